From an optimization exercise on the open Yosys and OpenROAD flow, aimed at small area; shortcuts taken in it are not production practice.
The RTL was checked by simulation tests, not by an equivalence proof against the original design.
Order is by start time. A run may have started before the one above it ended, and the first run may already hold edits.
Not every run is shown, and edits may drop behaviour that the tests do not exercise.
Power and IR drop assume default switching activity.

--- flow/constraint.sdc ---
create_clock -name core_clock -period 4.0 [get_ports {GCK}]
set_input_delay 0.8000 -clock core_clock [delete_from_list [all_inputs] [get_ports {GCK}]]
set_output_delay 0.8000 -clock core_clock [all_outputs]
set_load 0.01 [all_outputs]
--- flow/design.v ---
module PWMConvert(GCK, Vsync, mode, rst, OUT, data, addr, en);
input            GCK;
input            Vsync;
input            mode;
input            rst;
input     [15:0] data;
output    [15:0] OUT;
output    [ 8:0] addr;
output           en;
reg       [15:0] OUT;
reg              en;
reg       [10:0] rd_addr;
reg       [15:0] rd_reg     [0:15];
reg       [15:0] out_buffer [0:15];
reg       [ 2:0] out_cs;
reg       [ 2:0] out_ns;
reg              push_reg;
reg              rd_addr_add;
reg              push_buffer;
reg              r_push_reg;
reg              r_push_buffer;
reg              r_carry_60;
reg       [ 4:0] cnt;
parameter [ 2:0] OUT_IDLE   = 3'b000,
                 OUT_ACTION = 3'b001,
                 OUT_SEND   = 3'b010,
                 OUT_PUSH   = 3'b011,
                 OUT_STALL  = 3'b100;
integer i;
always @(posedge GCK or posedge rst) begin
  if (rst) out_cs <= OUT_IDLE;
  else     out_cs <= out_ns;
end
always @(*) begin
  out_ns = out_cs;
  case (out_cs)
    OUT_IDLE: begin
      out_ns = OUT_ACTION;
    end
    OUT_ACTION: begin
      if (cnt[4]) out_ns = OUT_SEND;
    end
    OUT_SEND: begin
      if (~Vsync) out_ns = OUT_PUSH;
    end
    OUT_PUSH: begin
      out_ns = OUT_STALL;
    end
    OUT_STALL: begin
      out_ns = OUT_IDLE;
    end
  endcase
end
always @(*) begin
  push_reg     = 1'b0;
  rd_addr_add  = 1'b0;
  push_buffer  = 1'b0;
  case (out_cs)
    OUT_ACTION: begin
      push_reg = 1'b1;
      rd_addr_add  = 1'b1;
    end
    OUT_PUSH: begin
      push_buffer  = 1'b1;
    end
  endcase
end
always @(posedge GCK or posedge rst) begin
  if (rst) begin
    r_push_reg     <= 1'b0;
    r_carry_60     <= 1'b0;
    r_push_buffer  <= 1'b0;
  end
  else begin
    r_push_reg     <= push_reg;  
    r_carry_60     <= ~rd_addr[9];
    r_push_buffer  <= push_buffer;
  end
end
assign addr = rd_addr[8:0];
always @(posedge GCK or posedge rst) begin
  if (rst)      cnt <= 5'b0;
  else begin
    if (~Vsync) cnt <= 5'b1;
    else        cnt <= cnt + 5'b1;
  end
end
always @(posedge GCK or posedge rst) begin
  if (rst)    en <= 1'b0;
  else begin
    if (mode) en <= rd_addr[10];
    else      en <= rd_addr[9];
  end
end
always @(posedge GCK or posedge rst) begin
  if (rst)           rd_addr <= 11'h10;
  else begin
    if (rd_addr_add) rd_addr <= rd_addr + 11'b1;
  end
end
always @(posedge GCK or posedge rst) begin
  if (rst) begin
    for (i = 0; i < 16; i = i + 1) begin
      rd_reg[i] <= 15'b0;
    end
  end
  else begin
    if (r_push_reg) begin
      rd_reg[15] <= mode ? {1'b0, data[15:1]} + (data[0] & r_carry_60) : data;
      for (i = 0; i < 15; i = i + 1) begin
        rd_reg[i] <= rd_reg[i + 1];
      end
    end
  end
end
always @(posedge GCK or posedge rst) begin
  if (rst) begin
    OUT <= 16'b0;
    for (i = 0; i < 16; i = i + 1) begin
      out_buffer[i] <= 16'b0;
    end
  end
  else begin
    for (i = 0; i < 16; i = i + 1) begin
      {OUT[i], out_buffer[i]} <= r_push_buffer ? ({1'b1, ~rd_reg[i]}) : {OUT[i], out_buffer[i]} + 17'b1;
    end
  end
end
endmodule
--- flow/config.mk ---
export PLATFORM = sky130hd
export DESIGN_NAME = PWMConvert
export DESIGN_NICKNAME = PWMConvert
export VERILOG_FILES = /design/flow/design.v
export SDC_FILE = /design/flow/constraint.sdc
export NUM_CORES = 4
export LEC_CHECK = 0
export CAP_MARGIN = 20
export CORE_MARGIN = 2
export CORE_UTILIZATION = 40
export SLEW_MARGIN = 20
--- flow/run.sh ---
#!/bin/bash
# synth_recipe.tcl (not shown) runs the flow's synth.tcl, then flattens the netlist and writes it again
# the make line also repeats each setting of config.mk as NAME=value (left out here)
make -C /OpenROAD-flow-scripts/flow DESIGN_CONFIG=/design/flow/config.mk WORK_HOME=/design/flow/orfs CLKGATE_MAP_FILE= SYNTH_SCRIPT=/design/flow/synth_recipe.tcl finish
==> flow_summary.ini, run 1 <==
[floorplanning]
initial_core_util_pct = 40.6
fp.coreArea_mm2 = 0.0619
core.rowCount = 91
io_pins = 46
die_area_mm2 = 0.0649
dieHeight_um = 255
die_width_um = 255

[timing]
maxSlewViolCount = 0
finalHoldViolations = 0
fin_ws_ns = 1.47
relSlewSlack_pct = 30.9
setup_tns_ns = 0
period_share_pct = 63.2
grt_setup_unrepaired = false
skew_ns = 0.0160
worst_pin_slew_ns = 1.04
fin_crit_ns = 2.53
fmax_mhz = 395
hold_slack_ns = 0.447
setup_violations = 0

[worst_setup_path]
crit_arrival_ns = 1.73
worst_setup_path_start_kind = flip-flop
crit_family = flip-flops
critPathBufInv = 1
crit_fanout = 6
max_stage_delay_ns = 0.58
reg2reg_from = r_push_buffer
path_cells = clkdlybuf4s50_1
timing.critical_path.slowest_stage_cell = dfstp_2
crit_start = rd_addr[4]
worstSetupPathType = reg2out
cp-end-kind = primary output
crit_required_ns = 3.20

[place]
place_hpwl_um = 34500
routabilityCongestion = 0.827
port_buffers = 45
dpl_worst_slack_ns = 1.18

[global_routing]
use_met2_pct = 26.7
antenna_found_initial = 0
busiest_layer = met2
grt_overflow_total = 0
grt_max_degree = 98
use_met3_pct = 2.35
grt_first_pass_wirelength_um = 87300
globalRouteTotalUtil_pct = 16.5
grt_use_met1_pct = 23.3
grt_pass1_vias = 16300

[outcome]
status = timing/DRC/antenna clean

[pwr]
p_seq_share_pct = 49.8
p_leak_nw = 12.6
switching_power_mw = 5.39
power.density_mw_per_mm2 = 620
p_int_mw = 12.4
swShare_pct = 30.4
vdd_drop_max_mv = 0.356
p_comb_share_pct = 19.0
total_power_mw = 17.8
clkPwrFrac_pct = 31.2

[min_path]
holdCritPathClass = reg2reg
worstHoldStart = rd_reg[0][7]

[cells_and_area]
final-seq-area_mm2 = 0.0138
area_growth_pct = 14.0
diodes = 0
nNetsFinal = 2220
drive_gt1_share_pct = 17.9
fill_cells = 5647
multiInputGateArea_mm2 = 0.0107

[clock_tree]
cts_buffers = 59
ctsResizeCount = 0
cts-root-buf = clkbuf_16
clk_pin_slew_worst_paths_ns = 0.06
cts_tree = built
clockBufferDepth = 3
insertion_delay_ns = 0.62
hold_buffers = 0
cts_max_level = 2
cts.sinks = 551
cts_setup_buffers = 0

[synthesis]
yosysTopAreaCell = dfrtp_1
synth.yosys.seq_area_share_pct = 54.9
synth_edf_count = 0
synthTopCellsByArea = dfrtp_1, mux2_2, mux2i_1
syn_area_mm2 = 0.0251
syn_inst = 2137
synth_nets = 2177
avgSynthCellArea_um2 = 11.8
synth_cell_type_count = 51
synth_seq_cells = 551
synthArstFlopShare_pct = 100
synth_ff_type = dfrtp_1
synth_top_area_share_pct = 54.8
yosys_warnings = 3

[drt]
drc = 0
dr.pass1.iters = 5
wl_per_cell_um = 16.9
drt_iter0_markers = 825
viasPerCell = 5.29
totalWireLength_um = 51800
vias = 16200
antenna_left = 0

[flow_run]
maxCapViolCount = 0
-- final cells by class --
type	count	area share, %
multi-input combinational	1435	37.4
timing repair buffer	75	3.10
sequential	551	48.1
clock inverter	22	0.882
clock buffer	85	6.05
inverter	58	0.799
tap	837	3.65
-- through the flow --
| stage | instances | util (%) | instance area [µm²] |
|---|---|---|---|
| 2_1_floorplan | 2137 | - | 25100 |
| 3_3_place_gp | 2956 | 43.1 | 26700 |
| 3_5_place_dp | 2956 | 43.1 | 26700 |
| 4_1_cts | 3063 | 46.3 | 28700 |
| 5_1_grt | 3063 | 46.3 | 28700 |
| 6_report | 3063 | 46.3 | 28700 |
-- kinds of logic after synthesis --
logic type      share of synthesized area, %
mux                                     16.9
compound gates                          5.34
flops                                   54.9
fa+ha+maj                               1.04
buf+inv                                 2.51
simple gates                            12.7
xor+xnor                                6.62
-- power by group through the flow --
stage / Sequential [mW] / Clock [mW] / Combinational [mW]
6_report: 8.84 / 5.55 / 3.37
5_1_grt: 9.09 / 5.97 / 3.84
4_1_cts: 8.86 / 5.73 / 3.42
3_5_place_dp: 8.94 / 0 / 3.38
3_3_place_gp: 8.87 / 0 / 3.25
2_1_floorplan: 8.28 / 0 / 2.83
-- layout by cell type (no fill, tap or decap), drive strengths merged, types with 2 or more instances in the layout --
cell type      netlist  routed
nand4               51      51
o21ai              111     111
or3                 22      22
bufinv               0       5
and3                20      20
nor2b                6       6
nor2                41      41
inv                 58      61
or2                  6       6
nand3               88      88
xnor2              145     145
nor3                72      72
dfrtp              550     550
a21boi               3       3
xor2                45      45
o21a                10      10
or4                  8       8
nand2              180     180
nor4                59      59
a21o                 2       2
clkinvlp             0       2
o211ai               5       5
clkinv               0      12
buf                 43      30
ha                  20      20
nand2b               3       3
clkbuf              50      85
mux2i              148     148
and3b                2       2
o31ai                2       2
a31oi               30      30
a21oi               26      26
o22ai                2       2
mux2               246     246
and2                26      26
clkdlybuf4s50        0      45
o31a                18      18
o221ai              12      12
and4                20      20
-- Yosys cell counts (20+ instances only) --
library cell and n:
nor3_1 72, and4_1 20, nand3_1 86, nor4_1 56, and3_1 20, nand2_1 180
o21ai_0 111, xor2_1 45, or3_1 22, xnor2_1 145, mux2i_1 148, and2_1 26
a31oi_1 30, inv_1 57, clkbuf_1 50, nor2_1 41, a21oi_1 26, ha_1 20
mux2_2 246, dfrtp_1 550, nand4_1 46, buf_2 25
-- final timing paths --
kind,slack (ns),depth (start not counted),end
hold / removal,0.45,1,out_buffer[0][7]
setup reg to reg,1.71,4,out_buffer[1][12]
setup / recovery,1.47,1,addr[4]
max in group asynchronous,2.30,4,rd_reg[7][7]
hold reg to reg,0.45,1,out_buffer[0][7]
min in group asynchronous,0.70,2,out_buffer[6][5]
-- worst register-to-register path: stages, from the launching register on --
cell and delay, ns:
dfrtp_4 0.70, inv_8 0.59, buf_4 0.61, nand2_1 0.13, o221ai_1 0.17
-- routing by layer --
layer,vias up,routed length (µm)
met4,0,909
met2,245,24300
met1,8161,24900
met5,-,0
met3,69,1630
li1,7725,-
==> run 2, diff against run 1 <==
==> flow/design.v (replaced) <==
module PWMConvert(GCK, Vsync, mode, rst, OUT, data, addr, en);
input            GCK;
input            Vsync;
input            mode;
input            rst;
input     [15:0] data;
output    [15:0] OUT;
output    [ 8:0] addr;
output           en;
reg       [15:0] OUT;
reg       [15:0] S;         
reg       [ 6:0] Q;         
reg       [ 1:0] lc;        
reg              pf_d;      
reg              p9_d;      
reg       [ 4:0] early [0:15];
reg       [ 4:0] c     [0:15];
integer i;
wire l1   = ~Vsync & (lc == 2'd0);
wire xfer = ~Vsync & (lc == 2'd2);
wire pf   = (S[15:4] == 12'd0);
always @(posedge GCK or posedge rst) begin
  if (rst) begin
    lc   <= 2'd3;
    S    <= 16'd0;
    Q    <= 7'd1;
    pf_d <= 1'b0;
    p9_d <= 1'b0;
  end
  else begin
    lc   <= Vsync ? 2'd0 : lc + 2'd1;
    S    <= l1 ? 16'd0 : S + 16'd1;
    if (l1) Q <= Q + 7'd1;
    pf_d <= pf;
    p9_d <= base[5];
  end
end
wire [6:0] base = pf ? Q : Q - 7'd1;
assign addr = {base[4:0], S[3:0]};
assign en   = mode ? base[6] : base[5];
wire [15:0] m   = mode ? {1'b0, data[15:1]} : data;
wire        cin = mode & data[0] & ~p9_d;
wire [15:0] v   = m + cin;
wire [17:0] d   = {2'b0, v} + 18'd1 - {2'b0, S};
wire arm   = (d[17:4] == 14'd0);              
wire early_ok = d[17] | (d[16:4] == 13'd0);   
wire [4:0] k = pf_d ? v[4:0] : d[4:0];
reg  [4:0] lfsr_pre;
always @(*) begin
  case (k)
      5'd0: lfsr_pre = 5'h00;
      5'd1: lfsr_pre = 5'h10;
      5'd2: lfsr_pre = 5'h18;
      5'd3: lfsr_pre = 5'h0c;
      5'd4: lfsr_pre = 5'h06;
      5'd5: lfsr_pre = 5'h13;
      5'd6: lfsr_pre = 5'h09;
      5'd7: lfsr_pre = 5'h14;
      5'd8: lfsr_pre = 5'h1a;
      5'd9: lfsr_pre = 5'h0d;
      5'd10: lfsr_pre = 5'h16;
      5'd11: lfsr_pre = 5'h1b;
      5'd12: lfsr_pre = 5'h1d;
      5'd13: lfsr_pre = 5'h1e;
      5'd14: lfsr_pre = 5'h0f;
      5'd15: lfsr_pre = 5'h17;
      5'd16: lfsr_pre = 5'h0b;
      5'd17: lfsr_pre = 5'h15;
      5'd18: lfsr_pre = 5'h0a;
      5'd19: lfsr_pre = 5'h05;
      5'd20: lfsr_pre = 5'h02;
      5'd21: lfsr_pre = 5'h11;
      5'd22: lfsr_pre = 5'h08;
      5'd23: lfsr_pre = 5'h04;
      5'd24: lfsr_pre = 5'h12;
      5'd25: lfsr_pre = 5'h19;
      5'd26: lfsr_pre = 5'h1c;
      5'd27: lfsr_pre = 5'h0e;
      5'd28: lfsr_pre = 5'h07;
      5'd29: lfsr_pre = 5'h03;
      5'd30: lfsr_pre = 5'h01;
      default: lfsr_pre = 5'h00;
  endcase
end
wire [4:0] bus = (pf_d & ~early_ok) ? 5'h1f : lfsr_pre;
always @(posedge GCK) begin
  for (i = 0; i < 16; i = i + 1) begin
    if (pf_d && S[3:0] == ((i + 1) & 15)) early[i] <= bus;
    if (xfer)
      c[i] <= early[i];
    else if (~pf_d && arm && S[3:0] == ((i + 1) & 15))
      c[i] <= bus;
    else
      c[i] <= {c[i][3:0], ~(c[i][4] ^ c[i][2])};
  end
end
always @(posedge GCK or posedge rst) begin
  if (rst) OUT <= 16'b0;
  else begin
    for (i = 0; i < 16; i = i + 1) begin
      if (xfer)              OUT[i] <= 1'b1;
      else if (c[i] == 5'd0) OUT[i] <= 1'b0;
    end
  end
end
endmodule
==> flow_summary.ini, run 2 <==
[drt]
wl_per_cell_um = 19.4
drc = 0
dr.pass1.iters = 5
vias = 9920
viasPerCell = 5.84
drt_iter0_markers = 885
antenna_left = 0
totalWireLength_um = 32900

[clock_tree]
cts_max_level = 1
cts.sinks = 203
hold_buffers = 0
cts-root-buf = clkbuf_16
clockBufferDepth = 3
insertion_delay_ns = 0.53
cts_buffers = 23
clk_pin_slew_worst_paths_ns = 0.06
cts_tree = built

[outcome]
status = complete, but fails checks
so.violations = negative setup slack

[timing]
fin_ws_ns = -0.937
relSlewSlack_pct = 12.0
setup_tns_ns = -138.38
worst_pin_slew_ns = 1.31
finalHoldViolations = 0
fmax_mhz = 203
setup_violations = 160
maxSlewViolCount = 0
grt_setup_unrepaired = true
period_share_pct = 123
skew_ns = 0.0118
fin_crit_ns = 4.94

[synthesis]
synth.yosys.seq_area_share_pct = 46.2
synth_most_common_cell = nor2_1
synth_ff_type = edfxtp_1
syn_inst = 1177
avgSynthCellArea_um2 = 9.35
yosysTopAreaCell = edfxtp_1
synth_nets = 1246
synthArstFlopShare_pct = 21.2
synthTopCellsByArea = edfxtp_1, dfxtp_1, dfrtp_1
syn_area_mm2 = 0.0110
synth_cell_type_count = 77
synth_edf_count = 80
synth_top_area_share_pct = 21.8
yosys_warnings = 3
netlist_top_cells_count = nor2_1, nand2_1, o21ai_0
synth_seq_cells = 203

[global_routing]
busiest_layer = met2
use_met3_pct = 3.63
antenna_found_initial = 0
grt_first_pass_wirelength_um = 51300
globalRouteTotalUtil_pct = 22.1
use_met2_pct = 36.6
grt_max_degree = 93
grt_use_met1_pct = 30.0
grt_pass1_vias = 9652
grt_overflow_total = 0

[flow_run]
maxCapViolCount = 0

[place]
routabilityCongestion = 0.873
dpl_worst_slack_ns = -2.19
port_buffers = 45
dp.cells = 1620
place_hpwl_um = 21400

[min_path]
holdCritPathClass = reg2reg
hold_path_depth = 2

[floorplanning]
core.rowCount = 60
die_width_um = 170
initial_core_util_pct = 40.8
io_pins = 46
die_area_mm2 = 0.0289
fp.coreArea_mm2 = 0.0270
dieHeight_um = 170

[pwr]
swShare_pct = 33.7
switching_power_mw = 3.01
power.density_mw_per_mm2 = 607
p_comb_share_pct = 37.1
clkPwrFrac_pct = 26.3
p_seq_share_pct = 36.6
p_leak_nw = 5.59
p_int_mw = 5.92
vdd_drop_max_mv = 0.405

[worst_setup_path]
reg2reg_from = p9_d
crit_end = early[3][3]
regToRegEndpoint = early[3][3]
crit_fanout = 8
cp-end-kind = flip-flop
worst_setup_path_start_kind = input pin
crit_start = mode
reg2reg_slack_ns = -0.86
crit_required_ns = 4.26
crit_arrival_ns = 5.19
worstSetupPathType = in2reg
ff2ff_path_depth = 20

[cells_and_area]
drive_gt1_share_pct = 23.0
fin_cells = 1698
area_growth_pct = 33.8
most-common-layout-cells = buf_4, nor2_1, nand2_1, dfxtp_1, edfxtp_1
diodes = 0
final_common_cell = buf_4
nNetsFinal = 1409
fill_cells = 2342
## run 2: cells by family after synthesis
group                      after synthesis  share of synthesized area [%]
xor gates and xnor gates                50                           3.98
and+or+nand+nor                        427                           19.1
muxes                                   17                           1.60
AOI/OAI and AO/OA                      303                           18.4
adders and majority gates               49                           5.71
buffers and inverters                  128                           5.07
DFF                                    203                           46.2
## run 2: critical path, cell delays in order
cell      delay, ns
buf_8          0.10
mux2_4         0.21
ha_4           0.15
nand3_4        0.06
a211o_1        0.28
nor4b_4        0.26
nand3_2        0.14
nor2_4         0.16
nand2_2        0.08
a21oi_2        0.12
a311oi_2       0.07
ha_2           0.23
fa_2           0.59
o32ai_2        0.10
or4_4          0.56
nor4_4         0.26
and4_4         0.28
and3_4         0.26
a21o_4         0.21
buf_8          0.15
nand2b_4       0.12
## run 2: through the flow
step	area, µm²	utilization (%)	hold WS, ns	power, mW
final	14700	54.6	0.440	8.94
after global routing	14700	54.6	0.463	9.41
after CTS	14200	52.9	0.445	8.82
after detailed placement	12800	47.6	0.431	6.16
after global placement	12800	47.6	0.423	6.14
after floorplan	11200	-	0.418	4.97
## run 2: area by class of cell
class,count,area (µm²),share of cell area [%]
tap,341,427,2.90
clock buffer,28,634,4.31
clock inverter,14,211,1.44
sequential,203,5080,34.5
timing repair buffer,223,2300,15.6
inverter,41,154,1.05
multi-input combinational,848,5920,40.2
## run 2: worst min path at each step
stage                       from       end  slack, ns
detailed placement  early[14][2]  c[14][2]       0.43
floorplan           early[12][2]  c[12][2]       0.42
finish              early[14][2]  c[14][2]       0.44
global placement     early[9][2]   c[9][2]       0.42
CTS                 early[14][2]  c[14][2]       0.44
global route        early[14][2]  c[14][2]       0.46
## run 2: power groups by stage
stage	registers [mW]	clock network, mW	logic (mW)
2_1_floorplan	3.18	0	1.79
3_3_place_gp	3.29	0	2.85
3_5_place_dp	3.29	0	2.87
4_1_cts	3.26	2.38	3.18
5_1_grt	3.34	2.47	3.60
6_report	3.27	2.35	3.31
## run 2: what timing repair did
item                                    CTS  global route
gates cloned                             10             8
gates resized for setup                  75            82
buffers inserted                         20             2
endpoints found under the setup margin  160           161
pin swaps                                63            78
## run 2: per-layer routing
| metal | vias up | wire [µm] |
|---|---|---|
| met5 | - | 0 |
| met4 | 0 | 877 |
| met3 | 79 | 2380 |
| met2 | 416 | 15300 |
| met1 | 4721 | 14400 |
| li1 | 4704 | - |
==> run 3, diff against run 2 <==
==> flow/design.v (replaced) <==
module PWMConvert(GCK, Vsync, mode, rst, OUT, data, addr, en);
input            GCK;
input            Vsync;
input            mode;
input            rst;
input     [15:0] data;
output    [15:0] OUT;
output    [ 8:0] addr;
output           en;
reg       [15:0] OUT;
reg       [15:0] R;         
reg       [ 6:0] Q;         
reg       [ 1:0] lc;        
reg              pf;        
reg              p9_d;      
reg       [ 4:0] early [0:15];
reg       [ 4:0] cs    [0:15];
integer i;
wire l1   = ~Vsync & (lc == 2'd0);
wire xfer = ~Vsync & (lc == 2'd2);
wire [6:0] base = pf ? Q : Q - 7'd1;
always @(posedge GCK or posedge rst) begin
  if (rst) begin
    lc   <= 2'd3;
    R    <= 16'hffff;
    Q    <= 7'd1;
    pf   <= 1'b1;
    p9_d <= 1'b0;
  end
  else begin
    lc   <= Vsync ? 2'd0 : lc + 2'd1;
    R    <= l1 ? 16'hffff : R + 16'd1;
    if (l1) Q <= Q + 7'd1;
    pf   <= l1 | (pf & (R[3:0] != 4'd14));
    p9_d <= base[5];
  end
end
assign addr = {base[4:0], R[3:0]};
assign en   = mode ? base[6] : base[5];
wire        pf_d = (R[15:4] == 12'd0);            
wire [15:0] m    = mode ? {1'b0, data[15:1]} : data;
wire        cin  = mode & data[0] & ~p9_d;
wire [ 4:0] vl5  = {1'b0, m[3:0]} + {4'b0, cin};   
wire [11:0] mh   = m[15:4];
wire [11:0] Rh   = R[15:4];
reg  [11:0] tp, tm;
integer b;
always @(*) begin
  tp[0] = 1'b1;
  tm[0] = 1'b1;
  for (b = 1; b < 12; b = b + 1) begin
    tp[b] = tp[b-1] &  Rh[b-1];
    tm[b] = tm[b-1] & ~Rh[b-1];
  end
end
wire [11:0] x   = mh ^ Rh;
wire        eqA = (x == 12'd0);    
wire        eqP = (x == tp);       
wire        eqM = (x == tm);       
wire        hi0 = vl5[4] ? eqM : eqA;    
wire        hi1 = vl5[4] ? eqA : eqP;    
wire        lge = (vl5[3:0] >= R[3:0]);
wire arm      = (hi0 & lge) | (hi1 & ~lge);       
wire early_ok = hi0 | (hi1 & ~lge);               
wire [4:0] v5 = {m[4] ^ vl5[4], vl5[3:0]};
wire [4:0] k  = pf_d ? v5 : v5 - R[4:0];
reg  [4:0] lfsr_pre;
always @(*) begin
  case (k)
      5'd0: lfsr_pre = 5'h00;
      5'd1: lfsr_pre = 5'h0f;
      5'd2: lfsr_pre = 5'h08;
      5'd3: lfsr_pre = 5'h1b;
      5'd4: lfsr_pre = 5'h02;
      5'd5: lfsr_pre = 5'h0e;
      5'd6: lfsr_pre = 5'h18;
      5'd7: lfsr_pre = 5'h13;
      5'd8: lfsr_pre = 5'h16;
      5'd9: lfsr_pre = 5'h04;
      5'd10: lfsr_pre = 5'h0d;
      5'd11: lfsr_pre = 5'h09;
      5'd12: lfsr_pre = 5'h0b;
      5'd13: lfsr_pre = 5'h0a;
      5'd14: lfsr_pre = 5'h1a;
      5'd15: lfsr_pre = 5'h12;
      5'd16: lfsr_pre = 5'h06;
      5'd17: lfsr_pre = 5'h0c;
      5'd18: lfsr_pre = 5'h19;
      5'd19: lfsr_pre = 5'h03;
      5'd20: lfsr_pre = 5'h1e;
      5'd21: lfsr_pre = 5'h10;
      5'd22: lfsr_pre = 5'h07;
      5'd23: lfsr_pre = 5'h1c;
      5'd24: lfsr_pre = 5'h11;
      5'd25: lfsr_pre = 5'h17;
      5'd26: lfsr_pre = 5'h14;
      5'd27: lfsr_pre = 5'h05;
      5'd28: lfsr_pre = 5'h1d;
      5'd29: lfsr_pre = 5'h01;
      5'd30: lfsr_pre = 5'h1f;
      default: lfsr_pre = 5'h00;
  endcase
end
wire [4:0] bus = (pf_d & ~early_ok) ? 5'h15 : lfsr_pre;
always @(posedge GCK) begin
  if (pf_d) begin
    early[15] <= ~bus;
    for (i = 0; i < 15; i = i + 1) early[i] <= early[i + 1];
  end
  for (i = 0; i < 16; i = i + 1) begin
    if (xfer)
      cs[i] <= ~early[(i + 1) & 15];
    else if (~pf_d && arm && R[3:0] == ((i + 1) & 15))
      cs[i] <= bus;
    else
      cs[i] <= {~cs[i][3:0], ~(cs[i][4] ^ cs[i][2])};
  end
end
always @(posedge GCK or posedge rst) begin
  if (rst) OUT <= 16'b0;
  else begin
    for (i = 0; i < 16; i = i + 1) begin
      if (xfer)               OUT[i] <= 1'b1;
      else if (cs[i] == 5'd0) OUT[i] <= 1'b0;
    end
  end
end
endmodule
==> flow_summary.ini, run 3 <==
[timing]
maxSlewViolCount = 0
period_share_pct = 95.2
grt_setup_unrepaired = false
fmax_mhz = 263
skew_ns = 0.0200
worst_pin_slew_ns = 0.904
relSlewSlack_pct = 39.0
finalHoldViolations = 0
setup_violations = 0
fin_ws_ns = 0.194
fin_crit_ns = 3.81

[synthesis]
synth_ff_type = edfxtp_1
synthXorXnorAreaFrac_pct = 4.89
synth-simple-area-share_pct = 16.1
synthTopCellsByArea = edfxtp_1, dfxtp_1, nand2_1
synth_compound_area_share_pct = 18.7
avgSynthCellArea_um2 = 9.75
synthAdderAreaFrac_pct = 2.77
synth_edf_count = 80
synth_nets = 1089
syn_area_mm2 = 0.0102
yosys_warnings = 3
synthArstFlopShare_pct = 21.2
synth_top_area_share_pct = 23.5
synth_cell_type_count = 73
synth_seq_cells = 203
synth_top_family_by_area = compound AO/OA/AOI/OAI gates
synth_most_common_cell = nand2_1
yosysTopAreaCell = edfxtp_1
synthMuxAreaShare_pct = 3.21
synth.yosys.seq_area_share_pct = 50.0
netlist_top_cells_count = nand2_1, o21ai_0, dfxtp_1, edfxtp_1, clkbuf_1
syn_inst = 1047

[cells_and_area]
area_growth_pct = 24.8
fill_cells = 2376
final_design_area_no_fill_mm2 = 0.0127
most-common-layout-cells = nand2_1, buf_4, o21ai_0, dfxtp_1, edfxtp_1
nNetsFinal = 1210
post-route-util_pct = 50.7
final_common_cell = nand2_1
diodes = 0
drive_gt1_share_pct = 21.4

[worst_setup_path]
crit_fanout = 12
cp-end-kind = flip-flop
path_common_cell = buf_4
path_cells = dlygate4sd2_1, buf_4, mux2i_4, xnor2_1, or4_1, or4_4, o21ai_2, o21ba_1, buf_12, buf_4, a211oi_2, buf_4, o22ai_1, a31o_2
crit_required_ns = 4.39
crit_arrival_ns = 4.19
crit_start = mode
worst_setup_path_start_kind = input pin
timing.critical_path.slowest_stage_cell = or4_1
max_stage_delay_ns = 0.56
ff2ff_path_depth = 12
worstSetupPathType = in2reg
reg2reg_from = R[4]

[clock_tree]
cts.sinks = 203
cts_tree = built
cts_max_level = 1
cts-root-buf = clkbuf_16
clockBufferDepth = 3
clk_pin_slew_worst_paths_ns = 0.06
insertion_delay_ns = 0.51
hold_buffers = 0
cts_buffers = 22

[global_routing]
grt_first_pass_wirelength_um = 40600
grt_overflow_total = 0
grt_pass1_vias = 7876
antenna_found_initial = 0
globalRouteTotalUtil_pct = 18.7
grt_max_degree = 75

[floorplanning]
fp.coreArea_mm2 = 0.0251
die_width_um = 164
die_area_mm2 = 0.0268
io_pins = 46
core.rowCount = 58
initial_core_util_pct = 40.6
dieHeight_um = 164

[pwr]
vdd_drop_max_mv = 0.460
p_leak_nw = 4.96
power.density_mw_per_mm2 = 852

[drt]
wl_per_cell_um = 16.2
dr.pass1.iters = 5
drc = 0
vias = 8127
antenna_left = 0
drt_iter0_markers = 511
viasPerCell = 5.37
totalWireLength_um = 24600

[min_path]
worstHoldStart = early[1][4]
holdCritPathClass = reg2reg
hold_path_depth = 0

[outcome]
status = timing/DRC/antenna clean

[flow_run]
maxCapViolCount = 0

[place]
routabilityCongestion = 0.859
place_hpwl_um = 17400
dpl_cell_area_mm2 = 0.0119
port_buffers = 45
dpl_worst_slack_ns = -0.604
run 3: cell count changes after synthesis, sizes merged, moves of 15 or more:
cell | before | now
a21oi | 25 | 40
a31oi | 70 | 46
buf | 42 | 18
dfrtp | 40 | 23
dfstp | 3 | 20
ha | 47 | 21
nand2 | 110 | 186
nand4 | 62 | 7
nor2 | 128 | 42
o211ai | 30 | 3
o22ai | 0 | 15
run 3: final cells by class:
type / count / area (µm²) / share of cell area, %
sequential: 203 / 5100 / 40.1
multi-input combinational: 745 / 4870 / 38.3
timing repair buffer: 169 / 1490 / 11.7
clock buffer: 32 / 639 / 5.02
tap: 330 / 413 / 3.24
inverter: 27 / 108 / 0.845
clock inverter: 7 / 101 / 0.796
run 3: per-stage QoR:
stage	hold WS [ns]	instances	TNS (ns)	total power, mW
floorplan	0.417	1047	-7.62	6.70
global placement	0.428	1471	-41.21	8.62
detailed placement	0.432	1471	-43.40	8.69
CTS	0.448	1513	0	10.8
global route	0.458	1513	0	11.6
finish	0.447	1513	0	10.9
run 3: worst paths after layout:
kind	endpoint	slack (ns)
worst max-delay path	cs[15][0]	0.19
worst min-delay path	early[0][4]	0.45
worst max register to register	cs[15][0]	0.48
worst min register to register	early[0][4]	0.45
max in group asynchronous	OUT[15]	2.61
min in group asynchronous	OUT[3]	0.73
run 3: kinds of logic (layout without fill, tap and decap cells):
logic type	count (synthesis)	after routing
adder cells (fa/ha/maj)	22	22
flip-flops	203	203
AO/OA/AOI/OAI	281	281
XOR/XNOR	57	57
AND/OR/NAND/NOR	354	354
buffers and inverters	99	235
multiplexers	31	31
run 3: layer usage:
metal	track usage [%]	vias to the layer above	routed length, µm
met5	0	-	0
met2	31.2	132	11500
li1	-	4041	-
met4	4.55	0	416
met3	2.25	33	855
met1	26.0	3921	11800
run 3: critical path, delay by kind of cell:
kind	cells	cell delay, ns
mux	1	0.29
compound gates	5	0.86
buf+inv	5	1.02
simple gates	2	1.10
xor+xnor	1	0.11
run 3: repair_timing:
item,4_1_cts,5_1_grt
setup endpoints to repair,42,65
pin swaps,3,1
setup buffers,3,0
gates resized for setup,4,15
run 3: report_power, final:
group          switching (mW)  internal (mW)
Clock                   0.794           1.24
Combinational            2.83           2.57
Sequential              0.536           2.87
==> run 4, diff against run 3 <==
--- a/flow/design.v
+++ b/flow/design.v
@@ -13,4 +13,6 @@
 reg       [ 1:0] lc;        
 reg              pf;        
+reg              pf_d;      
+reg              xfer;      
 reg              p9_d;      
 reg       [ 4:0] early [0:15];
@@ -18,25 +20,28 @@
 integer i;
 wire l1   = ~Vsync & (lc == 2'd0);
-wire xfer = ~Vsync & (lc == 2'd2);
 wire [6:0] base = pf ? Q : Q - 7'd1;
 always @(posedge GCK or posedge rst) begin
   if (rst) begin
     lc   <= 2'd3;
-    R    <= 16'hffff;
     Q    <= 7'd1;
     pf   <= 1'b1;
+    pf_d <= 1'b0;
+    xfer <= 1'b0;
     p9_d <= 1'b0;
   end
   else begin
     lc   <= Vsync ? 2'd0 : lc + 2'd1;
-    R    <= l1 ? 16'hffff : R + 16'd1;
     if (l1) Q <= Q + 7'd1;
     pf   <= l1 | (pf & (R[3:0] != 4'd14));
+    pf_d <= pf;
+    xfer <= ~Vsync & (lc == 2'd1);
     p9_d <= base[5];
   end
 end
+always @(posedge GCK) begin
+  R <= (l1 | rst) ? 16'hffff : R + 16'd1;
+end
 assign addr = {base[4:0], R[3:0]};
 assign en   = mode ? base[6] : base[5];
-wire        pf_d = (R[15:4] == 12'd0);            
 wire [15:0] m    = mode ? {1'b0, data[15:1]} : data;
 wire        cin  = mode & data[0] & ~p9_d;
==> flow_summary.ini, run 4 <==
[floorplanning]
initial_core_util_pct = 40.4
fp.coreArea_mm2 = 0.0250
die_area_mm2 = 0.0266
core.rowCount = 58
dieHeight_um = 163
io_pins = 46
die_width_um = 163

[timing]
fin_ws_ns = -0.0490
grt_setup_unrepaired = true
setup_violations = 10
fin_crit_ns = 4.05
period_share_pct = 101
worst_pin_slew_ns = 1.12
setup_tns_ns = -0.257
fmax_mhz = 247
skew_ns = 0.00722
finalHoldViolations = 0
maxSlewViolCount = 0
relSlewSlack_pct = 25.3

[cells_and_area]
final_common_cell = buf_4
area_growth_pct = 25.7
final_design_area_no_fill_mm2 = 0.0127
nNetsFinal = 1132
most-common-layout-cells = buf_4, dfxtp_1, nand2_1, edfxtp_1, nor2_1
drive_gt1_share_pct = 21.8
diodes = 0

[synthesis]
syn_inst = 964
yosysTopAreaCell = edfxtp_1
synth_most_common_cell = dfxtp_1
yosys_warnings = 3
synthXorXnorAreaFrac_pct = 6.12
synthAdderAreaFrac_pct = 2.79
synth_ff_type = dfxtp_1
synthArstFlopShare_pct = 14.1
avgSynthCellArea_um2 = 10.5
synthMuxAreaShare_pct = 3.43
synth.yosys.seq_area_share_pct = 49.9
synth_top_area_share_pct = 23.7
synth_nets = 1006
synth_compound_area_share_pct = 16.3
synth_seq_cells = 205
netlist_top_cells_count = dfxtp_1, nand2_1, edfxtp_1
synth_edf_count = 80
synth_top_family_by_area = simple AND/OR/NAND/NOR gates
synth-simple-area-share_pct = 17.2
synth_cell_type_count = 81
synthTopCellsByArea = edfxtp_1, dfxtp_1, dfrtp_1
syn_area_mm2 = 0.0101

[worst_setup_path]
cp-end-kind = flip-flop
worstSetupPathType = in2reg
crit_arrival_ns = 4.43
reg2reg_slack_ns = 0.06
worst_setup_path_start_kind = input pin
crit_required_ns = 4.38
crit_fanout = 7

[clock_tree]
cts.sinks = 205
clk_pin_slew_worst_paths_ns = 0.06
cts_max_level = 1
cts-root-buf = clkbuf_16
insertion_delay_ns = 0.49
cts_tree = built
cts_buffers = 22
clockBufferDepth = 3

[global_routing]
grt_max_degree = 108
antenna_found_initial = 0
globalRouteTotalUtil_pct = 19.7
grt_first_pass_wirelength_um = 41900
grt_pass1_vias = 7797
grt_overflow_total = 0

[min_path]
holdCritPathClass = reg2reg

[pwr]
p_int_mw = 5.92
clkPwrFrac_pct = 21.9
vdd_drop_max_mv = 0.354
switching_power_mw = 2.93
power.density_mw_per_mm2 = 696
total_power_mw = 8.85
p_leak_nw = 4.97
p_seq_share_pct = 44.7
p_comb_share_pct = 33.3
swShare_pct = 33.1

[flow_run]
maxCapViolCount = 0

[place]
dpl_worst_slack_ns = -0.848
place_hpwl_um = 18200
port_buffers = 45
routabilityCongestion = 0.835
dpl_cell_area_mm2 = 0.0116

[drt]
totalWireLength_um = 26500
drc = 0
vias = 8001
wl_per_cell_um = 18.5
dr.pass1.iters = 6
antenna_left = 0
drt_iter0_markers = 818
viasPerCell = 5.57

[outcome]
status = complete, but fails checks
so.violations = negative setup slack
## run 4: through the flow
step,hold slack [ns],cells,utilization (%)
finish,0.440,1436,50.8
global route,0.455,1436,50.8
CTS,0.436,1423,49.7
detailed placement,0.428,1372,46.3
global placement,0.427,1372,46.3
floorplan,0.411,964,-
## run 4: final cells by class
cell class              instances  area (µm²)
clock inverters                 3        15.0
flip-flops and latches        205        5060
clock buffers                  37         679
well taps                     330         413
fillers                      2295       12300
multi-input cells             665        4990
inverters                      27         101
repair buffers                169        1470
## run 4: cell families after synthesis
kind of cell	after synthesis
AOI/OAI and AO/OA	206
buffers and inverters	94
xor gates and xnor gates	69
adders and majority gates	22
DFF	205
and+or+nand+nor	335
muxes	33
## run 4: critical path, stage by stage
cell	delay [ns]
buf_8	0.10
mux2_4	0.30
ha_4	0.19
a311oi_2	0.33
a211oi_2	0.10
ha_1	0.35
nor2_2	0.11
a21oi_2	0.05
a41o_1	0.22
or4b_4	0.50
nor3_4	0.21
a31oi_4	0.18
buf_4	0.18
a21oi_2	0.10
buf_4	0.15
nor2_1	0.05
buf_4	0.17
a221o_1	0.35
## run 4: final timing paths
check | end | depth (start not counted) | startpoint
max in group asynchronous | Q[0] | 3 | rst
min in group asynchronous | OUT[3] | 2 | rst
worst min-delay path | cs[10][2] | 1 | cs[10][1]
worst max register to register | cs[10][0] | 19 | p9_d
worst max-delay path | cs[10][0] | 18 | mode
worst min register to register | cs[10][2] | 1 | cs[10][1]
## run 4: per-layer routing
metal | GRT usage (%) | vias to the layer above | wire [µm]
li1 | - | 3844 | -
met4 | 3.66 | 0 | 399
met2 | 33.1 | 211 | 12700
met3 | 2.51 | 31 | 1280
met1 | 27.5 | 3915 | 12100
met5 | 0 | - | 0
## run 4: timing repair
action,in CTS,in global routing
resized for setup,24,46
hold buffers,0,0
setup endpoints to repair,85,79
gates cloned,0,1
pin swaps,12,27
buffers inserted,11,12
## run 4: power by group through the flow
stage / Sequential, mW / Combinational, mW / Clock (mW)
floorplan: 3.72 / 1.86 / 0
global placement: 3.98 / 2.72 / 0
detailed placement: 3.97 / 2.75 / 0
CTS: 3.96 / 2.81 / 1.97
global route: 4.07 / 3.25 / 2.06
finish: 3.96 / 2.95 / 1.94
==> run 5, diff against run 4 <==
--- a/flow/config.mk
+++ b/flow/config.mk
@@ -9,3 +9,5 @@
 export CORE_MARGIN = 2
 export CORE_UTILIZATION = 40
+export CTS_BUF_LIST = sky130_fd_sc_hd__clkbuf_4
+export GPL_TIMING_DRIVEN = 0
 export SLEW_MARGIN = 20
==> flow_summary.ini, run 5 <==
[outcome]
status = timing/DRC/antenna clean

[timing]
fin_crit_ns = 3.92
grt_setup_unrepaired = true
relSlewSlack_pct = 37.3
setup_violations = 0
worst_pin_slew_ns = 0.934
skew_ns = 0.0360
fin_ws_ns = 0.0824
maxSlewViolCount = 0
fmax_mhz = 255
finalHoldViolations = 0
period_share_pct = 97.9

[global_routing]
antenna_found_initial = 0
globalRouteTotalUtil_pct = 21.3
grt_pass1_vias = 8131
grt_max_degree = 59
grt_overflow_total = 0
grt_first_pass_wirelength_um = 44500

[worst_setup_path]
worstSetupPathType = in2reg
worst_setup_path_start_kind = input pin
cp-end-kind = flip-flop
crit_family = compound AO/OA/AOI/OAI gates
path_cells = buf_12, mux2_4, ha_4, a311oi_4, a211oi_2, ha_1, nor2_2, a21oi_2, a41o_1, or4b_4, nor3_4, a31oi_4, buf_12, buf_6, o32a_1, buf_6, a311o_1
max_stage_delay_ns = 0.50
crit_arrival_ns = 4.44
crit_fanout = 6
reg2reg_from = p9_d
critPathBufInv = 4
crit_start = mode
timing.critical_path.slowest_stage_cell = or4b_4
crit_required_ns = 4.53

[pwr]
p_leak_nw = 4.83
total_power_mw = 8.66
vdd_drop_max_mv = 0.379
power.density_mw_per_mm2 = 683
p_int_mw = 5.64
p_comb_share_pct = 34.4
swShare_pct = 34.9
clkPwrFrac_pct = 20.8
p_seq_share_pct = 44.7
switching_power_mw = 3.03

[synthesis]
syn_inst = 964
synthArstFlopShare_pct = 14.1
synth_ff_type = dfxtp_1
synthTopCellsByArea = edfxtp_1, dfxtp_1, dfrtp_1
synth_cell_type_count = 81
synth_edf_count = 80
syn_area_mm2 = 0.0101
synth_most_common_cell = dfxtp_1
synth_top_area_share_pct = 23.7
netlist_top_cells_count = dfxtp_1, nand2_1, edfxtp_1
synth_seq_cells = 205
avgSynthCellArea_um2 = 10.5
synth_nets = 1006
yosys_warnings = 3
synth.yosys.seq_area_share_pct = 49.9
yosysTopAreaCell = edfxtp_1

[drt]
totalWireLength_um = 27800
dr.pass1.iters = 7
wl_per_cell_um = 19.1
vias = 8161
viasPerCell = 5.59
drt_iter0_markers = 693
antenna_left = 0
drc = 0

[clock_tree]
clockBufferDepth = 3
cts_tree = built
cts_buffers = 51
hold_buffers = 0
cts.sinks = 205
cts_max_level = 2
cts-root-buf = clkbuf_4
clk_pin_slew_worst_paths_ns = 0.07
insertion_delay_ns = 0.67

[cells_and_area]
drive_gt1_share_pct = 23.4
final_design_area_no_fill_mm2 = 0.0127
area_growth_pct = 25.3
fill_cells = 2314
post-route-util_pct = 50.7
nNetsFinal = 1131
final_common_cell = dfxtp_1
fin_cells = 1461
most-common-layout-cells = dfxtp_1, nand2_1, clkbuf_4, edfxtp_1, nor2_1
diodes = 0

[place]
dp.cells = 1341
place_hpwl_um = 19100
port_buffers = 45
dpl_worst_slack_ns = -1.97
dpl_cell_area_mm2 = 0.0112
routabilityCongestion = 0.863

[floorplanning]
io_pins = 46
core.rowCount = 58
die_width_um = 163
initial_core_util_pct = 40.4
die_area_mm2 = 0.0266
dieHeight_um = 163
fp.coreArea_mm2 = 0.0250

[flow_run]
maxCapViolCount = 0

[min_path]
holdCritPathClass = reg2reg
worstHoldStart = cs[10][0]
run 5: cell counts after synthesis:
Identical to the previous run, type by type.
run 5: worst paths after layout:
check | depth (start not counted) | endpoint | slack [ns]
worst min register to register | 1 | cs[10][1] | 0.43
min in group asynchronous | 2 | OUT[2] | 0.55
worst min-delay path | 1 | cs[10][1] | 0.43
worst max-delay path | 17 | cs[14][0] | 0.08
worst max register to register | 17 | cs[14][0] | 0.11
max in group asynchronous | 3 | lc[1] | 2.90
run 5: worst register-to-register path, cell delays in order, from the launching register on:
cell      delay [ns]
dfrtp_1         0.43
nor2_2          0.15
ha_4            0.21
nand3_2         0.11
a21oi_4         0.17
a211oi_2        0.06
ha_1            0.33
nor2_2          0.10
a21oi_2         0.05
a41o_1          0.25
or4b_4          0.50
nor3_4          0.21
a31oi_4         0.13
buf_12          0.16
buf_6           0.11
o32a_1          0.32
buf_6           0.15
a311o_1         0.34
run 5: logic make-up after synthesis:
| logic type | after synthesis | share of synthesized area (%) |
|---|---|---|
| buffers and inverters | 94 | 4.30 |
| adders and majority gates | 22 | 2.79 |
| muxes | 33 | 3.43 |
| AOI/OAI and AO/OA | 206 | 16.3 |
| and+or+nand+nor | 335 | 17.2 |
| xor gates and xnor gates | 69 | 6.12 |
| DFF | 205 | 49.9 |
run 5: final cells by class:
type / instances / area, µm² / share of cell area [%]
buffer: 59 / 310 / 2.45
clock buffer: 85 / 638 / 5.03
clock inverter: 10 / 46.3 / 0.365
inverter: 27 / 116 / 0.917
multi-input combinational: 665 / 5240 / 41.3
sequential: 205 / 5060 / 39.9
tap: 330 / 413 / 3.25
timing repair buffer: 80 / 863 / 6.80
run 5: timing repair:
action                                  in CTS  in global routing
setup buffers                               30                  1
resized for setup                           96                 26
endpoints found under the setup margin      85                 85
gates cloned                                 2                  0
pin swaps                                   57                 13
run 5: metrics by stage:
| stage | hold slack (ns) | TNS (ns) |
|---|---|---|
| 2_1_floorplan | 0.411 | -43.50 |
| 3_3_place_gp | 0.423 | -149.30 |
| 3_5_place_dp | 0.428 | -151.23 |
| 4_1_cts | 0.426 | -7.15 |
| 5_1_grt | 0.446 | -0.186 |
| 6_report | 0.427 | 0 |
run 5: power groups by stage:
stage               combinational [mW]  clock (mW)  sequential [mW]
global route                      3.27        1.97             3.99
finish                            2.98        1.80             3.87
CTS                               2.94        1.86             3.88
global placement                  2.54           0             3.96
detailed placement                2.64           0             3.90
floorplan                         1.86           0             3.72
run 5: layer usage:
| metal | GRT usage, % | share of wire, % | up-vias |
|---|---|---|---|
| met3 | 4.55 | 5.5 | 47 |
| met2 | 33.6 | 46 | 236 |
| met4 | 6.44 | 2.1 | 0 |
| li1 | - | - | 3886 |
| met5 | 0 | 0 | - |
| met1 | 29.5 | 47 | 3992 |
==> run 6, diff against run 5 <==
--- a/flow/design.v
+++ b/flow/design.v
@@ -9,16 +9,20 @@
 output           en;
 reg       [15:0] OUT;
-reg       [15:0] R;         
+reg       [15:0] T;         
 reg       [ 6:0] Q;         
 reg       [ 1:0] lc;        
 reg              pf;        
 reg              pf_d;      
+reg              p9_d;      
 reg              xfer;      
-reg              p9_d;      
+reg              sh_r;      
+reg              ld_r;      
+reg       [ 4:0] bus_r;     
 reg       [ 4:0] early [0:15];
 reg       [ 4:0] cs    [0:15];
 integer i;
-wire l1   = ~Vsync & (lc == 2'd0);
-wire [6:0] base = pf ? Q : Q - 7'd1;
+wire       l1    = ~Vsync & (lc == 2'd0);
+wire       pfrd  = l1 | pf;
+wire [6:0] base  = l1 ? Q + 7'd1 : pf ? Q : Q - 7'd1;
 always @(posedge GCK or posedge rst) begin
   if (rst) begin
@@ -33,6 +37,6 @@
     lc   <= Vsync ? 2'd0 : lc + 2'd1;
     if (l1) Q <= Q + 7'd1;
-    pf   <= l1 | (pf & (R[3:0] != 4'd14));
-    pf_d <= pf;
+    pf   <= l1 | (pf & (T[3:0] != 4'd14));
+    pf_d <= pfrd;
     xfer <= ~Vsync & (lc == 2'd1);
     p9_d <= base[5];
@@ -40,7 +44,9 @@
 end
 always @(posedge GCK) begin
-  R <= (l1 | rst) ? 16'hffff : R + 16'd1;
+  if (rst)     T <= 16'hffff;
+  else if (l1) T <= 16'd0;
+  else         T <= T + 16'd1;
 end
-assign addr = {base[4:0], R[3:0]};
+assign addr = {base[4:0], l1 ? 4'd15 : T[3:0]};
 assign en   = mode ? base[6] : base[5];
 wire [15:0] m    = mode ? {1'b0, data[15:1]} : data;
@@ -48,5 +54,5 @@
 wire [ 4:0] vl5  = {1'b0, m[3:0]} + {4'b0, cin};   
 wire [11:0] mh   = m[15:4];
-wire [11:0] Rh   = R[15:4];
+wire [11:0] Th   = T[15:4];
 reg  [11:0] tp, tm;
 integer b;
@@ -55,9 +61,9 @@
   tm[0] = 1'b1;
   for (b = 1; b < 12; b = b + 1) begin
-    tp[b] = tp[b-1] &  Rh[b-1];
-    tm[b] = tm[b-1] & ~Rh[b-1];
+    tp[b] = tp[b-1] &  Th[b-1];
+    tm[b] = tm[b-1] & ~Th[b-1];
   end
 end
-wire [11:0] x   = mh ^ Rh;
+wire [11:0] x   = mh ^ Th;
 wire        eqA = (x == 12'd0);    
 wire        eqP = (x == tp);       
@@ -65,9 +71,9 @@
 wire        hi0 = vl5[4] ? eqM : eqA;    
 wire        hi1 = vl5[4] ? eqA : eqP;    
-wire        lge = (vl5[3:0] >= R[3:0]);
+wire        lge = (vl5[3:0] >= T[3:0]);
 wire arm      = (hi0 & lge) | (hi1 & ~lge);       
 wire early_ok = hi0 | (hi1 & ~lge);               
 wire [4:0] v5 = {m[4] ^ vl5[4], vl5[3:0]};
-wire [4:0] k  = pf_d ? v5 : v5 - R[4:0];
+wire [4:0] k  = pf_d ? v5 : v5 - T[4:0];
 reg  [4:0] lfsr_pre;
 always @(*) begin
@@ -107,8 +113,12 @@
   endcase
 end
-wire [4:0] bus = (pf_d & ~early_ok) ? 5'h15 : lfsr_pre;
 always @(posedge GCK) begin
-  if (pf_d) begin
-    early[15] <= ~bus;
+  sh_r  <= pf_d;
+  ld_r  <= ~pf_d & arm;
+  bus_r <= (pf_d & ~early_ok) ? 5'h15 : lfsr_pre;
+end
+always @(posedge GCK) begin
+  if (sh_r) begin
+    early[15] <= ~bus_r;
     for (i = 0; i < 15; i = i + 1) early[i] <= early[i + 1];
   end
@@ -116,6 +126,6 @@
     if (xfer)
       cs[i] <= ~early[(i + 1) & 15];
-    else if (~pf_d && arm && R[3:0] == ((i + 1) & 15))
-      cs[i] <= bus;
+    else if (ld_r && T[3:0] == ((i + 2) & 15))
+      cs[i] <= bus_r;
     else
       cs[i] <= {~cs[i][3:0], ~(cs[i][4] ^ cs[i][2])};
--- a/flow/config.mk
+++ b/flow/config.mk
@@ -9,5 +9,3 @@
 export CORE_MARGIN = 2
 export CORE_UTILIZATION = 40
-export CTS_BUF_LIST = sky130_fd_sc_hd__clkbuf_4
-export GPL_TIMING_DRIVEN = 0
 export SLEW_MARGIN = 20
==> flow_summary.ini, run 6 <==
[outcome]
status = timing/DRC/antenna clean

[synthesis]
synth_cell_type_count = 77
synth_ff_type = dfxtp_1
synthAdderAreaFrac_pct = 2.97
avgSynthCellArea_um2 = 9.81
netlist_top_cells_count = nor2_1, a21oi_1, dfxtp_1
synth_top_area_share_pct = 24.1
synth_nets = 1057
synth_compound_area_share_pct = 15.9
synthArstFlopShare_pct = 13.7
synthXorXnorAreaFrac_pct = 5.96
synthTopCellsByArea = edfxtp_1, dfxtp_1, a21oi_1
synth-simple-area-share_pct = 15.9
synthMuxAreaShare_pct = 3.17
syn_area_mm2 = 0.00995
synth_top_family_by_area = simple AND/OR/NAND/NOR gates
synth_most_common_cell = nor2_1
synth_edf_count = 80
syn_inst = 1014
synth.yosys.seq_area_share_pct = 52.2
yosys_warnings = 3
yosysTopAreaCell = edfxtp_1
synth_seq_cells = 212

[floorplanning]
die_width_um = 162
initial_core_util_pct = 40.8
fp.coreArea_mm2 = 0.0244
die_area_mm2 = 0.0262
io_pins = 46
core.rowCount = 57
dieHeight_um = 162

[min_path]
holdPathEnd = cs[15][2]
worstHoldStart = early[0][2]
holdCritPathClass = reg2reg
hold_path_depth = 1

[timing]
fin_crit_ns = 3.86
skew_ns = 0.0211
finalHoldViolations = 0
period_share_pct = 96.6
fin_ws_ns = 0.136
setup_violations = 0
maxSlewViolCount = 0
setup_tns_ns = 0
hold_slack_ns = 0.423
fmax_mhz = 259
relSlewSlack_pct = 35.7
worst_pin_slew_ns = 0.964

[worst_setup_path]
ff2ff_path_depth = 11
crit_arrival_ns = 3.06
reg2reg_from = p9_d
crit_fanout = 3
worst_setup_path_start_kind = flip-flop
cp-end-kind = primary output
crit_required_ns = 3.20
worstSetupPathType = reg2out
regToRegEndpoint = bus_r[4]
reg2reg_slack_ns = 1.17

[clock_tree]
cts_setup_buffers = 0
cts-root-buf = clkbuf_16
clk_pin_slew_worst_paths_ns = 0.06
clockBufferDepth = 3
cts_max_level = 1
cts_tree = built
cts_buffers = 24
cts.sinks = 212
insertion_delay_ns = 0.52

[drt]
dr.pass1.iters = 5
viasPerCell = 5.27
vias = 7384
drc = 0
drt_iter0_markers = 453
wl_per_cell_um = 16.3
antenna_left = 0
totalWireLength_um = 22900

[cells_and_area]
most-common-layout-cells = nor2_1, a21oi_1, dfxtp_1, edfxtp_1, nand2_1
fill_cells = 2307
final_design_area_no_fill_mm2 = 0.0117
drive_gt1_share_pct = 9.74
diodes = 0
final_common_cell = nor2_1
area_growth_pct = 17.2
multiInputGateArea_mm2 = 0.00441
post-route-util_pct = 47.8
nNetsFinal = 1103
fin_cells = 1402
final-seq-area_mm2 = 0.00520

[place]
dpl_worst_slack_ns = -0.382
routabilityCongestion = 0.907
dp.cells = 1357
place_hpwl_um = 15300
port_buffers = 45
dpl_cell_area_mm2 = 0.0108

[global_routing]
grt_overflow_total = 0
grt_max_degree = 100
grt_first_pass_wirelength_um = 37300
antenna_found_initial = 0
grt_pass1_vias = 7051
globalRouteTotalUtil_pct = 17.7

[pwr]
p_int_mw = 5.58
power.density_mw_per_mm2 = 703
total_power_mw = 8.20
vdd_drop_max_mv = 0.304
p_seq_share_pct = 48.5
switching_power_mw = 2.62
p_leak_nw = 4.50
clkPwrFrac_pct = 26.1
p_comb_share_pct = 25.4
swShare_pct = 32.0

[flow_run]
maxCapViolCount = 0
[run 6: cell types whose count changed after synthesis, moves of 10 or more]
cell	previous run	this run
nand2_1	91	47
a21oi_1	9	135
nor2_1	67	168
a222oi_1	28	0
mux2i_1	28	14
a31oi_1	24	3
and2_1	28	3
nor3b_1	20	4
a221o_1	11	1
xnor2_1	40	30
nor3_1	26	14
a211oi_1	28	38
[run 6: metal layers]
layer,GRT usage [%],up-vias,wire length [µm]
li1,-,3715,-
met1,24.6,3504,10800
met2,29.1,138,10800
met3,2.66,27,864
met4,4.38,0,393
met5,0,-,0
[run 6: final cells by class]
| cell class | count | share of cell area (%) |
|---|---|---|
| inverters | 27 | 0.869 |
| clock buffers | 32 | 5.49 |
| clock inverters | 12 | 1.11 |
| well taps | 324 | 3.48 |
| repair buffers | 84 | 6.65 |
| flip-flops and latches | 212 | 44.6 |
| multi-input cells | 711 | 37.8 |
[run 6: cells by family (layout without fill, tap and decap cells)]
kind of cell | after synthesis | after routing
adders and majority gates | 23 | 23
xor gates and xnor gates | 66 | 66
muxes | 26 | 26
AOI/OAI and AO/OA | 261 | 261
buffers and inverters | 91 | 155
and+or+nand+nor | 335 | 335
DFF | 212 | 212
[run 6: timing repair]
item	4_1_cts	5_1_grt
resized for setup	0	3
hold buffers	0	0
endpoints found under the setup margin	0	2
[run 6: power by group through the flow]
stage / clock network [mW] / registers, mW / logic, mW
floorplan: 0 / 3.72 / 1.57
finish: 2.14 / 3.98 / 2.08
global route: 2.28 / 4.10 / 2.36
CTS: 2.19 / 4.02 / 2.04
detailed placement: 0 / 4.05 / 2.02
global placement: 0 / 4.04 / 2.00
[run 6: worst max path at each step]
stage / from / end / slack [ns]
final: lc[0] / en / 0.14
after global routing: lc[0] / en / -0.01
after detailed placement: mode / bus_r[4] / -0.38
after floorplan: mode / bus_r[4] / 0.006
after global placement: mode / bus_r[4] / -0.30
after CTS: lc[0] / en / 0.05
[run 6: worst max-delay path, cell delays in order, from the launching register on]
cell and delay, ns:
dfstp_2 0.54, inv_1 0.04, ha_1 0.19, nor2b_1 0.14, nor2_1 0.15, inv_1 0.13
nor4b_2 0.27, buf_4 0.15, a21oi_1 0.07, xnor2_1 0.12, mux2_2 0.26, clkdlybuf4s50_1 0.49
==> run 7, diff against run 6 <==
--- a/flow/config.mk
+++ b/flow/config.mk
@@ -9,3 +9,4 @@
 export CORE_MARGIN = 2
 export CORE_UTILIZATION = 40
+export GPL_TIMING_DRIVEN = 0
 export SLEW_MARGIN = 20
==> flow_summary.ini, run 7 <==
[drt]
dr.pass1.iters = 5
wl_per_cell_um = 17.2
drt_iter0_markers = 419
vias = 7549
antenna_left = 0
drc = 0
viasPerCell = 5.28
totalWireLength_um = 24600

[min_path]
holdPathEnd = sh_r
worstHoldStart = pf_d
hold_path_depth = 0
holdCritPathClass = reg2reg

[cells_and_area]
most-common-layout-cells = nor2_1, a21oi_1, dfxtp_1, edfxtp_1, clkbuf_1
final_common_cell = nor2_1
nNetsFinal = 1130
area_growth_pct = 17.8
drive_gt1_share_pct = 8.42
diodes = 0

[synthesis]
avgSynthCellArea_um2 = 9.81
syn_inst = 1014
synth_top_area_share_pct = 24.1
synthArstFlopShare_pct = 13.7
synth_nets = 1057
yosysTopAreaCell = edfxtp_1
synthTopCellsByArea = edfxtp_1, dfxtp_1, a21oi_1
synth_most_common_cell = nor2_1
netlist_top_cells_count = nor2_1, a21oi_1, dfxtp_1
yosys_warnings = 3
synth_seq_cells = 212
synth_ff_type = dfxtp_1
synth_cell_type_count = 77
synth_edf_count = 80
syn_area_mm2 = 0.00995
synth.yosys.seq_area_share_pct = 52.2

[global_routing]
antenna_found_initial = 0
grt_overflow_total = 0
grt_first_pass_wirelength_um = 39300
grt_max_degree = 55
globalRouteTotalUtil_pct = 18.8
grt_pass1_vias = 7404

[clock_tree]
cts-root-buf = clkbuf_16
insertion_delay_ns = 0.51
clockBufferDepth = 3
cts.sinks = 212
cts_buffers = 24
hold_buffers = 0
cts_tree = built
cts_max_level = 1
clk_pin_slew_worst_paths_ns = 0.06

[worst_setup_path]
worstSetupPathType = in2out
crit_arrival_ns = 2.98
crit_required_ns = 3.20
reg2reg_from = p9_d
crit_fanout = 10
ff2ff_path_depth = 11
worst_setup_path_start_kind = input pin
cp-end-kind = primary output
reg2reg_slack_ns = 1.03
regToRegEndpoint = bus_r[4]

[timing]
setup_violations = 0
fmax_mhz = 265
skew_ns = 0.00701
setup_tns_ns = 0
finalHoldViolations = 0
maxSlewViolCount = 0
period_share_pct = 94.4
fin_ws_ns = 0.223
worst_pin_slew_ns = 0.987
relSlewSlack_pct = 33.7
fin_crit_ns = 3.78
grt_setup_unrepaired = false
hold_slack_ns = 0.422

[place]
place_hpwl_um = 17000
dpl_worst_slack_ns = -1.07
port_buffers = 44
routabilityCongestion = 0.879

[pwr]
p_leak_nw = 4.49
vdd_drop_max_mv = 0.340
power.density_mw_per_mm2 = 702

[floorplanning]
initial_core_util_pct = 40.8
die_area_mm2 = 0.0262
die_width_um = 162
core.rowCount = 57
dieHeight_um = 162
io_pins = 46
fp.coreArea_mm2 = 0.0244

[outcome]
status = timing/DRC/antenna clean

[flow_run]
maxCapViolCount = 0
-- run 7: how the worst max path moves through the flow --
stage	startpoint	to	slack, ns	cells past startpoint
2_1_floorplan	mode	bus_r[4]	0.006	14
3_3_place_gp	mode	bus_r[0]	-1.03	16
3_5_place_dp	mode	bus_r[0]	-1.07	16
4_1_cts	mode	bus_r[4]	0.01	13
5_1_grt	Vsync	en	0.008	9
6_report	Vsync	addr[8]	0.22	10
-- run 7: final cells by class --
class	count	area, µm²
Clock buffer	38	734
Tap cell	324	405
Buffer	62	284
Multi-Input combinational cell	711	4440
Sequential cell	212	5200
Clock inverter	6	35.0
Fill cell	2289	12700
Timing Repair Buffer	49	517
Inverter	27	101
-- run 7: per-layer routing --
layer	vias up	global-route usage, %	share of wire [%]	wire length, µm
met2	150	30.6	46	11300
li1	3743	-	-	-
met4	0	4.91	2.4	588
met5	-	0	0	0
met3	42	2.37	3.8	936
met1	3614	26.5	48	11700
-- run 7: per-stage QoR --
step	std cells	cell area, µm²	util, %	total power, mW
after floorplan	1014	9970	-	5.28
after global placement	1382	10800	44.4	6.07
after detailed placement	1383	10900	44.5	6.10
after CTS	1428	11700	47.9	8.29
after global routing	1429	11700	48.0	8.75
final	1429	11700	48.0	8.23
-- run 7: cell families (layout without fill, tap and decap cells) --
logic type                 count (synthesis)  count (layout)  share of synthesized area [%]
xor gates and xnor gates                  66              66                           5.96
AOI/OAI and AO/OA                        261             261                           15.9
DFF                                      212             212                           52.2
adders and majority gates                 23              23                           2.97
and+or+nand+nor                          335             335                           15.9
muxes                                     26              26                           3.17
buffers and inverters                     91             182                           3.90
-- run 7: worst max-delay path, stage by stage --
cell             delay, ns
clkdlybuf4s50_1       0.55
nor2b_1               0.10
clkbuf_4              0.21
nor2_2                0.12
inv_2                 0.08
nor4b_4               0.24
nor2_1                0.10
xnor2_1               0.14
buf_4                 0.12
clkdlybuf4s50_1       0.52
-- run 7: where the power goes --
| part | total [mW] | internal (mW) | switching, mW |
|---|---|---|---|
| registers | 3.84 | 3.27 | 0.574 |
| logic | 2.28 | 1.06 | 1.22 |
| clock network | 2.11 | 1.26 | 0.851 |
-- run 7: timing repair --
action                     in CTS  in global routing
buffers inserted                3                  0
cloned                          0                  1
pin swaps                       4                  1
setup endpoints to repair       9                  8
gates resized for setup        14                  4
==> run 8, diff against run 7 <==
--- a/flow/config.mk
+++ b/flow/config.mk
@@ -9,4 +9,5 @@
 export CORE_MARGIN = 2
 export CORE_UTILIZATION = 40
-export GPL_TIMING_DRIVEN = 0
+export CTS_BUF_LIST = sky130_fd_sc_hd__clkbuf_4 sky130_fd_sc_hd__clkbuf_8
+export CTS_CLUSTER_SIZE = 30
 export SLEW_MARGIN = 20
==> flow_summary.ini, run 8 <==
[drt]
vias = 7472
wl_per_cell_um = 16.3
drt_iter0_markers = 477
dr.pass1.iters = 5
drc = 0
antenna_left = 0
totalWireLength_um = 23200
viasPerCell = 5.23

[worst_setup_path]
regToRegEndpoint = bus_r[4]
ff2ff_path_depth = 11
worst_setup_path_start_kind = input pin
cp-end-kind = flip-flop
max_stage_delay_ns = 0.61
reg2reg_slack_ns = 1.05
critPathBufInv = 1
timing.critical_path.slowest_stage_cell = clkdlybuf4s50_1
crit_arrival_ns = 4.26
crit_family = adder cells
path_cells = clkdlybuf4s50_1, mux2_2, ha_1, ha_1, ha_1, nor2b_1, o21ai_0, nor3b_1, o31a_2, mux2_1, nor3_1, o32ai_2
worstSetupPathType = in2reg
crit_required_ns = 4.41
crit_fanout = 6
path_common_cell = ha_1
reg2reg_from = p9_d

[timing]
period_share_pct = 96.3
maxSlewViolCount = 0
setup_tns_ns = 0
fmax_mhz = 260
fin_ws_ns = 0.149
worst_pin_slew_ns = 0.964
relSlewSlack_pct = 35.7
fin_crit_ns = 3.85
finalHoldViolations = 0
grt_setup_unrepaired = false
skew_ns = 0.0328
setup_violations = 0

[cells_and_area]
final_design_area_no_fill_mm2 = 0.0117
most-common-layout-cells = nor2_1, a21oi_1, dfxtp_1, edfxtp_1, nand2_1
final-seq-area_mm2 = 0.00520
nNetsFinal = 1117
fill_cells = 2301
final_common_cell = nor2_1
drive_gt1_share_pct = 11.9
multiInputGateArea_mm2 = 0.00440
diodes = 0
fin_cells = 1428
area_growth_pct = 17.8

[outcome]
status = timing/DRC/antenna clean

[place]
routabilityCongestion = 0.907
port_buffers = 45
dpl_worst_slack_ns = -0.382
dp.cells = 1357
dpl_cell_area_mm2 = 0.0108
place_hpwl_um = 15300

[global_routing]
grt_pass1_vias = 7145
grt_overflow_total = 0
grt_first_pass_wirelength_um = 37500
globalRouteTotalUtil_pct = 17.8
grt_max_degree = 100
antenna_found_initial = 0

[pwr]
power.density_mw_per_mm2 = 706
total_power_mw = 8.27
p_leak_nw = 4.54
vdd_drop_max_mv = 0.299

[flow_run]
maxCapViolCount = 0

[synthesis]
netlist_top_cells_count = nor2_1, a21oi_1, dfxtp_1
synth_ff_type = dfxtp_1
synthTopCellsByArea = edfxtp_1, dfxtp_1, a21oi_1
yosys_warnings = 3
synth_most_common_cell = nor2_1
synth_edf_count = 80
synth_top_area_share_pct = 24.1
syn_area_mm2 = 0.00995
syn_inst = 1014
synth_nets = 1057
synth_seq_cells = 212
yosysTopAreaCell = edfxtp_1
synthArstFlopShare_pct = 13.7
avgSynthCellArea_um2 = 9.81
synth_cell_type_count = 77
synth.yosys.seq_area_share_pct = 52.2

[floorplanning]
die_width_um = 162
initial_core_util_pct = 40.8
io_pins = 46
die_area_mm2 = 0.0262
dieHeight_um = 162
core.rowCount = 57
fp.coreArea_mm2 = 0.0244

[min_path]
holdPathEnd = cs[15][2]
worstHoldStart = early[0][2]
holdCritPathClass = reg2reg
hold_path_depth = 1

[clock_tree]
cts_max_level = 2
cts_tree = built
cts-root-buf = clkbuf_8
clockBufferDepth = 3
cts.sinks = 212
insertion_delay_ns = 0.53
clk_pin_slew_worst_paths_ns = 0.06
cts_buffers = 38
## run 8: changes by cell type in the layout (fill, tap and decap cells not counted), sizes merged
cell           delta
clkinvlp          +3
clkbuf           -34
dlymetal6s2s      -1
buf              +17
clkinv            +7
clkdlybuf4s50     +3
bufinv            +4
dlygate4sd2       -1
inv               +1
## run 8: kinds of logic after synthesis
family / synth area share (%)
buffers and inverters: 3.90
adder cells (fa/ha/maj): 2.97
AND/OR/NAND/NOR: 15.9
XOR/XNOR: 5.96
flip-flops: 52.2
multiplexers: 3.17
AO/OA/AOI/OAI: 15.9
## run 8: metal layers
metal	part of all wire [%]	global-route usage [%]
met1	47	24.4
met2	46	29.3
met3	4.4	2.96
met4	1.7	4.95
met5	0	0
## run 8: worst max path at each step
stage	cells past startpoint	start	endpoint
finish	12	mode	bus_r[4]
global route	12	mode	bus_r[4]
CTS	11	lc[0]	en
detailed placement	12	mode	bus_r[4]
global placement	12	mode	bus_r[4]
floorplan	14	mode	bus_r[4]
## run 8: what timing repair did
| action | CTS | global route |
|---|---|---|
| hold buffers | 0 | 0 |
| setup endpoints to repair | 0 | 1 |
| setup buffers | 0 | 0 |
| resized for setup | 0 | 2 |
## run 8: final cells by class
| class | instances | area share, % |
|---|---|---|
| Sequential cell | 212 | 44.4 |
| Multi-Input combinational cell | 711 | 37.6 |
| Inverter | 27 | 0.865 |
| Clock buffer | 49 | 5.33 |
| Timing Repair Buffer | 84 | 6.62 |
| Clock inverter | 21 | 1.78 |
| Tap cell | 324 | 3.46 |
## run 8: per-stage QoR
step	utilization [%]	hold slack (ns)
after CTS	47.9	0.424
final	48.1	0.420
after detailed placement	44.5	0.415
after global placement	44.5	0.410
after floorplan	-	0.345
after global routing	48.1	0.445
## run 8: where the power goes
| group | switching (mW) | internal, mW |
|---|---|---|
| registers | 0.715 | 3.27 |
| clock network | 0.914 | 1.29 |
| logic | 1.03 | 1.05 |
| total | 2.66 | 5.61 |
==> run 9, diff against run 8 <==
--- a/flow/config.mk
+++ b/flow/config.mk
@@ -9,5 +9,6 @@
 export CORE_MARGIN = 2
 export CORE_UTILIZATION = 40
-export CTS_BUF_LIST = sky130_fd_sc_hd__clkbuf_4 sky130_fd_sc_hd__clkbuf_8
+export CTS_BUF_LIST = sky130_fd_sc_hd__clkbuf_16
+export CTS_CLUSTER_DIAMETER = 60
 export CTS_CLUSTER_SIZE = 30
 export SLEW_MARGIN = 20
==> flow_summary.ini, run 9 <==
[outcome]
status = timing/DRC/antenna clean

[cells_and_area]
drive_gt1_share_pct = 9.74
area_growth_pct = 16.3
diodes = 0
nNetsFinal = 1098
most-common-layout-cells = nor2_1, a21oi_1, dfxtp_1, edfxtp_1, nand2_1
final_common_cell = nor2_1

[worst_setup_path]
crit_arrival_ns = 3.05
worst_setup_path_start_kind = flip-flop
crit_required_ns = 3.20
worstSetupPathType = reg2out
cp-end-kind = primary output
crit_fanout = 3

[pwr]
vdd_drop_max_mv = 0.277
p_leak_nw = 4.47
power.density_mw_per_mm2 = 698

[floorplanning]
fp.coreArea_mm2 = 0.0244
die_width_um = 162
core.rowCount = 57
io_pins = 46
die_area_mm2 = 0.0262
initial_core_util_pct = 40.8
dieHeight_um = 162

[clock_tree]
cts.sinks = 212
clk_pin_slew_worst_paths_ns = 0.08
hold_buffers = 0
cts_tree = built
cts_buffers = 19
cts-root-buf = clkbuf_16
cts_max_level = 1
clockBufferDepth = 3
insertion_delay_ns = 0.51

[drt]
drt_iter0_markers = 472
dr.pass1.iters = 4
totalWireLength_um = 23000
wl_per_cell_um = 16.5
viasPerCell = 5.27
drc = 0
antenna_left = 0
vias = 7335

[timing]
skew_ns = 0.0124
relSlewSlack_pct = 35.4
maxSlewViolCount = 0
finalHoldViolations = 0
fmax_mhz = 260
worst_pin_slew_ns = 0.969
setup_violations = 0
fin_crit_ns = 3.85
hold_slack_ns = 0.418
period_share_pct = 96.2
fin_ws_ns = 0.152

[global_routing]
globalRouteTotalUtil_pct = 17.5
grt_pass1_vias = 6962
grt_overflow_total = 0
grt_max_degree = 100
grt_first_pass_wirelength_um = 36900
antenna_found_initial = 0

[flow_run]
maxCapViolCount = 0

[place]
port_buffers = 45
place_hpwl_um = 15300
routabilityCongestion = 0.907
dpl_worst_slack_ns = -0.382

[synthesis]
synthArstFlopShare_pct = 13.7
synth_ff_type = dfxtp_1
syn_inst = 1014
syn_area_mm2 = 0.00995
synth_edf_count = 80
synth_top_area_share_pct = 24.1
netlist_top_cells_count = nor2_1, a21oi_1, dfxtp_1
synth_seq_cells = 212
synth.yosys.seq_area_share_pct = 52.2
synth_nets = 1057
synth_most_common_cell = nor2_1
synthTopCellsByArea = edfxtp_1, dfxtp_1, a21oi_1
avgSynthCellArea_um2 = 9.81
yosysTopAreaCell = edfxtp_1
yosys_warnings = 3
synth_cell_type_count = 77

[min_path]
holdCritPathClass = reg2reg
[run 9: cell types whose count changed in the layout (fill, tap and decap cells not counted), moves of 2 or more]
cell | previous run | this run
clkinvlp_4 | 4 | 0
clkinv_1 | 8 | 0
clkbuf_4 | 8 | 0
inv_6 | 1 | 3
bufinv_16 | 4 | 1
clkbuf_16 | 0 | 19
clkinv_2 | 4 | 1
inv_16 | 0 | 4
inv_8 | 0 | 5
clkbuf_8 | 41 | 0
[run 9: final timing paths]
kind / start / to / slack (ns) / cells past startpoint
min in group asynchronous: rst / xfer / 0.77 / 2
hold / removal: early[0][1] / cs[15][1] / 0.42 / 1
max in group asynchronous: rst / OUT[6] / 2.57 / 3
hold reg to reg: early[0][1] / cs[15][1] / 0.42 / 1
setup reg to reg: p9_d / bus_r[0] / 1.10 / 11
setup / recovery: lc[0] / en / 0.15 / 11
[run 9: stage by stage]
stage,TNS (ns),power [mW],utilization [%],cells,instance area (µm²)
floorplan,0,5.28,-,1014,9970
global placement,-1.03,6.04,44.5,1357,10800
detailed placement,-1.28,6.08,44.5,1357,10800
CTS,0,8.12,47.3,1391,11500
global route,-0.00946,8.59,47.5,1392,11600
finish,0,8.07,47.5,1392,11600
[run 9: area by class of cell]
class	count	area [µm²]
Sequential cell	212	5200
Clock buffer	19	475
Inverter	27	101
Fill cell	2294	12800
Tap cell	324	405
Multi-Input combinational cell	711	4410
Clock inverter	15	206
Timing Repair Buffer	84	776
[run 9: cells by family (layout without fill, tap and decap cells)]
logic type / Yosys count / in the layout / share of synthesized area [%]
multiplexers: 26 / 26 / 3.17
AO/OA/AOI/OAI: 261 / 261 / 15.9
buffers and inverters: 91 / 145 / 3.90
flip-flops: 212 / 212 / 52.2
AND/OR/NAND/NOR: 335 / 335 / 15.9
XOR/XNOR: 66 / 66 / 5.96
adder cells (fa/ha/maj): 23 / 23 / 2.97
[run 9: where the power goes]
group          switching, mW  internal [mW]  leakage [nW]
clock network          0.979           1.03         0.339
logic                   1.04           1.05          2.15
registers              0.712           3.26          1.98
[run 9: repair_timing]
action                     4_1_cts  5_1_grt
setup endpoints to repair        0        2
buffers inserted                 0        0
gates resized for setup          0        3
[run 9: layer usage]
metal  up-vias  GRT usage [%]  part of all wire [%]
met5         -              0                     0
met4         0           4.02                   1.7
met3        24           2.60                   3.9
met2       148           28.9                    47
met1      3474           24.4                    47
li1       3689              -                     -
[run 9: worst max-delay path: stages (launching register included)]
cell	delay, ns
dfstp_2	0.55
inv_1	0.04
ha_1	0.19
nor2b_1	0.14
nor2_1	0.15
inv_1	0.12
nor4b_2	0.27
buf_4	0.15
a21oi_1	0.07
xnor2_1	0.12
mux2_2	0.26
clkdlybuf4s50_1	0.49
==> run 10, diff against run 9 <==
==> flow/flow/run.sh (new file) <==
#!/bin/bash
# The standard layout (standard.sh, unchanged synthesis and steps) with two knobs:
# port buffers use the smallest buffer cell, and CTS inserts no dummy loads.
set -euo pipefail
export BUFFER_PORTS_ARGS="-buffer_cell sky130_fd_sc_hd__buf_1"
export CTS_ARGS="-sink_clustering_enable -repair_clock_nets -sink_clustering_size 20 -sink_clustering_max_diameter 50 -buf_list sky130_fd_sc_hd__clkbuf_8 -dont_use_dummy_load"
bash standard.sh > standard.log 2>&1
==> flow/standard.sh (new file) <==
#!/bin/bash
# synth_recipe.tcl (not shown) runs the flow's synth.tcl, then flattens the netlist and writes it again
# the make line also repeats each setting of config.mk as NAME=value (left out here)
make -C /OpenROAD-flow-scripts/flow DESIGN_CONFIG=/design/flow/config.mk WORK_HOME=/design/flow/orfs CLKGATE_MAP_FILE= SYNTH_SCRIPT=/design/flow/synth_recipe.tcl "${@:-finish}"
--- a/flow/config.mk
+++ b/flow/config.mk
@@ -9,6 +9,6 @@
 export CORE_MARGIN = 2
 export CORE_UTILIZATION = 40
-export CTS_BUF_LIST = sky130_fd_sc_hd__clkbuf_16
-export CTS_CLUSTER_DIAMETER = 60
-export CTS_CLUSTER_SIZE = 30
+export CTS_BUF_LIST = sky130_fd_sc_hd__clkbuf_8
+export CTS_CLUSTER_DIAMETER = 50
+export CTS_CLUSTER_SIZE = 20
 export SLEW_MARGIN = 20
removed: flow/run.sh
==> flow_summary.ini, run 10 <==
[cells_and_area]
drive_gt1_share_pct = 6.40
post-route-util_pct = 43.9
fill_cells = 2381
fin_cells = 1356
most-common-layout-cells = nor2_1, a21oi_1, dfxtp_1, edfxtp_1, nand2_1
final_common_cell = nor2_1
nNetsFinal = 1077
diodes = 0
area_growth_pct = 7.59

[synthesis]
synth.yosys.seq_area_share_pct = 52.2
synth_top_family_by_area = simple AND/OR/NAND/NOR gates
synthMuxAreaShare_pct = 3.17
netlist_top_cells_count = nor2_1, a21oi_1, dfxtp_1
synth_compound_area_share_pct = 15.9
synthAdderAreaFrac_pct = 2.97
synthXorXnorAreaFrac_pct = 5.96
syn_area_mm2 = 0.00995
syn_inst = 1014
synth_ff_type = dfxtp_1
synthArstFlopShare_pct = 13.7
synthTopCellsByArea = edfxtp_1, dfxtp_1, a21oi_1
synth_nets = 1057
synth_top_area_share_pct = 24.1
synth-simple-area-share_pct = 15.9
synth_cell_type_count = 77
synth_edf_count = 80
yosysTopAreaCell = edfxtp_1
avgSynthCellArea_um2 = 9.81
yosys_warnings = 3
synth_seq_cells = 212
synth_most_common_cell = nor2_1

[drt]
wl_per_cell_um = 16.7
viasPerCell = 5.30
totalWireLength_um = 22600
drc = 0
vias = 7185
antenna_left = 0
dr.pass1.iters = 5
drt_iter0_markers = 422

[place]
port_buffers = 45
dpl_worst_slack_ns = -0.0957
dp.cells = 1331
routabilityCongestion = 0.846
place_hpwl_um = 15000

[worst_setup_path]
worst_setup_path_start_kind = input pin
worstSetupPathType = in2reg
reg2reg_slack_ns = 0.83
crit_required_ns = 4.39
crit_fanout = 11
crit_arrival_ns = 4.01
cp-end-kind = flip-flop

[timing]
grt_setup_unrepaired = false
maxSlewViolCount = 0
hold_slack_ns = 0.344
relSlewSlack_pct = 35.2
worst_pin_slew_ns = 0.970
period_share_pct = 90.5
setup_violations = 0
setup_tns_ns = 0
finalHoldViolations = 0
fin_crit_ns = 3.62
fmax_mhz = 276
skew_ns = 0.0769
fin_ws_ns = 0.381

[floorplanning]
die_width_um = 162
core.rowCount = 57
dieHeight_um = 162
fp.coreArea_mm2 = 0.0244
die_area_mm2 = 0.0262
io_pins = 46
initial_core_util_pct = 40.8

[outcome]
status = timing/DRC/antenna clean

[clock_tree]
cts_setup_buffers = 0
cts_max_level = 1
cts.sinks = 212
clk_pin_slew_worst_paths_ns = 0.10
cts-root-buf = clkbuf_8
clockBufferDepth = 3
insertion_delay_ns = 0.56
cts_buffers = 24
hold_buffers = 0
cts_tree = built
ctsResizeCount = 0

[global_routing]
grt_first_pass_wirelength_um = 36600
use_met3_pct = 2.43
grt_overflow_total = 0
busiest_layer = met2
globalRouteTotalUtil_pct = 17.3
antenna_found_initial = 0
grt_pass1_vias = 6921
use_met2_pct = 28.1
grt_max_degree = 151
grt_use_met1_pct = 24.5

[pwr]
p_comb_share_pct = 26.1
clkPwrFrac_pct = 17.4
power.density_mw_per_mm2 = 658
p_seq_share_pct = 56.5
switching_power_mw = 2.41
swShare_pct = 34.2
p_int_mw = 4.63
vdd_drop_max_mv = 0.199
p_leak_nw = 4.03

[min_path]
holdCritPathClass = in2async

[flow_run]
maxCapViolCount = 0
## run 10: layout make-up
type / instances / area [µm²] / area share, %
sequential: 212 / 5200 / 48.6
timing repair buffer: 58 / 278 / 2.59
clock buffer: 24 / 330 / 3.09
tap: 324 / 405 / 3.79
multi-input combinational: 711 / 4390 / 41.0
inverter: 27 / 101 / 0.947
## run 10: per-stage QoR
step                      cell area (µm²)  power, mW
final                               10700       7.04
after global routing                10700       7.58
after CTS                           10700       7.11
after detailed placement            10400       5.86
after global placement              10400       5.84
after floorplan                      9970       5.28
## run 10: per-layer routing
metal,wire [µm],share of wire [%],up-vias
li1,-,-,3613
met1,11100,49,3409
met2,10300,45,128
met3,871,3.9,35
met4,410,1.8,0
met5,0,0,-
## run 10: cells by family after synthesis
kind of cell / count (synthesis)
buffers and inverters: 91
xor gates and xnor gates: 66
adders and majority gates: 23
AOI/OAI and AO/OA: 261
DFF: 212
and+or+nand+nor: 335
muxes: 26
## run 10: final timing paths
kind / from / endpoint / depth (start not counted)
min in group core_clock: early[0][0] / cs[15][0] / 1
setup / recovery: mode / bus_r[4] / 12
hold reg to reg: early[0][0] / cs[15][0] / 1
max in group asynchronous: rst / lc[0] / 3
setup reg to reg: p9_d / bus_r[4] / 11
hold / removal: rst / OUT[4] / 2
## run 10: critical path: stages
cell and delay [ns]:
clkbuf_2 0.16, buf_4 0.21, mux2_2 0.36, ha_1 0.24, xnor2_1 0.31, ha_1 0.33
nor2b_1 0.16, o21ai_1 0.23, a31oi_1 0.14, xnor2_1 0.66, o2111a_1 0.32, o32ai_2 0.09
## run 10: power groups by stage
| stage | logic [mW] | registers (mW) | clock network (mW) |
|---|---|---|---|
| final | 1.84 | 3.98 | 1.23 |
| after CTS | 1.85 | 3.99 | 1.27 |
| after floorplan | 1.57 | 3.72 | 0 |
| after detailed placement | 1.84 | 4.03 | 0 |
| after global routing | 2.12 | 4.11 | 1.35 |
| after global placement | 1.82 | 4.02 | 0 |
==> run 11, diff against run 10 <==
==> flow/run.sh (new file) <==
#!/bin/bash
# synth_recipe.tcl (not shown) runs the flow's synth.tcl, then flattens the netlist and writes it again
# the make line also repeats each setting of config.mk as NAME=value (left out here)
make -C /OpenROAD-flow-scripts/flow DESIGN_CONFIG=/design/flow/config.mk WORK_HOME=/design/flow/orfs CLKGATE_MAP_FILE= SYNTH_SCRIPT=/design/flow/synth_recipe.tcl finish
removed: flow/flow/run.sh
removed: flow/standard.sh
==> flow_summary.ini, run 11 <==
[clock_tree]
hold_buffers = 0
cts_max_level = 1
cts_tree = built
cts.sinks = 212
cts_buffers = 25
cts-root-buf = clkbuf_8
clk_pin_slew_worst_paths_ns = 0.10
insertion_delay_ns = 0.56
clockBufferDepth = 3

[timing]
finalHoldViolations = 0
setup_tns_ns = 0
fin_crit_ns = 3.85
grt_setup_unrepaired = false
period_share_pct = 96.3
setup_violations = 0
fmax_mhz = 260
skew_ns = 0.0255
maxSlewViolCount = 0
worst_pin_slew_ns = 0.960
relSlewSlack_pct = 35.9

[outcome]
status = timing/DRC/antenna clean

[worst_setup_path]
crit_fanout = 6
reg2reg_slack_ns = 0.99
crit_arrival_ns = 4.28
crit_required_ns = 4.43
crit_start = mode
cp-end-kind = flip-flop
worstSetupPathType = in2reg
worst_setup_path_start_kind = input pin
reg2reg_from = p9_d

[floorplanning]
fp.coreArea_mm2 = 0.0244
core.rowCount = 57
dieHeight_um = 162
die_area_mm2 = 0.0262
die_width_um = 162
initial_core_util_pct = 40.8
io_pins = 46

[synthesis]
synth-simple-area-share_pct = 15.9
synthXorXnorAreaFrac_pct = 5.96
yosysTopAreaCell = edfxtp_1
synth_top_area_share_pct = 24.1
yosys_warnings = 3
synth_nets = 1057
synth_compound_area_share_pct = 15.9
synthTopCellsByArea = edfxtp_1, dfxtp_1, a21oi_1
synth.yosys.seq_area_share_pct = 52.2
synth_edf_count = 80
synth_top_family_by_area = simple AND/OR/NAND/NOR gates
netlist_top_cells_count = nor2_1, a21oi_1, dfxtp_1
synth_most_common_cell = nor2_1
synth_ff_type = dfxtp_1
synth_cell_type_count = 77
synthArstFlopShare_pct = 13.7
synthMuxAreaShare_pct = 3.17
synthAdderAreaFrac_pct = 2.97
avgSynthCellArea_um2 = 9.81
syn_inst = 1014
synth_seq_cells = 212
syn_area_mm2 = 0.00995

[cells_and_area]
most-common-layout-cells = nor2_1, a21oi_1, dfxtp_1, edfxtp_1, nand2_1
drive_gt1_share_pct = 10.5
area_growth_pct = 15.3
final_common_cell = nor2_1
diodes = 0
fin_cells = 1403
nNetsFinal = 1104

[place]
port_buffers = 45
place_hpwl_um = 15300
dp.cells = 1357
routabilityCongestion = 0.907

[pwr]
power.density_mw_per_mm2 = 675
switching_power_mw = 2.68
p_seq_share_pct = 51.3
p_leak_nw = 4.44
p_int_mw = 5.06
swShare_pct = 34.6
p_comb_share_pct = 26.9
clkPwrFrac_pct = 21.8
vdd_drop_max_mv = 0.244

[min_path]
worstHoldStart = early[0][1]
holdCritPathClass = reg2reg

[global_routing]
globalRouteTotalUtil_pct = 17.5
grt_overflow_total = 0
antenna_found_initial = 0
grt_first_pass_wirelength_um = 37000
grt_pass1_vias = 7005
grt_max_degree = 100

[drt]
vias = 7408
viasPerCell = 5.28
dr.pass1.iters = 5
totalWireLength_um = 22800
antenna_left = 0
drt_iter0_markers = 418
wl_per_cell_um = 16.2
drc = 0

[flow_run]
maxCapViolCount = 0
run 11: path summary, 6_finish.rpt:
path,to,depth (start not counted)
worst min register to register,cs[15][1],1
worst max-delay path,bus_r[4],12
worst max register to register,bus_r[4],11
min in group asynchronous,OUT[12],2
worst min-delay path,cs[15][1],1
max in group asynchronous,OUT[3],3
run 11: kinds of logic (layout without fill, tap and decap cells):
group,count (synthesis),after routing
flops,212,212
compound gates,261,261
buf+inv,91,156
xor+xnor,66,66
mux,26,26
simple gates,335,335
fa+ha+maj,23,23
run 11: critical path, stage by stage:
cell             delay, ns
clkdlybuf4s50_1       0.62
mux2_2                0.37
ha_1                  0.19
ha_1                  0.30
ha_1                  0.29
nor2b_1               0.13
o21ai_0               0.20
nor3b_1               0.44
o31a_2                0.26
mux2_1                0.36
nor3_1                0.21
o32ai_2               0.13
run 11: layer usage:
metal / track usage, % / part of all wire [%] / up-vias
met4: 4.18 / 1.4 / 0
met3: 2.53 / 4.2 / 30
met1: 24.5 / 48 / 3516
met2: 28.7 / 47 / 154
met5: 0 / 0 / -
li1: - / - / 3708
run 11: timing repair:
item                                    CTS  global route
buffers inserted                          0             0
gates resized for setup                   0             3
endpoints found under the setup margin    0             1
run 11: final cells by class:
class                   count  area (µm²)
clock buffers              26         358
flip-flops and latches    212        5200
inverters                  27         101
clock inverters            19         221
multi-input cells         711        4400
fillers                  2306       12900
repair buffers             84         778
well taps                 324         405
run 11: power by group through the flow:
stage	sequential, mW	clock (mW)	combinational, mW
2_1_floorplan	3.72	0	1.57
3_3_place_gp	4.04	0	2.00
3_5_place_dp	4.05	0	2.02
4_1_cts	4.02	1.73	2.04
5_1_grt	4.09	1.82	2.36
6_report	3.97	1.69	2.08
run 11: metrics by stage:
stage / utilization (%) / power (mW) / cell area (µm²) / worst slack [ns] / hold slack, ns
2_1_floorplan: - / 5.28 / 9970 / 0.00597 / 0.345
3_3_place_gp: 44.5 / 6.04 / 10800 / -0.297 / 0.410
3_5_place_dp: 44.5 / 6.08 / 10800 / -0.382 / 0.415
4_1_cts: 46.8 / 7.79 / 11400 / 0.00697 / 0.419
5_1_grt: 47.0 / 8.27 / 11500 / 0.0265 / 0.421
6_report: 47.0 / 7.74 / 11500 / 0.148 / 0.417
==> run 12, diff against run 11 <==
==> flow/flow/run.sh (new file) <==
#!/bin/bash
# The standard layout (standard.sh) with these changes:
# - synthesis runs ORFS's own scripts, copied here, with an area-only ABC
#   script (flow/abc_area.script, selected by ABC_AREA=1) and without the
#   adder-extraction step (ADDER_MAP_FILE empty); registers are unchanged;
# - port buffers use the smallest buffer cell;
# - CTS inserts no dummy loads.
set -euo pipefail
rm -rf myscripts
cp -r "$FLOW_HOME/scripts" myscripts
cp flow/abc_area.script myscripts/abc_area.script
bash standard.sh SCRIPTS_DIR="$PWD/myscripts" ABC_AREA=1 ADDER_MAP_FILE= synth > synth.log 2>&1
export BUFFER_PORTS_ARGS="-buffer_cell sky130_fd_sc_hd__buf_1"
export CTS_ARGS="-sink_clustering_enable -repair_clock_nets -sink_clustering_size 20 -sink_clustering_max_diameter 50 -buf_list sky130_fd_sc_hd__clkbuf_8 -dont_use_dummy_load"
bash standard.sh > layout.log 2>&1
==> flow/flow/abc_area.script (new file) <==
strash
&get -n
&dch -f
&nf -R 1000
&put
topo
==> flow/standard.sh (new file) <==
#!/bin/bash
# synth_recipe.tcl (not shown) runs the flow's synth.tcl, then flattens the netlist and writes it again
# the make line also repeats each setting of config.mk as NAME=value (left out here)
make -C /OpenROAD-flow-scripts/flow DESIGN_CONFIG=/design/flow/config.mk WORK_HOME=/design/flow/orfs CLKGATE_MAP_FILE= SYNTH_SCRIPT=/design/flow/synth_recipe.tcl "${@:-finish}"
removed: flow/run.sh
==> flow_summary.ini, run 12 <==
[floorplanning]
io_pins = 46
initial_core_util_pct = 40.8
die_area_mm2 = 0.0235
fp.coreArea_mm2 = 0.0219
die_width_um = 153
core.rowCount = 54
dieHeight_um = 153

[global_routing]
antenna_found_initial = 0
grt_overflow_total = 0
grt_pass1_vias = 6330
globalRouteTotalUtil_pct = 17.0
grt_first_pass_wirelength_um = 32800
grt_max_degree = 103

[clock_tree]
ctsResizeCount = 0
insertion_delay_ns = 0.57
cts_max_level = 1
cts_setup_buffers = 0
clk_pin_slew_worst_paths_ns = 0.09
cts_tree = built
hold_buffers = 0
clockBufferDepth = 3
cts-root-buf = clkbuf_8
cts_buffers = 23
cts.sinks = 212

[worst_setup_path]
crit_required_ns = 3.20
ff2ff_path_depth = 13
worst_setup_path_start_kind = flip-flop
crit_arrival_ns = 2.51
crit_fanout = 6
regToRegEndpoint = bus_r[2]
worstSetupPathType = reg2out
reg2reg_from = p9_d
cp-end-kind = primary output
reg2reg_slack_ns = 0.92

[timing]
period_share_pct = 82.7
fmax_mhz = 302
setup_violations = 0
grt_setup_unrepaired = false
finalHoldViolations = 0
skew_ns = 0.109
maxSlewViolCount = 0
fin_ws_ns = 0.693
worst_pin_slew_ns = 1.07
fin_crit_ns = 3.31
setup_tns_ns = 0
relSlewSlack_pct = 27.8

[synthesis]
synth_seq_cells = 212
synthArstFlopShare_pct = 13.7
synth_most_common_cell = nor2_1
yosys_warnings = 3
synth_cell_type_count = 44
avgSynthCellArea_um2 = 9.96
synth_nets = 917
syn_inst = 897
synth_edf_count = 80
synth_ff_type = dfxtp_1
syn_area_mm2 = 0.00893
netlist_top_cells_count = nor2_1, a21oi_1, dfxtp_1
synthTopCellsByArea = edfxtp_1, dfxtp_1, a21oi_1
yosysTopAreaCell = edfxtp_1
synth_top_area_share_pct = 26.9
synth.yosys.seq_area_share_pct = 58.2

[place]
dpl_worst_slack_ns = 0.407
dpl_cell_area_mm2 = 0.00950
routabilityCongestion = 0.881
place_hpwl_um = 13500
port_buffers = 45

[drt]
totalWireLength_um = 20100
viasPerCell = 5.30
drc = 0
wl_per_cell_um = 16.1
antenna_left = 0
dr.pass1.iters = 5
vias = 6628
drt_iter0_markers = 375

[cells_and_area]
diodes = 0
drive_gt1_share_pct = 4.23
nNetsFinal = 992
most-common-layout-cells = nor2_1, a21oi_1, dfxtp_1, edfxtp_1, nand2_1
area_growth_pct = 9.92
final_common_cell = nor2_1
final_design_area_no_fill_mm2 = 0.00982
fill_cells = 2131
post-route-util_pct = 44.9

[pwr]
p_leak_nw = 3.59
vdd_drop_max_mv = 0.371
power.density_mw_per_mm2 = 672

[outcome]
status = timing/DRC/antenna clean

[min_path]
holdCritPathClass = in2async

[flow_run]
maxCapViolCount = 0
## run 12: final cells by class
cell class / instances / area, µm² / area share (%)
sequential: 212 / 5200 / 53.0
timing repair buffer: 55 / 244 / 2.48
tap: 280 / 350 / 3.57
inverter: 10 / 37.5 / 0.382
clock buffer: 23 / 317 / 3.22
multi-input combinational: 670 / 3670 / 37.4
## run 12: cells by family after synthesis
family                 synth area share, %
AO/OA/AOI/OAI                         17.3
multiplexers                          1.46
flip-flops                            58.2
buffers and inverters                0.840
AND/OR/NAND/NOR                       16.8
XOR/XNOR                              5.49
## run 12: worst max path at each step
stage / startpoint / end / cells after the start
floorplan: data[1] / bus_r[2] / 13
global placement: mode / bus_r[0] / 14
detailed placement: mode / bus_r[4] / 14
CTS: Q[1] / en / 9
global route: Q[1] / en / 9
finish: Q[1] / en / 9
## run 12: power breakdown
part	leakage [nW]	total, mW	switching (mW)	internal, mW
clock	0.165	1.20	0.685	0.510
sequential	1.98	3.87	0.657	3.21
combinational	1.45	1.53	0.821	0.714
## run 12: through the flow
stage                     std cells  total power [mW]  hold WS, ns
after global routing           1250              7.08        0.238
final                          1250              6.60        0.204
after detailed placement       1227              5.46        0.422
after floorplan                 897              4.94        0.405
after CTS                      1250              6.67        0.196
after global placement         1227              5.43        0.423
## run 12: layer usage
layer,vias to the layer above,part of all wire (%),GRT usage (%)
met4,0,1.4,3.63
li1,3382,-,-
met3,21,3.6,2.64
met5,-,0,0
met1,3108,49,23.7
met2,117,46,28.0
## run 12: worst max-delay path, stage by stage (launching register included)
cell	delay, ns
dfrtp_1	0.43
or2_0	0.26
nor3_1	0.27
nand2b_1	0.16
nor3_1	0.25
nor2_1	0.08
o21ai_0	0.21
nand2b_1	0.08
nand2_1	0.07
buf_1	0.14
==> run 13, diff against run 12 <==
--- a/flow/flow/run.sh
+++ b/flow/flow/run.sh
@@ -12,4 +12,4 @@
 bash standard.sh SCRIPTS_DIR="$PWD/myscripts" ABC_AREA=1 ADDER_MAP_FILE= synth > synth.log 2>&1
 export BUFFER_PORTS_ARGS="-buffer_cell sky130_fd_sc_hd__buf_1"
-export CTS_ARGS="-sink_clustering_enable -repair_clock_nets -sink_clustering_size 20 -sink_clustering_max_diameter 50 -buf_list sky130_fd_sc_hd__clkbuf_8 -dont_use_dummy_load"
+export CTS_ARGS="-sink_clustering_enable -repair_clock_nets -sink_clustering_size 10 -sink_clustering_max_diameter 40 -buf_list sky130_fd_sc_hd__clkbuf_4 -dont_use_dummy_load"
 bash standard.sh > layout.log 2>&1
==> flow_summary.ini, run 13 <==
[synthesis]
synth_top_area_share_pct = 26.9
synth_cell_type_count = 44
yosysTopAreaCell = edfxtp_1
synthArstFlopShare_pct = 13.7
syn_area_mm2 = 0.00893
synth_most_common_cell = nor2_1
synthTopCellsByArea = edfxtp_1, dfxtp_1, a21oi_1
synth_ff_type = dfxtp_1
synth.yosys.seq_area_share_pct = 58.2
netlist_top_cells_count = nor2_1, a21oi_1, dfxtp_1
syn_inst = 897
yosys_warnings = 3
synth_edf_count = 80
synth_seq_cells = 212
synth_nets = 917
avgSynthCellArea_um2 = 9.96

[place]
place_hpwl_um = 13500
dpl_cell_area_mm2 = 0.00950
port_buffers = 45
dp.cells = 1227
dpl_worst_slack_ns = 0.407
routabilityCongestion = 0.881

[drt]
vias = 6709
drt_iter0_markers = 443
antenna_left = 0
totalWireLength_um = 20100
wl_met3_um = 687
dr.pass1.iters = 4
met1_length_um = 9770
wl_per_cell_um = 16.0
dr_wl_met2_um = 9250
highest_layer = met4
viasPerCell = 5.33
drc = 0

[global_routing]
globalRouteTotalUtil_pct = 17.0
grt_max_degree = 103
grt_pass1_vias = 6442
grt_overflow_total = 0
antenna_found_initial = 1
grt_first_pass_wirelength_um = 32900

[timing]
setup_violations = 0
grt_setup_unrepaired = false
maxSlewViolCount = 0
fmax_mhz = 289
fin_ws_ns = 0.538
worst_pin_slew_ns = 1.06
finalHoldViolations = 0
skew_ns = 0.117
hold_slack_ns = 0.0609
fin_crit_ns = 3.46
relSlewSlack_pct = 28.8
period_share_pct = 86.6
setup_tns_ns = 0

[worst_setup_path]
worst_setup_path_start_kind = flip-flop
crit_start = Q[1]
reg2reg_slack_ns = 0.89
regToRegEndpoint = bus_r[2]
crit_end = en
reg2reg_from = p9_d
crit_required_ns = 3.20
ff2ff_path_depth = 13
cp-end-kind = primary output
crit_arrival_ns = 2.66
crit_fanout = 6
worstSetupPathType = reg2out

[clock_tree]
clk_pin_slew_worst_paths_ns = 0.10
insertion_delay_ns = 0.69
cts_max_level = 1
cts_tree = built
ctsResizeCount = 0
cts_buffers = 30
clockBufferDepth = 3
hold_buffers = 0
cts.sinks = 212
cts-root-buf = clkbuf_4
cts_setup_buffers = 0

[floorplanning]
io_pins = 46
dieHeight_um = 153
fp.coreArea_mm2 = 0.0219
initial_core_util_pct = 40.8
core.rowCount = 54
die_area_mm2 = 0.0235
die_width_um = 153

[pwr]
power.density_mw_per_mm2 = 658
switching_power_mw = 2.14
p_int_mw = 4.27
clkPwrFrac_pct = 15.6
p_seq_share_pct = 60.4
p_comb_share_pct = 23.9
p_leak_nw = 3.57
total_power_mw = 6.41
vdd_drop_max_mv = 0.312
swShare_pct = 33.4

[cells_and_area]
most-common-layout-cells = nor2_1, a21oi_1, dfxtp_1, edfxtp_1, nand2_1
final_design_area_no_fill_mm2 = 0.00973
nNetsFinal = 999
multiInputGateArea_mm2 = 0.00367
drive_gt1_share_pct = 4.91
post-route-util_pct = 44.5
final_common_cell = nor2_1
area_growth_pct = 8.95
fin_cells = 1259
final-seq-area_mm2 = 0.00520
fill_cells = 2156

[outcome]
status = timing/DRC/antenna clean

[min_path]
holdCritPathClass = in2async

[flow_run]
maxCapViolCount = 0
run 13: cell counts after synthesis:
No cell type changed its count.
run 13: kinds of logic after synthesis:
family	count (synthesis)	share of synthesized area (%)
XOR/XNOR	56	5.49
flip-flops	212	58.2
AO/OA/AOI/OAI	272	17.3
buffers and inverters	15	0.840
AND/OR/NAND/NOR	329	16.8
multiplexers	13	1.46
run 13: final cells by class:
| type | count | share of cell area [%] |
|---|---|---|
| Clock buffer | 30 | 2.31 |
| Tap cell | 280 | 3.60 |
| Timing Repair Buffer | 55 | 2.51 |
| Inverter | 10 | 0.386 |
| Multi-Input combinational cell | 670 | 37.7 |
| Sequential cell | 212 | 53.5 |
| Antenna cell | 2 | 0.0514 |
run 13: power groups by stage:
stage               Combinational [mW]  Sequential [mW]  Clock, mW
finish                            1.53             3.87       1.00
global route                      1.76             4.00       1.13
CTS                               1.55             3.88       1.05
detailed placement                1.53             3.92          0
global placement                  1.52             3.91          0
floorplan                         1.20             3.73          0
run 13: worst min-delay path by stage:
stage	from	to	slack [ns]	cells past startpoint
4_1_cts	rst	OUT[13]	0.02	2
6_report	rst	OUT[13]	0.06	2
3_5_place_dp	early[0][3]	cs[15][3]	0.42	1
5_1_grt	rst	OUT[13]	0.06	2
3_3_place_gp	early[0][3]	cs[15][3]	0.42	1
2_1_floorplan	early[0][0]	cs[15][0]	0.40	1
run 13: routing by layer:
layer / up-vias / global-route usage [%]
met3: 31 / 2.61
met2: 113 / 28.4
met1: 3153 / 23.3
li1: 3412 / -
met4: 0 / 4.06
met5: - / 0
run 13: worst max-delay path: stages, from the launching register on:
cell	delay, ns
dfrtp_1	0.44
or2_0	0.26
nor3_1	0.27
nand2b_1	0.16
nor3_1	0.26
nor2_1	0.09
o21ai_0	0.22
nand2b_1	0.08
nand2_1	0.07
buf_1	0.14
==> run 14, diff against run 13 <==
--- a/flow/flow/run.sh
+++ b/flow/flow/run.sh
@@ -12,4 +12,4 @@
 bash standard.sh SCRIPTS_DIR="$PWD/myscripts" ABC_AREA=1 ADDER_MAP_FILE= synth > synth.log 2>&1
 export BUFFER_PORTS_ARGS="-buffer_cell sky130_fd_sc_hd__buf_1"
-export CTS_ARGS="-sink_clustering_enable -repair_clock_nets -sink_clustering_size 10 -sink_clustering_max_diameter 40 -buf_list sky130_fd_sc_hd__clkbuf_4 -dont_use_dummy_load"
+export CTS_ARGS="-sink_clustering_enable -repair_clock_nets -sink_clustering_size 30 -sink_clustering_max_diameter 60 -buf_list sky130_fd_sc_hd__clkbuf_16 -dont_use_dummy_load"
 bash standard.sh > layout.log 2>&1
==> flow_summary.ini, run 14 <==
[clock_tree]
cts_tree = built
clockBufferDepth = 3
cts_buffers = 17
cts_max_level = 1
ctsResizeCount = 0
hold_buffers = 0
cts.sinks = 212
cts_setup_buffers = 0
cts-root-buf = clkbuf_16
clk_pin_slew_worst_paths_ns = 0.07
insertion_delay_ns = 0.51

[global_routing]
grt_use_met1_pct = 23.4
use_met2_pct = 28.4
grt_pass1_vias = 6369
grt_first_pass_wirelength_um = 32700
grt_max_degree = 103
antenna_found_initial = 0
grt_overflow_total = 0
use_met3_pct = 2.41
busiest_layer = met2
globalRouteTotalUtil_pct = 16.9

[floorplanning]
dieHeight_um = 153
fp.coreArea_mm2 = 0.0219
io_pins = 46
die_area_mm2 = 0.0235
initial_core_util_pct = 40.8
die_width_um = 153
core.rowCount = 54

[place]
port_buffers = 45
dpl_worst_slack_ns = 0.407
place_hpwl_um = 13500
routabilityCongestion = 0.881
dp.cells = 1227

[timing]
grt_setup_unrepaired = false
setup_tns_ns = 0
fin_crit_ns = 3.24
worst_pin_slew_ns = 1.08
setup_violations = 0
fin_ws_ns = 0.758
skew_ns = 0.0672
relSlewSlack_pct = 27.6
maxSlewViolCount = 0
fmax_mhz = 308
finalHoldViolations = 0
hold_slack_ns = 0.265
period_share_pct = 81.0

[cells_and_area]
area_growth_pct = 11.1
final_common_cell = nor2_1
most-common-layout-cells = nor2_1, a21oi_1, dfxtp_1, edfxtp_1, nand2_1
drive_gt1_share_pct = 3.63
fin_cells = 1244
nNetsFinal = 986
diodes = 0

[worst_setup_path]
regToRegEndpoint = bus_r[2]
crit_required_ns = 3.20
max_stage_delay_ns = 0.43
ff2ff_path_depth = 13
crit_arrival_ns = 2.44
worstSetupPathType = reg2out
reg2reg_from = p9_d
path_cells = or2_0, nor3_1, nand2b_1, nor3_1, nor2_1, o21ai_0, nand2b_1, nand2_1, buf_1
critPathBufInv = 1
cp-end-kind = primary output
timing.critical_path.slowest_stage_cell = dfrtp_1
crit_start = Q[1]
worstSetupPathDepth = 9
worst_setup_path_start_kind = flip-flop
crit_end = en
reg2reg_slack_ns = 0.96
crit_family = simple AND/OR/NAND/NOR gates
crit_fanout = 6

[synthesis]
avgSynthCellArea_um2 = 9.96
yosysTopAreaCell = edfxtp_1
syn_area_mm2 = 0.00893
synth_edf_count = 80
synth_top_area_share_pct = 26.9
synth_nets = 917
yosys_warnings = 3
syn_inst = 897
synth_ff_type = dfxtp_1
synth_seq_cells = 212
synthArstFlopShare_pct = 13.7
synth_most_common_cell = nor2_1
synth_cell_type_count = 44
synth.yosys.seq_area_share_pct = 58.2
netlist_top_cells_count = nor2_1, a21oi_1, dfxtp_1
synthTopCellsByArea = edfxtp_1, dfxtp_1, a21oi_1

[pwr]
vdd_drop_max_mv = 0.387
p_leak_nw = 3.64
power.density_mw_per_mm2 = 691

[flow_run]
maxCapViolCount = 0

[min_path]
holdCritPathClass = in2async

[drt]
totalWireLength_um = 20000
drc = 0
antenna_left = 0
drt_iter0_markers = 361
viasPerCell = 5.32
wl_per_cell_um = 16.1
dr.pass1.iters = 5
vias = 6621

[outcome]
status = timing/DRC/antenna clean
-- run 14: logic make-up after synthesis --
logic type,after synthesis,share of synthesized area [%]
mux,13,1.46
flops,212,58.2
buf+inv,15,0.840
xor+xnor,56,5.49
compound gates,272,17.3
simple gates,329,16.8
-- run 14: worst min-delay path by stage --
| stage | start | end | slack, ns | cells after the start |
|---|---|---|---|---|
| 2_1_floorplan | early[0][0] | cs[15][0] | 0.40 | 1 |
| 3_3_place_gp | early[0][3] | cs[15][3] | 0.42 | 1 |
| 3_5_place_dp | early[0][3] | cs[15][3] | 0.42 | 1 |
| 4_1_cts | rst | OUT[13] | 0.28 | 2 |
| 5_1_grt | rst | OUT[13] | 0.31 | 2 |
| 6_report | rst | OUT[13] | 0.27 | 2 |
-- run 14: cell type report --
type                       count  area (µm²)
fill                        2125       12000
sequential                   212        5200
multi-input combinational    670        3670
clock buffer                  17         425
tap                          280         350
timing repair buffer          55         244
inverter                      10        37.5
-- run 14: routing by layer --
metal | vias to the layer above | routed length [µm] | part of all wire [%]
li1 | 3371 | - | -
met1 | 3105 | 9650 | 48
met2 | 117 | 9250 | 46
met3 | 28 | 726 | 3.6
met4 | 0 | 418 | 2.1
met5 | - | 0 | 0
-- run 14: report_power, final --
part / leakage, nW / switching, mW / internal, mW / total (mW)
Sequential: 1.98 / 0.656 / 3.21 / 3.87
Clock: 0.209 / 0.705 / 0.752 / 1.46
Combinational: 1.45 / 0.819 / 0.714 / 1.53
Total: 3.64 / 2.18 / 4.68 / 6.86
-- run 14: worst register-to-register path, cell delays in order (launching register included) --
cell and delay (ns):
dfrtp_1 0.37, and4b_1 0.34, xnor2_1 0.17, and2_0 0.21, nor2_1 0.17, a21oi_1 0.13, nor2_1 0.16, nor3_1 0.07
nor2_1 0.20, xor2_1 0.16, nor2_1 0.06, xnor2_1 0.53, o221ai_1 0.24, o211ai_1 0.14
-- run 14: per-stage QoR --
stage / cell area (µm²) / power, mW / utilization [%]
global placement: 9500 / 5.43 / 43.4
floorplan: 8930 / 4.94 / -
CTS: 9930 / 6.92 / 45.4
global route: 9930 / 7.34 / 45.4
finish: 9930 / 6.86 / 45.4
detailed placement: 9500 / 5.46 / 43.4
==> run 15, diff against run 14 <==
--- a/flow/flow/run.sh
+++ b/flow/flow/run.sh
@@ -12,4 +12,4 @@
 bash standard.sh SCRIPTS_DIR="$PWD/myscripts" ABC_AREA=1 ADDER_MAP_FILE= synth > synth.log 2>&1
 export BUFFER_PORTS_ARGS="-buffer_cell sky130_fd_sc_hd__buf_1"
-export CTS_ARGS="-sink_clustering_enable -repair_clock_nets -sink_clustering_size 30 -sink_clustering_max_diameter 60 -buf_list sky130_fd_sc_hd__clkbuf_16 -dont_use_dummy_load"
+export CTS_ARGS="-sink_clustering_enable -repair_clock_nets -sink_clustering_size 10 -sink_clustering_max_diameter 40 -buf_list sky130_fd_sc_hd__clkbuf_4 -dont_use_dummy_load"
 bash standard.sh > layout.log 2>&1
==> flow/flow/abc_area.script (replaced) <==
strash
dc2
&get -n
&dch -f
&nf -a -R 1000
&put
topo
==> flow_summary.ini, run 15 <==
[outcome]
status = timing/DRC/antenna clean

[timing]
finalHoldViolations = 0
relSlewSlack_pct = 31.5
setup_violations = 0
fin_ws_ns = 0.462
grt_setup_unrepaired = false
maxSlewViolCount = 0
worst_pin_slew_ns = 1.03
period_share_pct = 88.4
setup_tns_ns = 0
skew_ns = 0.0831
fmax_mhz = 283
fin_crit_ns = 3.54

[worst_setup_path]
cp-end-kind = primary output
reg2reg_from = T[6]
crit_required_ns = 3.20
regToRegEndpoint = bus_r[0]
crit_end = en
worstSetupPathType = reg2out
reg2reg_slack_ns = 0.62
crit_arrival_ns = 2.74
crit_fanout = 5
crit_start = Q[2]
worst_setup_path_start_kind = flip-flop
ff2ff_path_depth = 14

[cells_and_area]
drive_gt1_share_pct = 5.40
area_growth_pct = 9.49
final_common_cell = nor2_1
nNetsFinal = 948
most-common-layout-cells = nor2_1, a21oi_1, dfxtp_1, a211oi_1, edfxtp_1
fill_cells = 2124

[synthesis]
synth_edf_count = 80
netlist_top_cells_count = nor2_1, a21oi_1, dfxtp_1
synthTopCellsByArea = edfxtp_1, dfxtp_1, dfrtp_1
syn_inst = 846
synth_most_common_cell = nor2_1
synthArstFlopShare_pct = 13.7
avgSynthCellArea_um2 = 10.5
synth_top_area_share_pct = 27.1
syn_area_mm2 = 0.00885
yosysTopAreaCell = edfxtp_1
synth_seq_cells = 212
synth_ff_type = dfxtp_1
synth_nets = 866
synth.yosys.seq_area_share_pct = 58.7
synth_cell_type_count = 46
yosys_warnings = 3

[floorplanning]
die_area_mm2 = 0.0233
io_pins = 46
dieHeight_um = 153
core.rowCount = 54
die_width_um = 153
initial_core_util_pct = 40.7
fp.coreArea_mm2 = 0.0218

[global_routing]
grt_overflow_total = 0
grt_max_degree = 99
antenna_found_initial = 1
grt_pass1_vias = 6387
grt_first_pass_wirelength_um = 32700
globalRouteTotalUtil_pct = 16.9

[pwr]
vdd_drop_max_mv = 0.297
power.density_mw_per_mm2 = 663
total_power_mw = 6.42
p_leak_nw = 3.46

[clock_tree]
insertion_delay_ns = 0.66
cts-root-buf = clkbuf_4
ctsResizeCount = 0
cts_setup_buffers = 0
cts_buffers = 28
clockBufferDepth = 3
hold_buffers = 0
cts_max_level = 1
cts.sinks = 212
cts_tree = built
clk_pin_slew_worst_paths_ns = 0.11

[drt]
met1_length_um = 9560
dr_wl_met2_um = 8980
antenna_left = 0
drc = 0
viasPerCell = 5.51
dr.pass1.iters = 5
totalWireLength_um = 20000
vias = 6651
drt_iter0_markers = 467
wl_met3_um = 979
wl_per_cell_um = 16.6
highest_layer = met4

[min_path]
holdCritPathClass = in2async

[place]
dpl_worst_slack_ns = 0.440
place_hpwl_um = 13300
port_buffers = 45
routabilityCongestion = 0.876

[flow_run]
maxCapViolCount = 0
==> run 15: changes by cell type after synthesis, sizes merged, moves of 3 or more <==
| cell | change |
|---|---|
| a211oi | +42 |
| a21oi | -42 |
| a221oi | +3 |
| and2 | -4 |
| and3 | +3 |
| nand2 | +3 |
| nand3 | -7 |
| nand4 | -3 |
| nor2 | -52 |
| o211ai | -5 |
| o21a | -3 |
| o31ai | +5 |
| xnor2 | -3 |
==> run 15: per-layer routing <==
metal / GRT usage, % / vias up
met5: 0 / -
met4: 4.37 / 0
li1: - / 3314
met1: 23.4 / 3134
met3: 3.24 / 33
met2: 27.4 / 170
==> run 15: logic make-up (layout without fill, tap and decap cells) <==
group / Yosys count / after routing / share of synthesized area, %
AO/OA/AOI/OAI: 274 / 274 / 18.9
XOR/XNOR: 54 / 54 / 5.35
adder cells (fa/ha/maj): 1 / 1 / 0.113
buffers and inverters: 17 / 97 / 0.933
flip-flops: 212 / 212 / 58.7
multiplexers: 13 / 13 / 1.48
other: 0 / 1 / 0
AND/OR/NAND/NOR: 275 / 275 / 14.5
==> run 15: power by group <==
part / switching (mW) / internal, mW / leakage, nW
sequential: 0.646 / 3.22 / 1.98
combinational: 0.847 / 0.739 / 1.35
clock: 0.658 / 0.320 / 0.129
==> run 15: stage by stage <==
stage                     cell area, µm²  std cells  util (%)  hold WS, ns
after floorplan                     8850        846         -        0.405
after global placement              9440       1177      43.4        0.411
after detailed placement            9440       1177      43.4        0.422
after CTS                           9650       1205      44.3        0.209
after global routing                9690       1207      44.5        0.244
final                               9690       1207      44.5        0.221
==> run 15: worst min-delay path by stage <==
stage                     cells after the start        start         to
after floorplan                               1  early[0][0]  cs[15][0]
after global placement                        1  early[0][2]  cs[15][2]
after detailed placement                      1  early[0][2]  cs[15][2]
after CTS                                     2          rst     OUT[1]
after global routing                          2          rst     OUT[1]
final                                         2          rst     OUT[1]
==> run 15: final cells by class <==
cell class,instances,area (µm²),area share [%]
timing repair buffer,57,292,3.01
sequential,212,5200,53.7
multi-input combinational,617,3590,37.0
clock buffer,28,210,2.17
antenna,1,2.50,0.0258
tap,280,350,3.62
inverter,12,45.0,0.465
==> run 15: critical path, stage by stage (launching register included) <==
cell     delay, ns
dfrtp_1       0.43
or4_1         0.65
nor4_1        0.30
o21ai_0       0.13
a21oi_1       0.13
o21ai_0       0.10
a21bo_1       0.20
buf_1         0.15
==> run 16, diff against run 15 <==
==> flow/flow/abc_area.script (replaced) <==
strash
&get -n
&fraig -x
&put
scorr
dc2
strash
&get -n
&dch -f
&nf -R 1000
&put
topo
==> flow_summary.ini, run 16 <==
[outcome]
status = timing/DRC/antenna clean

[drt]
drc = 0
totalWireLength_um = 19900
antenna_left = 0
vias = 6625
drt_iter0_markers = 412
viasPerCell = 5.48
wl_per_cell_um = 16.4
dr.pass1.iters = 4

[synthesis]
synth_ff_type = dfxtp_1
yosysTopAreaCell = edfxtp_1
synth_nets = 868
synth_top_area_share_pct = 27.1
avgSynthCellArea_um2 = 10.4
synth_seq_cells = 212
syn_inst = 848
synth_edf_count = 80
netlist_top_cells_count = nor2_1, a21oi_1, dfxtp_1
syn_area_mm2 = 0.00885
yosys_warnings = 3
synthArstFlopShare_pct = 13.7
synth.yosys.seq_area_share_pct = 58.7
synth_most_common_cell = nor2_1
synth_cell_type_count = 42
synthTopCellsByArea = edfxtp_1, dfxtp_1, dfrtp_1

[worst_setup_path]
reg2reg_slack_ns = 0.78
worstSetupPathType = reg2out
crit_arrival_ns = 2.65
crit_required_ns = 3.20
worst_setup_path_start_kind = flip-flop
crit_fanout = 7
cp-end-kind = primary output

[timing]
skew_ns = 0.100
fmax_mhz = 290
grt_setup_unrepaired = false
finalHoldViolations = 0
period_share_pct = 86.2
setup_violations = 0
worst_pin_slew_ns = 1.10
maxSlewViolCount = 0
setup_tns_ns = 0
relSlewSlack_pct = 26.8
fin_crit_ns = 3.45

[cells_and_area]
fin_cells = 1210
most-common-layout-cells = nor2_1, a21oi_1, dfxtp_1, a211oi_1, edfxtp_1
final_common_cell = nor2_1
area_growth_pct = 9.48
nNetsFinal = 952
drive_gt1_share_pct = 5.38
fill_cells = 2098
diodes = 0
final_design_area_no_fill_mm2 = 0.00969

[flow_run]
maxCapViolCount = 0

[clock_tree]
clockBufferDepth = 3
hold_buffers = 0
cts.sinks = 212
cts-root-buf = clkbuf_4
cts_setup_buffers = 0
clk_pin_slew_worst_paths_ns = 0.11
cts_max_level = 1
insertion_delay_ns = 0.68
cts_tree = built
ctsResizeCount = 0
cts_buffers = 30

[pwr]
power.density_mw_per_mm2 = 680
vdd_drop_max_mv = 0.312
total_power_mw = 6.59
p_leak_nw = 3.44

[global_routing]
antenna_found_initial = 0
grt_overflow_total = 0
globalRouteTotalUtil_pct = 16.7
grt_pass1_vias = 6217
grt_first_pass_wirelength_um = 32300
grt_max_degree = 110

[place]
routabilityCongestion = 0.883
dpl_cell_area_mm2 = 0.00944
port_buffers = 45
dp.cells = 1178
place_hpwl_um = 12900

[floorplanning]
die_width_um = 153
fp.coreArea_mm2 = 0.0218
dieHeight_um = 153
core.rowCount = 54
io_pins = 46
die_area_mm2 = 0.0233
initial_core_util_pct = 40.7

[min_path]
holdCritPathClass = in2async
## run 16: where the power goes
part           total [mW]  internal, mW  switching (mW)
logic                1.62         0.750           0.868
clock network        1.01         0.341           0.665
registers            3.96          3.27           0.695
## run 16: cells by family (layout without fill, tap and decap cells)
group | count (synthesis) | in the layout | share of synthesized area [%]
XOR/XNOR | 56 | 56 | 5.54
multiplexers | 13 | 13 | 1.48
AO/OA/AOI/OAI | 276 | 276 | 19.0
adder cells (fa/ha/maj) | 2 | 2 | 0.226
AND/OR/NAND/NOR | 268 | 268 | 14.0
buffers and inverters | 21 | 103 | 1.10
flip-flops | 212 | 212 | 58.7
## run 16: per-layer routing
layer	wire length, µm	track usage [%]
met1	9440	23.0
met2	9300	28.0
met3	805	2.76
met4	320	3.48
met5	0	0
## run 16: final timing paths
kind / from / endpoint / cells after the start
max: Q[1] / en / 6
min: rst / OUT[3] / 2
max reg2reg: p9_d / bus_r[4] / 12
min reg2reg: early[14][1] / cs[13][1] / 1
max in group asynchronous: rst / lc[1] / 3
min in group core_clock: Vsync / lc[0] / 2
## run 16: worst max-delay path, cell delays in order (launching register included)
cell and delay [ns]:
dfrtp_1 0.48, or4_1 0.61, nor3_1 0.27, xor2_1 0.11, a21o_1 0.21, o22a_1 0.20
buf_1 0.13
## run 16: final cells by class
| class | count | area, µm² | share of cell area (%) |
|---|---|---|---|
| Clock buffer | 30 | 225 | 2.32 |
| Inverter | 16 | 60.1 | 0.620 |
| Multi-Input combinational cell | 615 | 3570 | 36.8 |
| Sequential cell | 212 | 5200 | 53.7 |
| Tap cell | 280 | 350 | 3.61 |
| Timing Repair Buffer | 57 | 289 | 2.98 |
## run 16: metrics by stage
step	util [%]	hold WS [ns]	worst slack [ns]
floorplan	-	0.405	0.394
global placement	43.4	0.407	0.210
detailed placement	43.4	0.416	0.158
CTS	44.4	0.174	0.481
global route	44.6	0.208	0.342
finish	44.6	0.218	0.551
==> run 17, diff against run 16 <==
==> flow/flow/abc_area.script (replaced) <==
strash
dc2
&get -n
&dch -f
&nf -a -R 1000
&put
topo
--- a/flow/config.mk
+++ b/flow/config.mk
@@ -8,5 +8,5 @@
 export CAP_MARGIN = 20
 export CORE_MARGIN = 2
-export CORE_UTILIZATION = 40
+export CORE_UTILIZATION = 60
 export CTS_BUF_LIST = sky130_fd_sc_hd__clkbuf_8
 export CTS_CLUSTER_DIAMETER = 50
==> flow_summary.ini, run 17 <==
[synthesis]
synth_seq_cells = 212
syn_inst = 846
synth_ff_type = dfxtp_1
synthTopCellsByArea = edfxtp_1, dfxtp_1, dfrtp_1
synthArstFlopShare_pct = 13.7
synth_cell_type_count = 46
synth_top_area_share_pct = 27.1
yosysTopAreaCell = edfxtp_1
synth.yosys.seq_area_share_pct = 58.7
synth_nets = 866
avgSynthCellArea_um2 = 10.5
synth_most_common_cell = nor2_1
yosys_warnings = 3
synth_edf_count = 80
netlist_top_cells_count = nor2_1, a21oi_1, dfxtp_1
syn_area_mm2 = 0.00885

[clock_tree]
hold_buffers = 0
cts_max_level = 1
cts_buffers = 29
ctsResizeCount = 0
clk_pin_slew_worst_paths_ns = 0.11
insertion_delay_ns = 0.67
cts.sinks = 212
cts_setup_buffers = 0
clockBufferDepth = 3
cts_tree = built
cts-root-buf = clkbuf_4

[drt]
totalWireLength_um = 19900
antenna_left = 0
viasPerCell = 6.16
wl_per_cell_um = 18.0
drc = 0
vias = 6821
dr.pass1.iters = 5
drt_iter0_markers = 678

[worst_setup_path]
worst_setup_path_start_kind = flip-flop
reg2reg_slack_ns = 0.61
timing.critical_path.slowest_stage_cell = or4_1
cp-end-kind = primary output
max_stage_delay_ns = 0.65
crit_arrival_ns = 2.76
worstSetupPathType = reg2out
critPathBufInv = 1
crit_family = simple AND/OR/NAND/NOR gates
path_cells = or4_1, nor4_1, o21ai_0, a21oi_1, o21ai_0, a21bo_1, buf_1
regToRegEndpoint = bus_r[0]
crit_required_ns = 3.20
path_common_cell = o21ai_0
ff2ff_path_depth = 12
reg2reg_from = T[4]
crit_fanout = 5

[min_path]
holdCritPathClass = in2async

[global_routing]
grt_first_pass_wirelength_um = 32700
grt_max_degree = 111
globalRouteTotalUtil_pct = 25.1
grt_overflow_total = 0
grt_pass1_vias = 6583
antenna_found_initial = 0

[timing]
setup_tns_ns = 0
skew_ns = 0.103
relSlewSlack_pct = 30.3
maxSlewViolCount = 0
fmax_mhz = 281
setup_violations = 0
period_share_pct = 89.1
fin_crit_ns = 3.56
grt_setup_unrepaired = false
worst_pin_slew_ns = 1.04
finalHoldViolations = 0
hold_slack_ns = 0.139

[pwr]
vdd_drop_max_mv = 0.364
p_leak_nw = 3.44
power.density_mw_per_mm2 = 680

[place]
port_buffers = 45
dpl_cell_area_mm2 = 0.00928
routabilityCongestion = 0.946
place_hpwl_um = 13200

[cells_and_area]
nNetsFinal = 945
most-common-layout-cells = nor2_1, a21oi_1, dfxtp_1, a211oi_1, edfxtp_1
area_growth_pct = 7.73
diodes = 0
drive_gt1_share_pct = 4.77
final_common_cell = nor2_1
final_design_area_no_fill_mm2 = 0.00953

[floorplanning]
die_width_um = 125
core.rowCount = 44
dieHeight_um = 125
die_area_mm2 = 0.0157
fp.coreArea_mm2 = 0.0145
io_pins = 46
initial_core_util_pct = 61.1

[flow_run]
maxCapViolCount = 0

[outcome]
status = timing/DRC/antenna clean
## run 17: cell count changes in the layout (fill, tap and decap cells not counted), moves of 3 or more
cell and delta:
a221oi_1 +3, nand2b_1 +3, nand2_1 +7, nand3_1 -4, buf_4 -3, nand4_1 -3
o21ai_0 -4, clkinv_1 -3
## run 17: metal layers
layer	wire (µm)	up-vias	global-route usage [%]
li1	-	3297	-
met1	9150	3237	36.2
met2	9180	246	39.9
met3	1200	41	4.07
met4	395	0	6.41
met5	0	-	0
## run 17: worst max-delay path by stage
stage                     slack [ns]  startpoint  endpoint  cells after the start
after floorplan                 0.78        mode  bus_r[4]                     14
after global placement          0.35        mode  bus_r[0]                     13
after detailed placement        0.26        mode  bus_r[0]                     14
after CTS                       0.43        Q[2]        en                      7
after global routing            0.30        Q[2]        en                      7
final                           0.44        Q[2]        en                      7
## run 17: where the power goes
group / total, mW / internal [mW] / switching [mW]
logic: 1.62 / 0.731 / 0.887
registers: 3.88 / 3.22 / 0.662
clock network: 0.982 / 0.331 / 0.651
## run 17: cells by family after synthesis
group | share of synthesized area (%)
AOI/OAI and AO/OA | 18.9
xor gates and xnor gates | 5.35
adders and majority gates | 0.113
buffers and inverters | 0.933
DFF | 58.7
muxes | 1.48
and+or+nand+nor | 14.5
## run 17: layout make-up
class	instances	area, µm²
Inverter	12	45.0
Clock buffer	29	218
Timing Repair Buffer	53	262
Sequential cell	212	5200
Multi-Input combinational cell	617	3580
Fill cell	1147	4950
Tap cell	184	230
## run 17: worst reg2reg max path, stage by stage (launching register included)
cell and delay [ns]:
dfxtp_1 0.45, or3_1 0.43, or3_1 0.42, nor3_1 0.28, nand2b_1 0.16, nor2_1 0.15
xnor2_1 0.08, a2111oi_0 0.52, nand3_1 0.13, o21ai_0 0.16, nor2_1 0.17, a41oi_1 0.21
o21ai_0 0.11
## run 17: metrics by stage
step / setup slack [ns] / std cells / utilization [%] / total power [mW]
6_report: 0.436 / 1107 / 65.8 / 6.48
2_1_floorplan: 0.779 / 846 / - / 4.97
5_1_grt: 0.303 / 1107 / 65.8 / 6.90
3_3_place_gp: 0.351 / 1077 / 64.1 / 5.39
3_5_place_dp: 0.256 / 1077 / 64.1 / 5.50
4_1_cts: 0.431 / 1106 / 65.6 / 6.48
==> run 18, diff against run 17 <==
--- a/flow/config.mk
+++ b/flow/config.mk
@@ -12,3 +12,4 @@
 export CTS_CLUSTER_DIAMETER = 50
 export CTS_CLUSTER_SIZE = 20
+export PLACE_DENSITY = 0.75
 export SLEW_MARGIN = 20
==> flow_summary.ini, run 18 <==
[synthesis]
synth_top_family_by_area = compound AO/OA/AOI/OAI gates
yosysTopAreaCell = edfxtp_1
synth-simple-area-share_pct = 14.5
netlist_top_cells_count = nor2_1, a21oi_1, dfxtp_1
synth_top_area_share_pct = 27.1
synthMuxAreaShare_pct = 1.48
synth_most_common_cell = nor2_1
yosys_warnings = 3
synthXorXnorAreaFrac_pct = 5.35
synth_seq_cells = 212
synth_edf_count = 80
synth_nets = 866
synth_cell_type_count = 46
synthArstFlopShare_pct = 13.7
synth_ff_type = dfxtp_1
syn_inst = 846
synthTopCellsByArea = edfxtp_1, dfxtp_1, dfrtp_1
synth.yosys.seq_area_share_pct = 58.7
avgSynthCellArea_um2 = 10.5
synthAdderAreaFrac_pct = 0.113
syn_area_mm2 = 0.00885
synth_compound_area_share_pct = 18.9

[floorplanning]
initial_core_util_pct = 61.1
core.rowCount = 44
dieHeight_um = 125
io_pins = 46
die_area_mm2 = 0.0157
die_width_um = 125
fp.coreArea_mm2 = 0.0145

[pwr]
p_leak_nw = 3.43
vdd_drop_max_mv = 0.442
total_power_mw = 6.42
power.density_mw_per_mm2 = 675

[cells_and_area]
fin_cells = 1108
final_common_cell = nor2_1
nNetsFinal = 946
area_growth_pct = 7.59
most-common-layout-cells = nor2_1, a21oi_1, dfxtp_1, a211oi_1, edfxtp_1
final_design_area_no_fill_mm2 = 0.00952
drive_gt1_share_pct = 4.87
diodes = 0
post-route-util_pct = 65.8

[timing]
setup_tns_ns = 0
maxSlewViolCount = 0
period_share_pct = 89.7
relSlewSlack_pct = 27.0
fin_ws_ns = 0.412
worst_pin_slew_ns = 1.10
finalHoldViolations = 0
skew_ns = 0.0856
setup_violations = 0
fin_crit_ns = 3.59
grt_setup_unrepaired = false
fmax_mhz = 279
hold_slack_ns = 0.192

[clock_tree]
cts_buffers = 27
ctsResizeCount = 0
cts_tree = built
cts-root-buf = clkbuf_4
insertion_delay_ns = 0.66
hold_buffers = 0
cts.sinks = 212
clockBufferDepth = 3
clk_pin_slew_worst_paths_ns = 0.10
cts_max_level = 1
cts_setup_buffers = 0

[global_routing]
grt_max_degree = 103
use_met3_pct = 3.72
grt_first_pass_wirelength_um = 32400
busiest_layer = met2
grt_use_met1_pct = 32.9
antenna_found_initial = 0
grt_pass1_vias = 6597
grt_overflow_total = 0
use_met2_pct = 42.8
globalRouteTotalUtil_pct = 25.0

[drt]
totalWireLength_um = 19800
antenna_left = 0
dr.pass1.iters = 5
viasPerCell = 6.10
wl_per_cell_um = 17.9
drc = 0
drt_iter0_markers = 493
vias = 6762

[worst_setup_path]
timing.critical_path.slowest_stage_cell = or4_1
path_cells = or4_1, nor4_1, o21ai_0, a21oi_1, o21ai_0, a21bo_1, buf_1
crit_arrival_ns = 2.79
worstSetupPathType = reg2out
cp-end-kind = primary output
max_stage_delay_ns = 0.65
crit_fanout = 5
path_common_cell = o21ai_0
crit_required_ns = 3.20
worst_setup_path_start_kind = flip-flop

[min_path]
holdCritPathClass = in2async

[place]
dp.cells = 1081
routabilityCongestion = 0.880
dpl_cell_area_mm2 = 0.00931
place_hpwl_um = 13600
dpl_worst_slack_ns = 0.156
port_buffers = 45

[flow_run]
maxCapViolCount = 0

[outcome]
status = timing/DRC/antenna clean
run 18: where the power goes:
group          switching (mW)  internal (mW)
sequential              0.685           3.22
combinational           0.854          0.724
clock                   0.630          0.310
total                    2.17           4.25
run 18: layer usage:
layer	vias up	share of wire (%)
li1	3306	-
met1	3200	43
met2	212	49
met3	44	5.1
met4	0	2.6
met5	-	0
run 18: cell type report:
class / instances / area [µm²]
Clock buffer: 27 / 203
Fill cell: 1144 / 4960
Inverter: 12 / 45.0
Multi-Input combinational cell: 617 / 3580
Sequential cell: 212 / 5200
Tap cell: 184 / 230
Timing Repair Buffer: 56 / 264
run 18: cell families (layout without fill, tap and decap cells):
logic type | count (synthesis) | count (layout)
buf+inv | 17 | 95
mux | 13 | 13
compound gates | 274 | 274
fa+ha+maj | 1 | 1
xor+xnor | 54 | 54
flops | 212 | 212
simple gates | 275 | 275
run 18: critical path: cells and delay by family (launching register included):
kind | cells | cell delay, ns
buf+inv | 1 | 0.18
flops | 1 | 0.43
compound gates | 4 | 0.65
simple gates | 2 | 0.94
run 18: worst paths after layout:
check                      slack [ns]            to          from  depth (start not counted)
max in group asynchronous        3.13          Q[0]           rst                          3
hold reg to reg                  0.39  early[10][4]  early[11][4]                          0
min in group core_clock          0.39  early[10][4]  early[11][4]                          0
setup reg to reg                 0.59      bus_r[0]          T[6]                         12
setup / recovery                 0.41            en          Q[2]                          7
hold / removal                   0.19       OUT[13]           rst                          2
==> run 19, diff against run 18 <==
--- a/flow/design.v
+++ b/flow/design.v
@@ -16,4 +16,5 @@
 reg              p9_d;      
 reg              xfer;      
+reg              st;        
 reg              sh_r;      
 reg              ld_r;      
@@ -22,5 +23,5 @@
 reg       [ 4:0] cs    [0:15];
 integer i;
-wire       l1    = ~Vsync & (lc == 2'd0);
+wire       l1    = (~Vsync & (lc == 2'd0)) | st;
 wire       pfrd  = l1 | pf;
 wire [6:0] base  = l1 ? Q + 7'd1 : pf ? Q : Q - 7'd1;
@@ -28,6 +29,6 @@
   if (rst) begin
     lc   <= 2'd3;
-    Q    <= 7'd1;
-    pf   <= 1'b1;
+    Q    <= 7'd0;
+    pf   <= 1'b0;
     pf_d <= 1'b0;
     xfer <= 1'b0;
@@ -43,8 +44,11 @@
   end
 end
+always @(posedge GCK or posedge rst) begin
+  if (rst) st <= 1'b1;
+  else     st <= 1'b0;
+end
 always @(posedge GCK) begin
-  if (rst)     T <= 16'hffff;
-  else if (l1) T <= 16'd0;
-  else         T <= T + 16'd1;
+  if (l1) T <= 16'd0;
+  else    T <= T + 16'd1;
 end
 assign addr = {base[4:0], l1 ? 4'd15 : T[3:0]};
==> flow_summary.ini, run 19 <==
[cells_and_area]
post-route-util_pct = 65.8
diodes = 0
final_design_area_no_fill_mm2 = 0.00949
most-common-layout-cells = nor2_1, a21oi_1, dfxtp_1, a211oi_1, edfxtp_1
drive_gt1_share_pct = 4.77
area_growth_pct = 7.65
fill_cells = 1153
nNetsFinal = 944
final_common_cell = nor2_1

[clock_tree]
cts_tree = built
cts-root-buf = clkbuf_4
insertion_delay_ns = 0.65
hold_buffers = 0
cts_setup_buffers = 0
clk_pin_slew_worst_paths_ns = 0.10
cts_max_level = 1
cts_buffers = 27
ctsResizeCount = 0
cts.sinks = 213
clockBufferDepth = 3

[global_routing]
busiest_layer = met2
use_met3_pct = 4.28
grt_pass1_vias = 6650
grt_use_met1_pct = 32.5
antenna_found_initial = 0
globalRouteTotalUtil_pct = 25.1
grt_first_pass_wirelength_um = 32500
use_met2_pct = 44.2
grt_max_degree = 105
grt_overflow_total = 0

[worst_setup_path]
crit_required_ns = 3.20
crit_arrival_ns = 2.58
worstSetupPathType = reg2out
path_common_cell = nor3_1
cp-end-kind = primary output
worst_setup_path_start_kind = flip-flop
crit_family = simple AND/OR/NAND/NOR gates
max_stage_delay_ns = 0.47
timing.critical_path.slowest_stage_cell = dfrtp_1
crit_fanout = 6
path_cells = nor3_1, nand2b_1, nor3_1, xnor2_1, o21ai_0, o22a_1, buf_1
critPathBufInv = 1

[synthesis]
synth_edf_count = 80
synth_ff_type = dfxtp_1
synth.yosys.seq_area_share_pct = 59.2
synth_nets = 865
netlist_top_cells_count = nor2_1, a21oi_1, dfxtp_1
synth_top_area_share_pct = 27.3
synth_cell_type_count = 45
synthArstFlopShare_pct = 14.1
synth_seq_cells = 213
yosys_warnings = 3
synth_most_common_cell = nor2_1
synthTopCellsByArea = edfxtp_1, dfxtp_1, dfrtp_1
syn_inst = 845
yosysTopAreaCell = edfxtp_1
syn_area_mm2 = 0.00881
avgSynthCellArea_um2 = 10.4

[drt]
drc = 0
viasPerCell = 6.05
wl_per_cell_um = 17.8
dr.pass1.iters = 6
totalWireLength_um = 19700
drt_iter0_markers = 607
antenna_left = 0
vias = 6696

[flow_run]
maxCapViolCount = 0

[outcome]
status = timing/DRC/antenna clean

[floorplanning]
fp.coreArea_mm2 = 0.0144
initial_core_util_pct = 61.1
dieHeight_um = 125
core.rowCount = 44
die_width_um = 125
die_area_mm2 = 0.0157
io_pins = 46

[timing]
setup_violations = 0
fin_crit_ns = 3.38
period_share_pct = 84.5
finalHoldViolations = 0
skew_ns = 0.0373
relSlewSlack_pct = 30.2
grt_setup_unrepaired = false
worst_pin_slew_ns = 1.05
setup_tns_ns = 0
fmax_mhz = 296
maxSlewViolCount = 0

[pwr]
total_power_mw = 5.19
vdd_drop_max_mv = 0.310
p_leak_nw = 3.38
power.density_mw_per_mm2 = 547

[place]
routabilityCongestion = 0.838
port_buffers = 45
place_hpwl_um = 13000
dpl_cell_area_mm2 = 0.00925

[min_path]
holdCritPathClass = in2async
-- run 19: cell type report --
class	instances	area, µm²	area share (%)
tap	184	230	2.43
clock buffer	27	203	2.14
sequential	213	5230	55.1
inverter	14	52.6	0.554
timing repair buffer	55	264	2.78
multi-input combinational	613	3510	37.0
-- run 19: path summary, 6_finish.rpt --
kind                             start  slack, ns        end  cells after the start
max in group asynchronous          rst       3.38         st                      3
min                                rst       0.22     OUT[1]                      3
max                               Q[0]       0.62         en                      7
max reg2reg                       p9_d       0.64   bus_r[3]                     16
min reg2reg                early[0][2]       0.42  cs[15][2]                      1
min in group core_clock          Vsync       0.37      lc[0]                      2
-- run 19: logic make-up (layout without fill, tap and decap cells) --
| family | after synthesis | in the layout | share of synthesized area, % |
|---|---|---|---|
| simple gates | 290 | 290 | 15.4 |
| mux | 12 | 12 | 1.36 |
| other cells | 1 | 1 | 0.0425 |
| compound gates | 255 | 255 | 17.5 |
| buf+inv | 19 | 96 | 1.02 |
| xor+xnor | 55 | 55 | 5.46 |
| flops | 213 | 213 | 59.2 |
-- run 19: routing by layer --
layer / up-vias / wire length [µm]
li1: 3249 / -
met1: 3210 / 8390
met2: 186 / 9870
met3: 51 / 970
met4: 0 / 460
met5: - / 0
-- run 19: worst min-delay path: cells and delay by family --
kind / cells / cell delay, ns
buffers and inverters: 3 / 0.51
-- run 19: report_power, final --
part	internal, mW	total [mW]	switching [mW]
registers	2.69	3.01	0.320
clock network	0.310	0.962	0.652
logic	0.571	1.21	0.642
total	3.57	5.19	1.61
-- run 19: metrics by stage --
step,cells,hold WS [ns],worst slack [ns]
floorplan,845,0.405,0.359
global placement,1078,0.412,0.361
detailed placement,1078,0.422,0.112
CTS,1105,0.200,0.288
global route,1106,0.240,0.298
finish,1106,0.222,0.619
==> run 20, diff against run 19 <==
--- a/flow/design.v
+++ b/flow/design.v
@@ -59,20 +59,10 @@
 wire [11:0] mh   = m[15:4];
 wire [11:0] Th   = T[15:4];
-reg  [11:0] tp, tm;
-integer b;
-always @(*) begin
-  tp[0] = 1'b1;
-  tm[0] = 1'b1;
-  for (b = 1; b < 12; b = b + 1) begin
-    tp[b] = tp[b-1] &  Th[b-1];
-    tm[b] = tm[b-1] & ~Th[b-1];
-  end
-end
-wire [11:0] x   = mh ^ Th;
-wire        eqA = (x == 12'd0);    
-wire        eqP = (x == tp);       
-wire        eqM = (x == tm);       
-wire        hi0 = vl5[4] ? eqM : eqA;    
-wire        hi1 = vl5[4] ? eqA : eqP;    
+wire        c   = vl5[4];
+wire [11:0] p   = ~(mh ^ Th);           
+wire [11:0] gA  = mh & ~Th;
+wire [11:0] oA  = mh | ~Th;
+wire        hi1 = (p[0] == c)  & ((p[11:1] ^ oA[10:0]) == 11'd0);
+wire        hi0 = (p[0] != c)  & ((p[11:1] ^ ~gA[10:0]) == 11'd0);
 wire        lge = (vl5[3:0] >= T[3:0]);
 wire arm      = (hi0 & lge) | (hi1 & ~lge);       
==> flow_summary.ini, run 20 <==
[cells_and_area]
fill_cells = 1150
post-route-util_pct = 65.6
drive_gt1_share_pct = 5.39
area_growth_pct = 7.92
fin_cells = 1094
most-common-layout-cells = nor2_1, a21oi_1, dfxtp_1, a211oi_1, edfxtp_1
nNetsFinal = 931
final_common_cell = nor2_1

[worst_setup_path]
crit_fanout = 15
crit_arrival_ns = 2.69
crit_required_ns = 3.20
cp-end-kind = primary output
worst_setup_path_start_kind = flip-flop
worstSetupPathType = reg2out

[drt]
viasPerCell = 6.01
antenna_left = 0
vias = 6571
drt_iter0_markers = 525
drc = 0
totalWireLength_um = 18500
wl_per_cell_um = 17.0
dr.pass1.iters = 5

[timing]
setup_violations = 0
relSlewSlack_pct = 29.5
grt_setup_unrepaired = false
fin_ws_ns = 0.512
fin_crit_ns = 3.49
worst_pin_slew_ns = 1.06
setup_tns_ns = 0
maxSlewViolCount = 0
skew_ns = 0.0389
finalHoldViolations = 0
fmax_mhz = 287
period_share_pct = 87.2

[min_path]
holdCritPathClass = in2async

[pwr]
switching_power_mw = 1.60
swShare_pct = 30.7
power.density_mw_per_mm2 = 550
total_power_mw = 5.21
vdd_drop_max_mv = 0.313
p_int_mw = 3.61
p_seq_share_pct = 57.6
p_leak_nw = 3.40
p_comb_share_pct = 23.6
clkPwrFrac_pct = 18.8

[synthesis]
synth.yosys.seq_area_share_pct = 59.5
netlist_top_cells_count = nor2_1, a21oi_1, dfxtp_1
synth_ff_type = dfxtp_1
synth_edf_count = 80
avgSynthCellArea_um2 = 10.6
synth_top_area_share_pct = 27.4
synth_seq_cells = 213
syn_area_mm2 = 0.00877
synth_nets = 847
syn_inst = 827
synth_cell_type_count = 45
synthArstFlopShare_pct = 14.1
yosys_warnings = 3
synthTopCellsByArea = edfxtp_1, dfxtp_1, dfrtp_1
synth_most_common_cell = nor2_1
yosysTopAreaCell = edfxtp_1

[global_routing]
grt_first_pass_wirelength_um = 31300
grt_max_degree = 81
globalRouteTotalUtil_pct = 24.3
grt_pass1_vias = 6412
grt_overflow_total = 0
antenna_found_initial = 1

[clock_tree]
ctsResizeCount = 0
cts_max_level = 1
cts.sinks = 213
cts_tree = built
cts_setup_buffers = 0
clockBufferDepth = 3
cts-root-buf = clkbuf_4
cts_buffers = 29
insertion_delay_ns = 0.63
hold_buffers = 0
clk_pin_slew_worst_paths_ns = 0.10

[place]
dpl_worst_slack_ns = 0.142
port_buffers = 45
routabilityCongestion = 0.903
dp.cells = 1064
place_hpwl_um = 12400

[flow_run]
maxCapViolCount = 0

[floorplanning]
die_area_mm2 = 0.0156
core.rowCount = 44
dieHeight_um = 125
io_pins = 46
fp.coreArea_mm2 = 0.0144
die_width_um = 125
initial_core_util_pct = 60.8

[outcome]
status = timing/DRC/antenna clean
## run 20: cell count changes after synthesis, moves of 3 or more
| cell | change |
|---|---|
| a211oi_1 | +4 |
| a21oi_1 | +7 |
| a31oi_1 | +6 |
| nand2_1 | -5 |
| nand2b_1 | -3 |
| nand3_1 | -11 |
| nor2_1 | -19 |
| o211ai_1 | +4 |
| o21ai_0 | -3 |
| o22ai_1 | +4 |
| xnor2_1 | -4 |
| xor2_1 | -3 |
## run 20: per-layer routing
metal	routed length, µm	GRT usage [%]
met1	8320	33.5
met4	386	7.06
met5	0	0
met3	969	3.78
met2	8880	40.2
## run 20: power by group through the flow
stage / Sequential, mW / Combinational, mW / Clock, mW
detailed placement: 3.04 / 1.22 / 0
CTS: 3.00 / 1.23 / 1.01
global route: 3.06 / 1.40 / 1.09
global placement: 3.02 / 1.16 / 0
floorplan: 3.02 / 0.945 / 0
finish: 3.00 / 1.23 / 0.979
## run 20: layout make-up
type	count	area [µm²]	share of cell area, %
inverter	16	60.1	0.635
multi-input combinational	593	3460	36.6
clock buffer	29	218	2.30
timing repair buffer	58	267	2.82
antenna	1	2.50	0.0265
sequential	213	5220	55.2
tap	184	230	2.43
## run 20: cells by family after synthesis
kind of cell             after synthesis  share of synthesized area (%)
AND/OR/NAND/NOR                      253                           13.6
AO/OA/AOI/OAI                        274                           18.9
buffers and inverters                 21                           1.11
other                                  1                         0.0428
XOR/XNOR                              48                           4.80
multiplexers                          15                           1.73
adder cells (fa/ha/maj)                2                          0.228
flip-flops                           213                           59.5
## run 20: final timing paths
path / start / to / slack (ns) / depth (start not counted)
min in group core_clock: Vsync / lc[0] / 0.40 / 2
hold / removal: rst / Q[3] / 0.23 / 3
setup reg to reg: p9_d / bus_r[4] / 0.58 / 15
max in group asynchronous: rst / xfer / 3.37 / 3
setup / recovery: lc[0] / en / 0.51 / 7
hold reg to reg: early[0][3] / cs[15][3] / 0.42 / 1
## run 20: stage by stage
stage / hold WS (ns) / instance area, µm²
after floorplan: 0.405 / 8770
after global placement: 0.417 / 9230
after detailed placement: 0.419 / 9230
after CTS: 0.208 / 9450
after global routing: 0.240 / 9460
final: 0.228 / 9460
## run 20: critical path, cell delays in order, from the launching register on
cell	delay (ns)
dfstp_2	0.56
nor3_1	0.09
nor2_1	0.70
a21oi_1	0.06
o21ai_0	0.15
o21ai_0	0.17
o22a_1	0.23
buf_1	0.12
==> run 21, diff against run 20 <==
--- a/flow/flow/run.sh
+++ b/flow/flow/run.sh
@@ -12,4 +12,4 @@
 bash standard.sh SCRIPTS_DIR="$PWD/myscripts" ABC_AREA=1 ADDER_MAP_FILE= synth > synth.log 2>&1
 export BUFFER_PORTS_ARGS="-buffer_cell sky130_fd_sc_hd__buf_1"
-export CTS_ARGS="-sink_clustering_enable -repair_clock_nets -sink_clustering_size 10 -sink_clustering_max_diameter 40 -buf_list sky130_fd_sc_hd__clkbuf_4 -dont_use_dummy_load"
+export CTS_ARGS="-sink_clustering_enable -repair_clock_nets -sink_clustering_size 6 -sink_clustering_max_diameter 30 -buf_list sky130_fd_sc_hd__clkbuf_2 -dont_use_dummy_load"
 bash standard.sh > layout.log 2>&1
==> flow_summary.ini, run 21 <==
[clock_tree]
insertion_delay_ns = 0.75
clockBufferDepth = 3
cts-root-buf = clkbuf_2
clk_pin_slew_worst_paths_ns = 0.12
cts.sinks = 213
cts_tree = built
cts_buffers = 45
ctsResizeCount = 0
cts_setup_buffers = 0
cts_max_level = 2
hold_buffers = 0

[timing]
fmax_mhz = 281
relSlewSlack_pct = 29.3
fin_crit_ns = 3.55
setup_tns_ns = 0
period_share_pct = 88.8
finalHoldViolations = 0
setup_violations = 0
skew_ns = 0.116
maxSlewViolCount = 0
grt_setup_unrepaired = false
worst_pin_slew_ns = 1.06

[synthesis]
syn_area_mm2 = 0.00877
netlist_top_cells_count = nor2_1, a21oi_1, dfxtp_1
synth_most_common_cell = nor2_1
syn_inst = 827
avgSynthCellArea_um2 = 10.6
synth_cell_type_count = 45
synthTopCellsByArea = edfxtp_1, dfxtp_1, dfrtp_1
synth_top_family_by_area = compound AO/OA/AOI/OAI gates
synth.yosys.seq_area_share_pct = 59.5
yosys_warnings = 3
yosysTopAreaCell = edfxtp_1
synth_ff_type = dfxtp_1
synth_compound_area_share_pct = 18.9
synthArstFlopShare_pct = 14.1
synthAdderAreaFrac_pct = 0.228
synth-simple-area-share_pct = 13.6
synth_edf_count = 80
synthXorXnorAreaFrac_pct = 4.80
synth_top_area_share_pct = 27.4
synthMuxAreaShare_pct = 1.73
synth_seq_cells = 213
synth_nets = 847

[cells_and_area]
post-route-util_pct = 65.6
area_growth_pct = 8.01
final_common_cell = nor2_1
nNetsFinal = 947
fill_cells = 1161
multiInputGateArea_mm2 = 0.00346
most-common-layout-cells = nor2_1, a21oi_1, dfxtp_1, a211oi_1, edfxtp_1
final-seq-area_mm2 = 0.00522
drive_gt1_share_pct = 7.03

[drt]
viasPerCell = 6.03
wl_per_cell_um = 17.0
dr.pass1.iters = 5
drc = 0
drt_iter0_markers = 550
vias = 6690
antenna_left = 0
totalWireLength_um = 18800

[pwr]
clkPwrFrac_pct = 19.1
switching_power_mw = 1.66
p_int_mw = 3.56
p_seq_share_pct = 57.4
p_leak_nw = 3.45
p_comb_share_pct = 23.5
swShare_pct = 31.8
vdd_drop_max_mv = 0.304
power.density_mw_per_mm2 = 552

[min_path]
holdCritPathClass = in2async

[floorplanning]
core.rowCount = 44
die_width_um = 125
fp.coreArea_mm2 = 0.0144
initial_core_util_pct = 60.8
dieHeight_um = 125
die_area_mm2 = 0.0156
io_pins = 46

[global_routing]
antenna_found_initial = 1
globalRouteTotalUtil_pct = 24.8
grt_pass1_vias = 6549
grt_first_pass_wirelength_um = 31600
grt_max_degree = 81
grt_overflow_total = 0

[worst_setup_path]
worst_setup_path_start_kind = flip-flop
crit_required_ns = 3.20
worstSetupPathType = reg2out
crit_arrival_ns = 2.75
cp-end-kind = primary output
crit_fanout = 15

[place]
port_buffers = 45
place_hpwl_um = 12400
routabilityCongestion = 0.903

[flow_run]
maxCapViolCount = 0

[outcome]
status = timing/DRC/antenna clean
run 21: power groups by stage:
stage / combinational [mW] / sequential, mW / clock, mW
after floorplan: 0.945 / 3.02 / 0
after global placement: 1.16 / 3.02 / 0
after detailed placement: 1.22 / 3.04 / 0
after CTS: 1.23 / 3.00 / 1.03
after global routing: 1.40 / 3.06 / 1.12
final: 1.23 / 3.00 / 0.996
run 21: area by class of cell:
class,count,area share (%)
Inverter,16,0.634
Antenna cell,1,0.0264
Clock buffer,45,2.38
Timing Repair Buffer,58,2.81
Sequential cell,213,55.2
Multi-Input combinational cell,593,36.5
Tap cell,184,2.43
run 21: cell families (layout without fill, tap and decap cells):
family,after synthesis,in the layout
fa+ha+maj,2,2
xor+xnor,48,48
simple gates,253,253
mux,15,15
flops,213,213
other cells,1,2
buf+inv,21,119
compound gates,274,274
run 21: critical path, stage by stage (launching register included):
cell	delay (ns)
dfstp_2	0.57
nor3_1	0.09
nor2_1	0.71
a21oi_1	0.06
o21ai_0	0.15
o21ai_0	0.18
o22a_1	0.23
buf_1	0.13
run 21: final timing paths:
check	depth (start not counted)	start	to	slack [ns]
setup / recovery	7	lc[0]	en	0.45
hold / removal	3	rst	OUT[13]	0.12
setup reg to reg	15	p9_d	bus_r[4]	0.69
hold reg to reg	0	early[14][2]	early[13][2]	0.36
max in group asynchronous	3	rst	xfer	3.41
min in group core_clock	0	early[14][2]	early[13][2]	0.36
run 21: routing by layer:
metal  track usage [%]  share of wire (%)  vias up
met3              4.81                5.3       46
met2              40.0                 48      198
met4              10.0                2.5        0
met1              33.3                 44     3175
li1                  -                  -     3271
met5                 0                  0        -
run 21: stage by stage:
step           instances  hold WS, ns  instance area (µm²)  worst slack (ns)  total power, mW
5_1_grt             1110       0.0694                 9470             0.163             5.59
3_3_place_gp        1064        0.417                 9230             0.297             4.17
3_5_place_dp        1064        0.419                 9230             0.142             4.27
2_1_floorplan        827        0.405                 8770             0.255             3.96
4_1_cts             1109       0.0644                 9460             0.416             5.26
6_report            1110        0.116                 9470             0.447             5.23
==> run 22, diff against run 21 <==
--- a/flow/flow/run.sh
+++ b/flow/flow/run.sh
@@ -12,4 +12,4 @@
 bash standard.sh SCRIPTS_DIR="$PWD/myscripts" ABC_AREA=1 ADDER_MAP_FILE= synth > synth.log 2>&1
 export BUFFER_PORTS_ARGS="-buffer_cell sky130_fd_sc_hd__buf_1"
-export CTS_ARGS="-sink_clustering_enable -repair_clock_nets -sink_clustering_size 6 -sink_clustering_max_diameter 30 -buf_list sky130_fd_sc_hd__clkbuf_2 -dont_use_dummy_load"
+export CTS_ARGS="-sink_clustering_enable -repair_clock_nets -sink_clustering_size 10 -sink_clustering_max_diameter 40 -buf_list sky130_fd_sc_hd__clkbuf_4 -dont_use_dummy_load"
 bash standard.sh > layout.log 2>&1
--- a/flow/config.mk
+++ b/flow/config.mk
@@ -8,8 +8,8 @@
 export CAP_MARGIN = 20
 export CORE_MARGIN = 2
-export CORE_UTILIZATION = 60
+export CORE_UTILIZATION = 50
 export CTS_BUF_LIST = sky130_fd_sc_hd__clkbuf_8
 export CTS_CLUSTER_DIAMETER = 50
 export CTS_CLUSTER_SIZE = 20
-export PLACE_DENSITY = 0.75
+export PLACE_DENSITY = 0.65
 export SLEW_MARGIN = 20
==> flow_summary.ini, run 22 <==
[outcome]
status = timing/DRC/antenna clean

[cells_and_area]
final-seq-area_mm2 = 0.00523
drive_gt1_share_pct = 5.28
nNetsFinal = 931
most-common-layout-cells = nor2_1, a21oi_1, dfxtp_1, a211oi_1, edfxtp_1
fill_cells = 1547
multiInputGateArea_mm2 = 0.00345
area_growth_pct = 8.65
final_design_area_no_fill_mm2 = 0.00952
final_common_cell = nor2_1

[timing]
fin_crit_ns = 3.62
setup_tns_ns = 0
skew_ns = 0.0832
finalHoldViolations = 0
setup_violations = 0
maxSlewViolCount = 0
grt_setup_unrepaired = false
worst_pin_slew_ns = 1.09
fmax_mhz = 277
relSlewSlack_pct = 27.1
period_share_pct = 90.4

[synthesis]
netlist_top_cells_count = nor2_1, a21oi_1, dfxtp_1
synthArstFlopShare_pct = 14.1
synth_edf_count = 80
syn_area_mm2 = 0.00877
synth_cell_type_count = 45
synthTopCellsByArea = edfxtp_1, dfxtp_1, dfrtp_1
syn_inst = 827
synth_nets = 847
synth_most_common_cell = nor2_1
synth_ff_type = dfxtp_1
synth.yosys.seq_area_share_pct = 59.5
yosysTopAreaCell = edfxtp_1
synth_top_area_share_pct = 27.4
avgSynthCellArea_um2 = 10.6
yosys_warnings = 3
synth_seq_cells = 213

[place]
dpl_cell_area_mm2 = 0.00929
routabilityCongestion = 0.865
place_hpwl_um = 12600
port_buffers = 45

[drt]
antenna_left = 0
dr.pass1.iters = 5
totalWireLength_um = 19400
drc = 0
wl_per_cell_um = 17.1
drt_iter0_markers = 349
vias = 6505
viasPerCell = 5.73

[pwr]
clkPwrFrac_pct = 19.3
power.density_mw_per_mm2 = 549
vdd_drop_max_mv = 0.274
swShare_pct = 30.8
switching_power_mw = 1.61
p_seq_share_pct = 57.4
p_leak_nw = 3.40
p_int_mw = 3.62
p_comb_share_pct = 23.3

[worst_setup_path]
cp-end-kind = primary output
crit_required_ns = 3.20
path_cells = nor3_1, buf_4, nor2_1, a21oi_1, o21ai_0, o21ai_0, o22a_1, buf_1
worstSetupPathType = reg2out
max_stage_delay_ns = 0.69
crit_fanout = 14
worst_setup_path_start_kind = flip-flop
crit_arrival_ns = 2.82
path_common_cell = o21ai_0
timing.critical_path.slowest_stage_cell = nor2_1

[global_routing]
grt_pass1_vias = 6433
grt_max_degree = 91
grt_overflow_total = 0
globalRouteTotalUtil_pct = 21.4
grt_first_pass_wirelength_um = 31800
antenna_found_initial = 1

[clock_tree]
ctsResizeCount = 0
hold_buffers = 0
cts_setup_buffers = 0
cts.sinks = 213
clk_pin_slew_worst_paths_ns = 0.11
insertion_delay_ns = 0.67
cts-root-buf = clkbuf_4
clockBufferDepth = 3
cts_buffers = 30
cts_tree = built
cts_max_level = 1

[floorplanning]
io_pins = 46
die_width_um = 136
fp.coreArea_mm2 = 0.0172
dieHeight_um = 136
die_area_mm2 = 0.0186
initial_core_util_pct = 50.9
core.rowCount = 48

[min_path]
holdCritPathClass = in2async

[flow_run]
maxCapViolCount = 0
-- run 22: cell counts after synthesis --
No cell type changed its count.
-- run 22: kinds of logic (layout without fill, tap and decap cells) --
| group | count (synthesis) | after routing | synth area share, % |
|---|---|---|---|
| flops | 213 | 213 | 59.5 |
| fa+ha+maj | 2 | 2 | 0.228 |
| xor+xnor | 48 | 48 | 4.80 |
| buf+inv | 21 | 103 | 1.11 |
| compound gates | 274 | 274 | 18.9 |
| mux | 15 | 15 | 1.73 |
| other cells | 1 | 3 | 0.0428 |
| simple gates | 253 | 253 | 13.6 |
-- run 22: power groups by stage --
| stage | Clock [mW] | Sequential (mW) | Combinational [mW] |
|---|---|---|---|
| floorplan | 0 | 3.02 | 0.945 |
| global placement | 0 | 3.02 | 1.16 |
| detailed placement | 0 | 3.05 | 1.22 |
| CTS | 1.04 | 3.00 | 1.23 |
| global route | 1.11 | 3.06 | 1.41 |
| finish | 1.01 | 3.00 | 1.22 |
-- run 22: path summary, 6_finish.rpt --
kind | from | end | slack [ns] | cells past startpoint
worst max register to register | p9_d | bus_r[4] | 0.68 | 15
max in group asynchronous | rst | xfer | 3.38 | 3
worst min-delay path | rst | OUT[6] | 0.21 | 3
worst min register to register | early[6][4] | cs[5][4] | 0.37 | 1
worst max-delay path | lc[0] | en | 0.38 | 8
min in group core_clock | early[6][4] | cs[5][4] | 0.37 | 1
-- run 22: layout make-up --
cell class,count,share of cell area (%)
flip-flops and latches,213,54.9
well taps,225,2.96
repair buffers,57,2.85
multi-input cells,593,36.3
inverters,16,0.631
diodes,2,0.0525
clock buffers,30,2.36
-- run 22: critical path: cells and delay by family, from the launching register on --
kind                   cells  cell delay, ns
buffers and inverters      2            0.27
and+or+nand+nor            2            0.74
AOI/OAI and AO/OA          4            0.59
DFF                        1            0.57
-- run 22: stage by stage --
step | cells | hold WS [ns] | power (mW) | setup WS [ns] | util (%)
CTS | 1134 | 0.184 | 5.27 | 0.345 | 55.2
global route | 1136 | 0.202 | 5.58 | 0.172 | 55.3
global placement | 1104 | 0.414 | 4.18 | 0.240 | 53.9
floorplan | 827 | 0.405 | 3.96 | 0.255 | -
finish | 1136 | 0.209 | 5.23 | 0.384 | 55.3
detailed placement | 1104 | 0.425 | 4.26 | 0.0304 | 53.9
-- run 22: metal layers --
| metal | GRT usage, % | share of wire, % |
|---|---|---|
| met5 | 0 | 0 |
| met4 | 6.08 | 2.2 |
| met3 | 3.77 | 4.2 |
| met2 | 37.0 | 49 |
| met1 | 27.6 | 44 |
==> run 23, diff against run 22 <==
--- a/flow/config.mk
+++ b/flow/config.mk
@@ -8,8 +8,8 @@
 export CAP_MARGIN = 20
 export CORE_MARGIN = 2
-export CORE_UTILIZATION = 50
+export CORE_UTILIZATION = 75
 export CTS_BUF_LIST = sky130_fd_sc_hd__clkbuf_8
 export CTS_CLUSTER_DIAMETER = 50
 export CTS_CLUSTER_SIZE = 20
-export PLACE_DENSITY = 0.65
+export PLACE_DENSITY = 0.85
 export SLEW_MARGIN = 20
==> flow_summary.ini, run 23 <==
[timing]
period_share_pct = 87.3
grt_setup_unrepaired = false
maxSlewViolCount = 0
setup_violations = 0
hold_slack_ns = 0.231
skew_ns = 0.0615
finalHoldViolations = 0
fin_ws_ns = 0.509
fin_crit_ns = 3.49
worst_pin_slew_ns = 1.01
fmax_mhz = 286
setup_tns_ns = 0
relSlewSlack_pct = 32.0

[clock_tree]
cts-root-buf = clkbuf_4
cts_tree = built
cts_buffers = 27
hold_buffers = 0
cts_max_level = 1
cts_setup_buffers = 0
clockBufferDepth = 3
cts.sinks = 213
insertion_delay_ns = 0.62
ctsResizeCount = 0
clk_pin_slew_worst_paths_ns = 0.12

[global_routing]
grt_overflow_total = 0
grt_pass1_vias = 6608
grt_max_degree = 69
antenna_found_initial = 0
grt_first_pass_wirelength_um = 30800
globalRouteTotalUtil_pct = 29.7

[worst_setup_path]
worstSetupPathType = reg2out
critPathBufInv = 1
crit_required_ns = 3.20
crit_fanout = 6
timing.critical_path.slowest_stage_cell = dfrtp_1
cp-end-kind = primary output
path_cells = nor3_1, nand2b_1, nor3_1, xnor2_1, o21ai_0, o22a_1, buf_1
reg2reg_slack_ns = 0.55
crit_family = simple AND/OR/NAND/NOR gates
crit_arrival_ns = 2.69
worst_setup_path_start_kind = flip-flop
path_common_cell = nor3_1
max_stage_delay_ns = 0.47

[place]
place_hpwl_um = 12800
dpl_cell_area_mm2 = 0.00918
dp.cells = 1023
routabilityCongestion = 0.889
port_buffers = 45
dpl_worst_slack_ns = 0.0186

[synthesis]
synth_ff_type = dfxtp_1
yosys_warnings = 3
synthAdderAreaFrac_pct = 0.228
synth_most_common_cell = nor2_1
synth_top_area_share_pct = 27.4
synth_nets = 847
syn_area_mm2 = 0.00877
synth-simple-area-share_pct = 13.6
yosysTopAreaCell = edfxtp_1
synthMuxAreaShare_pct = 1.73
netlist_top_cells_count = nor2_1, a21oi_1, dfxtp_1
synth_top_family_by_area = compound AO/OA/AOI/OAI gates
synthTopCellsByArea = edfxtp_1, dfxtp_1, dfrtp_1
synth_cell_type_count = 45
synth_edf_count = 80
avgSynthCellArea_um2 = 10.6
synthArstFlopShare_pct = 14.1
synth_compound_area_share_pct = 18.9
synth_seq_cells = 213
syn_inst = 827
synthXorXnorAreaFrac_pct = 4.80
synth.yosys.seq_area_share_pct = 59.5

[cells_and_area]
final-seq-area_mm2 = 0.00522
diodes = 0
nNetsFinal = 930
multiInputGateArea_mm2 = 0.00345
drive_gt1_share_pct = 5.18
most-common-layout-cells = nor2_1, a21oi_1, dfxtp_1, a211oi_1, edfxtp_1
final_design_area_no_fill_mm2 = 0.00939
area_growth_pct = 7.14
fin_cells = 1051
post-route-util_pct = 82.2
fill_cells = 717
final_common_cell = nor2_1

[floorplanning]
initial_core_util_pct = 76.8
core.rowCount = 39
io_pins = 46
fp.coreArea_mm2 = 0.0114
die_width_um = 112
dieHeight_um = 112
die_area_mm2 = 0.0126

[pwr]
power.density_mw_per_mm2 = 554
p_leak_nw = 3.39
vdd_drop_max_mv = 0.473
total_power_mw = 5.21

[drt]
dr.pass1.iters = 5
vias = 6738
antenna_left = 0
totalWireLength_um = 18900
drc = 0
viasPerCell = 6.41
wl_per_cell_um = 18.0
drt_iter0_markers = 568

[min_path]
holdCritPathClass = in2async

[flow_run]
maxCapViolCount = 0

[outcome]
status = timing/DRC/antenna clean
## run 23: cells by family after synthesis
logic type,Yosys count
buffers and inverters,21
adder cells (fa/ha/maj),2
multiplexers,15
AO/OA/AOI/OAI,274
XOR/XNOR,48
AND/OR/NAND/NOR,253
other,1
flip-flops,213
## run 23: per-layer routing
metal,track usage [%],part of all wire [%],vias to the layer above
li1,-,-,3226
met1,37.9,41,3182
met2,50.9,50,274
met3,4.91,6.1,56
met4,12.7,3.5,0
met5,0,0,-
## run 23: tightest hold or removal path, stage by stage
cell	delay (ns)
buf_1	0.07
clkinv_1	0.03
buf_4	0.41
## run 23: final cells by class
type                            count  share of cell area [%]
Clock buffer                       27                    2.16
Multi-Input combinational cell    593                    36.8
Tap cell                          143                    1.91
Inverter                           16                   0.639
Timing Repair Buffer               59                    2.89
Sequential cell                   213                    55.6
## run 23: power by group
group	internal, mW	leakage (nW)	switching [mW]	total [mW]
clock network	0.310	0.124	0.631	0.941
registers	2.70	2.02	0.315	3.01
logic	0.576	1.24	0.679	1.25
total	3.58	3.39	1.62	5.21
## run 23: worst paths after layout
kind | startpoint | to | cells past startpoint
worst max-delay path | Q[0] | en | 7
worst max register to register | p9_d | bus_r[4] | 15
worst min register to register | early[0][2] | cs[15][2] | 1
worst min-delay path | rst | OUT[13] | 3
max in group asynchronous | rst | p9_d | 3
min in group core_clock | early[0][2] | cs[15][2] | 1
==> run 24, diff against run 23 <==
--- a/flow/design.v
+++ b/flow/design.v
@@ -73,36 +73,36 @@
 always @(*) begin
   case (k)
-      5'd0: lfsr_pre = 5'h00;
-      5'd1: lfsr_pre = 5'h0f;
-      5'd2: lfsr_pre = 5'h08;
-      5'd3: lfsr_pre = 5'h1b;
-      5'd4: lfsr_pre = 5'h02;
-      5'd5: lfsr_pre = 5'h0e;
-      5'd6: lfsr_pre = 5'h18;
-      5'd7: lfsr_pre = 5'h13;
-      5'd8: lfsr_pre = 5'h16;
-      5'd9: lfsr_pre = 5'h04;
-      5'd10: lfsr_pre = 5'h0d;
-      5'd11: lfsr_pre = 5'h09;
-      5'd12: lfsr_pre = 5'h0b;
-      5'd13: lfsr_pre = 5'h0a;
-      5'd14: lfsr_pre = 5'h1a;
-      5'd15: lfsr_pre = 5'h12;
-      5'd16: lfsr_pre = 5'h06;
-      5'd17: lfsr_pre = 5'h0c;
-      5'd18: lfsr_pre = 5'h19;
-      5'd19: lfsr_pre = 5'h03;
-      5'd20: lfsr_pre = 5'h1e;
-      5'd21: lfsr_pre = 5'h10;
-      5'd22: lfsr_pre = 5'h07;
-      5'd23: lfsr_pre = 5'h1c;
-      5'd24: lfsr_pre = 5'h11;
-      5'd25: lfsr_pre = 5'h17;
-      5'd26: lfsr_pre = 5'h14;
-      5'd27: lfsr_pre = 5'h05;
-      5'd28: lfsr_pre = 5'h1d;
-      5'd29: lfsr_pre = 5'h01;
-      5'd30: lfsr_pre = 5'h1f;
-      default: lfsr_pre = 5'h00;
+      5'd0: lfsr_pre = 5'h0a;
+      5'd1: lfsr_pre = 5'h1a;
+      5'd2: lfsr_pre = 5'h12;
+      5'd3: lfsr_pre = 5'h06;
+      5'd4: lfsr_pre = 5'h0c;
+      5'd5: lfsr_pre = 5'h19;
+      5'd6: lfsr_pre = 5'h03;
+      5'd7: lfsr_pre = 5'h1e;
+      5'd8: lfsr_pre = 5'h10;
+      5'd9: lfsr_pre = 5'h07;
+      5'd10: lfsr_pre = 5'h1c;
+      5'd11: lfsr_pre = 5'h11;
+      5'd12: lfsr_pre = 5'h17;
+      5'd13: lfsr_pre = 5'h14;
+      5'd14: lfsr_pre = 5'h05;
+      5'd15: lfsr_pre = 5'h1d;
+      5'd16: lfsr_pre = 5'h01;
+      5'd17: lfsr_pre = 5'h1f;
+      5'd18: lfsr_pre = 5'h00;
+      5'd19: lfsr_pre = 5'h0f;
+      5'd20: lfsr_pre = 5'h08;
+      5'd21: lfsr_pre = 5'h1b;
+      5'd22: lfsr_pre = 5'h02;
+      5'd23: lfsr_pre = 5'h0e;
+      5'd24: lfsr_pre = 5'h18;
+      5'd25: lfsr_pre = 5'h13;
+      5'd26: lfsr_pre = 5'h16;
+      5'd27: lfsr_pre = 5'h04;
+      5'd28: lfsr_pre = 5'h0d;
+      5'd29: lfsr_pre = 5'h09;
+      5'd30: lfsr_pre = 5'h0b;
+      default: lfsr_pre = 5'h0a;
   endcase
 end
@@ -131,5 +131,5 @@
     for (i = 0; i < 16; i = i + 1) begin
       if (xfer)               OUT[i] <= 1'b1;
-      else if (cs[i] == 5'd0) OUT[i] <= 1'b0;
+      else if (i == 14 ? cs[i] == 5'h0a : cs[i][4:1] == 4'h5) OUT[i] <= 1'b0;
     end
   end
==> flow_summary.ini, run 24 <==
[synthesis]
yosysTopAreaCell = edfxtp_1
synth_cell_type_count = 45
yosys_warnings = 3
synth_edf_count = 80
synth_ff_type = dfxtp_1
synth.yosys.seq_area_share_pct = 59.9
synthArstFlopShare_pct = 14.1
syn_area_mm2 = 0.00872
synth_nets = 850
synth_seq_cells = 213
syn_inst = 830
synth_top_area_share_pct = 27.6
synth_most_common_cell = nor2_1
synthTopCellsByArea = edfxtp_1, dfxtp_1, dfrtp_1
netlist_top_cells_count = nor2_1, a21oi_1, dfxtp_1
avgSynthCellArea_um2 = 10.5

[drt]
vias = 6754
drt_iter0_markers = 877
drc = 0
totalWireLength_um = 18800
dr.pass1.iters = 5
wl_per_cell_um = 17.9
antenna_left = 0
viasPerCell = 6.44

[worst_setup_path]
crit_family = simple AND/OR/NAND/NOR gates
worstSetupPathDepth = 7
worstSetupPathType = reg2out
reg2reg_slack_ns = 0.69
crit_arrival_ns = 2.60
worst_setup_path_start_kind = flip-flop
ff2ff_path_depth = 14
reg2reg_from = p9_d
max_stage_delay_ns = 0.60
crit_fanout = 13
cp-end-kind = primary output
regToRegEndpoint = bus_r[1]
path_common_cell = o21ai_0
crit_end = en
path_cells = nor3_1, nor2_1, a21oi_1, o21ai_0, o21ai_0, o22a_1, buf_1
critPathBufInv = 1
crit_required_ns = 3.20
crit_start = lc[0]
timing.critical_path.slowest_stage_cell = nor2_1

[clock_tree]
clockBufferDepth = 3
clk_pin_slew_worst_paths_ns = 0.10
cts-root-buf = clkbuf_4
cts_setup_buffers = 0
ctsResizeCount = 0
insertion_delay_ns = 0.65
hold_buffers = 0
cts_max_level = 1
cts_buffers = 27
cts_tree = built
cts.sinks = 213

[flow_run]
maxCapViolCount = 0

[timing]
grt_setup_unrepaired = false
setup_violations = 0
fin_crit_ns = 3.40
setup_tns_ns = 0
maxSlewViolCount = 0
skew_ns = 0.102
relSlewSlack_pct = 31.7
period_share_pct = 85.1
finalHoldViolations = 0
fmax_mhz = 294
worst_pin_slew_ns = 1.02

[pwr]
switching_power_mw = 1.62
power.density_mw_per_mm2 = 560
clkPwrFrac_pct = 17.9
p_int_mw = 3.59
swShare_pct = 31.2
p_leak_nw = 3.39
vdd_drop_max_mv = 0.434
p_comb_share_pct = 24.3
p_seq_share_pct = 57.8

[cells_and_area]
nNetsFinal = 927
final_common_cell = nor2_1
drive_gt1_share_pct = 4.64
diodes = 0
post-route-util_pct = 81.9
most-common-layout-cells = nor2_1, a21oi_1, dfxtp_1, a211oi_1, edfxtp_1
area_growth_pct = 6.74

[floorplanning]
core.rowCount = 39
fp.coreArea_mm2 = 0.0114
dieHeight_um = 112
die_area_mm2 = 0.0125
initial_core_util_pct = 76.7
die_width_um = 112
io_pins = 46

[global_routing]
busiest_layer = met2
grt_pass1_vias = 6482
antenna_found_initial = 0
use_met2_pct = 51.8
grt_first_pass_wirelength_um = 30500
grt_use_met1_pct = 39.3
grt_overflow_total = 0
grt_max_degree = 77
globalRouteTotalUtil_pct = 29.7
use_met3_pct = 3.38

[place]
routabilityCongestion = 0.879
port_buffers = 45
place_hpwl_um = 12600

[outcome]
status = timing/DRC/antenna clean

[min_path]
holdCritPathClass = in2async
[run 24: kinds of logic after synthesis]
| group | count (synthesis) | share of synthesized area (%) |
|---|---|---|
| xor gates and xnor gates | 51 | 5.12 |
| DFF | 213 | 59.9 |
| other | 1 | 0.0430 |
| AOI/OAI and AO/OA | 278 | 19.8 |
| adders and majority gates | 1 | 0.115 |
| muxes | 12 | 1.38 |
| and+or+nand+nor | 254 | 12.6 |
| buffers and inverters | 20 | 1.08 |
[run 24: layer usage]
layer / routed length [µm] / share of wire (%)
met5: 0 / 0
met3: 1230 / 6.6
met2: 9300 / 50
met4: 533 / 2.8
met1: 7710 / 41
[run 24: stage by stage]
step | hold slack (ns) | instances | setup WS [ns] | power [mW] | instance area [µm²]
floorplan | 0.405 | 830 | 0.570 | 3.98 | 8720
global placement | 0.407 | 1021 | 0.449 | 4.17 | 9090
detailed placement | 0.419 | 1021 | 0.144 | 4.30 | 9090
CTS | 0.202 | 1048 | 0.600 | 5.22 | 9300
global route | 0.231 | 1048 | 0.341 | 5.51 | 9310
finish | 0.207 | 1048 | 0.596 | 5.21 | 9310
[run 24: power by group through the flow]
stage	registers, mW	clock network (mW)	logic [mW]
after global placement	3.02	0	1.15
final	3.01	0.932	1.27
after detailed placement	3.05	0	1.25
after global routing	3.06	1.03	1.42
after CTS	3.01	0.950	1.26
after floorplan	3.02	0	0.953
[run 24: final cells by class]
class	count	area (µm²)
fillers	674	2060
inverters	15	56.3
clock buffers	27	203
repair buffers	53	229
flip-flops and latches	213	5220
well taps	143	179
multi-input cells	597	3420
[run 24: worst min-delay path by stage]
| stage | start | depth (start not counted) | to |
|---|---|---|---|
| after global routing | rst | 3 | OUT[6] |
| final | rst | 3 | OUT[0] |
| after global placement | early[0][4] | 1 | cs[15][4] |
| after detailed placement | early[0][2] | 1 | cs[15][2] |
| after floorplan | early[0][0] | 1 | cs[15][0] |
| after CTS | rst | 3 | OUT[6] |
[run 24: tightest hold or removal path, cell delays in order]
cell	delay, ns
buf_1	0.07
clkinv_1	0.03
buf_4	0.39

port drivers added, routing unchanged:
Ports are ideal in the flow. The routed layouts listed here were re-timed in OpenROAD.
Step 1 sets driving cells, clkbuf_16 on the clock port and buf_2 on the other inputs (assumed; they add their load-dependent delay and slew).
Step 2 times the ports against the registers' clock, not the clock port: input delays grow and output delays shrink by t, the midpoint of the rising clock arrivals with the driver on.
Three values: ideal, step 1, step 2; two values: the first two.
run | shift t [ns] | slack for setup (ns) | worst setup path at the end | worst register clock-pin slew, ns
run 1 | 0.669 | 1.471 / 1.410 / 1.177 | input to register | 0.06 / 0.06
run 2 | 0.573 | -0.937 / -0.929 / -1.502 | input to register | 0.06 / 0.06
run 3 | 0.548 | 0.194 / 0.223 / -0.324 | input to register | 0.06 / 0.06
run 4 | 0.539 | -0.049 / -0.047 / -0.586 | input to register | 0.06 / 0.06
run 5 | 0.690 | 0.082 / 0.071 / -0.619 | input to register | 0.08 / 0.08
run 6 | 0.565 | 0.136 / 0.085 / -0.264 | input to register | 0.07 / 0.07
run 7 | 0.554 | 0.223 / 0.185 / -0.262 | input to register | 0.06 / 0.06
run 8 | 0.554 | 0.149 / 0.117 / -0.391 | input to register | 0.07 / 0.07
run 9 | 0.548 | 0.152 / 0.106 / -0.339 | input to register | 0.09 / 0.09
run 10 | 0.564 | 0.381 / 0.351 / -0.166 | input to register | 0.10 / 0.10
run 11 | 0.587 | 0.148 / 0.164 / -0.423 | input to register | 0.10 / 0.10
run 12 | 0.557 | 0.693 / 0.651 / 0.302 | input to register | 0.12 / 0.12
run 13 | 0.668 | 0.538 / 0.500 / 0.299 | input to register | 0.11 / 0.11
run 14 | 0.522 | 0.758 / 0.714 / 0.338 | input to register | 0.10 / 0.10
run 15 | 0.658 | 0.462 / 0.426 / 0.444 | input to register | 0.11 / 0.11
run 16 | 0.666 | 0.551 / 0.517 / 0.179 | input to register | 0.11 / 0.11
run 17 | 0.656 | 0.436 / 0.398 / 0.130 | input to register | 0.11 / 0.11
run 18 | 0.655 | 0.412 / 0.377 / 0.035 | input to register | 0.11 / 0.11
run 19 | 0.664 | 0.619 / 0.583 / 0.048 | input to register | 0.11 / 0.11
run 20 | 0.655 | 0.512 / 0.473 / 0.128 | input to register | 0.11 / 0.11
run 21 | 0.723 | 0.447 / 0.410 / 0.134 | input to register | 0.12 / 0.12
run 22 | 0.673 | 0.384 / 0.344 / 0.065 | input to register | 0.11 / 0.11
run 23 | 0.627 | 0.509 / 0.475 / -0.019 | input to register | 0.12 / 0.12
run 24 | 0.634 | 0.596 / 0.561 / 0.030 | input to register | 0.11 / 0.11
With both steps, setup timing fails in 9 of these runs, where it was met with ideal ports. For run 5, which loses most, drivers alone change the setup slack by -0.011 ns; drivers and shift together by -0.701 ns.
